This design comes from an exercise in tuning for small area on the open sky130 flow, not from production work. At most, simulation tests tie the RTL to the original design; equivalence was not proved. The runs stand in the order in which they began. Some may have run side by side, so a run need not build on the results above it, and the first need not be the original design. The series may have gaps, and a smaller design here may also do less where the tests do not look. The RTL of runs 8, 13 and 14 was laid out without a check of its function.

`design/flow/constraint.sdc`:
```
create_clock -name core_clock -period 150.0 [get_ports {clk}]
set_input_delay 30.0000 -clock core_clock [delete_from_list [all_inputs] [get_ports {clk}]]
set_output_delay 30.0000 -clock core_clock [all_outputs]
set_load 0.01 [all_outputs]
```
`design/flow/config.mk`:
```
export PLATFORM = sky130hd
export DESIGN_NAME = system
export DESIGN_NICKNAME = system
export VERILOG_FILES = /design/flow/design.v
export SDC_FILE = /design/flow/constraint.sdc
export NUM_CORES = 4
export LEC_CHECK = 0
export CAP_MARGIN = 20
export CORE_MARGIN = 2
export CORE_UTILIZATION = 40
export SLEW_MARGIN = 20
```
`design/flow/design.v`:
```
`timescale 1ns / 1ps
module uart_rx(
    input clk,
    input rst,
    input bit_in,
    output reg received,
    output reg [7:0] data_out
    );
    reg last_bit;
    reg receiving;
    reg [7:0] count;
    always@(posedge clk) begin
        if (rst) begin
            receiving <= 0;
            received <= 1;
            count <= 0;
            last_bit <= 1;
        end else begin
        if (~receiving & last_bit & ~bit_in) begin
            receiving <= 1;
            received <= 0;
            count <= 0;
        end
        last_bit <= bit_in;
        count <= (receiving) ? count+1 : 0;
        case (count)
            8'd24:  data_out[0] <= bit_in;
            8'd40:  data_out[1] <= bit_in;
            8'd56:  data_out[2] <= bit_in;
            8'd72:  data_out[3] <= bit_in;
            8'd88:  data_out[4] <= bit_in;
            8'd104: data_out[5] <= bit_in;
            8'd120: data_out[6] <= bit_in;
            8'd136: data_out[7] <= bit_in;
            8'd152: begin received <= 1; receiving <= 0; end
        endcase
        end
    end
endmodule
`timescale 1ns / 1ps
module uart_tx(
    input clk,
    input rst,
    input [7:0] data_transmit,
    input ena,
    output reg sent,
    output reg bit_out
    );
    reg last_ena;
    reg sending;
    reg [7:0] count;
    reg [7:0] temp;
    always@(posedge clk) begin
        if (rst) begin
            sending <= 0; sent <= 1; count <= 0; bit_out <= 1; last_ena <= 0;
        end else begin
        if (~sending & ~last_ena & ena) begin
            temp <= data_transmit;
            sending <= 1; sent <= 0; count <= 0;
        end
        last_ena <= ena;
        if (sending)    count <= count + 1;                      
        else            begin count <= 0; bit_out <= 1; end      
        case (count)
            8'd8: bit_out <= 0;
            8'd24: bit_out <= temp[0];  
            8'd40: bit_out <= temp[1];
            8'd56: bit_out <= temp[2];
            8'd72: bit_out <= temp[3];
            8'd88: bit_out <= temp[4];
            8'd104: bit_out <= temp[5];
            8'd120: bit_out <= temp[6];
            8'd136: bit_out <= temp[7];
            8'd152: begin sent <= 1; sending <= 0; end
        endcase
        end
    end
endmodule
`timescale 1ns / 1ps
`timescale 1ns / 1ps
module strToInt(input [31:0] buffer, output [31:0] val);
    wire    [31:0]  val1;
    strToInt2 s2f1(buffer[31:0],val1);
    assign val = val1;
endmodule
module strToInt2(input [31:0] buffer, output [31:0] val);
    wire    [3:0]   a1,a2,a3,a4;
    wire    [7:0]   i1,i2,i3,i4;
    assign {i1,i2,i3,i4} = buffer;
    charToInt c1(i1, a1);
    charToInt c2(i2, a2);
    charToInt c3(i3, a3);
    charToInt c4(i4, a4);
    wire    [19:0]  v1,v2,v3,v4,v5,v6;
    assign v1 = a1*1000;
    assign v2 = a2*100;
    assign v3 = a3*10;
    assign v4 = a4;
    assign val = v1+v2+v3+v4;
endmodule
module charToInt(input wire [7:0] c, output reg [3:0] i);
    always @(c)
        case(c)
            default: i=0;
            8'h30: i=0;
            8'h31: i=1;
            8'h32: i=2;
            8'h33: i=3;
            8'h34: i=4;
            8'h35: i=5;
            8'h36: i=6;
            8'h37: i=7;
            8'h38: i=8;
            8'h39: i=9;
        endcase
endmodule
`timescale 1ns / 1ps
module intToStr(
    input signed [31:0]  float,
    output       [7:0]   signbuffer,
    output       [31:0]  outputValBuffer,
    output reg           validout
    );
    reg signed  [31:0]  f;
    reg signed  [7:0]   a1,a2;
    wire        [15:0]  o1,o2;
    wire                negative;
    assign negative         = float[31];
    assign signbuffer       = (negative)? 8'h2D: 8'h2B;
    assign outputValBuffer  = {o1,o2};
    intToChar2 i2c1(a1, o1);
    intToChar2 i2c2(a2, o2);
    always @(float) begin
        f = float;
        if(negative) f = -float;
        a1 = f/100; f = f-a1*100;
        a2 = f;
        if(float>=10000 || float<=-10000) validout = 0;
        else validout = 1;
    end
endmodule
module intToChar2(input [7:0] i, output [15:0] c);
    reg [7:0] a;
    reg [3:0] i1,i2;
    intToChar i2c1(i1, c[15:8]);
    intToChar i2c2(i2, c[7:0]);
    always @(i) begin
        a = i;
        i1 = a/10;
        i2 = a-i1*10;
    end
endmodule
module intToChar(input [3:0] f, output reg [7:0] c);
    always @(f)
        case(f)
            default: c = 8'h30;
            0: c = 8'h30;
            1: c = 8'h31;
            2: c = 8'h32;
            3: c = 8'h33;
            4: c = 8'h34;
            5: c = 8'h35;
            6: c = 8'h36;
            7: c = 8'h37;
            8: c = 8'h38;
            9: c = 8'h39;
        endcase
endmodule
`timescale 1ns / 1ps
module calculator(
    input clk, input reset,input isvalid,
    input wire signed [31:0]   inputval,
    input wire        [2:0]    op,
    input wire                 en,
    output reg signed [31:0]   outputval
    );
    reg  signed [31:0] currentval;      
    wire signed [31:0] aluval;
    alu alu1(currentval, inputval, op, aluval);
    reg state;
    always @(posedge clk) begin
        if(reset)       begin currentval = 0; outputval <=0;   state = 0; end
        case(state)
            0: if(en)   begin currentval = aluval;      state = 1; end
            1: if(~en)  begin outputval <= currentval;   state = 0; end
        endcase
        if ((~isvalid || ((op == 3) && (inputval == 0))) && ~reset) begin outputval <= 14'd10000; state=0; end
    end
endmodule
module alu(
    input       signed  [31:0]  A,
    input       signed  [31:0]  B,
    input               [2:0]   op,
    output reg  signed  [31:0]  S
    );
    always@(A or B or op)
        case(op)
            0: S = A+B;
            1: S = A-B;
            2: S = (A*B);
            3: S = (A)/B;
            default: S = 0;
        endcase
endmodule
`timescale 1ns / 1ps
module system(output wire RsTx, input wire RsRx,input clk, input btnC);
    wire    [7:0]       data_out;        
    wire                received;        
    reg                 last_rec;        
    wire                new_input;
    assign new_input = ~last_rec & received;
    uart_rx receiver(clk, reset, RsRx, received, data_out);
    reg     [7:0]       data_in;         
    wire                sent;            
    reg                 wr_en;           
    uart_tx transmitter(clk, reset, data_in, wr_en, sent, RsTx);
    wire                reset;
    assign reset = btnC;
    reg     [111:0]     writebuffer;     
    reg     [31:0]      readbuffer;   
    reg     [31:0]      inputbuffer;
    wire    [31:0]      inputval;
    strToInt inputCast(inputbuffer, inputval);
    wire    [111:0]     outputbuffer;
    wire    [31:0]      outputval;
    wire                validOutput;     
    wire    [7:0]       signbuffer;
    wire    [31:0]      outputValBuffer;
    assign outputbuffer = {16'h0D0A,signbuffer,16'h2820,outputValBuffer,40'h2029203A20};
    intToStr outputCast(outputval, signbuffer, outputValBuffer, validOutput);
    reg     [2:0]       op;              
    reg                 enterkey;
    reg                 calculate;
    calculator cal(clk, reset, validOutput, inputval, op, calculate, outputval);
    reg     [2:0]       state;
    parameter GET_OPERATOR        = 3'd0;
    parameter GET_OPERAND    	  = 3'd1;
    parameter SENDMORE    	      = 3'd2;
    parameter DELAY               = 3'd3;
    parameter RECIEVED_ENTERKEY   = 3'd4;
    parameter CALCULATE           = 3'd5;
    reg     [7:0]       sendlen;         
    reg     [7:0]       counter;         
    reg operand;                  
    reg operator;                        
    always @(posedge clk) begin
        wr_en <= 0;
        if(reset) begin
            sendlen = 0; counter = 0; enterkey = 1; op <= 4; operand = 1; operator = 1;
            readbuffer   = 32'h30303030;
            inputbuffer <= 32'h30303030;
            writebuffer     = {40'h0D0A2B2820,readbuffer,40'h2029203A20};
            state = RECIEVED_ENTERKEY;
        end
        case(state)
            GET_OPERATOR:
                if(new_input) begin
                    case(data_out)
                        8'h2F: op <= 3;  
                        8'h2A: op <= 2;  
                        8'h2D: op <= 1;  
                        default: op <= 0;  
                    endcase
                    if(data_out == 13) begin enterkey = 1; inputbuffer <= {readbuffer}; end
                    else if(data_out == 8'h08) ;
                    else begin
                        if(data_out >= 8'h30 && data_out <=8'h39) begin
                            readbuffer[31:8] = readbuffer[23:0];
                            readbuffer[7:0] = data_out;
                        end
                        sendlen = 1;
                        writebuffer[111:104] = data_out;
                    end
                    operator = 0;
                    state = RECIEVED_ENTERKEY;
                end
            GET_OPERAND:
                if(new_input) begin
                    case(data_out)
                        13: begin enterkey = 1; inputbuffer <= {readbuffer}; end
                        default: 
                            if(data_out >= 8'h30 && data_out <=8'h39) begin  
                                readbuffer[31:8] = readbuffer[23:0];
                                readbuffer[7:0]  = data_out;
                                writebuffer[111:104]= data_out;
                                sendlen             = 1;
                            end
                    endcase
                    state = RECIEVED_ENTERKEY;
                end
            RECIEVED_ENTERKEY: begin
                if(enterkey) begin
                    readbuffer   = 32'h30303030;
                    enterkey        = 0;
                    calculate      <= 1;
                    state = CALCULATE;
                end
                else state = SENDMORE;
            end
            CALCULATE: begin
                calculate      <= 0;
                if(counter < 32) counter = counter+1;
                else begin 
                    if(validOutput) writebuffer = outputbuffer;
                    else writebuffer = 112'h0D0A4E2F4E_20202020_20203A20;
                    sendlen = 14;
                    operand = 1; operator = 1;
                    state = SENDMORE;
                    counter = 0;
                end
            end
            SENDMORE: begin
                if(sent & sendlen != 0) begin
                    wr_en      <= 1;
                    data_in    <= writebuffer[111:104];
                    writebuffer = writebuffer << 8;
                    sendlen     = sendlen - 1;
                    state       = DELAY;
                end
                else if(sendlen == 0) begin
                    if(operator)            state = GET_OPERATOR;
                    else if(operand)    state = GET_OPERAND;
                end
            end
            DELAY: begin
                if(counter < 20) counter = counter+1;
                else begin state = SENDMORE; counter = 0; end
            end
        endcase
        last_rec = received;
    end
endmodule
```
`design/flow/run.sh`:
```
#!/bin/bash
# synth_recipe.tcl (not shown) runs the flow's synth.tcl, then flattens the netlist and writes it again
# the make line also repeats each setting of config.mk as NAME=value (left out here)
make -C /OpenROAD-flow-scripts/flow DESIGN_CONFIG=/design/flow/config.mk WORK_HOME=/design/flow/orfs CLKGATE_MAP_FILE= SYNTH_SCRIPT=/design/flow/synth_recipe.tcl finish
```
==> results of run 1 <==
-- final cells by class --
type	instances	area [sq um]	share of cell area, %
multi-input combinational	6508	48100	78.3
sequential	316	6580	10.7
tap	1917	2400	3.91
inverter	590	2220	3.62
clock buffer	52	1080	1.76
timing repair buffer	115	872	1.42
clock inverter	13	176	0.287
antenna	1	2.50	0.00408
-- synthesized netlist by cell type, drive strengths merged (21+ instances only) --
master,count,area (sq um)
nand2,979,3680
inv,589,2220
ha,574,7180
nor2,547,2060
a21oi,484,2520
nor3,421,2150
o21ai,345,1780
o21a,314,2370
fa,311,6230
dfxtp,291,5830
clkbuf,282,1230
xnor2,270,2390
o31ai,216,1640
nand3,212,1070
and2,136,862
mux2,118,1330
a21o,114,865
xor2,88,771
nand4,84,532
buf,80,460
or3,79,518
and3,77,519
mux2i,73,747
nor2b,67,419
nor4,65,453
o21bai,61,465
a31oi,60,388
o22ai,60,382
a211oi,59,473
nand2b,58,363
o211ai,52,400
or2,46,290
nor3b,43,323
a211o,35,314
a22oi,33,268
a22o,28,248
a2111oi,27,299
edfxtp,25,751
or4,23,184
a21boi,21,158
-- metal layers --
layer / global-route usage [%] / part of all wire, %
met1: 32.7 / 47
met3: 1.90 / 5.5
met5: 0 / 0
met2: 37.3 / 45
met4: 5.00 / 2.0
-- sequential cells by signal (all words and copies together), names as in the netlist, 3 cells and up --
name,flops
writebuffer,112
receiver.data_out,8
state,3
cal.currentval,32
counter,8
inputbuffer,32
receiver.count,8
readbuffer,32
data_in,8
op,3
sendlen,8
transmitter.temp,8
transmitter.count,8
cal.outputval,32
-- per-stage QoR --
step	util [%]	instance area, sq um
after floorplan	-	58400
after global placement	41.4	60100
after detailed placement	41.4	60100
after CTS	42.3	61400
after global routing	42.3	61400
final	42.3	61400
-- kinds of logic after synthesis --
family          share of synthesized area, %
compound gates                          25.9
xor+xnor                                5.46
fa+ha+maj                               23.1
buf+inv                                 6.75
flops                                   11.3
mux                                     3.59
simple gates                            24.0
==> flow_metrics.py, run 1 <==
metrics = {
    "run_status": {
        "outcome": "complete, no violations",
    },
    "hold_path": {
        "hold_path_end": "last_rec$_DFF_P_",
        "holdCritStartpoint": "receiver.received$_SDFFE_PP1P_",
        "min_path_cells": 0,
        "hp-class": "reg -> reg",
    },
    "floorplan": {
        "die_y_um": 386,
        "die_w_um": 386,
        "ioPinCount": 4,
        "dieArea_sq_um": 149000,
        "core_area_sq_um": 145000,
        "num_rows": 140,
        "start_util_pct": 40.2,
    },
    "critical_path": {
        "critical_path.startpoint": "inputbuffer[28]$_DFF_P_",
        "worstReg2RegEnd": "cal.currentval[30]$_DFF_P_",
        "reg2reg_slack_ps": 27030,
        "end_kind": "flop",
        "critPathSlowestCell": "nor3_1",
        "endpoint": "cal.currentval[30]$_DFF_P_",
        "r2r_start": "inputbuffer[28]$_DFF_P_",
        "crit_required_ps": 150410,
        "cp_num_cells": 556,
        "crit_arrival_ps": 123380,
        "worstPathMaxFanout": 33,
        "cp_slowest_stage_delay_ps": 880,
        "critPathKind": "reg -> reg",
        "rr_worst_depth": 556,
        "critPathMostFrequentCell": "o21a_1",
        "cp-start-kind": "flop",
        "critPathTopFamily": "compound AO/OA/AOI/OAI gates",
        "cp_num_buf_inv": 28,
    },
    "sta": {
        "slew_headroom_pct": 23.7,
        "fmaxAchievable_mhz": 8.13,
        "layout_worst_path_cycle_share_pct": 82.0,
        "hold_slack_ps": 385,
        "clock_skew_ps": 29.9,
        "slew_violations": 0,
        "fin_ws_ps": 27030,
        "final.min_clock_period_ps": 122970,
        "setup_viol": 0,
        "rsz0062_at_grt": "false",
        "tns_ps": 0,
        "finalHoldViolations": 0,
        "worst_pin_slew_ps": 1120,
    },
    "detailed_routing": {
        "drc": 0,
        "drt_iter0_drc": 4311,
        "wl_per_cell_um": 18.5,
        "wirelength_mm": 176,
        "viasPerCell": 5.97,
        "ant_nets": 0,
        "via_count": 56800,
        "firstDrtPassIters": 8,
    },
    "clocking": {
        "root_buffer": "clkbuf_16",
        "cts_buffers": 37,
        "clock_sinks": 316,
        "clk-insertion-delay-late_ps": 570,
        "cts_tree": "yes",
        "postCtsHoldBufs": 0,
        "ctsResizeCount": 0,
        "clkTransAtPathRegs_ps": 60,
        "cts_setup_buffers": 0,
        "h-tree-depth": 2,
        "cts_buffer_depth": 3,
    },
    "synthesis": {
        "synthCells": 7779,
        "synth_cell_types": 166,
        "ys_async_sr_fraction_pct": 0,
        "synth_edf_count": 25,
        "ys.flop_type": "dfxtp_1",
        "netlist_area_sq_um": 58400,
        "synth-seq-cells": 316,
        "syn_nets": 8667,
        "yosysWarnings": 9,
        "yosysSeqAreaShare_pct": 11.3,
        "syn_area_per_cell_sq_um": 7.50,
    },
    "cells_and_area": {
        "layout_commonest_cell": "nand2_1",
        "final_nets": 8456,
        "layout_common_cells": "973 x nand2_1, 586 x inv_1, 574 x ha_1, 540 x nor2_1, 466 x a21oi_1",
        "drive_above_1_share_pct": 7.16,
        "final_cell_count_no_fill": 9512,
        "fillCellCount": 14700,
        "syn_to_final_growth_pct": 5.18,
    },
    "placement": {
        "gp_congestion": 0.928,
        "dpl.hpwl_mm": 133,
        "placed_cells": 9446,
        "place.port_buffers": 3,
        "preCtsSetupSlack_ps": 28400,
    },
    "grt": {
        "grt_pass1_vias": 52900,
        "grtUsageTotal_pct": 22.9,
        "grt_pass1_wl_mm": 284,
        "grt_max_degree": 95,
        "grt_overflow": 0,
        "antenna_found_initial": 0,
    },
    "job": {
        "maxCapViolations": 0,
    },
}
Power of run 1 is not shown: the default activity estimate is doubtful for this run.
==> run 2, diff against run 1 <==
==> design/flow/design.v (replaced) <==
`timescale 1ns / 1ps
module system(output wire RsTx, input wire RsRx, input clk, input btnC);
    wire reset = btnC;
    reg  [7:0] rv;
    reg        lastb;
    reg  [7:0] rxd;
    wire new_input = (rv == 8'd161);
    wire rx_idle   = (rv == 8'd0) | new_input;
    wire rx_samp   = (rv[3:0] == 4'd0) & (rv[7:5] != 3'd0) & ~(rv[7] & rv[5]);
    always @(posedge clk) begin
        if (reset) begin
            rv <= 8'd0; lastb <= 1'b1;
        end else begin
            lastb <= RsRx;
            if (rx_idle & lastb & ~RsRx) rv <= 8'd8;
            else if (new_input)          rv <= 8'd0;
            else if (rv != 8'd0)         rv <= rv + 8'd1;
            if (rx_samp) rxd <= {RsRx, rxd[7:1]};
        end
    end
    reg  [7:0] u;
    reg  [7:0] txb;
    reg        txo;
    assign RsTx = txo;
    wire sent = (u == 8'd0);
    wire issue;
    wire [7:0] ch;
    always @(posedge clk) begin
        if (reset) begin
            u <= 8'd0; txo <= 1'b1;
        end else begin
            if (issue)          u <= 8'd102;
            else if (u != 8'd0) u <= u + 8'd1;
            if (issue) txb <= ch;
            if (u == 8'd0) txo <= 1'b1;
            else if (u[3:0] == 4'hF) begin
                case (u[7:4])
                    4'd6:  txo <= 1'b0;
                    4'd7:  txo <= txb[0];
                    4'd8:  txo <= txb[1];
                    4'd9:  txo <= txb[2];
                    4'd10: txo <= txb[3];
                    4'd11: txo <= txb[4];
                    4'd12: txo <= txb[5];
                    4'd13: txo <= txb[6];
                    4'd14: txo <= txb[7];
                    default: ;
                endcase
            end
        end
    end
    localparam GETR = 3'd0, GETD = 3'd1, REN = 3'd2, CALC = 3'd3, SEND = 3'd4, DLY = 3'd5;
    reg  [2:0]  st;
    reg  [5:0]  cnt;      
    reg  [1:0]  op;       
    reg  [7:0]  E;        
    reg  [15:0] A, B, R;  
    reg         s, err, pz;
    wire inget  = (st == GETR) | (st == GETD);
    wire got    = inget & new_input;
    wire is_cr  = (rxd == 8'h0D);
    wire is_bs  = (rxd == 8'h08);
    wire is_dig = (rxd[7:4] == 4'h3) & (rxd[3:0] <= 4'd9);
    wire echo   = (st == GETR) ? ~is_bs : is_dig;
    assign issue = (st == SEND) & (cnt[3:0] != 4'd0) & sent;
    wire pshift = issue & (cnt[5:4] == 2'd0) & (cnt[3:0] >= 4'd2) & (cnt[3:0] <= 4'd9);
    wire neg = s & (R != 16'd0);
    reg [7:0] lc;
    always @* begin
        case (cnt[3:0])
            4'd14: lc = err ? 8'h00 : 8'h0D;
            4'd13: lc = err ? 8'h0D : 8'h0A;
            4'd12: lc = err ? 8'h0A : (neg ? 8'h2D : 8'h2B);
            4'd11: lc = err ? 8'h4E : 8'h28;
            4'd10: lc = err ? 8'h2F : 8'h20;
            4'd9:  lc = err ? 8'h4E : {4'h3, R[15:12]};
            4'd8, 4'd7, 4'd6: lc = err ? 8'h20 : {4'h3, R[15:12]};
            4'd4:  lc = err ? 8'h20 : 8'h29;
            4'd2:  lc = 8'h3A;
            default: lc = 8'h20;
        endcase
    end
    assign ch = cnt[4] ? E : lc;
    always @(posedge clk) begin
        if (reset) begin
            st <= CALC; cnt <= 6'd46;
        end else begin
            case (st)
                GETR, GETD: if (new_input) begin
                    if (is_cr) begin st <= CALC; cnt <= 6'd47; end
                    else begin st <= REN; cnt <= echo ? 6'd17 : 6'd16; end
                end
                REN:  st <= SEND;
                CALC: if (cnt == 6'd14) st <= SEND; else cnt <= cnt - 6'd1;
                SEND: if (cnt[3:0] == 4'd0) st <= cnt[4] ? GETD : GETR;
                      else if (sent) begin st <= DLY; cnt <= cnt - 6'd1; end
                DLY:  if (u == 8'd122) st <= SEND;
                default: st <= GETR;
            endcase
        end
        if (got & (st == GETR)) op <= (rxd == 8'h2F) ? 2'd3 : (rxd == 8'h2A) ? 2'd2 : (rxd == 8'h2D) ? 2'd1 : 2'd0;
        if (got & echo) E <= rxd;
    end
    function [3:0] n9(input [3:0] d);
        n9 = 4'd9 - d;
    endfunction
    reg xc, yc;
    reg [15:0] sum;
    reg        cy;
    reg [4:0]  t;
    reg [3:0]  xd, yd;
    integer k;
    always @* begin
        cy = xc | yc;
        for (k = 0; k < 4; k = k + 1) begin
            xd = xc ? n9(R[4*k +: 4]) : R[4*k +: 4];
            yd = yc ? n9(B[4*k +: 4]) : B[4*k +: 4];
            t  = xd + yd + cy;
            if (t > 5'd9) begin sum[4*k +: 4] = t[3:0] + 4'd6; cy = 1'b1; end
            else          begin sum[4*k +: 4] = t[3:0];        cy = 1'b0; end
        end
    end
    localparam AI = 3'd0, AR = 3'd1, AP = 3'd2, AL = 3'd3, AZ = 3'd4;
    reg [2:0] as;
    reg [1:0] dc;
    wire enter_d = got & (st == GETD) & is_cr;
    wire enter_r = got & (st == GETR) & is_cr;
    wire Bz      = (B == 16'd0);
    wire magadd  = ~(op[0] ^ s);
    wire isdiv   = op[0];
    wire [15:0] Rrot = {R[11:0], A[15:12]};
    always @* begin
        xc = (as == AR);
        yc = (as == AL) ? isdiv : (as == AR) ? 1'b0 : ~magadd;
    end
    always @(posedge clk) begin
        if (reset) begin
            A <= 16'd0; B <= 16'd0; R <= 16'd0; s <= 1'b0; err <= 1'b0; pz <= 1'b1;
            as <= AI; dc <= 2'd0;
        end else begin
            if ((got & is_dig) | pshift) B <= {B[11:0], got ? rxd[3:0] : 4'd0};
            if (pshift) begin R <= Rrot; A <= {A[11:0], R[15:12]}; end
            if (enter_r) pz <= 1'b1;
            if (enter_d) begin
                pz <= Bz;
                if (~err) begin
                    if (~op[1]) begin
                        if (magadd) begin R <= sum; if (cy) err <= 1'b1; end
                        else if (cy) R <= sum;
                        else as <= AR;
                    end else if (isdiv & (pz | Bz)) err <= 1'b1;
                    else as <= AP;
                end
            end
            case (as)
                AR: begin R <= sum; s <= ~s; as <= AI; end
                AP: begin
                    R <= Rrot; A <= {A[11:0], R[15:12]};
                    if (cnt == (isdiv ? 6'd43 : 6'd44)) begin as <= AL; dc <= 2'd0; end
                end
                AL: begin
                    if (isdiv ? cy : (A[15:12] != 4'd0)) begin
                        R <= sum;
                        if (isdiv) A[3:0] <= A[3:0] + 4'd1;
                        else begin A[15:12] <= A[15:12] - 4'd1; if (cy) err <= 1'b1; end
                    end else if (dc == 2'd3) begin
                        as <= isdiv ? AZ : AI; dc <= 2'd0;
                    end else begin
                        R <= Rrot; A <= {A[11:0], R[15:12]}; dc <= dc + 2'd1;
                        if (R[15:12] != 4'd0) err <= 1'b1;
                    end
                end
                AZ: begin
                    R <= Rrot; A <= {A[11:0], 4'd0}; dc <= dc + 2'd1;
                    if (dc == 2'd3) as <= AI;
                end
                default: ;
            endcase
        end
    end
endmodule
==> run 2 against run 1 <==
Via count shrank 88%. Clock skew shrank 18 ps. Area after synthesis shrank 87%. Global-route usage shrank 2.4 points. Still clean.
==> flow_metrics.py, run 2 <==
metrics = {
    "synthesis": {
        "synth_commonest_cells": "124 x nand2_1, 93 x nor2_1, 86 x a21oi_1, 83 x dfxtp_1, 76 x o21ai_0",
        "ys.flop_type": "dfxtp_1",
        "synthCells": 988,
        "netlist_area_sq_um": 7810,
        "synth_edf_count": 26,
        "ys_async_sr_fraction_pct": 0,
        "yosysSeqAreaShare_pct": 31.3,
        "synth_cell_types": 75,
        "syn_nets": 1036,
        "synth-seq-cells": 109,
        "yosysMostFrequentCell": "nand2_1",
        "synth.area.top_cells": "dfxtp_1 21%, edfxtp_1 10%, nand2_1 6.0%",
        "synth_top_cell_area_share_pct": 21.3,
        "yosysWarnings": 1,
        "syn_area_per_cell_sq_um": 7.91,
        "synth_area_leader_cell": "dfxtp_1",
    },
    "cells_and_area": {
        "final_cell_count_no_fill": 1221,
        "drive_above_1_share_pct": 6.18,
        "layout_commonest_cell": "nand2_1",
        "largestRegisters": "A (16), B (16), R (16)",
        "fillCellCount": 1949,
        "final_nets": 998,
        "syn_to_final_growth_pct": 5.75,
        "layout_common_cells": "124 x nand2_1, 93 x nor2_1, 86 x a21oi_1, 83 x dfxtp_1, 75 x o21ai_0",
    },
    "grt": {
        "antenna_found_initial": 1,
        "grt_overflow": 0,
        "grt_pass1_wl_mm": 33.5,
        "grt_max_degree": 46,
        "grt_pass1_vias": 6267,
        "grtUsageTotal_pct": 20.5,
    },
    "critical_path": {
        "worstReg2RegEnd": "R[10]$_SDFF_PP0_",
        "end_kind": "flop",
        "critPathSlowestCell": "buf_4",
        "crit_chain": "buf_2, buf_4, inv_1, and2_1, a32o_1",
        "worstPathMaxFanout": 45,
        "cp_slowest_stage_delay_ps": 530,
        "r2r_start": "op[0]$_SDFFCE_PP1P_",
        "cp-start-kind": "input pin",
        "reg2reg_slack_ps": 140030,
        "rr_worst_depth": 35,
        "crit_required_ps": 150270,
        "critPathKind": "in -> reg",
        "crit_arrival_ps": 31940,
    },
    "clocking": {
        "ctsResizeCount": 0,
        "cts_buffer_depth": 2,
        "clock_sinks": 109,
        "cts_tree": "yes",
        "postCtsHoldBufs": 0,
        "clkTransAtPathRegs_ps": 80,
        "root_buffer": "clkbuf_16",
        "clk-insertion-delay-late_ps": 370,
        "cts_setup_buffers": 0,
        "cts_buffers": 9,
        "h-tree-depth": 3,
    },
    "job": {
        "maxCapViolations": 0,
    },
    "sta": {
        "tns_ps": 0,
        "final.min_clock_period_ps": 31670,
        "fmaxAchievable_mhz": 31.6,
        "finalHoldViolations": 0,
        "layout_worst_path_cycle_share_pct": 21.1,
        "setup_viol": 0,
        "slew_violations": 0,
        "hold_slack_ps": 461,
        "slew_headroom_pct": 22.1,
        "rsz0062_at_grt": "false",
        "clock_skew_ps": 11.4,
        "worst_pin_slew_ps": 1160,
    },
    "placement": {
        "dpl.hpwl_mm": 14.6,
        "gp_congestion": 0.888,
        "place.port_buffers": 3,
        "placed_cells": 1204,
    },
    "detailed_routing": {
        "firstDrtPassIters": 5,
        "via_count": 7034,
        "wl_per_cell_um": 17.0,
        "viasPerCell": 5.76,
        "ant_nets": 0,
        "wirelength_mm": 20.7,
        "drt_iter0_drc": 610,
        "drc": 0,
    },
    "floorplan": {
        "num_rows": 51,
        "ioPinCount": 4,
        "start_util_pct": 40.4,
        "dieArea_sq_um": 20700,
        "die_y_um": 144,
        "die_w_um": 144,
        "core_area_sq_um": 19300,
    },
    "hold_path": {
        "holdCritStartpoint": "dc[1]$_SDFFE_PP0P_",
        "min_path_cells": 2,
        "hold_path_end": "dc[1]$_SDFFE_PP0P_",
        "hp-class": "reg -> reg",
    },
    "run_status": {
        "outcome": "complete, no violations",
    },
}
run 2: cell type report:
class | count | area [sq um] | area share, %
Sequential cell | 109 | 2440 | 29.6
Inverter | 45 | 169 | 2.04
Antenna cell | 1 | 2.50 | 0.0303
Clock inverter | 6 | 57.6 | 0.696
Clock buffer | 10 | 229 | 2.77
Tap cell | 265 | 332 | 4.01
Timing Repair Buffer | 9 | 67.6 | 0.818
Multi-Input combinational cell | 776 | 4960 | 60.1
run 2: worst max-delay path by stage:
stage                     start               end  slack [ps]  cells past startpoint
after floorplan            btnC  rxd[0]$_DFFE_PP_      117800                      3
after global placement     btnC   R[2]$_SDFF_PP0_      118000                      5
after detailed placement   btnC   R[2]$_SDFF_PP0_      117950                      5
after CTS                  btnC   R[2]$_SDFF_PP0_      118340                      5
after global routing       btnC   R[2]$_SDFF_PP0_      118200                      5
final                      btnC  R[10]$_SDFF_PP0_      118330                      5
run 2: routing by layer:
metal,global-route usage (%),wire (um),up-vias
met4,6.97,526,0
met3,2.40,1120,29
met5,0,0,-
li1,-,-,3493
met2,30.8,8970,217
met1,30.4,10100,3295
run 2: stage by stage:
stage	setup WS (ps)	util [%]	cell area, sq um
after floorplan	117800	-	7820
after global placement	118000	41.2	7960
after detailed placement	117950	41.2	7970
after CTS	118340	42.7	8260
after global routing	118200	42.7	8260
final	118330	42.7	8260
run 2: critical path: cells and delay by family:
family	cells	cell delay (ps)
buf+inv	3	1370
simple gates	1	300
compound gates	1	210
run 2: kinds of logic after synthesis:
| group | Yosys count | synth area share (%) |
|---|---|---|
| mux | 34 | 4.72 |
| xor+xnor | 39 | 4.47 |
| simple gates | 361 | 21.7 |
| flops | 109 | 31.3 |
| buf+inv | 103 | 5.32 |
| fa+ha+maj | 45 | 7.97 |
| compound gates | 297 | 24.6 |
Power of run 2 is not shown: the default activity estimate is doubtful for this run.
==> run 3, diff against run 2 <==
--- a/design/flow/design.v
+++ b/design/flow/design.v
@@ -20,7 +20,8 @@
     end
     reg  [7:0] u;
     reg  [7:0] txb;
-    reg        txo;
+    reg        txo, tsp;
+    wire [7:0] tb = tsp ? 8'h20 : txb;
     assign RsTx = txo;
     wire sent = (u == 8'd0);
     wire issue;
@@ -31,19 +32,20 @@
         end else begin
             if (issue)          u <= 8'd102;
             else if (u != 8'd0) u <= u + 8'd1;
-            if (issue) txb <= ch;
+            if (issue) begin txb <= ch; tsp <= (cnt == 6'd1); end
+            else if (got & (st == GETR)) txb <= rxd;
             if (u == 8'd0) txo <= 1'b1;
             else if (u[3:0] == 4'hF) begin
                 case (u[7:4])
                     4'd6:  txo <= 1'b0;
-                    4'd7:  txo <= txb[0];
-                    4'd8:  txo <= txb[1];
-                    4'd9:  txo <= txb[2];
-                    4'd10: txo <= txb[3];
-                    4'd11: txo <= txb[4];
-                    4'd12: txo <= txb[5];
-                    4'd13: txo <= txb[6];
-                    4'd14: txo <= txb[7];
+                    4'd7: txo <= tb[0];
+                    4'd8: txo <= tb[1];
+                    4'd9: txo <= tb[2];
+                    4'd10: txo <= tb[3];
+                    4'd11: txo <= tb[4];
+                    4'd12: txo <= tb[5];
+                    4'd13: txo <= tb[6];
+                    4'd14: txo <= tb[7];
                     default: ;
                 endcase
             end
@@ -53,7 +55,6 @@
     reg  [2:0]  st;
     reg  [5:0]  cnt;      
     reg  [1:0]  op;       
-    reg  [7:0]  E;        
     reg  [15:0] A, B, R;  
     reg         s, err, pz;
     wire inget  = (st == GETR) | (st == GETD);
@@ -80,7 +81,7 @@
             default: lc = 8'h20;
         endcase
     end
-    assign ch = cnt[4] ? E : lc;
+    assign ch = cnt[4] ? (cnt[5] ? {4'h3, B[3:0]} : txb) : lc;
     always @(posedge clk) begin
         if (reset) begin
             st <= CALC; cnt <= 6'd46;
@@ -88,7 +89,7 @@
             case (st)
                 GETR, GETD: if (new_input) begin
                     if (is_cr) begin st <= CALC; cnt <= 6'd47; end
-                    else begin st <= REN; cnt <= echo ? 6'd17 : 6'd16; end
+                    else begin st <= REN; cnt <= ~echo ? 6'd16 : (st == GETD) ? 6'd49 : 6'd17; end
                 end
                 REN:  st <= SEND;
                 CALC: if (cnt == 6'd14) st <= SEND; else cnt <= cnt - 6'd1;
@@ -99,7 +100,6 @@
             endcase
         end
         if (got & (st == GETR)) op <= (rxd == 8'h2F) ? 2'd3 : (rxd == 8'h2A) ? 2'd2 : (rxd == 8'h2D) ? 2'd1 : 2'd0;
-        if (got & echo) E <= rxd;
     end
     function [3:0] n9(input [3:0] d);
         n9 = 4'd9 - d;
==> design/flow/flow/run.sh (new file) <==
#!/bin/bash
set -euo pipefail
cd "$(dirname "$0")/.."
W=$PWD
sed "s|$W/synth_recipe.tcl|$W/flow/synth_area.tcl|g" standard.sh > flow/my_standard.sh
grep -q synth_area.tcl flow/my_standard.sh
bash flow/my_standard.sh finish > flow/make.log 2>&1
==> design/flow/flow/abc_area.script (new file) <==
&get -n
&st
&syn2
&dch -f
&nf -a -R 1000
&put
==> design/flow/flow/synth_area.tcl (new file) <==
# The standard flow's synthesis (synth_recipe.tcl) with ABC mapping for area instead of delay
set ::area_dir [file dirname [file normalize [info script]]]
proc abc {args} {
  set j [lsearch -exact $args -script]
  if {$j >= 0} { set args [lreplace $args [expr {$j+1}] [expr {$j+1}] [file join $::area_dir abc_area.script]] }
  yosys abc {*}$args
}
source [file join [file dirname $::area_dir] synth_recipe.tcl]
==> design/flow/standard.sh (new file) <==
#!/bin/bash
# synth_recipe.tcl (not shown) runs the flow's synth.tcl, then flattens the netlist and writes it again
# the make line also repeats each setting of config.mk as NAME=value (left out here)
make -C /OpenROAD-flow-scripts/flow DESIGN_CONFIG=/design/flow/config.mk WORK_HOME=/design/flow/orfs CLKGATE_MAP_FILE= SYNTH_SCRIPT=/design/flow/synth_recipe.tcl "${@:-finish}"
--- a/design/flow/config.mk
+++ b/design/flow/config.mk
@@ -8,4 +8,5 @@
 export CAP_MARGIN = 20
 export CORE_MARGIN = 2
 export CORE_UTILIZATION = 40
+export CTS_BUF_LIST = sky130_fd_sc_hd__clkbuf_8
 export SLEW_MARGIN = 20
removed: design/flow/run.sh
==> run 3 against run 2 <==
Still clean. First-iteration DRC count is 8.5% lower. Hold slack better by 2.3 ps. Non-clock buffer count is 1 higher. Maximum frequency is 1.3% higher. Wire length is 16% lower. Count of clock-buffer cells in the layout is 1 lower. Die area is 14% lower. Critical path type is now reg -> out.
==> flow_metrics.py, run 3 <==
metrics = {
    "sta": {
        "clock_skew_ps": 17.9,
        "final.min_clock_period_ps": 31270,
        "slew_violations": 0,
        "tns_ps": 0,
        "finalHoldViolations": 0,
        "rsz0062_at_grt": "false",
        "layout_worst_path_cycle_share_pct": 20.8,
        "slew_headroom_pct": 33.7,
        "setup_viol": 0,
        "fmaxAchievable_mhz": 32.0,
        "worst_pin_slew_ps": 994,
    },
    "synthesis": {
        "synth_edf_count": 19,
        "synth_commonest_cells": "138 x nor2_1, 124 x nand2_1, 90 x a21oi_1, 83 x dfxtp_1, 53 x o21ai_0",
        "yosysWarnings": 1,
        "ys.flop_type": "dfxtp_1",
        "synthCells": 867,
        "synth_cell_types": 50,
        "yosysSeqAreaShare_pct": 33.4,
        "synth-seq-cells": 102,
        "syn_area_per_cell_sq_um": 7.71,
        "netlist_area_sq_um": 6680,
        "ys_async_sr_fraction_pct": 0,
        "synth_area_leader_cell": "dfxtp_1",
        "syn_nets": 915,
        "yosysMostFrequentCell": "nor2_1",
        "synth_top_cell_area_share_pct": 24.9,
        "synth.area.top_cells": "dfxtp_1 25%, edfxtp_1 8.5%, nor2_1 7.7%",
    },
    "critical_path": {
        "cp-start-kind": "flop",
        "crit_required_ps": 120000,
        "crit_chain": "clkdlybuf4s50_1",
        "crit_arrival_ps": 1270,
        "cp_slowest_stage_delay_ps": 530,
        "end_kind": "primary output",
        "cp_num_buf_inv": 1,
        "critPathTopFamily": "buffers and inverters",
        "worstPathMaxFanout": 2,
        "critPathKind": "reg -> out",
        "critPathSlowestCell": "clkdlybuf4s50_1",
    },
    "grt": {
        "grt_pass1_vias": 5510,
        "grtUsageMet2_pct": 31.4,
        "grt_overflow": 0,
        "use_met1_pct": 29.2,
        "antenna_found_initial": 0,
        "grt-busiest-layer": "met2",
        "grt_max_degree": 78,
        "grtUsageMet3_pct": 3.16,
        "grtUsageTotal_pct": 20.1,
        "grt_pass1_wl_mm": 28.9,
    },
    "detailed_routing": {
        "wl_per_cell_um": 15.7,
        "drt_iter0_drc": 558,
        "via_count": 6285,
        "firstDrtPassIters": 5,
        "wirelength_mm": 17.5,
        "viasPerCell": 5.65,
        "ant_nets": 0,
        "drc": 0,
    },
    "placement": {
        "dpl.hpwl_mm": 12.3,
        "placed_area_sq_um": 7050,
        "place.port_buffers": 3,
        "gp_congestion": 0.830,
    },
    "clocking": {
        "root_buffer": "clkbuf_8",
        "cts_buffer_depth": 2,
        "h-tree-depth": 3,
        "cts_buffers": 9,
        "ctsResizeCount": 0,
        "postCtsHoldBufs": 0,
        "clkTransAtPathRegs_ps": 110,
        "clock_sinks": 102,
        "cts_tree": "yes",
        "clk-insertion-delay-late_ps": 400,
        "cts_setup_buffers": 0,
    },
    "cells_and_area": {
        "n_antenna_cell": 0,
        "drive_above_1_share_pct": 2.91,
        "final_util_pct": 43.9,
        "layout_commonest_cell": "nor2_1",
        "final_nets": 936,
        "fillCellCount": 1723,
        "largestRegisters": "A (16), B (16), R (16)",
        "syn_to_final_growth_pct": 8.24,
        "layout_common_cells": "138 x nor2_1, 124 x nand2_1, 90 x a21oi_1, 83 x dfxtp_1, 50 x o21ai_0",
        "final_area_sq_um": 7230,
    },
    "floorplan": {
        "die_y_um": 133,
        "die_w_um": 133,
        "core_area_sq_um": 16500,
        "dieArea_sq_um": 17800,
        "start_util_pct": 40.6,
        "ioPinCount": 4,
        "num_rows": 47,
    },
    "job": {
        "maxCapViolations": 0,
    },
    "run_status": {
        "outcome": "complete, no violations",
    },
    "hold_path": {
        "hp-class": "reg -> reg",
    },
}
-- run 3: cell types whose count changed in the layout (fill, tap and decap cells not counted), sizes merged, moves of 19 or more --
cell,previous run,this run
o21ai,76,53
clkinv,3,44
nor2,93,138
a221oi,3,22
inv,48,4
-- run 3: kinds of logic (layout without fill, tap and decap cells) --
kind of cell | after synthesis | after routing | synth area share [%]
xor+xnor | 40 | 40 | 5.24
fa+ha+maj | 45 | 45 | 9.32
mux | 9 | 9 | 1.37
simple gates | 389 | 389 | 26.0
buf+inv | 41 | 67 | 2.30
compound gates | 241 | 241 | 22.4
flops | 102 | 102 | 33.4
-- run 3: worst paths after layout --
kind                                       start          endpoint  slack [ps]  cells past startpoint
worst max-delay path            txo$_SDFFE_PP1P_              RsTx      118730                      1
worst min-delay path             A[7]$_SDFF_PP0_   A[7]$_SDFF_PP0_         460                      2
worst max register to register  as[0]$_SDFF_PP0_  R[10]$_SDFF_PP0_      138430                     39
worst min register to register   A[7]$_SDFF_PP0_   A[7]$_SDFF_PP0_         460                      2
-- run 3: layout make-up --
class,count,area (sq um),area share (%)
inverters,41,154,2.13
clock inverters,7,65.1,0.899
clock buffers,9,124,1.71
repair buffers,10,77.6,1.07
multi-input cells,724,4310,59.5
flip-flops and latches,102,2230,30.9
well taps,220,275,3.80
-- run 3: per-stage QoR --
step	setup slack [ps]	hold WS [ps]	std cells
finish	118730	464	1113
global route	118630	488	1113
CTS	118700	467	1113
detailed placement	118340	450	1097
global placement	118350	439	1097
floorplan	118680	426	867
-- run 3: routing by layer --
layer  wire, um  share of wire (%)  vias up
li1           -                  -     3203
met1       8690                 50     2944
met3        770                4.4       13
met5          0                  0        -
met4        188                1.1        0
met2       7860                 45      125
Power of run 3 is not shown: the default activity estimate is doubtful for this run.
==> run 4, diff against run 3 <==
==> design/flow/flow/run.sh (replaced) <==
#!/bin/bash
set -euo pipefail
cd "$(dirname "$0")/.."
W=$PWD
sed "s|$W/synth_recipe.tcl|$W/flow/synth_area.tcl|g" standard.sh > flow/my_standard.sh
grep -q synth_area.tcl flow/my_standard.sh
export CTS_ARGS="-sink_clustering_enable -repair_clock_nets -buf_list sky130_fd_sc_hd__clkbuf_8 -dont_use_dummy_load"
bash flow/my_standard.sh finish > "$W/flow_make.log" 2>&1
==> design/flow/flow/my_standard.sh (new file) <==
#!/bin/bash
# The standard flow's own layout of this design, on the ORFS make targets given (by default finish). After
# finish it leaves the final layout's DEF at /design/flow/out/final.def.
set -euo pipefail
make -C /OpenROAD-flow-scripts/flow DESIGN_CONFIG=/design/flow/config.mk WORK_HOME=/design/flow/orfs CLKGATE_MAP_FILE= SYNTH_SCRIPT=/design/flow/flow/synth_area.tcl CAP_MARGIN=20 CORE_MARGIN=2 CORE_UTILIZATION=40 CTS_BUF_LIST=sky130_fd_sc_hd__clkbuf_8 SLEW_MARGIN=20 "${@:-finish}"
if [[ -f /design/flow/orfs/results/sky130hd/system/base/6_final.odb ]]; then
  : # left out here: write the final layout as DEF
fi
==> run 4 against run 3 <==
Final cell count fell by 0.63%. Flip-flop and latch count did not move. Global-route usage barely moved. Utilization fell by 0.40 points. Area after synthesis did not move. Setup slack improved by 9.0 ps. Still clean. Design area fell by 0.90%.
==> flow_metrics.py, run 4 <==
metrics = {
    "synthesis": {
        "synth_commonest_cells": "138 x nor2_1, 124 x nand2_1, 90 x a21oi_1, 83 x dfxtp_1, 53 x o21ai_0",
        "syn_area_per_cell_sq_um": 7.71,
        "yosysWarnings": 1,
        "ys_async_sr_fraction_pct": 0,
        "yosysMostFrequentCell": "nor2_1",
        "netlist_area_sq_um": 6680,
        "synth.area.top_cells": "dfxtp_1 25%, edfxtp_1 8.5%, nor2_1 7.7%",
        "ys.flop_type": "dfxtp_1",
        "synth_edf_count": 19,
        "synth_top_cell_area_share_pct": 24.9,
        "yosysSeqAreaShare_pct": 33.4,
        "syn_nets": 915,
        "synth_area_leader_cell": "dfxtp_1",
        "synth-seq-cells": 102,
        "synth_cell_types": 50,
        "synthCells": 867,
    },
    "cells_and_area": {
        "final_nets": 936,
        "drive_above_1_share_pct": 2.14,
        "register_area_sq_um": 2230,
        "syn_to_final_growth_pct": 7.26,
        "fillCellCount": 1729,
        "multi_input_area_sq_um": 4310,
        "largestRegisters": "A (16), B (16), R (16)",
        "layout_commonest_cell": "nor2_1",
        "layout_common_cells": "138 x nor2_1, 124 x nand2_1, 90 x a21oi_1, 83 x dfxtp_1, 50 x o21ai_0",
        "final_cell_count_no_fill": 1106,
        "n_antenna_cell": 0,
        "final_area_sq_um": 7170,
    },
    "grt": {
        "grtUsageTotal_pct": 20.1,
        "grt_overflow": 0,
        "grt_pass1_wl_mm": 28.8,
        "grt_pass1_vias": 5518,
        "grt_max_degree": 78,
        "antenna_found_initial": 0,
    },
    "floorplan": {
        "core_area_sq_um": 16500,
        "die_w_um": 133,
        "num_rows": 47,
        "start_util_pct": 40.6,
        "ioPinCount": 4,
        "die_y_um": 133,
        "dieArea_sq_um": 17800,
    },
    "clocking": {
        "root_buffer": "clkbuf_8",
        "clk-insertion-delay-late_ps": 400,
        "clkTransAtPathRegs_ps": 90,
        "postCtsHoldBufs": 0,
        "cts_setup_buffers": 0,
        "cts_buffer_depth": 2,
        "clock_sinks": 102,
        "h-tree-depth": 3,
        "cts_tree": "yes",
        "ctsResizeCount": 0,
        "cts_buffers": 9,
    },
    "sta": {
        "slew_violations": 0,
        "hold_slack_ps": 461,
        "clock_skew_ps": 38.5,
        "fmaxAchievable_mhz": 32.0,
        "final.min_clock_period_ps": 31270,
        "setup_viol": 0,
        "finalHoldViolations": 0,
        "slew_headroom_pct": 32.1,
        "tns_ps": 0,
        "worst_pin_slew_ps": 1020,
        "layout_worst_path_cycle_share_pct": 20.8,
        "rsz0062_at_grt": "false",
    },
    "detailed_routing": {
        "drt_iter0_drc": 496,
        "wirelength_mm": 17.5,
        "drc": 0,
        "firstDrtPassIters": 5,
        "wl_per_cell_um": 15.8,
        "via_count": 6277,
        "ant_nets": 0,
        "viasPerCell": 5.68,
    },
    "critical_path": {
        "critical_path.startpoint": "btnC",
        "critPathKind": "in -> reg",
        "crit_required_ps": 150100,
        "end_kind": "flop",
        "rr_worst_depth": 39,
        "cp-start-kind": "input pin",
        "worstPathMaxFanout": 77,
        "endpoint": "txb[0]$_DFFE_PP_",
        "crit_arrival_ps": 31360,
        "r2r_start": "as[0]$_SDFF_PP0_",
        "worstReg2RegEnd": "R[9]$_SDFF_PP0_",
        "reg2reg_slack_ps": 138370,
    },
    "hold_path": {
        "hp-class": "reg -> reg",
        "holdCritStartpoint": "A[7]$_SDFF_PP0_",
    },
    "placement": {
        "placed_area_sq_um": 7050,
        "gp_congestion": 0.830,
        "place.port_buffers": 3,
        "dpl.hpwl_mm": 12.3,
        "placed_cells": 1097,
    },
    "run_status": {
        "outcome": "complete, no violations",
    },
    "job": {
        "maxCapViolations": 0,
    },
}
[run 4: cell counts after synthesis]
Identical to the previous run, type by type.
[run 4: worst min path at each step]
stage / to / depth (start not counted)
after detailed placement: A[7]$_SDFF_PP0_ / 2
after CTS: A[7]$_SDFF_PP0_ / 2
after global placement: A[5]$_SDFF_PP0_ / 2
after floorplan: A[4]$_SDFF_PP0_ / 2
after global routing: A[4]$_SDFF_PP0_ / 2
final: A[7]$_SDFF_PP0_ / 2
[run 4: layer usage]
layer | GRT usage [%] | vias to the layer above | part of all wire [%]
met1 | 29.0 | 2945 | 50
li1 | - | 3187 | -
met3 | 2.40 | 15 | 3.9
met4 | 5.97 | 0 | 1.4
met5 | 0 | - | 0
met2 | 31.5 | 130 | 45
[run 4: cell type report]
cell class | instances | share of cell area, %
clock buffer | 9 | 1.73
inverter | 41 | 2.15
multi-input combinational | 724 | 60.1
sequential | 102 | 31.1
tap | 220 | 3.84
timing repair buffer | 10 | 1.08
[run 4: worst max-delay path, cell delays in order]
cell,delay (ps)
buf_2,70
buf_4,620
nor2_1,170
a22o_1,390
[run 4: cell families after synthesis]
logic type	synth area share [%]
buffers and inverters	2.30
AO/OA/AOI/OAI	22.4
flip-flops	33.4
adder cells (fa/ha/maj)	9.32
multiplexers	1.37
XOR/XNOR	5.24
AND/OR/NAND/NOR	26.0
[run 4: per-stage QoR]
step           setup WS [ps]  utilization [%]
6_report              118740             43.5
5_1_grt               118600             43.5
4_1_cts               118730             43.5
3_5_place_dp          118340             42.8
3_3_place_gp          118350             42.8
2_1_floorplan         118680                -
Power of run 4 is not shown: the default activity estimate is doubtful for this run.
==> run 5, diff against run 4 <==
==> design/flow/flow/abc_area.script (replaced) <==
&get -n
&st
&syn2
&dch -f
&nf -a -R 1000
&put
mfs3 -ae
==> run 5 against run 4 <==
Register-to-register slack worse by 330 ps. Maximum frequency about the same. Critical path depth down 3. Flip-flop and latch count stayed put. First-iteration DRC count down 8.7%. Critical path type is now reg -> out. Largest cell class unchanged.
==> flow_metrics.py, run 5 <==
metrics = {
    "run_status": {
        "outcome": "complete, no violations",
    },
    "cells_and_area": {
        "fillCellCount": 1679,
        "syn_to_final_growth_pct": 7.74,
        "final_nets": 906,
        "layout_commonest_cell": "nor2_1",
        "layout_common_cells": "145 x nor2_1, 102 x nand2_1, 83 x dfxtp_1, 77 x a21oi_1, 48 x clkinv_1",
        "largestRegisters": "A (16), B (16), R (16)",
        "drive_above_1_share_pct": 2.57,
        "n_antenna_cell": 0,
    },
    "grt": {
        "grt_overflow": 0,
        "grt_max_degree": 56,
        "grt_pass1_wl_mm": 28.2,
        "antenna_found_initial": 0,
        "grt_pass1_vias": 5530,
        "grtUsageTotal_pct": 19.8,
    },
    "sta": {
        "layout_worst_path_cycle_share_pct": 20.8,
        "fmaxAchievable_mhz": 32.0,
        "rsz0062_at_grt": "false",
        "tns_ps": 0,
        "worst_pin_slew_ps": 838,
        "finalHoldViolations": 0,
        "slew_violations": 0,
        "setup_viol": 0,
        "clock_skew_ps": 30.6,
        "slew_headroom_pct": 43.9,
        "final.min_clock_period_ps": 31270,
    },
    "synthesis": {
        "ys.flop_type": "dfxtp_1",
        "synth_commonest_cells": "145 x nor2_1, 102 x nand2_1, 83 x dfxtp_1, 77 x a21oi_1",
        "netlist_area_sq_um": 6550,
        "synth_cell_types": 50,
        "synth_edf_count": 19,
        "synth_top_cell_area_share_pct": 25.4,
        "yosysSeqAreaShare_pct": 34.1,
        "synth.area.top_cells": "dfxtp_1 25%, edfxtp_1 8.7%, nor2_1 8.3%",
        "syn_nets": 881,
        "yosysWarnings": 1,
        "syn_area_per_cell_sq_um": 7.86,
        "ys_async_sr_fraction_pct": 0,
        "yosysMostFrequentCell": "nor2_1",
        "synth-seq-cells": 102,
        "synthCells": 833,
        "synth_area_leader_cell": "dfxtp_1",
    },
    "detailed_routing": {
        "drt_iter0_drc": 453,
        "wirelength_mm": 16.9,
        "ant_nets": 0,
        "firstDrtPassIters": 4,
        "wl_per_cell_um": 15.8,
        "viasPerCell": 5.60,
        "via_count": 6003,
        "drc": 0,
    },
    "critical_path": {
        "critPathKind": "reg -> out",
        "worstPathMaxFanout": 2,
        "cp_slowest_stage_delay_ps": 530,
        "crit_required_ps": 120000,
        "crit_chain": "clkdlybuf4s50_1",
        "critPathTopFamily": "buffers and inverters",
        "end_kind": "primary output",
        "cp-start-kind": "flop",
        "critPathSlowestCell": "clkdlybuf4s50_1",
        "crit_arrival_ps": 1270,
        "cp_num_buf_inv": 1,
    },
    "floorplan": {
        "die_w_um": 132,
        "die_y_um": 132,
        "start_util_pct": 41.1,
        "dieArea_sq_um": 17400,
        "core_area_sq_um": 15900,
        "ioPinCount": 4,
        "num_rows": 46,
    },
    "clocking": {
        "clock_sinks": 102,
        "postCtsHoldBufs": 0,
        "clk-insertion-delay-late_ps": 400,
        "cts_setup_buffers": 0,
        "cts_buffer_depth": 2,
        "h-tree-depth": 3,
        "clkTransAtPathRegs_ps": 100,
        "cts_tree": "yes",
        "ctsResizeCount": 0,
        "root_buffer": "clkbuf_8",
        "cts_buffers": 9,
    },
    "hold_path": {
        "hp-class": "reg -> reg",
    },
    "job": {
        "maxCapViolations": 0,
    },
    "placement": {
        "gp_congestion": 0.852,
        "place.port_buffers": 3,
        "dpl.hpwl_mm": 12.0,
    },
}
run 5: layer usage:
layer | vias to the layer above | GRT usage, % | part of all wire [%]
li1 | 3054 | - | -
met1 | 2823 | 28.6 | 51
met2 | 102 | 30.1 | 44
met3 | 24 | 2.23 | 3.1
met4 | 0 | 7.73 | 2.3
met5 | - | 0 | 0
run 5: cells by family (layout without fill, tap and decap cells):
kind of cell,after synthesis,in the layout,share of synthesized area (%)
compound gates,217,217,20.9
xor+xnor,39,39,5.22
fa+ha+maj,45,45,9.52
buf+inv,48,71,2.75
flops,102,102,34.1
mux,19,19,2.94
simple gates,363,363,24.6
run 5: final timing paths:
| kind | end | depth (start not counted) | slack (ps) | startpoint |
|---|---|---|---|---|
| hold reg to reg | A[10]$_SDFF_PP0_ | 2 | 520 | A[6]$_SDFF_PP0_ |
| setup reg to reg | R[14]$_SDFF_PP0_ | 43 | 138040 | as[2]$_SDFF_PP0_ |
| hold / removal | A[10]$_SDFF_PP0_ | 2 | 520 | A[6]$_SDFF_PP0_ |
| setup / recovery | RsTx | 1 | 118730 | txo$_SDFFE_PP1P_ |
run 5: area by class of cell:
class / count / area (sq um) / share of cell area, %
Sequential cell: 102 / 2230 / 31.7
Tap cell: 216 / 270 / 3.83
Clock buffer: 9 / 124 / 1.76
Multi-Input combinational cell: 683 / 4140 / 58.7
Inverter: 48 / 180 / 2.56
Timing Repair Buffer: 14 / 108 / 1.53
run 5: metrics by stage:
stage,setup slack [ps],util [%],hold WS [ps],instance area [sq um],cells
after floorplan,118680,-,459,6550,833
final,118730,44.2,516,7050,1072
after global placement,118520,43.5,481,6930,1063
after detailed placement,118520,43.5,502,6930,1063
after global routing,118690,44.2,546,7050,1072
after CTS,118710,44.2,523,7050,1072
Power of run 5 is not shown: the default activity estimate is doubtful for this run.
==> run 6, diff against run 5 <==
removed: design/flow/flow/my_standard.sh
==> run 6 against run 5 <==
Non-clock buffer count unchanged. Die area unchanged. Synthesized cell count unchanged. Count of clock-buffer cells in the layout unchanged. Hold slack unchanged. First-iteration DRC count unchanged. Flip-flop and latch count unchanged. Global-route usage unchanged. Critical path type unchanged. Critical endpoint unchanged.
==> flow_metrics.py, run 6 <==
metrics = {
    "placement": {
        "placed_cells": 1063,
        "gp_congestion": 0.852,
        "place.port_buffers": 3,
        "dpl.hpwl_mm": 12.0,
    },
    "synthesis": {
        "yosysMostFrequentCell": "nor2_1",
        "synthCells": 833,
        "yosysSeqAreaShare_pct": 34.1,
        "synth-seq-cells": 102,
        "ys.flop_type": "dfxtp_1",
        "netlist_area_sq_um": 6550,
        "synth_commonest_cells": "145 x nor2_1, 102 x nand2_1, 83 x dfxtp_1, 77 x a21oi_1",
        "syn_nets": 881,
        "synth_cell_types": 50,
        "synth_area_leader_cell": "dfxtp_1",
        "syn_area_per_cell_sq_um": 7.86,
        "ys_async_sr_fraction_pct": 0,
        "synth_edf_count": 19,
        "yosysWarnings": 1,
        "synth_top_cell_area_share_pct": 25.4,
        "synth.area.top_cells": "dfxtp_1 25%, edfxtp_1 8.7%, nor2_1 8.3%",
    },
    "cells_and_area": {
        "largestRegisters": "A (16), B (16), R (16)",
        "layout_common_cells": "145 x nor2_1, 102 x nand2_1, 83 x dfxtp_1, 77 x a21oi_1, 48 x clkinv_1",
        "syn_to_final_growth_pct": 7.74,
        "n_antenna_cell": 0,
        "fillCellCount": 1679,
        "final_cell_count_no_fill": 1072,
        "layout_commonest_cell": "nor2_1",
        "final_util_pct": 44.2,
        "final_nets": 906,
        "drive_above_1_share_pct": 2.57,
    },
    "floorplan": {
        "dieArea_sq_um": 17400,
        "ioPinCount": 4,
        "core_area_sq_um": 15900,
        "start_util_pct": 41.1,
        "num_rows": 46,
        "die_y_um": 132,
        "die_w_um": 132,
    },
    "clocking": {
        "cts_buffer_depth": 2,
        "cts_setup_buffers": 0,
        "postCtsHoldBufs": 0,
        "clock_sinks": 102,
        "h-tree-depth": 3,
        "ctsResizeCount": 0,
        "cts_tree": "yes",
        "cts_buffers": 9,
        "clk-insertion-delay-late_ps": 400,
        "root_buffer": "clkbuf_8",
        "clkTransAtPathRegs_ps": 100,
    },
    "sta": {
        "fmaxAchievable_mhz": 32.0,
        "final.min_clock_period_ps": 31270,
        "clock_skew_ps": 30.6,
        "rsz0062_at_grt": "false",
        "tns_ps": 0,
        "finalHoldViolations": 0,
        "worst_pin_slew_ps": 838,
        "layout_worst_path_cycle_share_pct": 20.8,
        "hold_slack_ps": 516,
        "slew_headroom_pct": 43.9,
        "slew_violations": 0,
        "setup_viol": 0,
    },
    "critical_path": {
        "crit_required_ps": 120000,
        "r2r_start": "as[2]$_SDFF_PP0_",
        "critPathKind": "reg -> out",
        "critPathTopFamily": "buffers and inverters",
        "reg2reg_slack_ps": 138040,
        "rr_worst_depth": 43,
        "cp_slowest_stage_delay_ps": 530,
        "worstReg2RegEnd": "R[14]$_SDFF_PP0_",
        "worstPathMaxFanout": 2,
        "crit_chain": "clkdlybuf4s50_1",
        "critPathSlowestCell": "clkdlybuf4s50_1",
        "end_kind": "primary output",
        "cp-start-kind": "flop",
        "crit_arrival_ps": 1270,
        "cp_num_buf_inv": 1,
    },
    "detailed_routing": {
        "wirelength_mm": 16.9,
        "ant_nets": 0,
        "via_count": 6003,
        "drt_iter0_drc": 453,
        "firstDrtPassIters": 4,
        "viasPerCell": 5.60,
        "drc": 0,
        "wl_per_cell_um": 15.8,
    },
    "hold_path": {
        "holdCritStartpoint": "A[6]$_SDFF_PP0_",
        "min_path_cells": 2,
        "hold_path_end": "A[10]$_SDFF_PP0_",
        "hp-class": "reg -> reg",
    },
    "grt": {
        "grt_pass1_vias": 5530,
        "grt_pass1_wl_mm": 28.2,
        "antenna_found_initial": 0,
        "grt_max_degree": 56,
        "grt_overflow": 0,
        "grtUsageTotal_pct": 19.8,
    },
    "run_status": {
        "outcome": "complete, no violations",
    },
    "job": {
        "maxCapViolations": 0,
    },
}
run 6: cell counts after synthesis:
No cell type changed its count.
run 6: per-stage QoR:
stage          instance area [sq um]  worst slack (ps)
2_1_floorplan                   6550            118680
4_1_cts                         7050            118710
3_5_place_dp                    6930            118520
3_3_place_gp                    6930            118520
5_1_grt                         7050            118690
6_report                        7050            118730
run 6: cell type report:
| type | count | area, sq um | share of cell area (%) |
|---|---|---|---|
| Clock buffer | 9 | 124 | 1.76 |
| Multi-Input combinational cell | 683 | 4140 | 58.7 |
| Sequential cell | 102 | 2230 | 31.7 |
| Inverter | 48 | 180 | 2.56 |
| Timing Repair Buffer | 14 | 108 | 1.53 |
| Tap cell | 216 | 270 | 3.83 |
run 6: layer usage:
metal / routed length (um) / global-route usage [%]
met3: 526 / 2.23
met1: 8580 / 28.6
met4: 386 / 7.73
met2: 7390 / 30.1
met5: 0 / 0
run 6: kinds of logic (layout without fill, tap and decap cells):
family | count (synthesis) | count (layout) | share of synthesized area (%)
AOI/OAI and AO/OA | 217 | 217 | 20.9
xor gates and xnor gates | 39 | 39 | 5.22
adders and majority gates | 45 | 45 | 9.52
buffers and inverters | 48 | 71 | 2.75
DFF | 102 | 102 | 34.1
muxes | 19 | 19 | 2.94
and+or+nand+nor | 363 | 363 | 24.6
run 6: worst max-delay path by stage:
stage | depth (start not counted) | startpoint | endpoint | slack [ps]
2_1_floorplan | 1 | btnC | rxd[0]$_DFFE_PP_ | 118680
3_3_place_gp | 5 | btnC | A[3]$_SDFF_PP0_ | 118520
3_5_place_dp | 5 | btnC | A[3]$_SDFF_PP0_ | 118520
4_1_cts | 1 | txo$_SDFFE_PP1P_ | RsTx | 118710
5_1_grt | 1 | txo$_SDFFE_PP1P_ | RsTx | 118690
6_report | 1 | txo$_SDFFE_PP1P_ | RsTx | 118730
Power of run 6 is not shown: the default activity estimate is doubtful for this run.
==> run 7, diff against run 6 <==
==> design/flow/flow/run.sh (replaced) <==
#!/bin/bash
set -euo pipefail
cd "$(dirname "$0")/.."
W=$PWD
sed "s|$W/synth_recipe.tcl|$W/flow/synth_area.tcl|g" standard.sh > flow/my_standard.sh
grep -q synth_area.tcl flow/my_standard.sh
export CTS_ARGS="-sink_clustering_enable -repair_clock_nets -buf_list sky130_fd_sc_hd__clkbuf_8 -dont_use_dummy_load -sink_clustering_size 20 -sink_clustering_max_diameter 100"
bash flow/my_standard.sh finish > "$W/flow_make.log" 2>&1
==> design/flow/flow/my_standard.sh (new file) <==
#!/bin/bash
# The standard flow's own layout of this design, on the ORFS make targets given (by default finish). After
# finish it leaves the final layout's DEF at /design/flow/out/final.def.
set -euo pipefail
make -C /OpenROAD-flow-scripts/flow DESIGN_CONFIG=/design/flow/config.mk WORK_HOME=/design/flow/orfs CLKGATE_MAP_FILE= SYNTH_SCRIPT=/design/flow/flow/synth_area.tcl CAP_MARGIN=0 CORE_MARGIN=2 CORE_UTILIZATION=55 CTS_BUF_LIST=sky130_fd_sc_hd__clkbuf_8 SLEW_MARGIN=0 "${@:-finish}"
if [[ -f /design/flow/orfs/results/sky130hd/system/base/6_final.odb ]]; then
  : # left out here: write the final layout as DEF
fi
==> design/flow/config.mk (replaced) <==
export PLATFORM = sky130hd
export DESIGN_NAME = system
export DESIGN_NICKNAME = system
export VERILOG_FILES = /design/flow/design.v
export SDC_FILE = /design/flow/constraint.sdc
export NUM_CORES = 4
export LEC_CHECK = 0
export CAP_MARGIN = 0
export CORE_MARGIN = 2
export CORE_UTILIZATION = 55
export CTS_BUF_LIST = sky130_fd_sc_hd__clkbuf_8
export SLEW_MARGIN = 0
==> run 7 against run 6 <==
Critical path type unchanged. Via count rose by 0.72%. Die area fell by 27%. Non-clock buffer count fell by 1. Setup slack improved by 30 ps. Count of clock-buffer cells in the layout did not move. Synthesized cell count did not move. Global-route usage rose by 7.1 points. Design area fell by 1.4%. Maximum frequency barely moved. Area after synthesis did not move. Clock skew fell by 4.4 ps.
==> flow_metrics.py, run 7 <==
metrics = {
    "run_status": {
        "outcome": "complete, no violations",
    },
    "synthesis": {
        "synth_area_leader_cell": "dfxtp_1",
        "synth_edf_count": 19,
        "syn_nets": 881,
        "synth_top_cell_area_share_pct": 25.4,
        "synth_cell_types": 50,
        "synth-seq-cells": 102,
        "yosysWarnings": 1,
        "syn_area_per_cell_sq_um": 7.86,
        "yosysMostFrequentCell": "nor2_1",
        "synth_commonest_cells": "145 x nor2_1, 102 x nand2_1, 83 x dfxtp_1, 77 x a21oi_1",
        "netlist_area_sq_um": 6550,
        "ys.flop_type": "dfxtp_1",
        "synth.area.top_cells": "dfxtp_1 25%, edfxtp_1 8.7%, nor2_1 8.3%",
        "synthCells": 833,
        "yosysSeqAreaShare_pct": 34.1,
        "ys_async_sr_fraction_pct": 0,
    },
    "critical_path": {
        "crit_chain": "clkdlybuf4s50_1",
        "critPathSlowestCell": "clkdlybuf4s50_1",
        "reg2reg_slack_ps": 137950,
        "critPathKind": "reg -> out",
        "critPathTopFamily": "buffers and inverters",
        "cp_num_buf_inv": 1,
        "end_kind": "primary output",
        "worstPathMaxFanout": 2,
        "crit_arrival_ps": 1240,
        "crit_required_ps": 120000,
        "cp_slowest_stage_delay_ps": 530,
        "cp-start-kind": "flop",
    },
    "cells_and_area": {
        "n_antenna_cell": 0,
        "syn_to_final_growth_pct": 6.23,
        "largestRegisters": "A (16), B (16), R (16)",
        "layout_commonest_cell": "nor2_1",
        "layout_common_cells": "145 x nor2_1, 102 x nand2_1, 83 x dfxtp_1, 77 x a21oi_1, 48 x clkinv_1",
        "final_nets": 905,
        "drive_above_1_share_pct": 2.46,
    },
    "sta": {
        "slew_violations": 0,
        "worst_pin_slew_ps": 1040,
        "fmaxAchievable_mhz": 32.0,
        "rsz0062_at_grt": "false",
        "clock_skew_ps": 26.2,
        "layout_worst_path_cycle_share_pct": 20.8,
        "finalHoldViolations": 0,
        "tns_ps": 0,
        "setup_viol": 0,
        "final.min_clock_period_ps": 31240,
        "slew_headroom_pct": 30.3,
    },
    "clocking": {
        "h-tree-depth": 3,
        "cts_tree": "yes",
        "clkTransAtPathRegs_ps": 100,
        "postCtsHoldBufs": 0,
        "root_buffer": "clkbuf_8",
        "cts_setup_buffers": 0,
        "cts_buffer_depth": 2,
        "clock_sinks": 102,
        "ctsResizeCount": 0,
        "cts_buffers": 9,
        "clk-insertion-delay-late_ps": 400,
    },
    "hold_path": {
        "hp-class": "reg -> reg",
    },
    "floorplan": {
        "die_w_um": 113,
        "core_area_sq_um": 11500,
        "die_y_um": 113,
        "num_rows": 39,
        "ioPinCount": 4,
        "dieArea_sq_um": 12800,
        "start_util_pct": 56.8,
    },
    "detailed_routing": {
        "wl_per_cell_um": 16.5,
        "drt_iter0_drc": 502,
        "viasPerCell": 6.06,
        "via_count": 6046,
        "wirelength_mm": 16.4,
        "firstDrtPassIters": 17,
        "ant_nets": 0,
        "drc": 0,
    },
    "grt": {
        "antenna_found_initial": 0,
        "grt_max_degree": 47,
        "grt_overflow": 0,
        "grtUsageTotal_pct": 26.9,
        "grt_pass1_wl_mm": 28.0,
        "grt_pass1_vias": 5652,
    },
    "placement": {
        "gp_congestion": 0.890,
        "dpl.hpwl_mm": 11.8,
        "place.port_buffers": 3,
    },
    "job": {
        "maxCapViolations": 0,
    },
}
[run 7: cell counts after synthesis]
Identical to the previous run, type by type.
[run 7: logic make-up after synthesis]
family | count (synthesis) | share of synthesized area (%)
AOI/OAI and AO/OA | 217 | 20.9
xor gates and xnor gates | 39 | 5.22
adders and majority gates | 45 | 9.52
buffers and inverters | 48 | 2.75
DFF | 102 | 34.1
muxes | 19 | 2.94
and+or+nand+nor | 363 | 24.6
[run 7: per-layer routing]
layer | track usage, % | up-vias | wire length, um
li1 | - | 3039 | -
met1 | 38.0 | 2833 | 7960
met2 | 42.9 | 157 | 7500
met3 | 4.87 | 17 | 805
met4 | 6.34 | 0 | 170
met5 | 0 | - | 0
[run 7: worst paths after layout]
| check | from | endpoint | cells past startpoint |
|---|---|---|---|
| max | txo$_SDFFE_PP1P_ | RsTx | 1 |
| max reg2reg | as[2]$_SDFF_PP0_ | R[14]$_SDFF_PP0_ | 43 |
| min | B[6]$_SDFFE_PP0P_ | B[10]$_SDFFE_PP0P_ | 2 |
| min reg2reg | B[6]$_SDFFE_PP0P_ | B[10]$_SDFFE_PP0P_ | 2 |
[run 7: area by class of cell]
| cell class | count | area [sq um] |
|---|---|---|
| inverters | 48 | 180 |
| well taps | 143 | 179 |
| flip-flops and latches | 102 | 2230 |
| fillers | 1093 | 4560 |
| repair buffers | 13 | 100 |
| clock buffers | 9 | 124 |
| multi-input cells | 683 | 4140 |
[run 7: stage by stage]
| stage | hold slack, ps | instances | utilization [%] | setup slack (ps) | cell area (sq um) |
|---|---|---|---|---|---|
| after floorplan | 459 | 833 | - | 118680 | 6550 |
| after global placement | 478 | 989 | 59.3 | 118400 | 6830 |
| after detailed placement | 495 | 989 | 59.3 | 118380 | 6830 |
| after CTS | 507 | 998 | 60.4 | 118750 | 6950 |
| after global routing | 551 | 998 | 60.4 | 118700 | 6950 |
| final | 501 | 998 | 60.4 | 118760 | 6950 |
Power of run 7 is not shown: the default activity estimate is doubtful for this run.
==> run 8, diff against run 7 <==
--- a/design/flow/design.v
+++ b/design/flow/design.v
@@ -20,19 +20,18 @@
     end
     reg  [7:0] u;
     reg  [7:0] txb;
-    reg        txo, tsp;
-    wire [7:0] tb = tsp ? 8'h20 : txb;
+    reg        txo, tml;
+    wire [7:0] tb = tml ? lc : txb;
     assign RsTx = txo;
     wire sent = (u == 8'd0);
     wire issue;
-    wire [7:0] ch;
     always @(posedge clk) begin
         if (reset) begin
             u <= 8'd0; txo <= 1'b1;
         end else begin
             if (issue)          u <= 8'd102;
             else if (u != 8'd0) u <= u + 8'd1;
-            if (issue) begin txb <= ch; tsp <= (cnt == 6'd1); end
+            if (issue) begin tml <= ~cnt[4]; if (cnt[5]) txb <= {4'h3, B[3:0]}; end
             else if (got & (st == GETR)) txb <= rxd;
             if (u == 8'd0) txo <= 1'b1;
             else if (u[3:0] == 4'hF) begin
@@ -68,20 +67,19 @@
     wire neg = s & (R != 16'd0);
     reg [7:0] lc;
     always @* begin
-        case (cnt[3:0])
-            4'd14: lc = err ? 8'h00 : 8'h0D;
-            4'd13: lc = err ? 8'h0D : 8'h0A;
-            4'd12: lc = err ? 8'h0A : (neg ? 8'h2D : 8'h2B);
-            4'd11: lc = err ? 8'h4E : 8'h28;
-            4'd10: lc = err ? 8'h2F : 8'h20;
-            4'd9:  lc = err ? 8'h4E : {4'h3, R[15:12]};
-            4'd8, 4'd7, 4'd6: lc = err ? 8'h20 : {4'h3, R[15:12]};
-            4'd4:  lc = err ? 8'h20 : 8'h29;
-            4'd2:  lc = 8'h3A;
+        case (cnt)
+            6'd13: lc = err ? 8'h00 : 8'h0D;
+            6'd12: lc = err ? 8'h0D : 8'h0A;
+            6'd11: lc = err ? 8'h0A : (neg ? 8'h2D : 8'h2B);
+            6'd10: lc = err ? 8'h4E : 8'h28;
+            6'd9:  lc = err ? 8'h2F : 8'h20;
+            6'd8:  lc = err ? 8'h4E : {4'h3, A[3:0]};
+            6'd7, 6'd6, 6'd5: lc = err ? 8'h20 : {4'h3, A[3:0]};
+            6'd3:  lc = err ? 8'h20 : 8'h29;
+            6'd1:  lc = 8'h3A;
             default: lc = 8'h20;
         endcase
     end
-    assign ch = cnt[4] ? (cnt[5] ? {4'h3, B[3:0]} : txb) : lc;
     always @(posedge clk) begin
         if (reset) begin
             st <= CALC; cnt <= 6'd46;
==> design/flow/flow/run.sh (replaced) <==
#!/bin/bash
set -euo pipefail
cd "$(dirname "$0")/.."
W=$PWD
sed "s|$W/synth_recipe.tcl|$W/flow/synth_area.tcl|g" standard.sh > flow/my_standard.sh
grep -q synth_area.tcl flow/my_standard.sh
export CTS_ARGS="-sink_clustering_enable -repair_clock_nets -buf_list sky130_fd_sc_hd__clkbuf_8 -dont_use_dummy_load"
bash flow/my_standard.sh finish > "$W/flow_make.log" 2>&1
==> design/flow/flow/my_standard.sh (replaced) <==
#!/bin/bash
# The standard flow's own layout of this design, on the ORFS make targets given (by default finish). After
# finish it leaves the final layout's DEF at /design/flow/out/final.def.
set -euo pipefail
make -C /OpenROAD-flow-scripts/flow DESIGN_CONFIG=/design/flow/config.mk WORK_HOME=/design/flow/orfs CLKGATE_MAP_FILE= SYNTH_SCRIPT=/design/flow/flow/synth_area.tcl CAP_MARGIN=20 CORE_MARGIN=2 CORE_UTILIZATION=40 CTS_BUF_LIST=sky130_fd_sc_hd__clkbuf_8 SLEW_MARGIN=20 "${@:-finish}"
if [[ -f /design/flow/orfs/results/sky130hd/system/base/6_final.odb ]]; then
  : # left out here: write the final layout as DEF
fi
==> design/flow/config.mk (replaced) <==
export PLATFORM = sky130hd
export DESIGN_NAME = system
export DESIGN_NICKNAME = system
export VERILOG_FILES = /design/flow/design.v
export SDC_FILE = /design/flow/constraint.sdc
export NUM_CORES = 4
export LEC_CHECK = 0
export CAP_MARGIN = 20
export CORE_MARGIN = 2
export CORE_UTILIZATION = 40
export CTS_BUF_LIST = sky130_fd_sc_hd__clkbuf_8
export SLEW_MARGIN = 20
==> run 8 against run 7 <==
Still clean. Die area up 38%. Wire length up 4.0%. Hold slack worse by 12 ps. Global-route usage down 7.0 points. Critical path depth up 5. Register-to-register slack better by 530 ps. Clock skew up 5.1 ps. First-iteration DRC count down 20%. Count of clock-buffer cells in the layout unchanged. Setup slack worse by 87 ps. Area after synthesis up 1.6%.
==> flow_metrics.py, run 8 <==
metrics = {
    "synthesis": {
        "synth_cell_types": 52,
        "synth_area_leader_cell": "dfxtp_1",
        "syn_area_per_cell_sq_um": 7.83,
        "synth.area.top_cells": "dfxtp_1 25%, edfxtp_1 8.6%, nor2_1 7.8%",
        "synth_commonest_cells": "138 x nor2_1, 119 x nand2_1, 83 x dfxtp_1, 67 x a21oi_1, 52 x clkinv_1",
        "synth-seq-cells": 102,
        "yosysMostFrequentCell": "nor2_1",
        "ys.flop_type": "dfxtp_1",
        "yosysWarnings": 1,
        "synth_edf_count": 19,
        "syn_nets": 897,
        "netlist_area_sq_um": 6650,
        "yosysSeqAreaShare_pct": 33.6,
        "synth_top_cell_area_share_pct": 25.0,
        "synthCells": 849,
        "ys_async_sr_fraction_pct": 0,
    },
    "sta": {
        "finalHoldViolations": 0,
        "slew_headroom_pct": 34.4,
        "tns_ps": 0,
        "rsz0062_at_grt": "false",
        "setup_viol": 0,
        "fmaxAchievable_mhz": 31.9,
        "hold_slack_ps": 489,
        "slew_violations": 0,
        "final.min_clock_period_ps": 31320,
        "clock_skew_ps": 31.3,
        "worst_pin_slew_ps": 980,
        "layout_worst_path_cycle_share_pct": 20.9,
    },
    "clocking": {
        "cts_tree": "yes",
        "clock_sinks": 102,
        "cts_buffer_depth": 2,
        "clk-insertion-delay-late_ps": 390,
        "h-tree-depth": 3,
        "cts_setup_buffers": 0,
        "postCtsHoldBufs": 0,
        "root_buffer": "clkbuf_8",
        "clkTransAtPathRegs_ps": 100,
        "cts_buffers": 9,
        "ctsResizeCount": 0,
    },
    "critical_path": {
        "critPathMostFrequentCell": "buf_4",
        "worstPathMaxFanout": 47,
        "critPathKind": "in -> reg",
        "cp-start-kind": "input pin",
        "cp_slowest_stage_delay_ps": 580,
        "end_kind": "flop",
        "crit_chain": "buf_2, buf_4, clkinv_1, o311ai_0, buf_4, a211oi_1",
        "crit_arrival_ps": 31600,
        "crit_required_ps": 150280,
        "critPathSlowestCell": "buf_4",
    },
    "grt": {
        "grt_pass1_vias": 5700,
        "grtUsageTotal_pct": 19.9,
        "grt_pass1_wl_mm": 28.8,
        "grt_overflow": 0,
        "grt_max_degree": 48,
        "antenna_found_initial": 0,
    },
    "placement": {
        "place.port_buffers": 3,
        "gp_congestion": 0.804,
        "dpl.hpwl_mm": 12.2,
    },
    "detailed_routing": {
        "wirelength_mm": 17.1,
        "wl_per_cell_um": 15.7,
        "via_count": 6031,
        "drt_iter0_drc": 404,
        "ant_nets": 0,
        "viasPerCell": 5.52,
        "drc": 0,
        "firstDrtPassIters": 5,
    },
    "hold_path": {
        "hp-class": "reg -> reg",
    },
    "cells_and_area": {
        "syn_to_final_growth_pct": 7.77,
        "largestRegisters": "A (16), B (16), R (16)",
        "layout_commonest_cell": "nor2_1",
        "final_nets": 922,
        "fillCellCount": 1707,
        "drive_above_1_share_pct": 2.64,
        "n_antenna_cell": 0,
        "layout_common_cells": "138 x nor2_1, 119 x nand2_1, 83 x dfxtp_1, 67 x a21oi_1, 52 x clkinv_1",
    },
    "run_status": {
        "outcome": "complete, no violations",
    },
    "floorplan": {
        "start_util_pct": 40.5,
        "dieArea_sq_um": 17700,
        "core_area_sq_um": 16400,
        "num_rows": 47,
        "die_y_um": 133,
        "ioPinCount": 4,
        "die_w_um": 133,
    },
    "job": {
        "maxCapViolations": 0,
    },
}
-- run 8: cell types whose count changed after synthesis, sizes merged, moves of 5 or more --
cell / change
a211oi: +9
a21oi: -10
a221oi: -5
a32oi: +8
nand2: +17
nand2b: +5
nand3: +6
nor2: -7
or2: -5
xor2: +9
-- run 8: final timing paths --
check / startpoint / to / slack (ps) / cells past startpoint
setup reg to reg: as[2]$_SDFF_PP0_ / R[9]$_SDFF_PP0_ / 138480 / 38
setup / recovery: btnC / rv[5]$_SDFFE_PP0N_ / 118680 / 6
hold reg to reg: rxd[6]$_DFFE_PP_ / rxd[5]$_DFFE_PP_ / 490 / 0
hold / removal: rxd[6]$_DFFE_PP_ / rxd[5]$_DFFE_PP_ / 490 / 0
-- run 8: cell families (layout without fill, tap and decap cells) --
group | after synthesis | count (layout) | share of synthesized area (%)
simple gates | 380 | 380 | 25.4
compound gates | 209 | 209 | 20.3
flops | 102 | 102 | 33.6
buf+inv | 52 | 75 | 2.94
fa+ha+maj | 45 | 45 | 9.37
xor+xnor | 45 | 45 | 5.93
mux | 16 | 16 | 2.45
-- run 8: per-layer routing --
| metal | wire, um | GRT usage (%) |
|---|---|---|
| met4 | 246 | 5.32 |
| met5 | 0 | 0 |
| met3 | 366 | 2.61 |
| met2 | 7950 | 32.6 |
| met1 | 8530 | 27.6 |
-- run 8: metrics by stage --
stage | area [sq um] | instances | setup slack (ps) | utilization, %
after floorplan | 6650 | 849 | 118680 | -
after global placement | 7040 | 1083 | 118220 | 42.9
after detailed placement | 7040 | 1083 | 118210 | 42.9
after CTS | 7160 | 1092 | 118640 | 43.7
after global routing | 7160 | 1092 | 118490 | 43.7
final | 7160 | 1092 | 118680 | 43.7
-- run 8: cell type report --
cell class	count	area [sq um]	share of cell area, %
multi-input cells	695	4230	59.0
flip-flops and latches	102	2230	31.2
well taps	220	275	3.84
inverters	52	195	2.72
clock buffers	9	124	1.73
repair buffers	14	108	1.50
-- run 8: critical path, delay by kind of cell --
family          cells  cell delay, ps
buf+inv             4            1440
compound gates      2             160
Power of run 8 is not shown: the default activity estimate is doubtful for this run.
==> run 9, diff against run 8 <==
--- a/design/flow/design.v
+++ b/design/flow/design.v
@@ -20,18 +20,19 @@
     end
     reg  [7:0] u;
     reg  [7:0] txb;
-    reg        txo, tml;
-    wire [7:0] tb = tml ? lc : txb;
+    reg        txo, tsp;
+    wire [7:0] tb = tsp ? 8'h20 : txb;
     assign RsTx = txo;
     wire sent = (u == 8'd0);
     wire issue;
+    wire [7:0] ch;
     always @(posedge clk) begin
         if (reset) begin
             u <= 8'd0; txo <= 1'b1;
         end else begin
             if (issue)          u <= 8'd102;
             else if (u != 8'd0) u <= u + 8'd1;
-            if (issue) begin tml <= ~cnt[4]; if (cnt[5]) txb <= {4'h3, B[3:0]}; end
+            if (issue) begin txb <= ch; tsp <= (cnt == 6'd1); end
             else if (got & (st == GETR)) txb <= rxd;
             if (u == 8'd0) txo <= 1'b1;
             else if (u[3:0] == 4'hF) begin
@@ -67,19 +68,20 @@
     wire neg = s & (R != 16'd0);
     reg [7:0] lc;
     always @* begin
-        case (cnt)
-            6'd13: lc = err ? 8'h00 : 8'h0D;
-            6'd12: lc = err ? 8'h0D : 8'h0A;
-            6'd11: lc = err ? 8'h0A : (neg ? 8'h2D : 8'h2B);
-            6'd10: lc = err ? 8'h4E : 8'h28;
-            6'd9:  lc = err ? 8'h2F : 8'h20;
-            6'd8:  lc = err ? 8'h4E : {4'h3, A[3:0]};
-            6'd7, 6'd6, 6'd5: lc = err ? 8'h20 : {4'h3, A[3:0]};
-            6'd3:  lc = err ? 8'h20 : 8'h29;
-            6'd1:  lc = 8'h3A;
+        case (cnt[3:0])
+            4'd14: lc = err ? 8'h00 : 8'h0D;
+            4'd13: lc = err ? 8'h0D : 8'h0A;
+            4'd12: lc = err ? 8'h0A : (neg ? 8'h2D : 8'h2B);
+            4'd11: lc = err ? 8'h4E : 8'h28;
+            4'd10: lc = err ? 8'h2F : 8'h20;
+            4'd9:  lc = err ? 8'h4E : {4'h3, R[15:12]};
+            4'd8, 4'd7, 4'd6: lc = err ? 8'h20 : {4'h3, R[15:12]};
+            4'd4:  lc = err ? 8'h20 : 8'h29;
+            4'd2:  lc = 8'h3A;
             default: lc = 8'h20;
         endcase
     end
+    assign ch = cnt[4] ? (cnt[5] ? {4'h3, B[3:0]} : txb) : lc;
     always @(posedge clk) begin
         if (reset) begin
             st <= CALC; cnt <= 6'd46;
==> design/flow/flow/run.sh (replaced) <==
#!/bin/bash
set -euo pipefail
cd "$(dirname "$0")/.."
W=$PWD
sed "s|$W/synth_recipe.tcl|$W/flow/synth_area.tcl|g" standard.sh > flow/my_standard.sh
grep -q synth_area.tcl flow/my_standard.sh
export CTS_ARGS="-sink_clustering_enable -repair_clock_nets -buf_list sky130_fd_sc_hd__clkbuf_8 -dont_use_dummy_load -sink_clustering_size 30 -sink_clustering_max_diameter 150 -sink_clustering_levels 1"
bash flow/my_standard.sh finish > "$W/flow_make.log" 2>&1
==> run 9 against run 8 <==
Still clean. Flip-flop and latch count stayed put. Register-to-register slack worse by 440 ps. Clock skew is 0.67 ps lower. Non-clock buffer count stayed put.
==> flow_metrics.py, run 9 <==
metrics = {
    "synthesis": {
        "yosysWarnings": 1,
        "synth-seq-cells": 102,
        "synth_area_leader_cell": "dfxtp_1",
        "netlist_area_sq_um": 6550,
        "ys.flop_type": "dfxtp_1",
        "yosysMostFrequentCell": "nor2_1",
        "syn_area_per_cell_sq_um": 7.86,
        "synth.area.top_cells": "dfxtp_1 25%, edfxtp_1 8.7%, nor2_1 8.3%",
        "synth_cell_types": 50,
        "ys_async_sr_fraction_pct": 0,
        "yosysSeqAreaShare_pct": 34.1,
        "synth_edf_count": 19,
        "synth_commonest_cells": "145 x nor2_1, 102 x nand2_1, 83 x dfxtp_1, 77 x a21oi_1",
        "synthCells": 833,
        "synth_top_cell_area_share_pct": 25.4,
        "syn_nets": 881,
    },
    "critical_path": {
        "critPathTopFamily": "buffers and inverters",
        "crit_required_ps": 120000,
        "crit_arrival_ps": 1270,
        "end_kind": "primary output",
        "critical_path.startpoint": "txo$_SDFFE_PP1P_",
        "cp-start-kind": "flop",
        "critPathKind": "reg -> out",
        "critPathSlowestCell": "clkdlybuf4s50_1",
        "cp_slowest_stage_delay_ps": 530,
        "r2r_start": "as[2]$_SDFF_PP0_",
        "cp_num_buf_inv": 1,
        "crit_chain": "clkdlybuf4s50_1",
        "worstPathMaxFanout": 2,
    },
    "sta": {
        "worst_pin_slew_ps": 838,
        "setup_viol": 0,
        "final.min_clock_period_ps": 31270,
        "finalHoldViolations": 0,
        "tns_ps": 0,
        "rsz0062_at_grt": "false",
        "slew_headroom_pct": 43.9,
        "clock_skew_ps": 30.6,
        "fmaxAchievable_mhz": 32.0,
        "slew_violations": 0,
        "layout_worst_path_cycle_share_pct": 20.8,
    },
    "grt": {
        "grt_max_degree": 56,
        "antenna_found_initial": 0,
        "grt_pass1_wl_mm": 28.2,
        "grt_pass1_vias": 5530,
        "grt_overflow": 0,
        "grtUsageTotal_pct": 19.8,
    },
    "run_status": {
        "outcome": "complete, no violations",
    },
    "floorplan": {
        "dieArea_sq_um": 17400,
        "die_w_um": 132,
        "num_rows": 46,
        "ioPinCount": 4,
        "die_y_um": 132,
        "core_area_sq_um": 15900,
        "start_util_pct": 41.1,
    },
    "detailed_routing": {
        "via_count": 6003,
        "firstDrtPassIters": 4,
        "wirelength_mm": 16.9,
        "wl_per_cell_um": 15.8,
        "ant_nets": 0,
        "drt_iter0_drc": 453,
        "drc": 0,
        "viasPerCell": 5.60,
    },
    "cells_and_area": {
        "final_nets": 906,
        "n_antenna_cell": 0,
        "largestRegisters": "A (16), B (16), R (16)",
        "layout_common_cells": "145 x nor2_1, 102 x nand2_1, 83 x dfxtp_1, 77 x a21oi_1, 48 x clkinv_1",
        "fillCellCount": 1679,
        "layout_commonest_cell": "nor2_1",
        "drive_above_1_share_pct": 2.57,
        "syn_to_final_growth_pct": 7.74,
    },
    "clocking": {
        "ctsResizeCount": 0,
        "cts_buffers": 9,
        "clock_sinks": 102,
        "clk-insertion-delay-late_ps": 400,
        "h-tree-depth": 3,
        "cts_setup_buffers": 0,
        "root_buffer": "clkbuf_8",
        "cts_tree": "yes",
        "cts_buffer_depth": 2,
        "postCtsHoldBufs": 0,
        "clkTransAtPathRegs_ps": 100,
    },
    "placement": {
        "gp_congestion": 0.852,
        "place.port_buffers": 3,
        "dpl.hpwl_mm": 12.0,
    },
    "hold_path": {
        "hp-class": "reg -> reg",
        "holdCritStartpoint": "A[6]$_SDFF_PP0_",
    },
    "job": {
        "maxCapViolations": 0,
    },
}
run 9: layout make-up:
cell class	count	area [sq um]	area share, %
Sequential cell	102	2230	31.7
Multi-Input combinational cell	683	4140	58.7
Tap cell	216	270	3.83
Timing Repair Buffer	14	108	1.53
Clock buffer	9	124	1.76
Inverter	48	180	2.56
run 9: final timing paths:
check	end	slack (ps)	depth (start not counted)
min	A[10]$_SDFF_PP0_	520	2
max reg2reg	R[14]$_SDFF_PP0_	138040	43
min reg2reg	A[10]$_SDFF_PP0_	520	2
max	RsTx	118730	1
run 9: per-layer routing:
| metal | GRT usage (%) | up-vias | share of wire (%) |
|---|---|---|---|
| li1 | - | 3054 | - |
| met4 | 7.73 | 0 | 2.3 |
| met3 | 2.23 | 24 | 3.1 |
| met5 | 0 | - | 0 |
| met2 | 30.1 | 102 | 44 |
| met1 | 28.6 | 2823 | 51 |
run 9: cell families after synthesis:
kind of cell               count (synthesis)  share of synthesized area [%]
DFF                                      102                           34.1
buffers and inverters                     48                           2.75
and+or+nand+nor                          363                           24.6
adders and majority gates                 45                           9.52
AOI/OAI and AO/OA                        217                           20.9
xor gates and xnor gates                  39                           5.22
muxes                                     19                           2.94
run 9: per-stage QoR:
stage | setup slack [ps] | hold WS, ps | instances | utilization (%) | cell area (sq um)
detailed placement | 118520 | 502 | 1063 | 43.5 | 6930
finish | 118730 | 516 | 1072 | 44.2 | 7050
global placement | 118520 | 481 | 1063 | 43.5 | 6930
floorplan | 118680 | 459 | 833 | - | 6550
global route | 118690 | 546 | 1072 | 44.2 | 7050
CTS | 118710 | 523 | 1072 | 44.2 | 7050
Power of run 9 is not shown: the default activity estimate is doubtful for this run.
==> run 10, diff against run 9 <==
==> design/flow/flow/run.sh (replaced) <==
#!/bin/bash
set -euo pipefail
cd "$(dirname "$0")/.."
W=$PWD
sed "s|$W/synth_recipe.tcl|$W/flow/synth_area.tcl|g" standard.sh > flow/my_standard.sh
grep -q synth_area.tcl flow/my_standard.sh
export CTS_ARGS="-sink_clustering_enable -repair_clock_nets -buf_list sky130_fd_sc_hd__clkbuf_16 -dont_use_dummy_load -sink_clustering_size 50 -sink_clustering_max_diameter 200"
bash flow/my_standard.sh finish > "$W/flow_make.log" 2>&1
==> design/flow/flow/my_standard.sh (replaced) <==
#!/bin/bash
# The standard flow's own layout of this design, on the ORFS make targets given (by default finish). After
# finish it leaves the final layout's DEF at /design/flow/out/final.def.
set -euo pipefail
make -C /OpenROAD-flow-scripts/flow DESIGN_CONFIG=/design/flow/config.mk WORK_HOME=/design/flow/orfs CLKGATE_MAP_FILE= SYNTH_SCRIPT=/design/flow/flow/synth_area.tcl CAP_MARGIN=20 CORE_MARGIN=2 CORE_UTILIZATION=40 CTS_BUF_LIST=sky130_fd_sc_hd__clkbuf_16 SLEW_MARGIN=20 "${@:-finish}"
if [[ -f /design/flow/orfs/results/sky130hd/system/base/6_final.odb ]]; then
  : # left out here: write the final layout as DEF
fi
--- a/design/flow/config.mk
+++ b/design/flow/config.mk
@@ -8,5 +8,5 @@
 export CAP_MARGIN = 20
 export CORE_MARGIN = 2
 export CORE_UTILIZATION = 40
-export CTS_BUF_LIST = sky130_fd_sc_hd__clkbuf_8
+export CTS_BUF_LIST = sky130_fd_sc_hd__clkbuf_16
 export SLEW_MARGIN = 20
==> run 10 against run 9 <==
Wire length about the same. Utilization increased by 0.64 points. Count of clock-buffer cells in the layout did not move. Area after synthesis stayed put. Maximum frequency is 0.15% higher. Sequential share of layout area decreased by 0.45 points. Final cell count stayed put. First-iteration DRC count fell by 3.3%. Synthesized cell count did not move. Critical path type unchanged.
==> flow_metrics.py, run 10 <==
metrics = {
    "run_status": {
        "outcome": "complete, no violations",
    },
    "synthesis": {
        "yosysMostFrequentCell": "nor2_1",
        "synth_area_leader_cell": "dfxtp_1",
        "synth_cell_types": 50,
        "synth.area.top_cells": "dfxtp_1 25%, edfxtp_1 8.7%, nor2_1 8.3%",
        "netlist_area_sq_um": 6550,
        "ys_async_sr_fraction_pct": 0,
        "synth_commonest_cells": "145 x nor2_1, 102 x nand2_1, 83 x dfxtp_1, 77 x a21oi_1",
        "syn_nets": 881,
        "yosysSeqAreaShare_pct": 34.1,
        "synth_edf_count": 19,
        "ys.flop_type": "dfxtp_1",
        "synth-seq-cells": 102,
        "synth_top_cell_area_share_pct": 25.4,
        "yosysWarnings": 1,
        "synthCells": 833,
        "syn_area_per_cell_sq_um": 7.86,
    },
    "grt": {
        "antenna_found_initial": 0,
        "grt_pass1_wl_mm": 28.4,
        "grt_pass1_vias": 5564,
        "grtUsageTotal_pct": 19.9,
        "grt_max_degree": 56,
        "grt_overflow": 0,
    },
    "placement": {
        "place.port_buffers": 3,
        "gp_congestion": 0.852,
        "dpl.hpwl_mm": 12.0,
    },
    "cells_and_area": {
        "fillCellCount": 1670,
        "layout_commonest_cell": "nor2_1",
        "drive_above_1_share_pct": 2.57,
        "syn_to_final_growth_pct": 9.29,
        "largestRegisters": "A (16), B (16), R (16)",
        "n_antenna_cell": 0,
        "layout_common_cells": "145 x nor2_1, 102 x nand2_1, 83 x dfxtp_1, 77 x a21oi_1, 48 x clkinv_1",
        "final_nets": 906,
    },
    "clocking": {
        "root_buffer": "clkbuf_16",
        "cts_buffers": 9,
        "clock_sinks": 102,
        "clkTransAtPathRegs_ps": 70,
        "cts_buffer_depth": 2,
        "postCtsHoldBufs": 0,
        "cts_tree": "yes",
        "h-tree-depth": 3,
        "clk-insertion-delay-late_ps": 360,
        "cts_setup_buffers": 0,
        "ctsResizeCount": 0,
    },
    "sta": {
        "layout_worst_path_cycle_share_pct": 20.8,
        "slew_violations": 0,
        "setup_viol": 0,
        "final.min_clock_period_ps": 31220,
        "slew_headroom_pct": 44.6,
        "worst_pin_slew_ps": 828,
        "tns_ps": 0,
        "clock_skew_ps": 18.5,
        "fmaxAchievable_mhz": 32.0,
        "finalHoldViolations": 0,
        "rsz0062_at_grt": "false",
    },
    "critical_path": {
        "critPathSlowestCell": "clkdlybuf4s50_1",
        "critPathKind": "reg -> out",
        "cp_slowest_stage_delay_ps": 530,
        "crit_arrival_ps": 1220,
        "critPathTopFamily": "buffers and inverters",
        "crit_chain": "clkdlybuf4s50_1",
        "crit_required_ps": 120000,
        "cp_num_buf_inv": 1,
        "worstPathMaxFanout": 2,
        "end_kind": "primary output",
        "cp-start-kind": "flop",
    },
    "detailed_routing": {
        "ant_nets": 0,
        "firstDrtPassIters": 5,
        "wirelength_mm": 16.9,
        "via_count": 6004,
        "viasPerCell": 5.60,
        "drt_iter0_drc": 438,
        "wl_per_cell_um": 15.7,
        "drc": 0,
    },
    "job": {
        "maxCapViolations": 0,
    },
    "floorplan": {
        "dieArea_sq_um": 17400,
        "die_y_um": 132,
        "start_util_pct": 41.1,
        "ioPinCount": 4,
        "core_area_sq_um": 15900,
        "num_rows": 46,
        "die_w_um": 132,
    },
    "hold_path": {
        "hp-class": "reg -> reg",
    },
}
==> run 10: cell types whose count changed in the layout (fill, tap and decap cells not counted) <==
cell and change:
clkbuf_8 -9, clkbuf_16 +9
==> run 10: final cells by class <==
| cell class | instances | area (sq um) | share of cell area (%) |
|---|---|---|---|
| inverter | 48 | 180 | 2.52 |
| sequential | 102 | 2230 | 31.2 |
| tap | 216 | 270 | 3.78 |
| timing repair buffer | 14 | 108 | 1.50 |
| multi-input combinational | 683 | 4140 | 57.8 |
| clock buffer | 9 | 225 | 3.15 |
==> run 10: routing by layer <==
metal  track usage, %  wire length [um]  share of wire, %
met2             30.1              7380                44
met3             3.38               709               4.2
met4             6.70               361               2.1
met1             28.6              8420                50
met5                0                 0                 0
==> run 10: path summary, 6_finish.rpt <==
path	startpoint	endpoint	slack, ps	cells past startpoint
setup / recovery	txo$_SDFFE_PP1P_	RsTx	118780	1
hold / removal	A[6]$_SDFF_PP0_	A[10]$_SDFF_PP0_	510	2
setup reg to reg	as[2]$_SDFF_PP0_	R[14]$_SDFF_PP0_	138050	43
hold reg to reg	A[6]$_SDFF_PP0_	A[10]$_SDFF_PP0_	510	2
==> run 10: kinds of logic (layout without fill, tap and decap cells) <==
| group | count (synthesis) | count (layout) | synth area share (%) |
|---|---|---|---|
| AND/OR/NAND/NOR | 363 | 363 | 24.6 |
| AO/OA/AOI/OAI | 217 | 217 | 20.9 |
| flip-flops | 102 | 102 | 34.1 |
| buffers and inverters | 48 | 71 | 2.75 |
| adder cells (fa/ha/maj) | 45 | 45 | 9.52 |
| XOR/XNOR | 39 | 39 | 5.22 |
| multiplexers | 19 | 19 | 2.94 |
==> run 10: metrics by stage <==
step	area (sq um)	hold WS [ps]	instances	utilization (%)	setup slack, ps
2_1_floorplan	6550	459	833	-	118680
3_3_place_gp	6930	481	1063	43.5	118520
3_5_place_dp	6930	502	1063	43.5	118520
4_1_cts	7150	517	1072	44.9	118760
5_1_grt	7150	542	1072	44.9	118730
6_report	7150	509	1072	44.9	118780
Power of run 10 is not shown: the default activity estimate is doubtful for this run.
==> run 11, diff against run 10 <==
==> design/flow/flow/run.sh (replaced) <==
#!/bin/bash
set -euo pipefail
cd "$(dirname "$0")/.."
W=$PWD
sed "s|$W/synth_recipe.tcl|$W/flow/synth_area.tcl|g" standard.sh > flow/my_standard.sh
grep -q synth_area.tcl flow/my_standard.sh
export CTS_ARGS="-sink_clustering_enable -repair_clock_nets -buf_list sky130_fd_sc_hd__clkbuf_8 -dont_use_dummy_load"
bash flow/my_standard.sh finish > "$W/flow_make.log" 2>&1
==> design/flow/flow/my_standard.sh (replaced) <==
#!/bin/bash
# The standard flow's own layout of this design, on the ORFS make targets given (by default finish). After
# finish it leaves the final layout's DEF at /design/flow/out/final.def.
set -euo pipefail
make -C /OpenROAD-flow-scripts/flow DESIGN_CONFIG=/design/flow/config.mk WORK_HOME=/design/flow/orfs CLKGATE_MAP_FILE= SYNTH_SCRIPT=/design/flow/flow/synth_area.tcl CAP_MARGIN=20 CORE_MARGIN=2 CORE_UTILIZATION=40 CTS_BUF_LIST=sky130_fd_sc_hd__clkbuf_8 GPL_ROUTABILITY_DRIVEN=0 GPL_TIMING_DRIVEN=0 SLEW_MARGIN=20 "${@:-finish}"
if [[ -f /design/flow/orfs/results/sky130hd/system/base/6_final.odb ]]; then
  : # left out here: write the final layout as DEF
fi
--- a/design/flow/config.mk
+++ b/design/flow/config.mk
@@ -8,5 +8,7 @@
 export CAP_MARGIN = 20
 export CORE_MARGIN = 2
 export CORE_UTILIZATION = 40
-export CTS_BUF_LIST = sky130_fd_sc_hd__clkbuf_16
+export CTS_BUF_LIST = sky130_fd_sc_hd__clkbuf_8
+export GPL_ROUTABILITY_DRIVEN = 0
+export GPL_TIMING_DRIVEN = 0
 export SLEW_MARGIN = 20
==> run 11 against run 10 <==
Wire length down 3.0%. Flip-flop and latch count unchanged. Critical path depth unchanged. Critical endpoint unchanged. Area after synthesis unchanged. Register-to-register slack worse by 680 ps. Sequential share of layout area up 0.54 points. First-iteration DRC count down 13%. Maximum frequency down 0.10%. Final cell count down 0.75%. Clock skew up 19 ps. Via count down 2.7%. Die area unchanged.
==> flow_metrics.py, run 11 <==
metrics = {
    "clocking": {
        "cts_buffers": 9,
        "ctsResizeCount": 0,
        "cts_tree": "yes",
        "h-tree-depth": 3,
        "postCtsHoldBufs": 0,
        "clkTransAtPathRegs_ps": 100,
        "cts_setup_buffers": 0,
        "root_buffer": "clkbuf_8",
        "clock_sinks": 102,
        "clk-insertion-delay-late_ps": 400,
        "cts_buffer_depth": 2,
    },
    "critical_path": {
        "cp_num_buf_inv": 1,
        "cp_slowest_stage_delay_ps": 530,
        "critPathTopFamily": "buffers and inverters",
        "end_kind": "primary output",
        "crit_chain": "clkdlybuf4s50_1",
        "critPathSlowestCell": "clkdlybuf4s50_1",
        "worstPathMaxFanout": 2,
        "crit_arrival_ps": 1250,
        "r2r_start": "as[2]$_SDFF_PP0_",
        "critPathKind": "reg -> out",
        "cp-start-kind": "flop",
        "crit_required_ps": 120000,
        "critical_path.startpoint": "txo$_SDFFE_PP1P_",
    },
    "grt": {
        "grtUsageTotal_pct": 19.7,
        "grt_pass1_wl_mm": 28.3,
        "antenna_found_initial": 0,
        "grt_pass1_vias": 5607,
        "grt_overflow": 0,
        "grt_max_degree": 48,
    },
    "sta": {
        "slew_headroom_pct": 38.8,
        "finalHoldViolations": 0,
        "tns_ps": 0,
        "worst_pin_slew_ps": 918,
        "rsz0062_at_grt": "false",
        "clock_skew_ps": 37.0,
        "setup_viol": 0,
        "slew_violations": 0,
        "layout_worst_path_cycle_share_pct": 20.8,
        "fin_ws_ps": 118750,
        "final.min_clock_period_ps": 31250,
        "fmaxAchievable_mhz": 32.0,
    },
    "floorplan": {
        "die_y_um": 132,
        "core_area_sq_um": 15900,
        "dieArea_sq_um": 17400,
        "num_rows": 46,
        "ioPinCount": 4,
        "start_util_pct": 41.1,
        "die_w_um": 132,
    },
    "cells_and_area": {
        "n_antenna_cell": 0,
        "layout_common_cells": "144 x nor2_1, 102 x nand2_1, 83 x dfxtp_1, 77 x a21oi_1, 48 x clkinv_1",
        "layout_commonest_cell": "nor2_1",
        "final_nets": 898,
        "drive_above_1_share_pct": 2.24,
        "syn_to_final_growth_pct": 7.44,
        "largestRegisters": "A (16), B (16), R (16)",
    },
    "hold_path": {
        "hp-class": "reg -> reg",
        "holdCritStartpoint": "B[6]$_SDFFE_PP0P_",
    },
    "synthesis": {
        "syn_nets": 881,
        "yosysMostFrequentCell": "nor2_1",
        "yosysSeqAreaShare_pct": 34.1,
        "synth-seq-cells": 102,
        "synth_area_leader_cell": "dfxtp_1",
        "synth.area.top_cells": "dfxtp_1 25%, edfxtp_1 8.7%, nor2_1 8.3%",
        "synth_edf_count": 19,
        "syn_area_per_cell_sq_um": 7.86,
        "yosysWarnings": 1,
        "synthCells": 833,
        "synth_top_cell_area_share_pct": 25.4,
        "synth_cell_types": 50,
        "netlist_area_sq_um": 6550,
        "ys.flop_type": "dfxtp_1",
        "ys_async_sr_fraction_pct": 0,
        "synth_commonest_cells": "145 x nor2_1, 102 x nand2_1, 83 x dfxtp_1, 77 x a21oi_1",
    },
    "detailed_routing": {
        "drt_iter0_drc": 381,
        "wl_per_cell_um": 15.4,
        "ant_nets": 0,
        "firstDrtPassIters": 5,
        "via_count": 5843,
        "viasPerCell": 5.49,
        "wirelength_mm": 16.4,
        "drc": 0,
    },
    "placement": {
        "preCtsSetupSlack_ps": 118520,
        "dpl.hpwl_mm": 11.8,
        "place.port_buffers": 3,
    },
    "run_status": {
        "outcome": "complete, no violations",
    },
    "job": {
        "maxCapViolations": 0,
    },
}
-- run 11: cell type report --
cell class,count,area (sq um)
clock buffers,9,124
fillers,1642,8910
multi-input cells,683,4160
inverters,48,180
repair buffers,6,66.3
well taps,216,270
flip-flops and latches,102,2230
-- run 11: through the flow --
stage	cell area (sq um)	hold slack, ps	std cells	util, %
6_report	7030	512	1064	44.1
5_1_grt	7030	545	1064	44.1
2_1_floorplan	6550	459	833	-
3_5_place_dp	6910	498	1055	43.3
4_1_cts	7030	516	1064	44.1
3_3_place_gp	6850	485	1052	42.9
-- run 11: path summary, 6_finish.rpt --
kind | to | slack (ps) | cells after the start
worst min-delay path | B[10]$_SDFFE_PP0P_ | 510 | 2
worst max-delay path | RsTx | 118750 | 1
worst max register to register | R[6]$_SDFF_PP0_ | 137370 | 40
worst min register to register | B[10]$_SDFFE_PP0P_ | 510 | 2
-- run 11: kinds of logic (layout without fill, tap and decap cells) --
kind of cell    count (synthesis)  after routing  share of synthesized area, %
compound gates                217            217                          20.9
fa+ha+maj                      45             45                          9.52
xor+xnor                       39             39                          5.22
flops                         102            102                          34.1
simple gates                  363            363                          24.6
mux                            19             19                          2.94
buf+inv                        48             63                          2.75
-- run 11: routing by layer --
layer  GRT usage (%)  up-vias  part of all wire (%)  routed length (um)
li1                -     3020                     -                   -
met1            27.6     2729                    51                8300
met2            31.4       80                    45                7400
met3            3.00       14                   2.7                 447
met4            5.50        0                   1.3                 211
met5               0        -                     0                   0
Power of run 11 is not shown: the default activity estimate is doubtful for this run.
==> run 12, diff against run 11 <==
removed: design/flow/flow/my_standard.sh
==> run 12 against run 11 <==
Clock skew stayed put. Wire length stayed put. Design area stayed put. Still clean. Sequential share of layout area stayed put.
==> flow_metrics.py, run 12 <==
metrics = {
    "clocking": {
        "postCtsHoldBufs": 0,
        "cts_setup_buffers": 0,
        "clk-insertion-delay-late_ps": 400,
        "clock_sinks": 102,
        "cts_buffers": 9,
        "clkTransAtPathRegs_ps": 100,
        "root_buffer": "clkbuf_8",
        "cts_tree": "yes",
        "ctsResizeCount": 0,
        "cts_buffer_depth": 2,
        "h-tree-depth": 3,
    },
    "sta": {
        "setup_viol": 0,
        "tns_ps": 0,
        "final.min_clock_period_ps": 31250,
        "fmaxAchievable_mhz": 32.0,
        "finalHoldViolations": 0,
        "hold_slack_ps": 512,
        "clock_skew_ps": 37.0,
        "worst_pin_slew_ps": 918,
        "rsz0062_at_grt": "false",
        "slew_headroom_pct": 38.8,
        "layout_worst_path_cycle_share_pct": 20.8,
        "fin_ws_ps": 118750,
        "slew_violations": 0,
    },
    "cells_and_area": {
        "largestRegisters": "A (16), B (16), R (16)",
        "layout_common_cells": "144 x nor2_1, 102 x nand2_1, 83 x dfxtp_1, 77 x a21oi_1, 48 x clkinv_1",
        "syn_to_final_growth_pct": 7.44,
        "drive_above_1_share_pct": 2.24,
        "layout_commonest_cell": "nor2_1",
        "n_antenna_cell": 0,
        "final_nets": 898,
    },
    "critical_path": {
        "critPathTopFamily": "buffers and inverters",
        "worstPathMaxFanout": 2,
        "critPathSlowestCell": "clkdlybuf4s50_1",
        "cp_slowest_stage_delay_ps": 530,
        "crit_arrival_ps": 1250,
        "crit_required_ps": 120000,
        "end_kind": "primary output",
        "crit_chain": "clkdlybuf4s50_1",
        "critPathKind": "reg -> out",
        "cp_num_buf_inv": 1,
        "cp-start-kind": "flop",
    },
    "synthesis": {
        "synth-seq-cells": 102,
        "synth_cell_types": 50,
        "ys.flop_type": "dfxtp_1",
        "synthCells": 833,
        "yosysWarnings": 1,
        "synth_commonest_cells": "145 x nor2_1, 102 x nand2_1, 83 x dfxtp_1, 77 x a21oi_1",
        "synth.area.top_cells": "dfxtp_1 25%, edfxtp_1 8.7%, nor2_1 8.3%",
        "syn_area_per_cell_sq_um": 7.86,
        "yosysSeqAreaShare_pct": 34.1,
        "yosysMostFrequentCell": "nor2_1",
        "synth_edf_count": 19,
        "synth_area_leader_cell": "dfxtp_1",
        "syn_nets": 881,
        "synth_top_cell_area_share_pct": 25.4,
        "netlist_area_sq_um": 6550,
        "ys_async_sr_fraction_pct": 0,
    },
    "detailed_routing": {
        "wl_met2_mm": 7.40,
        "via_count": 5843,
        "drc": 0,
        "firstDrtPassIters": 5,
        "viasPerCell": 5.49,
        "met3WireLength_um": 447,
        "drt_iter0_drc": 381,
        "ant_nets": 0,
        "wl_met1_mm": 8.30,
        "wirelength_mm": 16.4,
        "top_layer": "met4",
        "wl_per_cell_um": 15.4,
    },
    "placement": {
        "place.port_buffers": 3,
        "dpl.hpwl_mm": 11.8,
        "preCtsSetupSlack_ps": 118520,
    },
    "floorplan": {
        "die_y_um": 132,
        "dieArea_sq_um": 17400,
        "core_area_sq_um": 15900,
        "num_rows": 46,
        "die_w_um": 132,
        "start_util_pct": 41.1,
        "ioPinCount": 4,
    },
    "hold_path": {
        "hp-class": "reg -> reg",
    },
    "run_status": {
        "outcome": "complete, no violations",
    },
    "grt": {
        "grt_pass1_vias": 5607,
        "grt_overflow": 0,
        "antenna_found_initial": 0,
        "grt_pass1_wl_mm": 28.3,
        "grt_max_degree": 48,
        "grtUsageTotal_pct": 19.7,
    },
    "job": {
        "maxCapViolations": 0,
    },
}
run 12: path summary, 6_finish.rpt:
kind | from | endpoint | slack (ps) | cells past startpoint
worst max-delay path | txo$_SDFFE_PP1P_ | RsTx | 118750 | 1
worst min-delay path | B[6]$_SDFFE_PP0P_ | B[10]$_SDFFE_PP0P_ | 510 | 2
worst max register to register | as[2]$_SDFF_PP0_ | R[6]$_SDFF_PP0_ | 137370 | 40
worst min register to register | B[6]$_SDFFE_PP0P_ | B[10]$_SDFFE_PP0P_ | 510 | 2
run 12: layout make-up:
type	instances	area, sq um
Tap cell	216	270
Clock buffer	9	124
Inverter	48	180
Timing Repair Buffer	6	66.3
Fill cell	1642	8910
Sequential cell	102	2230
Multi-Input combinational cell	683	4160
run 12: cell families (layout without fill, tap and decap cells):
group                      count (synthesis)  after routing  share of synthesized area, %
AOI/OAI and AO/OA                        217            217                          20.9
buffers and inverters                     48             63                          2.75
muxes                                     19             19                          2.94
and+or+nand+nor                          363            363                          24.6
xor gates and xnor gates                  39             39                          5.22
adders and majority gates                 45             45                          9.52
DFF                                      102            102                          34.1
run 12: per-stage QoR:
step           util, %  instances  area (sq um)
6_report          44.1       1064          7030
2_1_floorplan        -        833          6550
5_1_grt           44.1       1064          7030
4_1_cts           44.1       1064          7030
3_3_place_gp      42.9       1052          6850
3_5_place_dp      43.3       1055          6910
run 12: metal layers:
metal,track usage [%],vias up
met5,0,-
li1,-,3020
met1,27.6,2729
met4,5.50,0
met3,3.00,14
met2,31.4,80
Power of run 12 is not shown: the default activity estimate is doubtful for this run.
==> run 13, diff against run 12 <==
--- a/design/flow/design.v
+++ b/design/flow/design.v
@@ -101,23 +101,21 @@
         end
         if (got & (st == GETR)) op <= (rxd == 8'h2F) ? 2'd3 : (rxd == 8'h2A) ? 2'd2 : (rxd == 8'h2D) ? 2'd1 : 2'd0;
     end
-    function [3:0] n9(input [3:0] d);
-        n9 = 4'd9 - d;
+    function [3:0] c9(input [3:0] d, input c);
+        c9 = {c ? ~(d[3] | d[2] | d[1]) : d[3], d[2] ^ (c & d[1]), d[1], d[0] ^ c};
     endfunction
     reg xc, yc;
     reg [15:0] sum;
-    reg        cy;
+    reg        cy, corr;
     reg [4:0]  t;
-    reg [3:0]  xd, yd;
     integer k;
     always @* begin
         cy = xc | yc;
         for (k = 0; k < 4; k = k + 1) begin
-            xd = xc ? n9(R[4*k +: 4]) : R[4*k +: 4];
-            yd = yc ? n9(B[4*k +: 4]) : B[4*k +: 4];
-            t  = xd + yd + cy;
-            if (t > 5'd9) begin sum[4*k +: 4] = t[3:0] + 4'd6; cy = 1'b1; end
-            else          begin sum[4*k +: 4] = t[3:0];        cy = 1'b0; end
+            t    = c9(R[4*k +: 4], xc) + c9(B[4*k +: 4], yc) + cy;
+            corr = t[4] | (t[3] & (t[2] | t[1]));
+            sum[4*k +: 4] = t[3:0] + {1'b0, corr, corr, 1'b0};
+            cy   = corr;
         end
     end
     localparam AI = 3'd0, AR = 3'd1, AP = 3'd2, AL = 3'd3, AZ = 3'd4;
==> design/flow/flow/my_standard.sh (new file) <==
#!/bin/bash
# The standard flow's own layout of this design, on the ORFS make targets given (by default finish). After
# finish it leaves the final layout's DEF at /design/flow/out/final.def.
set -euo pipefail
make -C /OpenROAD-flow-scripts/flow DESIGN_CONFIG=/design/flow/config.mk WORK_HOME=/design/flow/orfs CLKGATE_MAP_FILE= SYNTH_SCRIPT=/design/flow/flow/synth_area.tcl CAP_MARGIN=20 CORE_MARGIN=2 CORE_UTILIZATION=40 CTS_BUF_LIST=sky130_fd_sc_hd__clkbuf_8 GPL_ROUTABILITY_DRIVEN=0 GPL_TIMING_DRIVEN=0 SLEW_MARGIN=20 "${@:-finish}"
if [[ -f /design/flow/orfs/results/sky130hd/system/base/6_final.odb ]]; then
  : # left out here: write the final layout as DEF
fi
==> run 13 against run 12 <==
Setup slack got worse by 14 ps. Final cell count grew 6.4%. Design area up 5.7%. First-iteration DRC count rose by 86%. Count of clock-buffer cells in the layout did not move. Sequential share of layout area is 1.7 points lower. Critical path depth did not move. Register-to-register slack worse by 590 ps. Utilization rose by 0.42 points. Via count rose by 13%. Critical path type unchanged. Global-route usage rose by 1.8 points. Maximum frequency about the same.
==> flow_metrics.py, run 13 <==
metrics = {
    "cells_and_area": {
        "final_nets": 958,
        "layout_commonest_cell": "nor2_1",
        "fillCellCount": 1700,
        "layout_common_cells": "151 x nor2_1, 111 x nand2_1, 101 x a21oi_1, 83 x dfxtp_1, 59 x o21ai_0",
        "largestRegisters": "A (16), B (16), R (16)",
        "drive_above_1_share_pct": 2.96,
        "n_antenna_cell": 0,
        "final_util_pct": 44.5,
        "syn_to_final_growth_pct": 8.41,
    },
    "sta": {
        "rsz0062_at_grt": "false",
        "fmaxAchievable_mhz": 32.0,
        "final.min_clock_period_ps": 31270,
        "tns_ps": 0,
        "slew_violations": 0,
        "clock_skew_ps": 30.1,
        "finalHoldViolations": 0,
        "worst_pin_slew_ps": 1130,
        "hold_slack_ps": 487,
        "layout_worst_path_cycle_share_pct": 20.8,
        "setup_viol": 0,
        "slew_headroom_pct": 23.8,
    },
    "floorplan": {
        "num_rows": 47,
        "core_area_sq_um": 16700,
        "ioPinCount": 4,
        "dieArea_sq_um": 18200,
        "die_w_um": 135,
        "start_util_pct": 41.1,
        "die_y_um": 135,
    },
    "detailed_routing": {
        "drt_iter0_drc": 710,
        "viasPerCell": 5.85,
        "drc": 0,
        "wl_per_cell_um": 16.9,
        "wirelength_mm": 19.2,
        "firstDrtPassIters": 6,
        "via_count": 6620,
        "ant_nets": 0,
    },
    "critical_path": {
        "critPathTopFamily": "buffers and inverters",
        "r2r_start": "as[0]$_SDFF_PP0_",
        "critical_path.startpoint": "txo$_SDFFE_PP1P_",
        "worstPathMaxFanout": 2,
        "reg2reg_slack_ps": 136780,
        "cp_num_cells": 1,
        "crit_chain": "clkdlybuf4s50_1",
        "worstReg2RegEnd": "R[9]$_SDFF_PP0_",
        "crit_required_ps": 120000,
        "critPathSlowestCell": "clkdlybuf4s50_1",
        "crit_arrival_ps": 1270,
        "cp_num_buf_inv": 1,
        "critPathKind": "reg -> out",
        "cp-start-kind": "flop",
        "endpoint": "RsTx",
        "end_kind": "primary output",
        "cp_slowest_stage_delay_ps": 530,
        "rr_worst_depth": 40,
    },
    "placement": {
        "dpl.hpwl_mm": 13.3,
        "place.port_buffers": 3,
    },
    "grt": {
        "grt_pass1_wl_mm": 31.5,
        "grt_overflow": 0,
        "antenna_found_initial": 0,
        "grt_pass1_vias": 6077,
        "grtUsageTotal_pct": 21.5,
        "grt_max_degree": 57,
    },
    "clocking": {
        "root_buffer": "clkbuf_8",
        "clkTransAtPathRegs_ps": 110,
        "cts_setup_buffers": 0,
        "ctsResizeCount": 0,
        "clock_sinks": 102,
        "cts_tree": "yes",
        "clk-insertion-delay-late_ps": 390,
        "cts_buffer_depth": 2,
        "postCtsHoldBufs": 0,
        "cts_buffers": 9,
        "h-tree-depth": 3,
    },
    "synthesis": {
        "synth_cell_types": 51,
        "netlist_area_sq_um": 6860,
        "yosysMostFrequentCell": "nor2_1",
        "synthCells": 895,
        "synth.area.top_cells": "dfxtp_1 24%, nor2_1 8.4%, edfxtp_1 8.3%",
        "yosysWarnings": 1,
        "ys.flop_type": "dfxtp_1",
        "synth_area_leader_cell": "dfxtp_1",
        "ys_async_sr_fraction_pct": 0,
        "synth_commonest_cells": "154 x nor2_1, 111 x nand2_1, 103 x a21oi_1, 83 x dfxtp_1, 62 x o21ai_0",
        "synth-seq-cells": 102,
        "yosysSeqAreaShare_pct": 32.5,
        "syn_area_per_cell_sq_um": 7.66,
        "syn_nets": 939,
        "synth_top_cell_area_share_pct": 24.2,
        "synth_edf_count": 19,
    },
    "hold_path": {
        "hp-class": "reg -> reg",
    },
    "job": {
        "maxCapViolations": 0,
    },
    "run_status": {
        "outcome": "complete, no violations",
    },
}
-- run 13: cell count changes after synthesis, sizes merged, moves of 8 or more --
cell	before	now
a21oi	77	103
clkinv	48	32
o21ai	48	62
nor3	33	45
mux2i	17	7
nand2	102	111
nor2	145	154
ha	37	29
nand3	12	20
-- run 13: how the worst min path moves through the flow --
stage,start,end,slack (ps),cells after the start
after floorplan,u[0]$_SDFFE_PP0N_,u[0]$_SDFFE_PP0N_,460,1
after global placement,txo$_SDFFE_PP1P_,txo$_SDFFE_PP1P_,480,2
after detailed placement,txo$_SDFFE_PP1P_,txo$_SDFFE_PP1P_,470,2
after CTS,txo$_SDFFE_PP1P_,txo$_SDFFE_PP1P_,500,2
after global routing,dc[1]$_SDFFE_PP0P_,dc[1]$_SDFFE_PP0P_,530,2
final,txo$_SDFFE_PP1P_,txo$_SDFFE_PP1P_,490,2
-- run 13: per-layer routing --
| layer | wire, um | part of all wire, % | vias up | global-route usage, % |
|---|---|---|---|---|
| met3 | 984 | 5.1 | 22 | 3.49 |
| met1 | 9520 | 50 | 3097 | 31.4 |
| li1 | - | - | 3299 | - |
| met2 | 8440 | 44 | 202 | 33.2 |
| met5 | 0 | 0 | - | 0 |
| met4 | 231 | 1.2 | 0 | 5.03 |
-- run 13: kinds of logic (layout without fill, tap and decap cells) --
logic type	count (synthesis)	count (layout)	synth area share, %
DFF	102	102	32.5
muxes	11	11	1.68
and+or+nand+nor	400	400	25.9
xor gates and xnor gates	41	41	5.24
buffers and inverters	32	49	1.75
AOI/OAI and AO/OA	268	268	24.1
adders and majority gates	41	41	8.79
-- run 13: area by class of cell --
cell class              count  area [sq um]  share of cell area [%]
flip-flops and latches    102          2230                    30.0
inverters                  32           120                    1.62
repair buffers              8           133                    1.78
well taps                 220           275                    3.70
multi-input cells         761          4550                    61.2
clock buffers               9           124                    1.67
-- run 13: stage by stage --
step                      worst slack, ps  std cells  instance area (sq um)
after floorplan                    118980        895                   6860
after global placement             115940       1118                   7160
after detailed placement           118530       1123                   7300
after CTS                          118720       1132                   7430
after global routing               118670       1132                   7440
final                              118730       1132                   7440
-- run 13: tightest hold or removal path, delay by kind of cell (launching register included) --
kind / cells / cell delay (ps)
muxes: 1 / 70
DFF: 1 / 340
and+or+nand+nor: 1 / 60
Power of run 13 is not shown: the default activity estimate is doubtful for this run.
==> run 14, diff against run 13 <==
--- a/design/flow/design.v
+++ b/design/flow/design.v
@@ -65,7 +65,9 @@
     wire echo   = (st == GETR) ? ~is_bs : is_dig;
     assign issue = (st == SEND) & (cnt[3:0] != 4'd0) & sent;
     wire pshift = issue & (cnt[5:4] == 2'd0) & (cnt[3:0] >= 4'd2) & (cnt[3:0] <= 4'd9);
-    wire neg = s & (R != 16'd0);
+    reg  cm;
+    wire [3:0] pd  = cm ? 4'd9 - R[15:12] : R[15:12];
+    wire neg = s & (cm | (R != 16'd0));
     reg [7:0] lc;
     always @* begin
         case (cnt[3:0])
@@ -74,8 +76,8 @@
             4'd12: lc = err ? 8'h0A : (neg ? 8'h2D : 8'h2B);
             4'd11: lc = err ? 8'h4E : 8'h28;
             4'd10: lc = err ? 8'h2F : 8'h20;
-            4'd9:  lc = err ? 8'h4E : {4'h3, R[15:12]};
-            4'd8, 4'd7, 4'd6: lc = err ? 8'h20 : {4'h3, R[15:12]};
+            4'd9:  lc = err ? 8'h4E : {4'h3, pd};
+            4'd8, 4'd7, 4'd6: lc = err ? 8'h20 : {4'h3, pd};
             4'd4:  lc = err ? 8'h20 : 8'h29;
             4'd2:  lc = 8'h3A;
             default: lc = 8'h20;
@@ -101,21 +103,23 @@
         end
         if (got & (st == GETR)) op <= (rxd == 8'h2F) ? 2'd3 : (rxd == 8'h2A) ? 2'd2 : (rxd == 8'h2D) ? 2'd1 : 2'd0;
     end
-    function [3:0] c9(input [3:0] d, input c);
-        c9 = {c ? ~(d[3] | d[2] | d[1]) : d[3], d[2] ^ (c & d[1]), d[1], d[0] ^ c};
+    function [3:0] n9(input [3:0] d);
+        n9 = 4'd9 - d;
     endfunction
-    reg xc, yc;
+    reg ci0, yc;
     reg [15:0] sum;
-    reg        cy, corr;
+    reg        cy;
     reg [4:0]  t;
+    reg [3:0]  xd, yd;
     integer k;
     always @* begin
-        cy = xc | yc;
+        cy = ci0;
         for (k = 0; k < 4; k = k + 1) begin
-            t    = c9(R[4*k +: 4], xc) + c9(B[4*k +: 4], yc) + cy;
-            corr = t[4] | (t[3] & (t[2] | t[1]));
-            sum[4*k +: 4] = t[3:0] + {1'b0, corr, corr, 1'b0};
-            cy   = corr;
+            xd = R[4*k +: 4];
+            yd = yc ? n9(B[4*k +: 4]) : B[4*k +: 4];
+            t  = xd + yd + cy;
+            if (t > 5'd9) begin sum[4*k +: 4] = t[3:0] + 4'd6; cy = 1'b1; end
+            else          begin sum[4*k +: 4] = t[3:0];        cy = 1'b0; end
         end
     end
     localparam AI = 3'd0, AR = 3'd1, AP = 3'd2, AL = 3'd3, AZ = 3'd4;
@@ -128,16 +132,16 @@
     wire isdiv   = op[0];
     wire [15:0] Rrot = {R[11:0], A[15:12]};
     always @* begin
-        xc = (as == AR);
-        yc = (as == AL) ? isdiv : (as == AR) ? 1'b0 : ~magadd;
+        yc  = (as == AL) ? isdiv : (as == AR) | ~magadd;
+        ci0 = yc & (as != AR);
     end
     always @(posedge clk) begin
         if (reset) begin
-            A <= 16'd0; B <= 16'd0; R <= 16'd0; s <= 1'b0; err <= 1'b0; pz <= 1'b1;
+            A <= 16'd0; B <= 16'd0; R <= 16'd0; s <= 1'b0; err <= 1'b0; pz <= 1'b1; cm <= 1'b0;
             as <= AI; dc <= 2'd0;
         end else begin
             if ((got & is_dig) | pshift) B <= {B[11:0], got ? rxd[3:0] : 4'd0};
-            if (pshift) begin R <= Rrot; A <= {A[11:0], R[15:12]}; end
+            if (pshift) begin R <= Rrot; A <= {A[11:0], pd}; if (cnt[3:0] == 4'd6) cm <= 1'b0; end
             if (enter_r) pz <= 1'b1;
             if (enter_d) begin
                 pz <= Bz;
@@ -151,7 +155,7 @@
                 end
             end
             case (as)
-                AR: begin R <= sum; s <= ~s; as <= AI; end
+                AR: begin R <= sum; s <= ~s; cm <= 1'b1; as <= AI; end
                 AP: begin
                     R <= Rrot; A <= {A[11:0], R[15:12]};
                     if (cnt == (isdiv ? 6'd43 : 6'd44)) begin as <= AL; dc <= 2'd0; end
==> run 14 against run 13 <==
Via count decreased by 2.8%. Die area decreased by 1.5%. Area after synthesis decreased by 1.6%. First-iteration DRC count increased by 0.28%. Non-clock buffer count increased by 2. Flip-flop and latch count increased by 1. Maximum frequency about the same.
==> flow_metrics.py, run 14 <==
metrics = {
    "run_status": {
        "outcome": "complete, no violations",
    },
    "grt": {
        "grt_max_degree": 41,
        "grt_overflow": 0,
        "grt_pass1_wl_mm": 31.2,
        "grtUsageTotal_pct": 21.7,
        "antenna_found_initial": 0,
        "grt_pass1_vias": 5842,
    },
    "sta": {
        "layout_worst_path_cycle_share_pct": 20.8,
        "fmaxAchievable_mhz": 32.0,
        "hold_slack_ps": 470,
        "setup_viol": 0,
        "slew_headroom_pct": 29.9,
        "rsz0062_at_grt": "false",
        "clock_skew_ps": 36.1,
        "finalHoldViolations": 0,
        "slew_violations": 0,
        "worst_pin_slew_ps": 1050,
        "tns_ps": 0,
        "final.min_clock_period_ps": 31270,
    },
    "placement": {
        "placed_cells": 1084,
        "place.port_buffers": 3,
        "dpl.hpwl_mm": 13.2,
    },
    "synthesis": {
        "synthCells": 854,
        "syn_nets": 899,
        "ys_async_sr_fraction_pct": 0,
        "synth_edf_count": 19,
        "synth-seq-cells": 103,
        "synth.area.top_cells": "dfxtp_1 25%, edfxtp_1 8.5%, a21oi_1 8.2%",
        "netlist_area_sq_um": 6750,
        "yosysSeqAreaShare_pct": 33.4,
        "ys.flop_type": "dfxtp_1",
        "syn_area_per_cell_sq_um": 7.90,
        "synth_area_leader_cell": "dfxtp_1",
        "yosysMostFrequentCell": "nor2_1",
        "yosysWarnings": 1,
        "synth_top_cell_area_share_pct": 24.9,
        "synth_commonest_cells": "136 x nor2_1, 110 x a21oi_1, 87 x nand2_1, 84 x dfxtp_1, 51 x o21ai_0",
        "synth_cell_types": 52,
    },
    "critical_path": {
        "end_kind": "primary output",
        "crit_required_ps": 120000,
        "worstPathMaxFanout": 2,
        "critPathSlowestCell": "clkdlybuf4s50_1",
        "crit_arrival_ps": 1260,
        "critPathKind": "reg -> out",
        "cp_num_buf_inv": 1,
        "cp-start-kind": "flop",
        "crit_chain": "clkdlybuf4s50_1",
        "cp_slowest_stage_delay_ps": 530,
        "critPathTopFamily": "buffers and inverters",
    },
    "clocking": {
        "root_buffer": "clkbuf_8",
        "postCtsHoldBufs": 0,
        "ctsResizeCount": 0,
        "cts_buffer_depth": 2,
        "clkTransAtPathRegs_ps": 110,
        "cts_buffers": 9,
        "clock_sinks": 103,
        "cts_tree": "yes",
        "clk-insertion-delay-late_ps": 400,
        "h-tree-depth": 3,
        "cts_setup_buffers": 0,
    },
    "cells_and_area": {
        "final_cell_count_no_fill": 1093,
        "syn_to_final_growth_pct": 7.82,
        "drive_above_1_share_pct": 2.86,
        "fillCellCount": 1674,
        "largestRegisters": "A (16), B (16), R (16)",
        "final_nets": 920,
        "layout_common_cells": "136 x nor2_1, 110 x a21oi_1, 87 x nand2_1, 84 x dfxtp_1, 50 x o21ai_0",
        "n_antenna_cell": 0,
        "layout_commonest_cell": "nor2_1",
    },
    "floorplan": {
        "num_rows": 47,
        "ioPinCount": 4,
        "die_y_um": 134,
        "dieArea_sq_um": 17900,
        "start_util_pct": 40.8,
        "die_w_um": 134,
        "core_area_sq_um": 16500,
    },
    "detailed_routing": {
        "wirelength_mm": 18.8,
        "drt_iter0_drc": 712,
        "firstDrtPassIters": 5,
        "ant_nets": 0,
        "drc": 0,
        "viasPerCell": 5.89,
        "via_count": 6433,
        "wl_per_cell_um": 17.2,
    },
    "job": {
        "maxCapViolations": 0,
    },
    "hold_path": {
        "hp-class": "reg -> reg",
    },
}
-- run 14: cell count changes after synthesis, moves of 8 or more --
| cell | change |
|---|---|
| clkinv_1 | +8 |
| mux2i_1 | +8 |
| nand2_1 | -24 |
| nor2_1 | -18 |
| nor3_1 | -17 |
| o21ai_0 | -11 |
| o221ai_1 | +12 |
-- run 14: final cells by class --
class / count / area [sq um] / area share (%)
tap: 220 / 275 / 3.78
multi-input combinational: 711 / 4380 / 60.2
clock buffer: 9 / 124 / 1.70
sequential: 103 / 2250 / 30.9
inverter: 40 / 150 / 2.06
timing repair buffer: 10 / 95.1 / 1.31
-- run 14: metal layers --
layer | track usage, % | share of wire, % | up-vias
li1 | - | - | 3193
met4 | 7.74 | 1.6 | 0
met1 | 31.7 | 50 | 3044
met2 | 32.6 | 44 | 175
met5 | 0 | 0 | -
met3 | 2.87 | 4.7 | 21
-- run 14: path summary, 6_finish.rpt --
kind                 startpoint                 end  slack (ps)  depth (start not counted)
min reg2reg  dc[0]$_SDFFE_PP0P_  dc[0]$_SDFFE_PP0P_         470                          2
max            txo$_SDFFE_PP1P_                RsTx      118740                          1
min          dc[0]$_SDFFE_PP0P_  dc[0]$_SDFFE_PP0P_         470                          2
max reg2reg    as[0]$_SDFF_PP0_     R[3]$_SDFF_PP0_      137270                         35
-- run 14: stage by stage --
| step | worst slack, ps | instance area [sq um] | utilization (%) |
|---|---|---|---|
| 2_1_floorplan | 118140 | 6750 | - |
| 3_5_place_dp | 118460 | 7150 | 43.3 |
| 4_1_cts | 118720 | 7280 | 44.0 |
| 3_3_place_gp | 114830 | 7060 | 42.7 |
| 6_report | 118740 | 7280 | 44.0 |
| 5_1_grt | 118690 | 7280 | 44.0 |
-- run 14: cell families after synthesis --
kind of cell,Yosys count,synth area share (%)
AOI/OAI and AO/OA,275,25.6
buffers and inverters,40,2.22
and+or+nand+nor,340,22.8
DFF,103,33.4
muxes,17,2.56
adders and majority gates,42,8.67
xor gates and xnor gates,37,4.80
Power of run 14 is not shown: the default activity estimate is doubtful for this run.
==> run 15, diff against run 14 <==
==> design/flow/design.v: back to that of run 3 <==
==> design/flow/flow/my_standard.sh (replaced) <==
#!/bin/bash
# The standard flow's own layout of this design, on the ORFS make targets given (by default finish). After
# finish it leaves the final layout's DEF at /design/flow/out/final.def.
set -euo pipefail
make -C /OpenROAD-flow-scripts/flow DESIGN_CONFIG=/design/flow/config.mk WORK_HOME=/design/flow/orfs CLKGATE_MAP_FILE= SYNTH_SCRIPT=/design/flow/flow/synth_area.tcl CAP_MARGIN=0 CORE_MARGIN=2 CORE_UTILIZATION=40 CTS_BUF_LIST=sky130_fd_sc_hd__clkbuf_8 GPL_ROUTABILITY_DRIVEN=0 GPL_TIMING_DRIVEN=0 SLEW_MARGIN=0 "${@:-finish}"
if [[ -f /design/flow/orfs/results/sky130hd/system/base/6_final.odb ]]; then
  : # left out here: write the final layout as DEF
fi
==> design/flow/config.mk (replaced) <==
export PLATFORM = sky130hd
export DESIGN_NAME = system
export DESIGN_NICKNAME = system
export VERILOG_FILES = /design/flow/design.v
export SDC_FILE = /design/flow/constraint.sdc
export NUM_CORES = 4
export LEC_CHECK = 0
export CAP_MARGIN = 0
export CORE_MARGIN = 2
export CORE_UTILIZATION = 40
export CTS_BUF_LIST = sky130_fd_sc_hd__clkbuf_8
export GPL_ROUTABILITY_DRIVEN = 0
export GPL_TIMING_DRIVEN = 0
export SLEW_MARGIN = 0
==> run 15 against run 14 <==
Utilization down 0.12 points. Non-clock buffer count down 5. Design area down 3.8%. Setup slack better by 10 ps. Global-route usage down 2.4 points. Hold slack better by 41 ps. Wire length down 13%. Area after synthesis down 3.0%. Still clean on timing, DRC and antenna. Register-to-register slack better by 70 ps. Count of clock-buffer cells in the layout unchanged. Maximum frequency about the same. Critical path type is now in -> reg. Highest routed layer unchanged.
==> flow_metrics.py, run 15 <==
metrics = {
    "floorplan": {
        "die_w_um": 132,
        "ioPinCount": 4,
        "num_rows": 46,
        "dieArea_sq_um": 17400,
        "core_area_sq_um": 15900,
        "die_y_um": 132,
        "start_util_pct": 41.1,
    },
    "sta": {
        "setup_viol": 0,
        "fin_ws_ps": 118750,
        "slew_headroom_pct": 9.54,
        "finalHoldViolations": 0,
        "slew_violations": 0,
        "rsz0062_at_grt": "false",
        "clock_skew_ps": 23.7,
        "final.min_clock_period_ps": 31250,
        "fmaxAchievable_mhz": 32.0,
        "tns_ps": 0,
        "layout_worst_path_cycle_share_pct": 20.8,
        "worst_pin_slew_ps": 1350,
    },
    "synthesis": {
        "syn_area_per_cell_sq_um": 7.86,
        "yosysWarnings": 1,
        "netlist_area_sq_um": 6550,
        "synth.area.top_cells": "dfxtp_1 25%, edfxtp_1 8.7%, nor2_1 8.3%",
        "synth_commonest_cells": "145 x nor2_1, 102 x nand2_1, 83 x dfxtp_1, 77 x a21oi_1",
        "synth_top_cell_area_share_pct": 25.4,
        "yosysSeqAreaShare_pct": 34.1,
        "synth_cell_types": 50,
        "ys.flop_type": "dfxtp_1",
        "synth_edf_count": 19,
        "synthCells": 833,
        "synth-seq-cells": 102,
        "yosysMostFrequentCell": "nor2_1",
        "ys_async_sr_fraction_pct": 0,
        "syn_nets": 881,
        "synth_area_leader_cell": "dfxtp_1",
    },
    "critical_path": {
        "cp-start-kind": "input pin",
        "reg2reg_slack_ps": 137340,
        "crit_arrival_ps": 31350,
        "worstPathMaxFanout": 77,
        "critPathKind": "in -> reg",
        "end_kind": "flop",
        "crit_required_ps": 150100,
    },
    "detailed_routing": {
        "drt_iter0_drc": 387,
        "ant_nets": 0,
        "firstDrtPassIters": 5,
        "via_count": 5911,
        "wl_per_cell_um": 15.4,
        "drc": 0,
        "viasPerCell": 5.56,
        "wirelength_mm": 16.4,
    },
    "clocking": {
        "cts_buffer_depth": 2,
        "clkTransAtPathRegs_ps": 80,
        "cts_tree": "yes",
        "postCtsHoldBufs": 0,
        "root_buffer": "clkbuf_8",
        "cts_buffers": 9,
        "cts_setup_buffers": 0,
        "ctsResizeCount": 0,
        "h-tree-depth": 3,
        "clock_sinks": 102,
        "clk-insertion-delay-late_ps": 390,
    },
    "cells_and_area": {
        "final_cell_count_no_fill": 1063,
        "layout_commonest_cell": "nor2_1",
        "syn_to_final_growth_pct": 7.00,
        "final_nets": 897,
        "layout_common_cells": "144 x nor2_1, 102 x nand2_1, 83 x dfxtp_1, 77 x a21oi_1, 48 x clkinv_1",
        "drive_above_1_share_pct": 1.89,
        "n_antenna_cell": 0,
        "largestRegisters": "A (16), B (16), R (16)",
    },
    "grt": {
        "grt_overflow": 0,
        "grt_pass1_vias": 5401,
        "grt_max_degree": 78,
        "grtUsageTotal_pct": 19.2,
        "grt_pass1_wl_mm": 27.6,
        "antenna_found_initial": 0,
    },
    "placement": {
        "preCtsSetupSlack_ps": 117950,
        "dpl.hpwl_mm": 11.6,
        "placed_cells": 1054,
        "place.port_buffers": 3,
    },
    "hold_path": {
        "hp-class": "reg -> reg",
    },
    "run_status": {
        "outcome": "complete, no violations",
    },
    "job": {
        "maxCapViolations": 0,
    },
}
[run 15: worst paths after layout]
check                     end              from  cells after the start
min           A[4]$_SDFF_PP0_   A[4]$_SDFF_PP0_                      2
max          txb[0]$_DFFE_PP_              btnC                      3
max reg2reg   R[5]$_SDFF_PP0_  as[2]$_SDFF_PP0_                     40
min reg2reg   A[4]$_SDFF_PP0_   A[4]$_SDFF_PP0_                      2
[run 15: layout make-up]
cell class | count | area (sq um)
Inverter | 48 | 180
Clock buffer | 9 | 124
Sequential cell | 102 | 2230
Tap cell | 216 | 270
Timing Repair Buffer | 5 | 46.3
Fill cell | 1644 | 8940
Multi-Input combinational cell | 683 | 4150
[run 15: worst max-delay path: stages]
cell and delay, ps:
buf_4 640, nor2_1 230, a22o_1 410
[run 15: cell families (layout without fill, tap and decap cells)]
kind of cell | after synthesis | after routing | synth area share [%]
buffers and inverters | 48 | 62 | 2.75
AND/OR/NAND/NOR | 363 | 363 | 24.6
multiplexers | 19 | 19 | 2.94
adder cells (fa/ha/maj) | 45 | 45 | 9.52
AO/OA/AOI/OAI | 217 | 217 | 20.9
flip-flops | 102 | 102 | 34.1
XOR/XNOR | 39 | 39 | 5.22
[run 15: routing by layer]
layer	share of wire, %	GRT usage (%)	vias up
met5	0	0	-
met4	1.7	6.70	0
met3	3.1	2.31	18
met2	45	30.2	94
met1	51	27.3	2775
li1	-	-	3024
[run 15: per-stage QoR]
stage | utilization (%) | instance area, sq um | hold slack (ps)
after floorplan | - | 6550 | 459
after global placement | 42.9 | 6850 | 485
after detailed placement | 43.1 | 6870 | 497
after CTS | 43.9 | 6990 | 514
after global routing | 43.9 | 7000 | 540
final | 43.9 | 7000 | 511
Power of run 15 is not shown: the default activity estimate is doubtful for this run.
==> run 16, diff against run 15 <==
removed: design/flow/flow/my_standard.sh
==> run 16 against run 15 <==
Still clean. Design area unchanged. Non-clock buffer count unchanged. Global-route usage stayed put. Via count unchanged. Utilization did not move. Maximum frequency unchanged. Final cell count did not move. Critical path type unchanged.
==> flow_metrics.py, run 16 <==
metrics = {
    "clocking": {
        "clk-insertion-delay-late_ps": 390,
        "clock_sinks": 102,
        "cts_setup_buffers": 0,
        "h-tree-depth": 3,
        "postCtsHoldBufs": 0,
        "clkTransAtPathRegs_ps": 80,
        "cts_tree": "yes",
        "cts_buffers": 9,
        "root_buffer": "clkbuf_8",
        "ctsResizeCount": 0,
        "cts_buffer_depth": 2,
    },
    "grt": {
        "antenna_found_initial": 0,
        "grtUsageMet3_pct": 2.31,
        "grtUsageTotal_pct": 19.2,
        "grt_overflow": 0,
        "grt_pass1_wl_mm": 27.6,
        "use_met1_pct": 27.3,
        "grt-busiest-layer": "met2",
        "grtUsageMet2_pct": 30.2,
        "grt_max_degree": 78,
        "grt_pass1_vias": 5401,
    },
    "detailed_routing": {
        "via_count": 5911,
        "drc": 0,
        "drt_iter0_drc": 387,
        "ant_nets": 0,
        "wirelength_mm": 16.4,
        "viasPerCell": 5.56,
        "firstDrtPassIters": 5,
        "wl_per_cell_um": 15.4,
    },
    "cells_and_area": {
        "layout_common_cells": "144 x nor2_1, 102 x nand2_1, 83 x dfxtp_1, 77 x a21oi_1, 48 x clkinv_1",
        "drive_above_1_share_pct": 1.89,
        "largestRegisters": "A (16), B (16), R (16)",
        "final_nets": 897,
        "syn_to_final_growth_pct": 7.00,
        "layout_commonest_cell": "nor2_1",
        "n_antenna_cell": 0,
        "final_util_pct": 43.9,
    },
    "synthesis": {
        "synth_edf_count": 19,
        "synth.area.top_cells": "dfxtp_1 25%, edfxtp_1 8.7%, nor2_1 8.3%",
        "syn_area_per_cell_sq_um": 7.86,
        "netlist_area_sq_um": 6550,
        "synth_commonest_cells": "145 x nor2_1, 102 x nand2_1, 83 x dfxtp_1, 77 x a21oi_1",
        "synth_cell_types": 50,
        "ys.flop_type": "dfxtp_1",
        "synth_top_cell_area_share_pct": 25.4,
        "synthCells": 833,
        "synth-seq-cells": 102,
        "yosysWarnings": 1,
        "yosysSeqAreaShare_pct": 34.1,
        "yosysMostFrequentCell": "nor2_1",
        "syn_nets": 881,
        "synth_area_leader_cell": "dfxtp_1",
        "ys_async_sr_fraction_pct": 0,
    },
    "floorplan": {
        "num_rows": 46,
        "core_area_sq_um": 15900,
        "die_w_um": 132,
        "ioPinCount": 4,
        "dieArea_sq_um": 17400,
        "start_util_pct": 41.1,
        "die_y_um": 132,
    },
    "critical_path": {
        "end_kind": "flop",
        "critPathKind": "in -> reg",
        "cp-start-kind": "input pin",
        "worstPathMaxFanout": 77,
        "crit_required_ps": 150100,
        "reg2reg_slack_ps": 137340,
        "crit_arrival_ps": 31350,
    },
    "sta": {
        "clock_skew_ps": 23.7,
        "slew_violations": 0,
        "layout_worst_path_cycle_share_pct": 20.8,
        "final.min_clock_period_ps": 31250,
        "setup_viol": 0,
        "fmaxAchievable_mhz": 32.0,
        "tns_ps": 0,
        "fin_ws_ps": 118750,
        "rsz0062_at_grt": "false",
        "finalHoldViolations": 0,
        "worst_pin_slew_ps": 1350,
        "hold_slack_ps": 511,
        "slew_headroom_pct": 9.54,
    },
    "placement": {
        "dpl.hpwl_mm": 11.6,
        "place.port_buffers": 3,
        "preCtsSetupSlack_ps": 117950,
    },
    "job": {
        "maxCapViolations": 0,
    },
    "hold_path": {
        "hp-class": "reg -> reg",
    },
    "run_status": {
        "outcome": "complete, no violations",
    },
}
run 16: cell counts after synthesis:
Identical to the previous run, type by type.
run 16: final timing paths:
kind	start	to	depth (start not counted)
worst max register to register	as[2]$_SDFF_PP0_	R[5]$_SDFF_PP0_	40
worst max-delay path	btnC	txb[0]$_DFFE_PP_	3
worst min-delay path	A[4]$_SDFF_PP0_	A[4]$_SDFF_PP0_	2
worst min register to register	A[4]$_SDFF_PP0_	A[4]$_SDFF_PP0_	2
run 16: area by class of cell:
| type | instances | area [sq um] |
|---|---|---|
| Timing Repair Buffer | 5 | 46.3 |
| Clock buffer | 9 | 124 |
| Inverter | 48 | 180 |
| Tap cell | 216 | 270 |
| Fill cell | 1644 | 8940 |
| Sequential cell | 102 | 2230 |
| Multi-Input combinational cell | 683 | 4150 |
run 16: per-stage QoR:
step / instance area, sq um / cells
detailed placement: 6870 / 1054
global route: 7000 / 1063
CTS: 6990 / 1063
finish: 7000 / 1063
global placement: 6850 / 1052
floorplan: 6550 / 833
run 16: metal layers:
layer	part of all wire (%)	wire, um
met1	51	8290
met2	45	7340
met3	3.1	502
met4	1.7	279
met5	0	0
run 16: cell families after synthesis:
family,after synthesis,share of synthesized area [%]
multiplexers,19,2.94
adder cells (fa/ha/maj),45,9.52
buffers and inverters,48,2.75
XOR/XNOR,39,5.22
flip-flops,102,34.1
AO/OA/AOI/OAI,217,20.9
AND/OR/NAND/NOR,363,24.6
run 16: worst max-delay path, cell delays in order:
cell	delay, ps
buf_4	640
nor2_1	230
a22o_1	410
Power of run 16 is not shown: the default activity estimate is doubtful for this run.
==> run 17, diff against run 16 <==
==> design/flow/flow/my_standard.sh (new file) <==
#!/bin/bash
# The standard flow's own layout of this design, on the ORFS make targets given (by default finish). After
# finish it leaves the final layout's DEF at /design/flow/out/final.def.
set -euo pipefail
make -C /OpenROAD-flow-scripts/flow DESIGN_CONFIG=/design/flow/config.mk WORK_HOME=/design/flow/orfs CLKGATE_MAP_FILE= SYNTH_SCRIPT=/design/flow/flow/synth_area.tcl CAP_MARGIN=0 CORE_MARGIN=2 CORE_UTILIZATION=55 CTS_BUF_LIST=sky130_fd_sc_hd__clkbuf_8 GPL_ROUTABILITY_DRIVEN=0 GPL_TIMING_DRIVEN=0 SLEW_MARGIN=0 "${@:-finish}"
if [[ -f /design/flow/orfs/results/sky130hd/system/base/6_final.odb ]]; then
  : # left out here: write the final layout as DEF
fi
--- a/design/flow/config.mk
+++ b/design/flow/config.mk
@@ -7,7 +7,7 @@
 export LEC_CHECK = 0
 export CAP_MARGIN = 0
 export CORE_MARGIN = 2
-export CORE_UTILIZATION = 40
+export CORE_UTILIZATION = 55
 export CTS_BUF_LIST = sky130_fd_sc_hd__clkbuf_8
 export GPL_ROUTABILITY_DRIVEN = 0
 export GPL_TIMING_DRIVEN = 0
==> run 17 against run 16 <==
Hold slack lost 6.6 ps. Die area shrank 27%. Flip-flop and latch count is the same. Utilization grew 16 points. Largest cell class unchanged. Maximum frequency shrank 0.60%. Non-clock buffer count grew 1. Final cell count shrank 6.8%. Register-to-register slack gained 250 ps. Global-route usage grew 7.0 points.
==> flow_metrics.py, run 17 <==
metrics = {
    "clocking": {
        "root_buffer": "clkbuf_8",
        "cts_tree": "yes",
        "h-tree-depth": 3,
        "cts_buffers": 9,
        "postCtsHoldBufs": 0,
        "clkTransAtPathRegs_ps": 90,
        "clock_sinks": 102,
        "ctsResizeCount": 0,
        "clk-insertion-delay-late_ps": 390,
        "cts_buffer_depth": 2,
        "cts_setup_buffers": 0,
    },
    "cells_and_area": {
        "syn_to_final_growth_pct": 5.87,
        "final_nets": 898,
        "layout_commonest_cell": "nor2_1",
        "n_antenna_cell": 0,
        "register_area_sq_um": 2230,
        "largestRegisters": "A (16), B (16), R (16)",
        "fillCellCount": 1105,
        "final_area_sq_um": 6930,
        "layout_common_cells": "144 x nor2_1, 102 x nand2_1, 83 x dfxtp_1, 77 x a21oi_1, 48 x clkinv_1",
        "drive_above_1_share_pct": 2.00,
        "final_cell_count_no_fill": 991,
        "multi_input_area_sq_um": 4150,
    },
    "detailed_routing": {
        "wl_per_cell_um": 16.2,
        "drt_iter0_drc": 571,
        "ant_nets": 0,
        "firstDrtPassIters": 16,
        "viasPerCell": 6.08,
        "via_count": 6025,
        "wirelength_mm": 16.1,
        "drc": 0,
    },
    "synthesis": {
        "synth_top_cell_area_share_pct": 25.4,
        "synthCells": 833,
        "yosysMostFrequentCell": "nor2_1",
        "synth_area_leader_cell": "dfxtp_1",
        "yosysWarnings": 1,
        "synth.area.top_cells": "dfxtp_1 25%, edfxtp_1 8.7%, nor2_1 8.3%",
        "synth_cell_types": 50,
        "synth_edf_count": 19,
        "syn_nets": 881,
        "netlist_area_sq_um": 6550,
        "ys.flop_type": "dfxtp_1",
        "synth_commonest_cells": "145 x nor2_1, 102 x nand2_1, 83 x dfxtp_1, 77 x a21oi_1",
        "ys_async_sr_fraction_pct": 0,
        "syn_area_per_cell_sq_um": 7.86,
        "yosysSeqAreaShare_pct": 34.1,
        "synth-seq-cells": 102,
    },
    "placement": {
        "place.port_buffers": 3,
        "placed_area_sq_um": 6790,
        "dpl.hpwl_mm": 11.7,
        "placed_cells": 982,
    },
    "floorplan": {
        "start_util_pct": 56.8,
        "ioPinCount": 4,
        "dieArea_sq_um": 12800,
        "core_area_sq_um": 11500,
        "die_y_um": 113,
        "die_w_um": 113,
        "num_rows": 39,
    },
    "hold_path": {
        "hp-class": "reg -> reg",
    },
    "sta": {
        "setup_viol": 0,
        "hold_slack_ps": 504,
        "rsz0062_at_grt": "false",
        "slew_violations": 0,
        "worst_pin_slew_ps": 1310,
        "tns_ps": 0,
        "layout_worst_path_cycle_share_pct": 21.0,
        "fmaxAchievable_mhz": 31.8,
        "clock_skew_ps": 23.1,
        "finalHoldViolations": 0,
        "final.min_clock_period_ps": 31440,
        "slew_headroom_pct": 12.9,
    },
    "job": {
        "maxCapViolations": 0,
    },
    "critical_path": {
        "crit_required_ps": 150030,
        "crit_arrival_ps": 31470,
        "cp-start-kind": "input pin",
        "end_kind": "flop",
        "worstPathMaxFanout": 44,
        "critPathKind": "in -> reg",
    },
    "grt": {
        "grt_max_degree": 45,
        "grt_overflow": 0,
        "grtUsageTotal_pct": 26.3,
        "grt_pass1_vias": 5522,
        "grt_pass1_wl_mm": 27.3,
        "antenna_found_initial": 0,
    },
    "run_status": {
        "outcome": "complete, no violations",
    },
}
## run 17: cell counts after synthesis
No cell type changed its count.
## run 17: through the flow
| stage | util [%] | setup WS [ps] |
|---|---|---|
| 2_1_floorplan | - | 118680 |
| 3_3_place_gp | 58.6 | 115970 |
| 3_5_place_dp | 59.0 | 117650 |
| 4_1_cts | 60.1 | 118100 |
| 5_1_grt | 60.2 | 118370 |
| 6_report | 60.2 | 118560 |
## run 17: area by class of cell
class / count / area share, %
clock buffer: 9 / 1.79
inverter: 48 / 2.60
multi-input combinational: 683 / 59.9
sequential: 102 / 32.2
tap: 143 / 2.58
timing repair buffer: 6 / 0.921
## run 17: critical path, stage by stage
cell,delay (ps)
buf_2,370
buf_12,310
nor4_2,760
## run 17: path summary, 6_finish.rpt
check	slack [ps]	endpoint	depth (start not counted)	startpoint
max	118560	rxd[1]$_DFFE_PP_	3	btnC
min	500	u[0]$_SDFFE_PP0N_	1	u[0]$_SDFFE_PP0N_
max reg2reg	137590	R[9]$_SDFF_PP0_	40	as[2]$_SDFF_PP0_
min reg2reg	500	u[0]$_SDFFE_PP0N_	1	u[0]$_SDFFE_PP0N_
## run 17: cell families (layout without fill, tap and decap cells)
kind of cell,after synthesis,count (layout),share of synthesized area (%)
buffers and inverters,48,63,2.75
and+or+nand+nor,363,363,24.6
muxes,19,19,2.94
DFF,102,102,34.1
AOI/OAI and AO/OA,217,217,20.9
xor gates and xnor gates,39,39,5.22
adders and majority gates,45,45,9.52
## run 17: per-layer routing
metal  up-vias  routed length (um)  GRT usage, %
li1       3029                   -             -
met1      2803                7740          37.8
met2       171                7160          40.4
met3        22                 941          5.52
met4         0                 223          6.75
met5         -                   0             0
Power of run 17 is not shown: the default activity estimate is doubtful for this run.
==> run 18, diff against run 17 <==
==> design/flow/flow/my_standard.sh (replaced) <==
#!/bin/bash
# The standard flow's own layout of this design, on the ORFS make targets given (by default finish). After
# finish it leaves the final layout's DEF at /design/flow/out/final.def.
set -euo pipefail
make -C /OpenROAD-flow-scripts/flow DESIGN_CONFIG=/design/flow/config.mk WORK_HOME=/design/flow/orfs CLKGATE_MAP_FILE= SYNTH_SCRIPT=/design/flow/flow/synth_area.tcl CAP_MARGIN=0 CORE_MARGIN=2 CORE_UTILIZATION=65 CTS_BUF_LIST=sky130_fd_sc_hd__clkbuf_8 GPL_ROUTABILITY_DRIVEN=0 GPL_TIMING_DRIVEN=0 PLACE_DENSITY=0.75 SLEW_MARGIN=0 "${@:-finish}"
if [[ -f /design/flow/orfs/results/sky130hd/system/base/6_final.odb ]]; then
  : # left out here: write the final layout as DEF
fi
--- a/design/flow/config.mk
+++ b/design/flow/config.mk
@@ -7,8 +7,9 @@
 export LEC_CHECK = 0
 export CAP_MARGIN = 0
 export CORE_MARGIN = 2
-export CORE_UTILIZATION = 55
+export CORE_UTILIZATION = 65
 export CTS_BUF_LIST = sky130_fd_sc_hd__clkbuf_8
 export GPL_ROUTABILITY_DRIVEN = 0
 export GPL_TIMING_DRIVEN = 0
+export PLACE_DENSITY = 0.75
 export SLEW_MARGIN = 0
==> run 18 against run 17 <==
Still clean on timing, DRC and antenna. Clock skew up 10 ps. Sequential share of layout area up 0.058 points. Final cell count down 1.0%. Synthesized cell count unchanged. Register-to-register slack worse by 250 ps. Maximum frequency up 0.56%. Count of clock-buffer cells in the layout unchanged. Setup slack better by 170 ps. Critical path depth up 1. Hold slack better by 13 ps. Largest cell class unchanged.
==> flow_metrics.py, run 18 <==
metrics = {
    "run_status": {
        "outcome": "complete, no violations",
    },
    "sta": {
        "fmaxAchievable_mhz": 32.0,
        "layout_worst_path_cycle_share_pct": 20.8,
        "clock_skew_ps": 33.1,
        "slew_headroom_pct": 12.3,
        "worst_pin_slew_ps": 1310,
        "finalHoldViolations": 0,
        "tns_ps": 0,
        "final.min_clock_period_ps": 31270,
        "setup_viol": 0,
        "rsz0062_at_grt": "false",
        "slew_violations": 0,
    },
    "synthesis": {
        "syn_area_per_cell_sq_um": 7.86,
        "synth_cell_types": 50,
        "yosysSeqAreaShare_pct": 34.1,
        "netlist_area_sq_um": 6550,
        "yosysMostFrequentCell": "nor2_1",
        "yosysWarnings": 1,
        "synth.area.top_cells": "dfxtp_1 25%, edfxtp_1 8.7%, nor2_1 8.3%",
        "ys_async_sr_fraction_pct": 0,
        "synth_edf_count": 19,
        "synth_top_cell_area_share_pct": 25.4,
        "ys.flop_type": "dfxtp_1",
        "synth_commonest_cells": "145 x nor2_1, 102 x nand2_1, 83 x dfxtp_1, 77 x a21oi_1",
        "syn_nets": 881,
        "synth-seq-cells": 102,
        "synth_area_leader_cell": "dfxtp_1",
        "synthCells": 833,
    },
    "clocking": {
        "cts_setup_buffers": 0,
        "cts_buffers": 9,
        "clk-insertion-delay-late_ps": 390,
        "postCtsHoldBufs": 0,
        "root_buffer": "clkbuf_8",
        "cts_buffer_depth": 2,
        "clkTransAtPathRegs_ps": 80,
        "h-tree-depth": 3,
        "clock_sinks": 102,
        "cts_tree": "yes",
        "ctsResizeCount": 0,
    },
    "cells_and_area": {
        "syn_to_final_growth_pct": 5.68,
        "largestRegisters": "A (16), B (16), R (16)",
        "n_antenna_cell": 0,
        "fillCellCount": 853,
        "drive_above_1_share_pct": 2.00,
        "layout_commonest_cell": "nor2_1",
        "final_nets": 898,
        "layout_common_cells": "144 x nor2_1, 102 x nand2_1, 83 x dfxtp_1, 77 x a21oi_1, 48 x clkinv_1",
    },
    "detailed_routing": {
        "ant_nets": 0,
        "viasPerCell": 6.29,
        "firstDrtPassIters": 7,
        "drc": 0,
        "drt_iter0_drc": 474,
        "wirelength_mm": 16.1,
        "wl_per_cell_um": 16.4,
        "via_count": 6175,
    },
    "critical_path": {
        "cp_num_buf_inv": 2,
        "cp_slowest_stage_delay_ps": 470,
        "critPathKind": "in -> reg",
        "reg2reg_slack_ps": 137340,
        "critPathSlowestCell": "buf_2",
        "crit_arrival_ps": 31360,
        "crit_chain": "buf_2, buf_12, nor2_1, a22o_1",
        "worstPathMaxFanout": 50,
        "end_kind": "flop",
        "critPathTopFamily": "buffers and inverters",
        "crit_required_ps": 150090,
        "cp-start-kind": "input pin",
    },
    "floorplan": {
        "die_w_um": 104,
        "core_area_sq_um": 9770,
        "dieArea_sq_um": 10900,
        "start_util_pct": 67.0,
        "die_y_um": 104,
        "num_rows": 36,
        "ioPinCount": 4,
    },
    "job": {
        "maxCapViolations": 0,
    },
    "hold_path": {
        "hp-class": "reg -> reg",
    },
    "grt": {
        "grt_overflow": 0,
        "antenna_found_initial": 0,
        "grt_max_degree": 51,
        "grt_pass1_wl_mm": 26.9,
        "grtUsageTotal_pct": 30.3,
        "grt_pass1_vias": 5720,
    },
    "placement": {
        "dpl.hpwl_mm": 11.7,
        "place.port_buffers": 3,
    },
}
[run 18: cell counts after synthesis]
Identical to the previous run, type by type.
[run 18: cell type report]
class                           count  area (sq um)  share of cell area, %
Clock buffer                        9           124                   1.79
Timing Repair Buffer                6          63.8                  0.923
Sequential cell                   102          2230                   32.3
Tap cell                          133           166                   2.41
Inverter                           48           180                   2.60
Multi-Input combinational cell    683          4150                   60.0
[run 18: path summary, 6_finish.rpt]
path / cells past startpoint / to / from
setup / recovery: 4 / txb[5]$_DFFE_PP_ / btnC
hold / removal: 1 / u[0]$_SDFFE_PP0N_ / u[0]$_SDFFE_PP0N_
setup reg to reg: 40 / R[9]$_SDFF_PP0_ / as[2]$_SDFF_PP0_
hold reg to reg: 1 / u[0]$_SDFFE_PP0N_ / u[0]$_SDFFE_PP0N_
[run 18: per-layer routing]
metal | part of all wire, % | up-vias | wire, um | track usage (%)
met1 | 44 | 2896 | 7170 | 41.6
met5 | 0 | - | 0 | 0
met3 | 6.5 | 33 | 1050 | 5.26
li1 | - | 3023 | - | -
met4 | 2.1 | 0 | 332 | 11.3
met2 | 47 | 223 | 7580 | 47.7
[run 18: logic make-up after synthesis]
| kind of cell | synth area share, % |
|---|---|
| mux | 2.94 |
| compound gates | 20.9 |
| xor+xnor | 5.22 |
| buf+inv | 2.75 |
| flops | 34.1 |
| simple gates | 24.6 |
| fa+ha+maj | 9.52 |
[run 18: through the flow]
| stage | cell area (sq um) | hold WS [ps] | cells | setup WS [ps] | utilization (%) |
|---|---|---|---|---|---|
| 2_1_floorplan | 6550 | 459 | 833 | 118680 | - |
| 3_3_place_gp | 6740 | 478 | 969 | 116020 | 69.0 |
| 3_5_place_dp | 6780 | 500 | 972 | 118040 | 69.4 |
| 4_1_cts | 6900 | 520 | 981 | 118470 | 70.6 |
| 5_1_grt | 6920 | 547 | 981 | 118690 | 70.8 |
| 6_report | 6920 | 517 | 981 | 118730 | 70.8 |
Power of run 18 is not shown: the default activity estimate is doubtful for this run.

==> separate check: timing with driven ports <==
No port has a modelled driver above. Below, the same layouts with a new extraction and two added sets of constraints.
Step 1 sets driving cells, clkbuf_16 on the clock port and buf_2 on the other inputs (assumed; they add their load-dependent delay and slew).
Step 2, shift: input delay + t, output delay - t, t = (earliest + latest rising clock arrival at the registers) / 2. This alone moves slack from input paths to output paths.
Slacks: no drivers / after step 1 / after step 2; pairs: no drivers / after step 1.
| run | shift t [ns] | slack for setup (ns) | hold WS [ns] |
|---|---|---|---|
| run 1 | 0.608 | 27.027 / 27.027 / 27.027 | 0.385 / 0.385 / 0.385 |
| run 2 | 0.413 | 118.328 / 118.352 / 117.939 | 0.461 / 0.461 / 0.461 |
| run 3 | 0.434 | 118.726 / 118.685 / 118.339 | 0.464 / 0.464 / 0.464 |
| run 4 | 0.423 | 118.735 / 118.715 / 118.332 | 0.461 / 0.461 / 0.461 |
| run 5 | 0.422 | 118.734 / 118.694 / 118.522 | 0.516 / 0.516 / 0.516 |
| run 6 | 0.422 | 118.734 / 118.694 / 118.522 | 0.516 / 0.516 / 0.516 |
| run 7 | 0.418 | 118.764 / 118.729 / 118.376 | 0.501 / 0.501 / 0.501 |
| run 8 | 0.414 | 118.677 / 118.691 / 118.276 | 0.489 / 0.489 / 0.489 |
| run 9 | 0.422 | 118.734 / 118.694 / 118.522 | 0.516 / 0.516 / 0.516 |
| run 10 | 0.391 | 118.779 / 118.738 / 118.522 | 0.509 / 0.509 / 0.509 |
| run 11 | 0.418 | 118.747 / 118.709 / 118.478 | 0.512 / 0.512 / 0.512 |
| run 12 | 0.418 | 118.747 / 118.709 / 118.478 | 0.512 / 0.512 / 0.512 |
| run 13 | 0.418 | 118.733 / 118.690 / 118.541 | 0.487 / 0.487 / 0.487 |
| run 14 | 0.420 | 118.735 / 118.697 / 118.478 | 0.470 / 0.470 / 0.470 |
| run 15 | 0.415 | 118.745 / 118.728 / 118.342 | 0.511 / 0.511 / 0.511 |
| run 16 | 0.415 | 118.745 / 118.728 / 118.342 | 0.511 / 0.511 / 0.511 |
| run 17 | 0.413 | 118.557 / 118.573 / 118.160 | 0.504 / 0.504 / 0.504 |
| run 18 | 0.409 | 118.732 / 118.704 / 118.338 | 0.517 / 0.517 / 0.517 |
After both steps setup and hold are still met in every run listed.
